Background: an optimization exercise with open tools, aiming at small area. Do not read the settings as production practice.
Only simulation tests tie the RTL to the original design; equivalence was not proved.
Runs are listed by start time; runs that overlapped did not see each other's results, and the first one shown may already differ from the original design.
Not every run is shown, and edits may drop behaviour that the tests do not exercise.
No activity file was given, so power comes from the tool's default toggle rates.

`flow/design.v`:
```
module processor
(
	input wire clk_i,
	input wire rst_i,
	input wire stall_i,
	output wire [31:0] addr_o,
	input wire [31:0] data_i,
	output wire [31:0] data_o,
	output wire [3:0] data_w_o,
	output wire [2:0] data_mode_o,
	input wire [7:0] extio_in,
	output wire [7:0] extio_out
);
	wire stall_cpu; wire mwait_cpu; wire irq_cpu; wire irq_ack_cpu; wire exception_cpu; wire data_b_cpu; wire data_h_cpu; wire data_access_cpu;
	wire [31:0] irq_vector_cpu; wire [31:0] inst_addr_cpu; wire [31:0] inst_in_cpu; wire [31:0] data_addr_cpu; wire [31:0] data_in_cpu; wire [31:0] data_out_cpu;
	wire [3:0] data_w_cpu;
	assign data_mode_o = {data_b_cpu,data_h_cpu,data_access_cpu};
	datapath core
	(
		.clock(clk_i),
		.reset(rst_i),
		.stall(stall_cpu),
		.mwait(mwait_cpu),
		.irq_vector(irq_vector_cpu),
		.irq(irq_cpu),
		.irq_ack(irq_ack_cpu),
		.exception(exception_cpu),
		.inst_addr(inst_addr_cpu),
		.inst_in(inst_in_cpu),
		.data_addr(data_addr_cpu),
		.data_in(data_in_cpu),
		.data_out(data_out_cpu),
		.data_w(data_w_cpu),
		.data_b(data_b_cpu),
		.data_h(data_h_cpu),
		.data_access(data_access_cpu)
	);
	interrupt_controller int_control
	(
		.clock(clk_i),
		.reset(rst_i),
		.stall(stall_i),
		.stall_cpu(stall_cpu),
		.mwait_cpu(mwait_cpu),
		.irq_vector_cpu(irq_vector_cpu),
		.irq_cpu(irq_cpu),
		.irq_ack_cpu(irq_ack_cpu),
		.exception_cpu(exception_cpu),
		.inst_addr_cpu(inst_addr_cpu),
		.inst_in_cpu(inst_in_cpu),
		.data_addr_cpu(data_addr_cpu),
		.data_in_cpu(data_in_cpu),
		.data_out_cpu(data_out_cpu),
		.data_w_cpu(data_w_cpu),
		.data_access_cpu(data_access_cpu),
		.addr_mem(addr_o),
		.data_read_mem(data_i),
		.data_write_mem(data_o),
		.data_we_mem(data_w_o),
		.extio_in(extio_in),
		.extio_out(extio_out)
	);
endmodule
module datapath
(
	input wire clock,
	input wire reset,
	input wire stall,
	input wire mwait,
	input wire [31:0] irq_vector,
	input wire irq,
	output wire irq_ack,
	output wire exception,
	output wire [31:0] inst_addr,
	input wire [31:0] inst_in,
	output wire [31:0] data_addr,
	input wire [31:0] data_in,
	output reg [31:0] data_out,
	output reg [3:0] data_w,
	output wire data_b,
	output wire data_h,
	output wire data_access
);
	wire [31:0] inst_in_s; reg [31:0] data_in_s; reg [31:0] pc; reg [31:0] pc_last;
	reg [31:0] pc_last2; wire [31:0] pc_plus4; wire [31:0] pc_next;
	wire [31:0] result; wire [31:0] branch; wire [31:0] ext32b;
	wire [31:0] ext32h; wire [31:0] alu_src1; wire [31:0] alu_src2;
	wire [31:12] ext32;
	wire [6:0] opcode; wire [6:0] funct7;
	wire [2:0] funct3;
	wire [3:0] read_reg1; wire [3:0] read_reg2; wire [3:0] write_reg;
	wire [4:0] rs1; wire [4:0] rs2; wire [4:0] rd;
	wire [31:0] write_data; wire [31:0] read_data1; wire [31:0] read_data2;
	wire [31:0] imm_i; wire [31:0] imm_s; wire [31:0] imm_sb;
	wire [31:0] imm_uj; wire [31:0] branch_src1; wire [31:0] branch_src2;
	wire [31:12] imm_u;
	wire wreg; wire zero; wire less_than; wire branch_taken; wire jump_taken; reg stall_reg;
	wire irq_ack_s; reg irq_ack_s_dly; reg bds; wire data_access_s; reg data_access_s_dly;
	wire reg_write_ctl; wire alu_src1_ctl; wire sig_read_ctl; wire reg_to_mem; wire mem_to_reg; wire except;
	wire [1:0] jump_ctl; wire [1:0] mem_write_ctl; wire [1:0] mem_read_ctl;
	wire [2:0] alu_src2_ctl; wire [2:0] branch_ctl;
	wire [3:0] alu_op_ctl;
	reg [4:0] rs1_r; reg [4:0] rs2_r; reg [4:0] rd_r;
	reg [31:0] imm_i_r; reg [31:0] imm_s_r; reg [31:0] imm_sb_r; reg [31:0] imm_uj_r;
	reg [31:12] imm_u_r;
	reg reg_write_ctl_r; reg alu_src1_ctl_r; reg sig_read_ctl_r; reg reg_to_mem_r; reg mem_to_reg_r;
	reg [1:0] jump_ctl_r; reg [1:0] mem_write_ctl_r; reg [1:0] mem_read_ctl_r;
	reg [2:0] alu_src2_ctl_r; reg [2:0] branch_ctl_r;
	reg [3:0] alu_op_ctl_r;
	always @(posedge clock or posedge reset) begin
		if (reset == 1'b1) begin
			pc <= {32{1'b0}};
			pc_last <= {32{1'b0}};
			pc_last2 <= {32{1'b0}};
		end else begin
			if (stall == 1'b0) begin
				pc <= pc_next;
				pc_last <= pc;
				pc_last2 <= pc_last;
			end
		end
	end
	assign pc_plus4 = pc + 4;
	assign pc_next = (irq == 1'b1 && irq_ack_s == 1'b1) || except == 1'b1 ? 
	irq_vector : branch_taken == 1'b1 || jump_taken == 1'b1 ? 
	branch : data_access_s == 1'b1 ?
	pc_last : pc_plus4;
	assign irq_ack_s = irq == 1'b1 && bds == 1'b0 && branch_taken == 1'b0 && jump_taken == 1'b0 && reg_to_mem_r == 1'b0 && mem_to_reg_r == 1'b0 ? 1'b1 : 1'b0;
	assign irq_ack = irq_ack_s_dly;
	assign exception = except == 1'b1 ? 1'b1 : 1'b0;
	always @(posedge clock or posedge reset) begin
		if (reset == 1'b1) begin
			irq_ack_s_dly <= 1'b0;
			bds <= 1'b0;
			data_access_s_dly <= 1'b0;
			stall_reg <= 1'b0;
		end else begin
			stall_reg <= stall;
			if (stall == 1'b0) begin
				data_access_s_dly <= data_access_s;
				if (mwait == 1'b0) begin
					irq_ack_s_dly <= irq_ack_s;
					if (branch_taken == 1'b1 || jump_taken == 1'b1) begin
						bds <= 1'b1;
					end
					else begin
						bds <= 1'b0;
					end
				end
			end
		end
	end
	assign inst_in_s = data_access_s == 1'b1 || except == 1'b1 || branch_taken == 1'b1 || 
		jump_taken == 1'b1 || bds == 1'b1 || irq_ack_s == 1'b1 ? 32'h00000000 : 
		{inst_in[7:0],inst_in[15:8],inst_in[23:16],inst_in[31:24]};
	assign opcode = inst_in_s[6:0];
	assign funct3 = inst_in_s[14:12];
	assign funct7 = inst_in_s[31:25];
	assign rd = inst_in_s[11:7];
	assign rs1 = inst_in_s[19:15];
	assign rs2 = inst_in_s[24:20];
	assign imm_i = {ext32[31:12],inst_in_s[31:20]};
	assign imm_s = {ext32[31:12],inst_in_s[31:25],inst_in_s[11:7]};
	assign imm_sb = {ext32[31:13],inst_in_s[31],inst_in_s[7],inst_in_s[30:25],inst_in_s[11:8],1'b0};
	assign imm_u = inst_in_s[31:12];
	assign imm_uj = {ext32[31:21],inst_in_s[31],inst_in_s[19:12],inst_in_s[20],inst_in_s[30:21],1'b0};
	assign ext32 = inst_in_s[31] == 1'b1 ? {20{1'b1}} : {20{1'b0}};
	control control_unit
	(
		.opcode(opcode),
		.funct3(funct3),
		.funct7(funct7),
		.reg_write(reg_write_ctl),
		.alu_src1(alu_src1_ctl),
		.alu_src2(alu_src2_ctl),
		.alu_op(alu_op_ctl),
		.jump(jump_ctl),
		.branch(branch_ctl),
		.mem_write(mem_write_ctl),
		.mem_read(mem_read_ctl),
		.sig_read(sig_read_ctl)
	);
	assign reg_to_mem = mem_write_ctl != 2'b00 ? 1'b1 : 1'b0;
	assign mem_to_reg = mem_read_ctl != 2'b00 ? 1'b1 : 1'b0;
	always @(posedge clock or posedge reset) begin
		if (reset == 1'b1) begin
			rd_r <= {5{1'b0}};
			rs1_r <= {5{1'b0}};
			rs2_r <= {5{1'b0}};
			imm_i_r <= {32{1'b0}};
			imm_s_r <= {32{1'b0}};
			imm_sb_r <= {32{1'b0}};
			imm_u_r <= {20{1'b0}};
			imm_uj_r <= {32{1'b0}};
			reg_write_ctl_r <= 1'b0;
			alu_src1_ctl_r <= 1'b0;
			alu_src2_ctl_r <= {3{1'b0}};
			alu_op_ctl_r <= {4{1'b0}};
			jump_ctl_r <= {2{1'b0}};
			branch_ctl_r <= {3{1'b0}};
			mem_write_ctl_r <= {2{1'b0}};
			mem_read_ctl_r <= {2{1'b0}};
			sig_read_ctl_r <= 1'b0;
			reg_to_mem_r <= 1'b0;
			mem_to_reg_r <= 1'b0;
		end else begin
			if (stall == 1'b0 && mwait == 1'b0) begin
				rd_r <= rd;
				rs1_r <= rs1;
				rs2_r <= rs2;
				imm_i_r <= imm_i;
				imm_s_r <= imm_s;
				imm_sb_r <= imm_sb;
				imm_u_r <= imm_u;
				imm_uj_r <= imm_uj;
				reg_write_ctl_r <= reg_write_ctl;
				alu_src1_ctl_r <= alu_src1_ctl;
				alu_src2_ctl_r <= alu_src2_ctl;
				alu_op_ctl_r <= alu_op_ctl;
				jump_ctl_r <= jump_ctl;
				branch_ctl_r <= branch_ctl;
				mem_write_ctl_r <= mem_write_ctl;
				mem_read_ctl_r <= mem_read_ctl;
				sig_read_ctl_r <= sig_read_ctl;
				reg_to_mem_r <= reg_to_mem;
				mem_to_reg_r <= mem_to_reg;
			end
		end
	end
	reg_bank register_bank
	(
		.clock(clock),
		.read_reg1(read_reg1),
		.read_reg2(read_reg2),
		.write_reg(write_reg),
		.wreg(wreg),
		.write_data(write_data),
		.read_data1(read_data1),
		.read_data2(read_data2)
	);
	assign read_reg1 = rs1_r[3:0];
	assign read_reg2 = rs2_r[3:0];
	assign write_reg = rd_r[3:0];
	assign wreg = (reg_write_ctl_r | mem_to_reg_r) &  ~mwait &  ~stall_reg;
	alu alu
	(
		.op1(alu_src1),
		.op2(alu_src2),
		.alu_op(alu_op_ctl_r),
		.result(result),
		.zero(zero),
		.less_than(less_than)
	);
	assign alu_src1 = alu_src1_ctl_r == 1'b0 ? read_data1 : pc_last2;
	assign alu_src2 = alu_src2_ctl_r == 3'b000 ? {imm_u_r,12'h000} : alu_src2_ctl_r == 3'b001 ? 
		imm_i_r : alu_src2_ctl_r == 3'b010 ? imm_s_r : alu_src2_ctl_r == 3'b011 ? 
		pc : alu_src2_ctl_r == 3'b100 ? {24'h000000,3'b000,rs2_r} : read_data2;
	assign branch_src1 = jump_ctl_r == 2'b11 ? read_data1 : pc_last2;
	assign branch_src2 = jump_ctl_r == 2'b10 ? imm_uj_r : jump_ctl_r == 2'b11 ? imm_i_r : imm_sb_r;
	assign branch = branch_src1 + branch_src2;
	assign branch_taken = (zero == 1'b1 && branch_ctl_r == 3'b001) || 
		(zero == 1'b0 && branch_ctl_r == 3'b010) || (less_than == 1'b1 && branch_ctl_r == 3'b011) || 
		(less_than == 1'b0 && branch_ctl_r == 3'b100) || (less_than == 1'b1 && branch_ctl_r == 3'b101) || 
		(less_than == 1'b0 && branch_ctl_r == 3'b110) ? 1'b1 : 1'b0;
	assign except = branch_ctl_r == 3'b111 ? 1'b1 : 1'b0;
	assign jump_taken = jump_ctl_r != 2'b00 ? 1'b1 : 1'b0;
	assign inst_addr = pc;
	assign data_addr = result;
	assign data_b = mem_read_ctl_r == 2'b01 || mem_write_ctl_r == 2'b01 ? 1'b1 : 1'b0;
	assign data_h = mem_read_ctl_r == 2'b10 || mem_write_ctl_r == 2'b10 ? 1'b1 : 1'b0;
	assign data_access_s = reg_to_mem_r == 1'b1 || mem_to_reg_r == 1'b1 ? 1'b1 : 1'b0;
	assign data_access = data_access_s == 1'b1 && data_access_s_dly == 1'b0 ? 1'b1 : 1'b0;
	always @(mem_write_ctl_r, result, read_data2) begin
		case (mem_write_ctl_r)
		2'b11 : begin
			data_out <= {read_data2[7:0],read_data2[15:8],read_data2[23:16],read_data2[31:24]};
			data_w <= 4'b1111;
		end
		2'b01 : begin
			data_out <= {read_data2[7:0],read_data2[7:0],read_data2[7:0],read_data2[7:0]};
			case (result[1:0])
			2'b11 : begin data_w <= 4'b0001; end
			2'b10 : begin data_w <= 4'b0010; end
			2'b01 : begin data_w <= 4'b0100; end
			default : begin data_w <= 4'b1000; end
			endcase
		end
		2'b10 : begin
			data_out <= {read_data2[7:0],read_data2[15:8],read_data2[7:0],read_data2[15:8]};
			case (result[1])
			1'b1 : begin data_w <= 4'b0011; end
			default : begin data_w <= 4'b1100; end
			endcase
			end
		default : begin
			data_out <= {read_data2[7:0],read_data2[15:8],read_data2[23:16],read_data2[31:24]};
			data_w <= 4'b0000;
		end
		endcase
	end
	always @(mem_read_ctl_r, result, data_in) begin
		case (mem_read_ctl_r)
		2'b01 : begin
			case (result[1:0])
			2'b11 : begin data_in_s <= {24'h000000,data_in[7:0]}; end
			2'b10 : begin data_in_s <= {24'h000000,data_in[15:8]}; end
			2'b01 : begin data_in_s <= {24'h000000,data_in[23:16]}; end
			default : begin data_in_s <= {24'h000000,data_in[31:24]}; end
			endcase
		end
		2'b10 : begin
			case (result[1])
			1'b1 : begin data_in_s <= {16'h0000,data_in[7:0],data_in[15:8]}; end
			default : begin data_in_s <= {16'h0000,data_in[23:16],data_in[31:24]}; end
			endcase
		end
		default : begin
			data_in_s <= {data_in[7:0],data_in[15:8],data_in[23:16],data_in[31:24]};
		end
		endcase
	end
	assign ext32b = (data_in_s[7] == 1'b0 || sig_read_ctl_r == 1'b0) ? 
		{24'h000000,data_in_s[7:0]} : {24'hffffff,data_in_s[7:0]};
	assign ext32h = (data_in_s[15] == 1'b0 || sig_read_ctl_r == 1'b0) ? 
		{16'h0000,data_in_s[15:0]} : {16'hffff,data_in_s[15:0]};
	assign write_data = mem_read_ctl_r == 2'b11 ? data_in_s : mem_read_ctl_r == 2'b01 ? 
		ext32b : mem_read_ctl_r == 2'b10 ? ext32h : jump_taken == 1'b1 ? 
		pc_last : result;
endmodule
module control
(
	input wire [6:0] opcode,
	input wire [2:0] funct3,
	input wire [6:0] funct7,
	output reg reg_write,
	output reg alu_src1,
	output reg [2:0] alu_src2,
	output reg [3:0] alu_op,
	output reg [1:0] jump,
	output reg [2:0] branch,
	output reg [1:0] mem_write,
	output reg [1:0] mem_read,
	output reg sig_read
);
	always @(opcode, funct3, funct7) begin
		case (opcode)			 
		7'b0110111 : begin		 
			reg_write <= 1'b1;
			alu_src1 <= 1'b0;
			alu_src2 <= 3'b000;
			alu_op <= 4'b0110;
			jump <= 2'b00;
			branch <= 3'b000;
			mem_write <= 2'b00;
			mem_read <= 2'b00;
			sig_read <= 1'b0;
		end
		7'b0010111 : begin		 
			reg_write <= 1'b1;
			alu_src1 <= 1'b1;
			alu_src2 <= 3'b000;
			alu_op <= 4'b0100;
			jump <= 2'b00;
			branch <= 3'b000;
			mem_write <= 2'b00;
			mem_read <= 2'b00;
			sig_read <= 1'b0;
		end
		7'b1101111 : begin		 
			reg_write <= 1'b1;
			alu_src1 <= 1'b0;
			alu_src2 <= 3'b011;
			alu_op <= 4'b0110;
			jump <= 2'b10;
			branch <= 3'b000;
			mem_write <= 2'b00;
			mem_read <= 2'b00;
			sig_read <= 1'b0;
		end
		7'b1100111 : begin		 
			reg_write <= 1'b1;
			alu_src1 <= 1'b0;
			alu_src2 <= 3'b011;
			alu_op <= 4'b0110;
			jump <= 2'b11;
			branch <= 3'b000;
			mem_write <= 2'b00;
			mem_read <= 2'b00;
			sig_read <= 1'b0;
		end
		7'b1100011 : begin		 
			case (funct3)
			3'b000 : begin		 
				reg_write <= 1'b0;
				alu_src1 <= 1'b0;
				alu_src2 <= 3'b101;
				alu_op <= 4'b0101;
				jump <= 2'b00;
				branch <= 3'b001;
				mem_write <= 2'b00;
				mem_read <= 2'b00;
				sig_read <= 1'b0;
			end
			3'b001 : begin		 
				reg_write <= 1'b0;
				alu_src1 <= 1'b0;
				alu_src2 <= 3'b101;
				alu_op <= 4'b0101;
				jump <= 2'b00;
				branch <= 3'b010;
				mem_write <= 2'b00;
				mem_read <= 2'b00;
				sig_read <= 1'b0;
			end
			3'b100 : begin		 
				reg_write <= 1'b0;
				alu_src1 <= 1'b0;
				alu_src2 <= 3'b101;
				alu_op <= 4'b0111;
				jump <= 2'b00;
				branch <= 3'b011;
				mem_write <= 2'b00;
				mem_read <= 2'b00;
				sig_read <= 1'b0;
			end
			3'b101 : begin		 
				reg_write <= 1'b0;
				alu_src1 <= 1'b0;
				alu_src2 <= 3'b101;
				alu_op <= 4'b0111;
				jump <= 2'b00;
				branch <= 3'b100;
				mem_write <= 2'b00;
				mem_read <= 2'b00;
				sig_read <= 1'b0;
			end
			3'b110 : begin		 
				reg_write <= 1'b0;
				alu_src1 <= 1'b0;
				alu_src2 <= 3'b101;
				alu_op <= 4'b1000;
				jump <= 2'b00;
				branch <= 3'b101;
				mem_write <= 2'b00;
				mem_read <= 2'b00;
				sig_read <= 1'b0;
			end
			3'b111 : begin		 
				reg_write <= 1'b0;
				alu_src1 <= 1'b0;
				alu_src2 <= 3'b101;
				alu_op <= 4'b1000;
				jump <= 2'b00;
				branch <= 3'b110;
				mem_write <= 2'b00;
				mem_read <= 2'b00;
				sig_read <= 1'b0;
			end
			default : begin
				reg_write <= 1'b0;
				alu_src1 <= 1'b0;
				alu_src2 <= 3'b000;
				alu_op <= 4'b0000;
				jump <= 2'b00;
				branch <= 3'b000;
				mem_write <= 2'b00;
				mem_read <= 2'b00;
				sig_read <= 1'b0;
			end
			endcase
		end
		7'b0000011 : begin		 
			case (funct3)
			3'b000 : begin		 
				reg_write <= 1'b1;
				alu_src1 <= 1'b0;
				alu_src2 <= 3'b001;
				alu_op <= 4'b0100;
				jump <= 2'b00;
				branch <= 3'b000;
				mem_write <= 2'b00;
				mem_read <= 2'b01;
				sig_read <= 1'b1;
			end
			3'b001 : begin		 
				reg_write <= 1'b1;
				alu_src1 <= 1'b0;
				alu_src2 <= 3'b001;
				alu_op <= 4'b0100;
				jump <= 2'b00;
				branch <= 3'b000;
				mem_write <= 2'b00;
				mem_read <= 2'b10;
				sig_read <= 1'b1;
			end
			3'b010 : begin		 
				reg_write <= 1'b1;
				alu_src1 <= 1'b0;
				alu_src2 <= 3'b001;
				alu_op <= 4'b0100;
				jump <= 2'b00;
				branch <= 3'b000;
				mem_write <= 2'b00;
				mem_read <= 2'b11;
				sig_read <= 1'b1;
			end
			3'b100 : begin		 
				reg_write <= 1'b1;
				alu_src1 <= 1'b0;
				alu_src2 <= 3'b001;
				alu_op <= 4'b0100;
				jump <= 2'b00;
				branch <= 3'b000;
				mem_write <= 2'b00;
				mem_read <= 2'b01;
				sig_read <= 1'b0;
			end
			3'b101 : begin		 
				reg_write <= 1'b1;
				alu_src1 <= 1'b0;
				alu_src2 <= 3'b001;
				alu_op <= 4'b0100;
				jump <= 2'b00;
				branch <= 3'b000;
				mem_write <= 2'b00;
				mem_read <= 2'b10;
				sig_read <= 1'b0;
			end
			default : begin
				reg_write <= 1'b0;
				alu_src1 <= 1'b0;
				alu_src2 <= 3'b000;
				alu_op <= 4'b0000;
				jump <= 2'b00;
				branch <= 3'b000;
				mem_write <= 2'b00;
				mem_read <= 2'b00;
				sig_read <= 1'b0;
			end
			endcase
		end
		7'b0100011 : begin		 
			case (funct3)
			3'b000 : begin		 
				reg_write <= 1'b0;
				alu_src1 <= 1'b0;
				alu_src2 <= 3'b010;
				alu_op <= 4'b0100;
				jump <= 2'b00;
				branch <= 3'b000;
				mem_write <= 2'b01;
				mem_read <= 2'b00;
				sig_read <= 1'b0;
			end
			3'b001 : begin		 
				reg_write <= 1'b0;
				alu_src1 <= 1'b0;
				alu_src2 <= 3'b010;
				alu_op <= 4'b0100;
				jump <= 2'b00;
				branch <= 3'b000;
				mem_write <= 2'b10;
				mem_read <= 2'b00;
				sig_read <= 1'b0;
			end
			3'b010 : begin		 
				reg_write <= 1'b0;
				alu_src1 <= 1'b0;
				alu_src2 <= 3'b010;
				alu_op <= 4'b0100;
				jump <= 2'b00;
				branch <= 3'b000;
				mem_write <= 2'b11;
				mem_read <= 2'b00;
				sig_read <= 1'b0;
			end
			default : begin
				reg_write <= 1'b0;
				alu_src1 <= 1'b0;
				alu_src2 <= 3'b000;
				alu_op <= 4'b0000;
				jump <= 2'b00;
				branch <= 3'b000;
				mem_write <= 2'b00;
				mem_read <= 2'b00;
				sig_read <= 1'b0;
			end
			endcase
		end
		7'b0010011 : begin		 
			case (funct3)
			3'b000 : begin		 
				reg_write <= 1'b1;
				alu_src1 <= 1'b0;
				alu_src2 <= 3'b001;
				alu_op <= 4'b0100;
				jump <= 2'b00;
				branch <= 3'b000;
				mem_write <= 2'b00;
				mem_read <= 2'b00;
				sig_read <= 1'b0;
			end
			3'b010 : begin		 
				reg_write <= 1'b1;
				alu_src1 <= 1'b0;
				alu_src2 <= 3'b001;
				alu_op <= 4'b0111;
				jump <= 2'b00;
				branch <= 3'b000;
				mem_write <= 2'b00;
				mem_read <= 2'b00;
				sig_read <= 1'b0;
			end
			3'b011 : begin		 
				reg_write <= 1'b1;
				alu_src1 <= 1'b0;
				alu_src2 <= 3'b001;
				alu_op <= 4'b1000;
				jump <= 2'b00;
				branch <= 3'b000;
				mem_write <= 2'b00;
				mem_read <= 2'b00;
				sig_read <= 1'b0;
			end
			3'b100 : begin		 
				reg_write <= 1'b1;
				alu_src1 <= 1'b0;
				alu_src2 <= 3'b001;
				alu_op <= 4'b0010;
				jump <= 2'b00;
				branch <= 3'b000;
				mem_write <= 2'b00;
				mem_read <= 2'b00;
				sig_read <= 1'b0;
			end
			3'b110 : begin		 
				reg_write <= 1'b1;
				alu_src1 <= 1'b0;
				alu_src2 <= 3'b001;
				alu_op <= 4'b0001;
				jump <= 2'b00;
				branch <= 3'b000;
				mem_write <= 2'b00;
				mem_read <= 2'b00;
				sig_read <= 1'b0;
			end
			3'b111 : begin		 
				reg_write <= 1'b1;
				alu_src1 <= 1'b0;
				alu_src2 <= 3'b001;
				alu_op <= 4'b0000;
				jump <= 2'b00;
				branch <= 3'b000;
				mem_write <= 2'b00;
				mem_read <= 2'b00;
				sig_read <= 1'b0;
			end
			3'b001 : begin		 
				reg_write <= 1'b1;
				alu_src1 <= 1'b0;
				alu_src2 <= 3'b100;
				alu_op <= 4'b1001;
				jump <= 2'b00;
				branch <= 3'b000;
				mem_write <= 2'b00;
				mem_read <= 2'b00;
				sig_read <= 1'b0;
			end
			3'b101 : begin
				case (funct7)
				7'b0000000 : begin	 
					reg_write <= 1'b1;
					alu_src1 <= 1'b0;
					alu_src2 <= 3'b100;
					alu_op <= 4'b1010;
					jump <= 2'b00;
					branch <= 3'b000;
					mem_write <= 2'b00;
					mem_read <= 2'b00;
					sig_read <= 1'b0;
				end
				7'b0100000 : begin	 
					reg_write <= 1'b1;
					alu_src1 <= 1'b0;
					alu_src2 <= 3'b100;
					alu_op <= 4'b1100;
					jump <= 2'b00;
					branch <= 3'b000;
					mem_write <= 2'b00;
					mem_read <= 2'b00;
					sig_read <= 1'b0;
				end
				default : begin
					reg_write <= 1'b0;
					alu_src1 <= 1'b0;
					alu_src2 <= 3'b000;
					alu_op <= 4'b0000;
					jump <= 2'b00;
					branch <= 3'b000;
					mem_write <= 2'b00;
					mem_read <= 2'b00;
					sig_read <= 1'b0;
				end
				endcase
			end
			default : begin
				reg_write <= 1'b0;
				alu_src1 <= 1'b0;
				alu_src2 <= 3'b000;
				alu_op <= 4'b0000;
				jump <= 2'b00;
				branch <= 3'b000;
				mem_write <= 2'b00;
				mem_read <= 2'b00;
				sig_read <= 1'b0;
			end
			endcase
		end
		7'b0110011 : begin		 
			case (funct3)
			3'b000 : begin
				case (funct7)
				7'b0000000 : begin
				reg_write <= 1'b1;
				alu_src1 <= 1'b0;
				alu_src2 <= 3'b101;
				alu_op <= 4'b0100;
				jump <= 2'b00;
				branch <= 3'b000;
				mem_write <= 2'b00;
				mem_read <= 2'b00;
				sig_read <= 1'b0;
				end
				7'b0100000 : begin
				reg_write <= 1'b1;
				alu_src1 <= 1'b0;
				alu_src2 <= 3'b101;
				alu_op <= 4'b0101;
				jump <= 2'b00;
				branch <= 3'b000;
				mem_write <= 2'b00;
				mem_read <= 2'b00;
				sig_read <= 1'b0;
				end
				default : begin
				reg_write <= 1'b0;
				alu_src1 <= 1'b0;
				alu_src2 <= 3'b000;
				alu_op <= 4'b0000;
				jump <= 2'b00;
				branch <= 3'b000;
				mem_write <= 2'b00;
				mem_read <= 2'b00;
				sig_read <= 1'b0;
				end
				endcase
			end
			3'b001 : begin			 
				reg_write <= 1'b1;
				alu_src1 <= 1'b0;
				alu_src2 <= 3'b101;
				alu_op <= 4'b1001;
				jump <= 2'b00;
				branch <= 3'b000;
				mem_write <= 2'b00;
				mem_read <= 2'b00;
				sig_read <= 1'b0;
			end
			3'b010 : begin			 
				reg_write <= 1'b1;
				alu_src1 <= 1'b0;
				alu_src2 <= 3'b101;
				alu_op <= 4'b0111;
				jump <= 2'b00;
				branch <= 3'b000;
				mem_write <= 2'b00;
				mem_read <= 2'b00;
				sig_read <= 1'b0;
			end
			3'b011 : begin			 
				reg_write <= 1'b1;
				alu_src1 <= 1'b0;
				alu_src2 <= 3'b101;
				alu_op <= 4'b1000;
				jump <= 2'b00;
				branch <= 3'b000;
				mem_write <= 2'b00;
				mem_read <= 2'b00;
				sig_read <= 1'b0;
			end
			3'b100 : begin			 
				reg_write <= 1'b1;
				alu_src1 <= 1'b0;
				alu_src2 <= 3'b101;
				alu_op <= 4'b0010;
				jump <= 2'b00;
				branch <= 3'b000;
				mem_write <= 2'b00;
				mem_read <= 2'b00;
				sig_read <= 1'b0;
			end
			3'b101 : begin
				case (funct7)		
				7'b0000000 : begin	 
					reg_write <= 1'b1;
					alu_src1 <= 1'b0;
					alu_src2 <= 3'b101;
					alu_op <= 4'b1010;
					jump <= 2'b00;
					branch <= 3'b000;
					mem_write <= 2'b00;
					mem_read <= 2'b00;
					sig_read <= 1'b0;
				end
				7'b0100000 : begin	 
					reg_write <= 1'b1;
					alu_src1 <= 1'b0;
					alu_src2 <= 3'b101;
					alu_op <= 4'b1100;
					jump <= 2'b00;
					branch <= 3'b000;
					mem_write <= 2'b00;
					mem_read <= 2'b00;
					sig_read <= 1'b0;
				end
				default : begin
					reg_write <= 1'b0;
					alu_src1 <= 1'b0;
					alu_src2 <= 3'b000;
					alu_op <= 4'b0000;
					jump <= 2'b00;
					branch <= 3'b000;
					mem_write <= 2'b00;
					mem_read <= 2'b00;
					sig_read <= 1'b0;
				end
				endcase
			end
			3'b110 : begin			 
				reg_write <= 1'b1;
				alu_src1 <= 1'b0;
				alu_src2 <= 3'b101;
				alu_op <= 4'b0001;
				jump <= 2'b00;
				branch <= 3'b000;
				mem_write <= 2'b00;
				mem_read <= 2'b00;
				sig_read <= 1'b0;
			end
			3'b111 : begin			 
				reg_write <= 1'b1;
				alu_src1 <= 1'b0;
				alu_src2 <= 3'b101;
				alu_op <= 4'b0000;
				jump <= 2'b00;
				branch <= 3'b000;
				mem_write <= 2'b00;
				mem_read <= 2'b00;
				sig_read <= 1'b0;
			end
			default : begin
				reg_write <= 1'b0;
				alu_src1 <= 1'b0;
				alu_src2 <= 3'b000;
				alu_op <= 4'b0000;
				jump <= 2'b00;
				branch <= 3'b000;
				mem_write <= 2'b00;
				mem_read <= 2'b00;
				sig_read <= 1'b0;
			end
			endcase
		end
		7'b1110011 : begin		 
			reg_write <= 1'b0;
			alu_src1 <= 1'b0;
			alu_src2 <= 3'b000;
			alu_op <= 4'b0000;
			jump <= 2'b00;
			branch <= 3'b111;
			mem_write <= 2'b00;
			mem_read <= 2'b00;
			sig_read <= 1'b0;
		end
		default : begin
			reg_write <= 1'b0;
			alu_src1 <= 1'b0;
			alu_src2 <= 3'b000;
			alu_op <= 4'b0000;
			jump <= 2'b00;
			branch <= 3'b000;
			mem_write <= 2'b00;
			mem_read <= 2'b00;
			sig_read <= 1'b0;
		end
		endcase
	end
endmodule
module reg_bank
(
	input wire clock,
	input wire [3:0] read_reg1,
	input wire [3:0] read_reg2,
	input wire [3:0] write_reg,
	input wire wreg,
	input wire [31:0] write_data,
	output wire [31:0] read_data1,
	output wire [31:0] read_data2
);
	reg [31:0] registers[0:15];
	always @(posedge clock) begin
		if (write_reg != 4'b0000 && wreg == 1'b1) begin
			registers[write_reg] <= write_data;
		end
	end
	assign read_data1 = read_reg1 != 4'b0000 ? registers[read_reg1] : {32{1'b0}};
	assign read_data2 = read_reg2 != 4'b0000 ? registers[read_reg2] : {32{1'b0}};
endmodule
module alu
(
	input wire [31:0] op1,
	input wire [31:0] op2,
	input wire [3:0] alu_op,
	output wire [31:0] result,
	output wire zero,
	output wire less_than
);
	reg [31:0] r; wire [31:0] shift;
	wire [4:0] shift_op2;
	wire [32:0] addsub;
	wire less; wire lshift; wire logical;
	always @(op1, op2, alu_op, addsub, less, shift_op2, shift) begin
		case (alu_op)
		4'b0000 : begin r <= op1 & op2; end
		4'b0001 : begin r <= op1 | op2; end
		4'b0010 : begin r <= op1 ^ op2; end
		4'b0100, 4'b0101 : begin r <= addsub[31:0]; end
		4'b0110 : begin r <= op2; end
		4'b0111,4'b1000 : begin r <= {28'h0000000,3'b000,less}; end
		default : begin r <= shift; end
		endcase
	end
	assign addsub = alu_op > 4'b0100 ? ({1'b0,op1}) - ({1'b0,op2}) : ({1'b0,op1}) + ({1'b0,op2});
	assign less = op1[31] == op2[31] || alu_op == 4'b1000 ? addsub[32] : op1[31];
	assign less_than = less;
	assign zero =  ~(r[31] | r[30] | r[29] | r[28] | r[27] | r[26] | 
		r[25] | r[24] | r[23] | r[22] | r[21] | r[20] | r[19] | 
		r[18] | r[17] | r[16] | r[15] | r[14] | r[13] | r[12] | 
		r[11] | r[10] | r[9] | r[8] | r[7] | r[6] | r[5] | r[4] | 
		r[3] | r[2] | r[1] | r[0]);
	assign shift_op2 = op2[4:0];
	assign lshift = alu_op[0] == 1'b1 ? 1'b1 : 1'b0;
	assign logical = alu_op[2] == 1'b0 ? 1'b1 : 1'b0;
	bshift barrel_shifter
	(
		.lshift(lshift),
		.logical(logical),
		.shift(shift_op2),
		.in(op1),
		.out(shift)
	);
	assign result = r;
endmodule
module bshift
(
	input wire lshift,
	input wire logical,
	input wire [4:0] shift,
	input wire [31:0] in,
	output wire [31:0] out
);
	wire [31:0] shift1l; wire [31:0] shift2l; wire [31:0] shift4l; wire [31:0] shift8l; wire [31:0] shift16l;
	wire [31:0] shift1r; wire [31:0] shift2r; wire [31:0] shift4r; wire [31:0] shift8r; wire [31:0] shift16r;
	wire [31:16] fill;
	assign fill = logical == 1'b0 ? {16{in[31]}} : 16'h0000;
	assign shift1l = shift[0] == 1'b1 ? {in[30:0],1'b0} : in;
	assign shift2l = shift[1] == 1'b1 ? {shift1l[29:0],2'b00} : shift1l;
	assign shift4l = shift[2] == 1'b1 ? {shift2l[27:0],4'h0} : shift2l;
	assign shift8l = shift[3] == 1'b1 ? {shift4l[23:0],8'h00} : shift4l;
	assign shift16l = shift[4] == 1'b1 ? {shift8l[15:0],16'h0000} : shift8l;
	assign shift1r = shift[0] == 1'b1 ? {fill[31],in[31:1]} : in;
	assign shift2r = shift[1] == 1'b1 ? {fill[31:30],shift1r[31:2]} : shift1r;
	assign shift4r = shift[2] == 1'b1 ? {fill[31:28],shift2r[31:4]} : shift2r;
	assign shift8r = shift[3] == 1'b1 ? {fill[31:24],shift4r[31:8]} : shift4r;
	assign shift16r = shift[4] == 1'b1 ? {fill[31:16],shift8r[31:16]} : shift8r;
	assign out = lshift == 1'b0 ? shift16r : shift16l;
endmodule
module interrupt_controller
(
	input wire clock,
	input wire reset,
	input wire stall,
	output wire stall_cpu,
	output wire mwait_cpu,
	output wire [31:0] irq_vector_cpu,
	output wire irq_cpu,
	input wire irq_ack_cpu,
	input wire exception_cpu,
	input wire [31:0] inst_addr_cpu,
	output wire [31:0] inst_in_cpu,
	input wire [31:0] data_addr_cpu,
	output wire [31:0] data_in_cpu,
	input wire [31:0] data_out_cpu,
	input wire [3:0] data_w_cpu,
	input wire data_access_cpu,
	output wire [31:0] addr_mem,
	input wire [31:0] data_read_mem,
	output wire [31:0] data_write_mem,
	output wire [3:0] data_we_mem,
	input wire [7:0] extio_in,
	output wire [7:0] extio_out
);
	wire [7:0] irq_cause; reg [7:0] irq_mask_reg; reg [7:0] irq_status_reg; reg [7:0] extio_out_reg;
	reg [31:0] periph_data; reg [31:0] irq_vector_reg; reg [31:0] irq_epc_reg; reg [31:0] inst_reg;
	wire interrupt; reg irq; reg data_access_cpu_dly;
	parameter [2:0] irq_idle = 0, irq_int = 1, irq_req = 2, irq_ackn = 3, irq_done = 4;
	reg [2:0] pulse_state;
	reg [2:0] pulse_next_state;
	wire periph_access; reg periph_access_dly; wire periph_access_we;
	wire [3:0] data_we_mem_s;
	always @(posedge clock or posedge reset) begin
		if (reset == 1'b1) begin
			periph_data <= {32{1'b0}};
		end else begin
			if (periph_access == 1'b1) begin
			case (data_addr_cpu[7:4])
			4'b0000 : begin periph_data <= irq_vector_reg; end			 
			4'b0001 : begin periph_data <= {irq_cause[7:0],24'h000000}; end		 
			4'b0010 : begin periph_data <= {irq_mask_reg[7:0],24'h000000}; end	 
			4'b0011 : begin periph_data <= {irq_status_reg,24'h000000}; end		 
			4'b0100 : begin 							 
				periph_data <= {irq_epc_reg[7:0],irq_epc_reg[15:8],irq_epc_reg[23:16],irq_epc_reg[31:24]};
			end
			4'b1000 : begin periph_data <= {extio_in,24'h000000}; end		 
			4'b1001 : begin periph_data <= {extio_out_reg,24'h000000}; end		 
			default : begin periph_data <= data_read_mem; end
			endcase
			end
		end
	end
	assign inst_in_cpu = data_access_cpu == 1'b0 ? data_read_mem : inst_reg;
	assign data_in_cpu = periph_access_dly == 1'b0 ? data_read_mem : periph_data;
	always @(posedge clock or posedge reset) begin
		if (reset == 1'b1) begin
			irq_vector_reg <= {32{1'b0}};
			irq_mask_reg <= {8{1'b0}};
			irq_status_reg <= {8{1'b0}};
			extio_out_reg <= {8{1'b0}};
		end else begin
			if (periph_access == 1'b1 && periph_access_we == 1'b1) begin
				case (data_addr_cpu[7:4])
				4'b0000 : begin				 
					irq_vector_reg <= {data_out_cpu[7:0],data_out_cpu[15:8],data_out_cpu[23:16],data_out_cpu[31:24]};
				end
				4'b0010 : begin				 
					irq_mask_reg <= data_out_cpu[31:24];
				end
				4'b0011 : begin				 
					irq_status_reg <= data_out_cpu[31:24];
				end
				4'b1001 : begin				 
					extio_out_reg <= data_out_cpu[31:24];
				end
				default : begin
				end
				endcase
			end
			if (irq_ack_cpu == 1'b1 || exception_cpu == 1'b1) begin
				irq_status_reg[0] <= 1'b0;		 
			end
		end
	end
	always @(posedge clock or posedge reset) begin
		if (reset == 1'b1) begin
			irq_epc_reg <= 32'h00000000;
		end else begin
			if (((irq == 1'b1 && irq_ack_cpu == 1'b0) || exception_cpu == 1'b1)) begin
				irq_epc_reg <= inst_addr_cpu;
			end
		end
	end
	always @(posedge clock or posedge reset) begin
		if (reset == 1'b1) begin
			pulse_state <= irq_idle;
			pulse_next_state <= irq_idle;
			irq <= 1'b0;
		end else begin
			if (stall == 1'b0) begin
				pulse_state <= pulse_next_state;
				case (pulse_state)
				irq_idle : begin
					if (interrupt == 1'b1 && irq_status_reg[0] == 1'b1) begin
						pulse_next_state <= irq_int;
					end
				end
				irq_int : begin
					irq <= 1'b1;
					pulse_next_state <= irq_req;
				end
				irq_req : begin
					if (irq_ack_cpu == 1'b1) begin
						irq <= 1'b0;
						pulse_next_state <= irq_ackn;
					end
				end
				irq_ackn : begin
					pulse_next_state <= irq_done;
				end
				irq_done : begin
					if (irq_status_reg[0] == 1'b1) begin
						pulse_next_state <= irq_idle;
					end
				end
				default : begin
					pulse_next_state <= irq_idle;
				end
				endcase
			end
		end
	end
	always @(posedge clock or posedge reset) begin
		if (reset == 1'b1) begin
			periph_access_dly <= 1'b0;
			data_access_cpu_dly <= 1'b0;
			inst_reg <= {32{1'b0}};
		end else begin
			if (stall == 1'b0) begin
				periph_access_dly <= periph_access;
				data_access_cpu_dly <= data_access_cpu;
				if ((data_access_cpu == 1'b0)) begin
					inst_reg <= data_read_mem;
				end
			end
		end
	end
	assign periph_access = data_addr_cpu[31:27] == 5'b11110 && data_access_cpu == 1'b1 ? 1'b1 : 1'b0;
	assign periph_access_we = periph_access <= 1'b1 && data_w_cpu != 4'b0000 ? 1'b1 : 1'b0;
	assign addr_mem = data_access_cpu == 1'b1 ? data_addr_cpu : inst_addr_cpu;
	assign data_write_mem = data_out_cpu;
	assign data_we_mem_s = data_access_cpu == 1'b1 && periph_access == 1'b0 ? data_w_cpu : 4'b0000;
	assign data_we_mem = data_we_mem_s;
	assign mwait_cpu = data_access_cpu == 1'b1 && data_access_cpu_dly == 1'b0 ? 1'b1 : 1'b0;
	assign stall_cpu = stall;
	assign interrupt = (irq_cause & irq_mask_reg) == 16'h0000 ? 1'b0 : 1'b1;
	assign irq_cause = extio_in;
	assign irq_cpu = irq;
	assign irq_vector_cpu = irq_vector_reg;
	assign extio_out = extio_out_reg;
endmodule
```
`flow/config.mk`:
```
export PLATFORM = sky130hd
export DESIGN_NAME = processor
export DESIGN_NICKNAME = processor
export VERILOG_FILES = /design/flow/design.v
export SDC_FILE = /design/flow/constraint.sdc
export NUM_CORES = 4
export LEC_CHECK = 0
export CAP_MARGIN = 20
export CORE_MARGIN = 2
export CORE_UTILIZATION = 40
export SLEW_MARGIN = 20
```
`flow/constraint.sdc`:
```
create_clock -name core_clock -period 12.0 [get_ports {clk_i}]
set_input_delay 2.4000 -clock core_clock [delete_from_list [all_inputs] [get_ports {clk_i}]]
set_output_delay 2.4000 -clock core_clock [all_outputs]
set_load 0.01 [all_outputs]
```
`flow/run.sh`:
```
#!/bin/bash
# synth_recipe.tcl (not shown) runs the flow's synth.tcl, then flattens the netlist and writes it again
# the make line also repeats each setting of config.mk as NAME=value (left out here)
make -C /OpenROAD-flow-scripts/flow DESIGN_CONFIG=/design/flow/config.mk WORK_HOME=/design/flow/orfs CLKGATE_MAP_FILE= SYNTH_SCRIPT=/design/flow/synth_recipe.tcl finish
```
==> results of run 1 <==
==> worst min-delay path by stage <==
stage                                                 from  slack (ns)                                           to
4_1_cts                   core.reg_write_ctl_r$_DFFE_PP0P_        0.49             core.reg_write_ctl_r$_DFFE_PP0P_
3_5_place_dp              core.reg_write_ctl_r$_DFFE_PP0P_        0.47             core.reg_write_ctl_r$_DFFE_PP0P_
5_1_grt                int_control.inst_reg[4]$_DFFE_PP0N_        0.52          int_control.inst_reg[4]$_DFFE_PP0N_
2_1_floorplan             core.reg_write_ctl_r$_DFFE_PP0P_        0.45             core.reg_write_ctl_r$_DFFE_PP0P_
6_report                    core.irq_ack_s_dly$_DFFE_PP0P_        0.50    int_control.irq_status_reg[0]$_DFFE_PP0P_
3_3_place_gp   int_control.data_access_cpu_dly$_DFFE_PP0N_        0.47  int_control.data_access_cpu_dly$_DFFE_PP0N_
==> worst max-delay path, delay by kind of cell, from the launching register on <==
kind                       cells  cell delay, ns
DFF                            1            0.62
and+or+nand+nor                8            2.48
AOI/OAI and AO/OA             12            3.04
xor gates and xnor gates       1            0.26
muxes                          1            0.21
adders and majority gates      2            0.63
buffers and inverters          6            1.35
==> power by group <==
| part | internal [mW] | leakage [nW] | total, mW | switching (mW) |
|---|---|---|---|---|
| registers | 3.22 | 8.55 | 3.56 | 0.344 |
| logic | 1.92 | 12.7 | 5.46 | 3.54 |
| clock network | 1.65 | 1.47 | 2.86 | 1.21 |
==> placed cells by master (no fill, tap or decap), drive strengths merged, types with 136 or more instances in the layout <==
cell,synthesis,layout
a21oi,295,295
buf,168,231
dfrtp,292,292
edfxtp,512,512
ha,136,136
mux2,204,204
mux2i,212,212
mux4,272,272
nand2,362,362
nor2,298,298
o21ai,295,295
==> metrics by stage <==
stage                     worst slack, ns  power (mW)
after floorplan                      1.54        6.42
after global placement              0.627        8.74
after detailed placement            0.612        8.75
after CTS                         0.00926        11.6
after global routing              0.00283        12.1
final                               0.320        11.9
==> logic make-up (layout without fill, tap and decap cells) <==
kind of cell | after synthesis | in the layout | share of synthesized area
multiplexers | 688 | 688 | 0.200
flip-flops | 804 | 804 | 0.430
AND/OR/NAND/NOR | 1096 | 1096 | 0.0994
AO/OA/AOI/OAI | 1352 | 1352 | 0.175
buffers and inverters | 526 | 647 | 0.0435
XOR/XNOR | 110 | 110 | 0.0183
adder cells (fa/ha/maj) | 140 | 140 | 0.0334
other | 1 | 44 | 0.0000711
==> cell type report <==
cell class | instances | area (um^2) | share of cell area
multi-input cells | 3418 | 28300 | 0.473
flip-flops and latches | 804 | 22700 | 0.380
repair buffers | 353 | 3090 | 0.0516
clock buffers | 125 | 2450 | 0.0410
well taps | 1755 | 2200 | 0.0367
clock inverters | 39 | 566 | 0.00946
inverters | 130 | 495 | 0.00829
diodes | 12 | 30.0 | 0.000502
==> layer usage <==
layer | vias to the layer above | track usage
li1 | 18600 | -
met1 | 23000 | 0.452
met2 | 3252 | 0.513
met3 | 876 | 0.125
met4 | 30 | 0.220
met5 | - | 0.00677
==> timing repair <==
action	4_1_cts	5_1_grt
buffers inserted	0	2
hold buffers	0	0
setup endpoints to repair	4	6
gates cloned	0	1
gates resized for setup	1	6
==> summary.txt, run 1 <==
Status
  • Outcome: finished clean

Synthesis
  • Synthesis Warnings: 5
  • Number of synthesized register bits: 804
  • Largest area contributor in the netlist: edfxtp_1
  • Top cells by count, synth: edfxtp_1, nand2_1, nor2_1
  • Ranking of synthesized cells by area: edfxtp_1, dfrtp_1, mux4_2
  • Top-count cell post-synth: edfxtp_1
  • FFs w/ async S/R, synth: 0.363
  • Syn Inst Count: 4,717
  • Register area share after synthesis: 0.430
  • Syn Std Cell Area: 0.0527 mm^2
  • Mean post-synth cell area: 11.2 um^2
  • Area share of the leading cell type in the synthesized netlist: 0.292
  • EDFF count, synth: 512
  • Unique masters post-synth: 112
  • Top FF cell, synth: edfxtp_1

Power
  • Pwr Density: 199 mW/mm^2
  • Peak supply drop: 0.147 mV
  • Leak Pwr: 22.8 nW

Clocking
  • Total CTS buffers: 87
  • Clock tree buffer depth: 3
  • H-Tree Depth: 3
  • Worst-Skew Late Latency: 0.72 ns
  • CTS tree: done
  • Clk root buf: clkbuf_16
  • Clk sinks: 804
  • Clock Pin Slew Worst Setup and Hold Paths: 0.06 ns

STA
  • Max-Slew Margin vs Limit: 0.110
  • Setup TNS: 0 ns
  • Final Setup Violations: 0
  • Unrepaired setup endpoints after global routing: no
  • Final setup skew: 0.0874 ns
  • Fmax: 85.6 MHz
  • Slew Limit Fails: 0
  • Hold Vio Cnt, Final: 0
  • Period Utilization, post-route: 0.973
  • Worst hold slack: 0.500 ns
  • Actual slew at the worst max-slew pin: 1.34 ns
  • Tmin final: 11.68 ns

Critical path
  • FF-to-FF End: core.pc[28]$_DFFE_PP0N_
  • Worst setup EP type: output port
  • Cell count of the worst reg-to-reg path: 36
  • CP startpoint: core.imm_u_r[20]$_DFFE_PP0P_
  • Crit start category: flop
  • Crit-path slowest cell: or4_1
  • CP Data Arrival Time: 9.28 ns
  • CP required: 9.60 ns
  • Type of the worst setup path: reg -> out
  • Flop2flop setup slack: 1.64 ns
  • Reg-to-Reg Start: core.imm_u_r[20]$_DFFE_PP0P_
  • Worst setup endpoint: data_w_o[3]
  • Crit Path Max Fanout: 15
  • Crit-path max cell delay: 0.67 ns

Final layout
  • Most flop-heavy register: core.register_bank.registers
  • Cell Count, Final, Fillers Out: 6,636
  • Number of fill cells: 12.1k
  • Final nets: 4,975
  • Area growth, synth to finish: 13.4%
  • Max reg flops: 512
  • Final instance area: 0.0598 mm^2
  • Layout cells sized above 1: 0.205
  • Final core occ: 0.456

Placed design
  • Cells after DPL: 6,455
  • Post-DP Area: 0.0566 mm^2
  • Detail Placement HPWL: 174,000 um
  • Port bufs: 121
  • GP Congestion: 1.07

Floorplanning
  • IO Count: 122
  • Core region area: 0.131 mm^2
  • Die area: 0.135 mm^2
  • Initial Utilization: 0.402
  • Row Count: 133
  • Die height: 367 um
  • Chip width: 367 um

Route
  • Metal2 WL: 103,000 um
  • Wire length on met3: 31,300 um
  • Highest Signal Layer: met5
  • Post-route DRC: 0
  • Post-DR wirelength/cell: 36.9 um
  • Pre-antenna DRT Iters: 7
  • WL met1: 91,300 um
  • DRT iter0 DRCs: 7,318
  • Vias per cell: 6.89
  • Final ANT Viol Nets: 0
  • Via count: 45.7k
  • Post-Route WL: 245,000 um

Min path
  • Worst hold stages: 1
  • Hold Path Class: reg -> reg

GRT
  • Vias in the first global route: 43.0k
  • Largest net degree at the start of global routing: 100
  • Grt ovf: 0
  • GRT Overall Usage: 0.355
  • Antenna violations before repair: 29
  • First-pass GRT wire length: 339,000 um

Run
  • Max-cap violations: 0
==> inputs of run 2 (changes only) <==
==> flow/design.v (replaced) <==
module processor
(
	input wire clk_i,
	input wire rst_i,
	input wire stall_i,
	output wire [31:0] addr_o,
	input wire [31:0] data_i,
	output wire [31:0] data_o,
	output wire [3:0] data_w_o,
	output wire [2:0] data_mode_o,
	input wire [7:0] extio_in,
	output wire [7:0] extio_out
);
	wire stall_cpu; wire mwait_cpu; wire irq_cpu; wire irq_ack_cpu; wire exception_cpu; wire data_b_cpu; wire data_h_cpu; wire data_access_cpu;
	wire [31:0] irq_vector_cpu; wire [31:0] inst_addr_cpu; wire [31:0] inst_in_cpu; wire [31:0] data_addr_cpu; wire [31:0] data_in_cpu; wire [31:0] data_out_cpu;
	wire [3:0] data_w_cpu;
	assign data_mode_o = {data_b_cpu,data_h_cpu,data_access_cpu};
	datapath core
	(
		.clock(clk_i),
		.reset(rst_i),
		.stall(stall_cpu),
		.mwait(mwait_cpu),
		.irq_vector(irq_vector_cpu),
		.irq(irq_cpu),
		.irq_ack(irq_ack_cpu),
		.exception(exception_cpu),
		.inst_addr(inst_addr_cpu),
		.inst_in(inst_in_cpu),
		.data_addr(data_addr_cpu),
		.data_in(data_in_cpu),
		.data_out(data_out_cpu),
		.data_w(data_w_cpu),
		.data_b(data_b_cpu),
		.data_h(data_h_cpu),
		.data_access(data_access_cpu)
	);
	interrupt_controller int_control
	(
		.clock(clk_i),
		.reset(rst_i),
		.stall(stall_i),
		.stall_cpu(stall_cpu),
		.mwait_cpu(mwait_cpu),
		.irq_vector_cpu(irq_vector_cpu),
		.irq_cpu(irq_cpu),
		.irq_ack_cpu(irq_ack_cpu),
		.exception_cpu(exception_cpu),
		.inst_addr_cpu(inst_addr_cpu),
		.inst_in_cpu(inst_in_cpu),
		.data_addr_cpu(data_addr_cpu),
		.data_in_cpu(data_in_cpu),
		.data_out_cpu(data_out_cpu),
		.data_w_cpu(data_w_cpu),
		.data_access_cpu(data_access_cpu),
		.addr_mem(addr_o),
		.data_read_mem(data_i),
		.data_write_mem(data_o),
		.data_we_mem(data_w_o),
		.extio_in(extio_in),
		.extio_out(extio_out)
	);
endmodule
module datapath
(
	input wire clock,
	input wire reset,
	input wire stall,
	input wire mwait,
	input wire [31:0] irq_vector,
	input wire irq,
	output wire irq_ack,
	output wire exception,
	output wire [31:0] inst_addr,
	input wire [31:0] inst_in,
	output wire [31:0] data_addr,
	input wire [31:0] data_in,
	output reg [31:0] data_out,
	output reg [3:0] data_w,
	output wire data_b,
	output wire data_h,
	output wire data_access
);
	localparam [3:0] T_NOP = 4'b0000, T_SYS = 4'b0001, T_JAL = 4'b0010, T_JALR = 4'b0011,
		T_BR = 4'b0100, T_LUI = 4'b0101, T_AUIPC = 4'b0110, T_OPI = 4'b1000, T_OP = 4'b1001,
		T_LD = 4'b1100, T_ST = 4'b1101;
	reg [31:0] pc; reg [31:0] pc_last; reg [31:0] pc_last2;
	wire [31:0] pc_plus4; wire [31:0] pc_next; wire [31:0] branch;
	wire [31:0] inst_sw; wire [3:0] itype_dec;
	reg [3:0] t; reg [31:7] ir;
	reg stall_reg; reg irq_ack_s_dly; reg bds; reg data_access_s_dly;
	wire irq_ack_s; wire data_access_s; wire branch_taken; wire jump_taken; wire except; wire kill;
	wire [31:0] read_data1; wire [31:0] read_data2; wire [31:0] write_data;
	wire [31:0] alu_src1; wire [31:0] alu_src2; wire [31:0] result;
	wire [31:0] imm_i; wire [31:0] imm_s; wire [31:0] imm_sb; wire [31:0] imm_uj; wire [31:0] imm_u;
	wire [31:0] ld; wire wreg; wire equal; wire less_than;
	wire [2:0] f3;
	always @(posedge clock or posedge reset) begin
		if (reset == 1'b1) begin
			pc <= {32{1'b0}};
			pc_last <= {32{1'b0}};
		end else begin
			if (stall == 1'b0) begin
				pc <= pc_next;
				pc_last <= pc;
			end
		end
	end
	always @(posedge clock) begin
		if (stall == 1'b0)
			pc_last2 <= pc_last;
	end
	assign pc_plus4 = {pc[31:2] + 30'd1, pc[1:0]};
	assign pc_next = irq_ack_s == 1'b1 || except == 1'b1 ? irq_vector :
		branch_taken == 1'b1 || jump_taken == 1'b1 ? branch :
		data_access_s == 1'b1 ? pc_last : pc_plus4;
	assign irq_ack_s = irq & ~bds & ~branch_taken & ~jump_taken & ~data_access_s;
	assign irq_ack = irq_ack_s_dly;
	assign exception = except;
	always @(posedge clock or posedge reset) begin
		if (reset == 1'b1) begin
			irq_ack_s_dly <= 1'b0;
			bds <= 1'b0;
			data_access_s_dly <= 1'b0;
			stall_reg <= 1'b0;
		end else begin
			stall_reg <= stall;
			if (stall == 1'b0) begin
				data_access_s_dly <= data_access_s;
				if (mwait == 1'b0) begin
					irq_ack_s_dly <= irq_ack_s;
					bds <= branch_taken | jump_taken;
				end
			end
		end
	end
	assign inst_sw = {inst_in[7:0],inst_in[15:8],inst_in[23:16],inst_in[31:24]};
	assign kill = data_access_s | except | branch_taken | jump_taken | bds | irq_ack_s;
	control control_unit
	(
		.opcode(inst_sw[6:0]),
		.funct3(inst_sw[14:12]),
		.funct7(inst_sw[31:25]),
		.itype(itype_dec)
	);
	always @(posedge clock or posedge reset) begin
		if (reset == 1'b1) begin
			t <= T_NOP;
		end else begin
			if (stall == 1'b0 && mwait == 1'b0)
				t <= kill ? T_NOP : itype_dec;
		end
	end
	always @(posedge clock) begin
		if (stall == 1'b0 && mwait == 1'b0)
			ir <= inst_sw[31:7];
	end
	wire is_mem = t[3] & t[2];
	wire is_ld = t == T_LD;
	wire is_st = t == T_ST;
	wire is_br = t == T_BR;
	wire is_jal = t == T_JAL;
	wire is_jalr = t == T_JALR;
	wire is_lui = t == T_LUI;
	wire is_auipc = t == T_AUIPC;
	wire is_op = t == T_OP;
	wire is_alu = t[3] & ~t[2];
	wire rw = is_jal | is_jalr | is_lui | is_auipc | is_alu | is_ld;
	assign f3 = ir[14:12];
	assign imm_i = {{20{ir[31]}}, ir[31:20]};
	assign imm_s = {{20{ir[31]}}, ir[31:25], ir[11:7]};
	assign imm_sb = {{19{ir[31]}}, ir[31], ir[7], ir[30:25], ir[11:8], 1'b0};
	assign imm_uj = {{11{ir[31]}}, ir[31], ir[19:12], ir[20], ir[30:21], 1'b0};
	assign imm_u = {ir[31:12], 12'h000};
	reg_bank register_bank
	(
		.clock(clock),
		.read_reg1(ir[18:15]),
		.read_reg2(ir[23:20]),
		.write_reg(ir[10:7]),
		.wreg(wreg),
		.write_data(write_data),
		.read_data1(read_data1),
		.read_data2(read_data2)
	);
	assign wreg = rw & ~mwait & ~stall_reg;
	assign alu_src1 = is_auipc ? pc_last2 : read_data1;
	assign alu_src2 = (is_op | is_br) ? read_data2 : is_st ? imm_s : (is_lui | is_auipc) ? imm_u : imm_i;
	alu alu
	(
		.op1(alu_src1),
		.op2(alu_src2),
		.sel(is_alu ? f3 : 3'b000),
		.sub(is_br | (is_alu & f3[2:1] == 2'b01) | (is_op & f3 == 3'b000 & ir[30])),
		.unsgn(is_br ? f3[1] : f3[0]),
		.arith(ir[30]),
		.pass(is_lui),
		.result(result),
		.equal(equal),
		.less_than(less_than)
	);
	assign branch = (is_jalr ? read_data1 : pc_last2) + (is_jal ? imm_uj : is_jalr ? imm_i : imm_sb);
	assign branch_taken = is_br & (f3[2] ? less_than ^ f3[0] : equal ^ f3[0]);
	assign except = t == T_SYS;
	assign jump_taken = is_jal | is_jalr;
	assign inst_addr = pc;
	assign data_addr = result;
	assign data_b = is_mem & f3[1:0] == 2'b00;
	assign data_h = is_mem & f3[1:0] == 2'b01;
	assign data_access_s = is_mem;
	assign data_access = data_access_s & ~data_access_s_dly;
	always @(*) begin
		data_out[31:24] = read_data2[7:0];
		data_out[23:16] = f3[1:0] == 2'b00 ? read_data2[7:0] : read_data2[15:8];
		data_out[15:8] = f3[1:0] == 2'b10 ? read_data2[23:16] : read_data2[7:0];
		data_out[7:0] = f3[1:0] == 2'b10 ? read_data2[31:24] : f3[1:0] == 2'b01 ? read_data2[15:8] : read_data2[7:0];
		if (is_st == 1'b0)
			data_w = 4'b0000;
		else if (f3[1:0] == 2'b10)
			data_w = 4'b1111;
		else if (f3[1:0] == 2'b01)
			data_w = result[1] ? 4'b0011 : 4'b1100;
		else
			case (result[1:0])
			2'b11 : data_w = 4'b0001;
			2'b10 : data_w = 4'b0010;
			2'b01 : data_w = 4'b0100;
			default : data_w = 4'b1000;
			endcase
	end
	wire [7:0] ld_b0; wire [7:0] ld_b1; wire ld_sign;
	assign ld_b0 = f3[1:0] == 2'b10 || result[1:0] == 2'b00 || (f3[1:0] == 2'b01 && result[1] == 1'b0) ? data_in[31:24] :
		result[1:0] == 2'b01 ? data_in[23:16] : result[1:0] == 2'b10 || f3[1:0] == 2'b01 ? data_in[15:8] : data_in[7:0];
	assign ld_b1 = f3[1:0] == 2'b10 || result[1] == 1'b0 ? data_in[23:16] : data_in[7:0];
	assign ld_sign = ~f3[2] & (f3[1:0] == 2'b00 ? ld_b0[7] : ld_b1[7]);
	assign ld = f3[1:0] == 2'b10 ? {data_in[7:0], data_in[15:8], ld_b1, ld_b0} :
		f3[1:0] == 2'b01 ? {{16{ld_sign}}, ld_b1, ld_b0} : {{24{ld_sign}}, ld_b0};
	assign write_data = is_ld ? ld : jump_taken ? pc_last : result;
endmodule
module control
(
	input wire [6:0] opcode,
	input wire [2:0] funct3,
	input wire [6:0] funct7,
	output reg [3:0] itype
);
	wire f7z = funct7 == 7'b0000000;
	wire f7s = funct7 == 7'b0100000;
	always @(*) begin
		case (opcode)
		7'b0110111 : itype = 4'b0101;
		7'b0010111 : itype = 4'b0110;
		7'b1101111 : itype = 4'b0010;
		7'b1100111 : itype = 4'b0011;
		7'b1100011 : itype = (funct3[2:1] == 2'b01) ? 4'b0000 : 4'b0100;
		7'b0000011 : itype = (funct3 == 3'b011 || funct3[2:1] == 2'b11) ? 4'b0000 : 4'b1100;
		7'b0100011 : itype = (funct3[2] == 1'b1 || funct3[1:0] == 2'b11) ? 4'b0000 : 4'b1101;
		7'b0010011 : itype = (funct3 == 3'b101 && !f7z && !f7s) ? 4'b0000 : 4'b1000;
		7'b0110011 : itype = ((funct3 == 3'b000 || funct3 == 3'b101) && !f7z && !f7s) ? 4'b0000 : 4'b1001;
		7'b1110011 : itype = 4'b0001;
		default : itype = 4'b0000;
		endcase
	end
endmodule
module reg_bank
(
	input wire clock,
	input wire [3:0] read_reg1,
	input wire [3:0] read_reg2,
	input wire [3:0] write_reg,
	input wire wreg,
	input wire [31:0] write_data,
	output wire [31:0] read_data1,
	output wire [31:0] read_data2
);
	reg [31:0] registers[1:15];
	reg [31:0] rd1; reg [31:0] rd2;
	integer i;
	always @(posedge clock) begin
		for (i = 1; i < 16; i = i + 1)
			if (wreg == 1'b1 && write_reg == i)
				registers[i] <= write_data;
	end
	always @(*) begin
		rd1 = {32{1'b0}};
		rd2 = {32{1'b0}};
		for (i = 1; i < 16; i = i + 1) begin
			rd1 = rd1 | (registers[i] & {32{read_reg1 == i}});
			rd2 = rd2 | (registers[i] & {32{read_reg2 == i}});
		end
	end
	assign read_data1 = rd1;
	assign read_data2 = rd2;
endmodule
module alu
(
	input wire [31:0] op1,
	input wire [31:0] op2,
	input wire [2:0] sel,
	input wire sub,
	input wire unsgn,
	input wire arith,
	input wire pass,
	output reg [31:0] result,
	output wire equal,
	output wire less_than
);
	wire [32:0] addsub; wire [31:0] shift; wire [31:0] x;
	wire less;
	assign addsub = sub ? {1'b0, op1} - {1'b0, op2} : {1'b0, op1} + {1'b0, op2};
	assign less = (op1[31] == op2[31] || unsgn) ? addsub[32] : op1[31];
	assign less_than = less;
	assign x = op1 ^ op2;
	assign equal = ~|x;
	bshift barrel_shifter
	(
		.lshift(~sel[2]),
		.arith(arith),
		.shift(op2[4:0]),
		.in(op1),
		.out(shift)
	);
	always @(*) begin
		if (pass)
			result = op2;
		else
			case (sel)
			3'b000 : result = addsub[31:0];
			3'b010, 3'b011 : result = {31'b0, less};
			3'b100 : result = x;
			3'b110 : result = op1 | op2;
			3'b111 : result = op1 & op2;
			default : result = shift;
			endcase
	end
endmodule
module bshift
(
	input wire lshift,
	input wire arith,
	input wire [4:0] shift,
	input wire [31:0] in,
	output wire [31:0] out
);
	wire [31:0] x; wire [31:0] y; wire [63:0] ext;
	wire fill;
	genvar i;
	generate
		for (i = 0; i < 32; i = i + 1) begin : rev
			assign x[i] = lshift ? in[31 - i] : in[i];
			assign out[i] = lshift ? y[31 - i] : y[i];
		end
	endgenerate
	assign fill = arith & ~lshift & in[31];
	assign ext = {{32{fill}}, x} >> shift;
	assign y = ext[31:0];
endmodule
module interrupt_controller
(
	input wire clock,
	input wire reset,
	input wire stall,
	output wire stall_cpu,
	output wire mwait_cpu,
	output wire [31:0] irq_vector_cpu,
	output wire irq_cpu,
	input wire irq_ack_cpu,
	input wire exception_cpu,
	input wire [31:0] inst_addr_cpu,
	output wire [31:0] inst_in_cpu,
	input wire [31:0] data_addr_cpu,
	output wire [31:0] data_in_cpu,
	input wire [31:0] data_out_cpu,
	input wire [3:0] data_w_cpu,
	input wire data_access_cpu,
	output wire [31:0] addr_mem,
	input wire [31:0] data_read_mem,
	output wire [31:0] data_write_mem,
	output wire [3:0] data_we_mem,
	input wire [7:0] extio_in,
	output wire [7:0] extio_out
);
	reg [7:0] irq_mask_reg; reg [7:0] irq_status_reg; reg [7:0] extio_out_reg;
	reg [31:0] periph_data; reg [31:0] irq_vector_reg; reg [31:0] irq_epc_reg;
	wire interrupt; reg irq;
	parameter [2:0] irq_idle = 0, irq_int = 1, irq_req = 2, irq_ackn = 3, irq_done = 4;
	reg [2:0] pulse_state;
	reg [2:0] pulse_next_state;
	wire periph_access; reg periph_access_dly; wire periph_access_we;
	always @(posedge clock) begin
		if (periph_access == 1'b1) begin
			case (data_addr_cpu[7:4])
			4'b0000 : begin periph_data <= irq_vector_reg; end			 
			4'b0001 : begin periph_data <= {extio_in,24'h000000}; end		 
			4'b0010 : begin periph_data <= {irq_mask_reg,24'h000000}; end		 
			4'b0011 : begin periph_data <= {irq_status_reg,24'h000000}; end		 
			4'b0100 : begin 							 
				periph_data <= {irq_epc_reg[7:0],irq_epc_reg[15:8],irq_epc_reg[23:16],irq_epc_reg[31:24]};
			end
			4'b1000 : begin periph_data <= {extio_in,24'h000000}; end		 
			4'b1001 : begin periph_data <= {extio_out_reg,24'h000000}; end		 
			default : begin periph_data <= data_read_mem; end
			endcase
		end
	end
	assign inst_in_cpu = data_read_mem;
	assign data_in_cpu = periph_access_dly == 1'b0 ? data_read_mem : periph_data;
	always @(posedge clock or posedge reset) begin
		if (reset == 1'b1) begin
			irq_vector_reg <= {32{1'b0}};
			irq_mask_reg <= {8{1'b0}};
			irq_status_reg <= {8{1'b0}};
			extio_out_reg <= {8{1'b0}};
		end else begin
			if (periph_access == 1'b1 && periph_access_we == 1'b1) begin
				case (data_addr_cpu[7:4])
				4'b0000 : begin				 
					irq_vector_reg <= {data_out_cpu[7:0],data_out_cpu[15:8],data_out_cpu[23:16],data_out_cpu[31:24]};
				end
				4'b0010 : begin				 
					irq_mask_reg <= data_out_cpu[31:24];
				end
				4'b0011 : begin				 
					irq_status_reg <= data_out_cpu[31:24];
				end
				4'b1001 : begin				 
					extio_out_reg <= data_out_cpu[31:24];
				end
				default : begin
				end
				endcase
			end
			if (irq_ack_cpu == 1'b1 || exception_cpu == 1'b1) begin
				irq_status_reg[0] <= 1'b0;		 
			end
		end
	end
	always @(posedge clock or posedge reset) begin
		if (reset == 1'b1) begin
			irq_epc_reg <= 32'h00000000;
		end else begin
			if (((irq == 1'b1 && irq_ack_cpu == 1'b0) || exception_cpu == 1'b1)) begin
				irq_epc_reg <= inst_addr_cpu;
			end
		end
	end
	always @(posedge clock or posedge reset) begin
		if (reset == 1'b1) begin
			pulse_state <= irq_idle;
			pulse_next_state <= irq_idle;
			irq <= 1'b0;
		end else begin
			if (stall == 1'b0) begin
				pulse_state <= pulse_next_state;
				case (pulse_state)
				irq_idle : begin
					if (interrupt == 1'b1 && irq_status_reg[0] == 1'b1) begin
						pulse_next_state <= irq_int;
					end
				end
				irq_int : begin
					irq <= 1'b1;
					pulse_next_state <= irq_req;
				end
				irq_req : begin
					if (irq_ack_cpu == 1'b1) begin
						irq <= 1'b0;
						pulse_next_state <= irq_ackn;
					end
				end
				irq_ackn : begin
					pulse_next_state <= irq_done;
				end
				irq_done : begin
					if (irq_status_reg[0] == 1'b1) begin
						pulse_next_state <= irq_idle;
					end
				end
				default : begin
					pulse_next_state <= irq_idle;
				end
				endcase
			end
		end
	end
	always @(posedge clock or posedge reset) begin
		if (reset == 1'b1) begin
			periph_access_dly <= 1'b0;
		end else begin
			if (stall == 1'b0) begin
				periph_access_dly <= periph_access;
			end
		end
	end
	assign periph_access = data_addr_cpu[31:27] == 5'b11110 && data_access_cpu == 1'b1 ? 1'b1 : 1'b0;
	assign periph_access_we = data_w_cpu != 4'b0000 ? 1'b1 : 1'b0;
	assign addr_mem = data_access_cpu == 1'b1 ? data_addr_cpu : inst_addr_cpu;
	assign data_write_mem = data_out_cpu;
	assign data_we_mem = data_access_cpu == 1'b1 && periph_access == 1'b0 ? data_w_cpu : 4'b0000;
	assign mwait_cpu = data_access_cpu;
	assign stall_cpu = stall;
	assign interrupt = (extio_in & irq_mask_reg) != 8'h00;
	assign irq_cpu = irq;
	assign irq_vector_cpu = irq_vector_reg;
	assign extio_out = extio_out_reg;
endmodule
--- a/flow/config.mk
+++ b/flow/config.mk
@@ -5,6 +5,7 @@
 export SDC_FILE = /design/flow/constraint.sdc
 export NUM_CORES = 4
 export LEC_CHECK = 0
+export ABC_AREA = 1
 export CAP_MARGIN = 20
 export CORE_MARGIN = 2
 export CORE_UTILIZATION = 40
==> summary.txt, run 2 <==
Status
  • Outcome: finished clean (unchanged)

Route
  • Post-DR wirelength/cell: 31.9 um (was 36.9 um)
  • Wire length on met3: 33,400 um (was 31,300 um)
  • Post-route DRC: 0 (unchanged)
  • Final ANT Viol Nets: 0 (unchanged)
  • Post-Route WL: 254,000 um (was 245,000 um)
  • Via count: 48.9k (was 45.7k)
  • Metal2 WL: 103,000 um (about the same)
  • Highest Signal Layer: met5 (unchanged)
  • DRT iter0 DRCs: 7,530 (was 7,318)
  • WL met1: 99,800 um (was 91,300 um)
  • Pre-antenna DRT Iters: 7 (unchanged)
  • Vias per cell: 6.13 (was 6.89)

Final layout
  • Max reg flops: 480 (was 512)
  • Layout cells sized above 1: 0.0802 (was 0.205)
  • Final nets: 6,525 (was 4,975)
  • Most frequent cells in the layout: nand2_1, nand3_1, edfxtp_1 (was edfxtp_1, nand2_1, dfrtp_1)
  • Number of fill cells: 12.0k (was 12.1k)
  • Most flop-heavy register: core.register_bank.registers (unchanged)
  • Area growth, synth to finish: 12.1% (was 13.4%)
  • Final core occ: 0.452 (was 0.456)
  • Commonest non-fill, non-tap cell in the layout: nand2_1 (was edfxtp_1)

Clocking
  • CTS tree: done (unchanged)
  • Worst-Skew Late Latency: 0.72 ns (about the same)
  • Clock tree buffer depth: 3 (unchanged)
  • Clk root buf: clkbuf_16 (unchanged)
  • Total CTS buffers: 85 (was 87)
  • H-Tree Depth: 3 (unchanged)
  • Hold_buf cts: 0 (unchanged)
  • Clock Pin Slew Worst Setup and Hold Paths: 0.06 ns (about the same)
  • Clk sinks: 737 (was 804)

Min path
  • Worst hold stages: 0 (was 1)
  • Hold Path Class: reg -> reg (unchanged)

Floorplanning
  • Initial Utilization: 0.403 (was 0.402)
  • Die height: 349 um (was 367 um)
  • Core region area: 0.118 mm^2 (was 0.131 mm^2)
  • Chip width: 349 um (was 367 um)
  • IO Count: 122 (unchanged)
  • Row Count: 126 (was 133)
  • Die area: 0.122 mm^2 (was 0.135 mm^2)

STA
  • Final Setup Violations: 0 (unchanged)
  • Actual slew at the worst max-slew pin: 1.38 ns (was 1.34 ns)
  • Slew Limit Fails: 0 (unchanged)
  • Hold Vio Cnt, Final: 0 (unchanged)
  • Final setup skew: 0.0890 ns (was 0.0874 ns)
  • Setup TNS: 0 ns (unchanged)
  • Unrepaired setup endpoints after global routing: no (unchanged)
  • Tmin final: 11.50 ns (was 11.68 ns)
  • Period Utilization, post-route: 0.959 (was 0.973)
  • Max-Slew Margin vs Limit: 0.0756 (was 0.110)
  • Fmax: 86.9 MHz (was 85.6 MHz)

Critical path
  • Crit-path slowest cell: o21ai_1 (was or4_1)
  • Crit start category: flop (unchanged)
  • CP Data Arrival Time: 9.10 ns (was 9.28 ns)
  • Crit Path Max Fanout: 19 (was 15)
  • Cell count of the worst reg-to-reg path: 42 (was 36)
  • Worst setup EP type: output port (unchanged)
  • Crit-path max cell delay: 0.61 ns (was 0.67 ns)
  • Most common cell on crit path: nand2_1
  • Type of the worst setup path: reg -> out (unchanged)
  • CP required: 9.60 ns (about the same)

Placed design
  • Port bufs: 121 (unchanged)
  • GP Congestion: 1.05 (was 1.07)
  • Detail Placement HPWL: 187,000 um (was 174,000 um)

Synthesis
  • Top FF cell, synth: edfxtp_1 (unchanged)
  • Mean post-synth cell area: 7.58 um^2 (was 11.2 um^2)
  • Number of synthesized register bits: 737 (was 804)
  • Ranking of synthesized cells by area: edfxtp_1, nand2_1, dfrtp_1 (was edfxtp_1, dfrtp_1, mux4_2)
  • Syn Std Cell Area: 0.0477 mm^2 (was 0.0527 mm^2)
  • FFs w/ async S/R, synth: 0.228 (was 0.363)
  • Syn Inst Count: 6,294 (was 4,717)
  • Unique masters post-synth: 69 (was 112)
  • Register area share after synthesis: 0.446 (was 0.430)
  • Top cells by count, synth: nand2_1, nand3_1, edfxtp_1 (was edfxtp_1, nand2_1, nor2_1)
  • Area share of the leading cell type in the synthesized netlist: 0.358 (was 0.292)
  • Top-count cell post-synth: nand2_1 (was edfxtp_1)
  • EDFF count, synth: 569 (was 512)
  • Synthesis Warnings: 6 (was 5)
  • Largest area contributor in the netlist: edfxtp_1 (unchanged)

GRT
  • Vias in the first global route: 44.9k (was 43.0k)
  • Antenna violations before repair: 16 (was 29)
  • Grt ovf: 0 (unchanged)
  • Largest net degree at the start of global routing: 73 (was 100)
  • GRT Overall Usage: 0.409 (was 0.355)
  • First-pass GRT wire length: 350,000 um (was 339,000 um)

Run
  • Max-cap violations: 0 (unchanged)

Power
  • Peak supply drop: 0.143 mV (was 0.147 mV)
  • Pwr Density: 178 mW/mm^2 (was 199 mW/mm^2)
  • Leak Pwr: 23.2 nW (was 22.8 nW)
[run 2: final timing paths]
| path | startpoint | end | slack, ns |
|---|---|---|---|
| worst max-delay path | core.ir[20]$_DFFE_PP_ | data_w_o[0] | 0.50 |
| worst min-delay path | core.pc_last[24]$_DFFE_PP0N_ | core.pc_last2[24]$_DFFE_PN_ | 0.48 |
| worst max register to register | core.t[3]$_DFFE_PP0P_ | core.register_bank.registers[1][18]$_DFFE_PP_ | 2.57 |
| worst min register to register | core.pc_last[24]$_DFFE_PP0N_ | core.pc_last2[24]$_DFFE_PN_ | 0.48 |
| max in group asynchronous | rst_i | core.pc[11]$_DFFE_PP0N_ | 7.86 |
| min in group asynchronous | rst_i | int_control.pulse_next_state[1]$_DFFE_PP0P_ | 2.17 |
[run 2: logic make-up (layout without fill, tap and decap cells)]
group	after synthesis	in the layout	synth area share
adders and majority gates	131	131	0.0347
AOI/OAI and AO/OA	849	849	0.101
DFF	737	737	0.446
and+or+nand+nor	3728	3728	0.331
xor gates and xnor gates	72	72	0.0132
buffers and inverters	758	885	0.0693
muxes	19	19	0.00399
other	0	9	0
[run 2: per-layer routing]
metal / global-route usage / vias to the layer above
li1: - / 21200
met3: 0.108 / 705
met4: 0.246 / 14
met5: 0.00549 / -
met1: 0.557 / 23300
met2: 0.579 / 3625
[run 2: final cells by class]
class | instances | area [um^2] | share of cell area
inverter | 454 | 1720 | 0.0322
clock inverter | 54 | 469 | 0.00877
multi-input combinational | 4799 | 23400 | 0.437
antenna | 9 | 22.5 | 0.000421
sequential | 737 | 21300 | 0.398
clock buffer | 103 | 2290 | 0.0428
timing repair buffer | 274 | 2390 | 0.0447
tap | 1536 | 1920 | 0.0359
[run 2: what timing repair did]
item	in CTS	in global routing
setup buffers	0	10
endpoints found under the setup margin	0	4
resized for setup	0	1
[run 2: metrics by stage]
stage / power (mW) / worst slack (ns) / area [um^2] / instances / hold WS [ns]
global placement: 6.76 / 1.38 / 50600 / 7790 / 0.460
global route: 9.76 / 0.00303 / 53500 / 7957 / 0.501
CTS: 9.35 / 0.340 / 53400 / 7947 / 0.474
floorplan: 5.12 / 3.98 / 47700 / 6294 / 0.447
detailed placement: 6.76 / 1.15 / 50600 / 7790 / 0.459
finish: 9.51 / 0.498 / 53500 / 7966 / 0.483
[run 2: critical path: cells and delay by family (launching register included)]
kind,cells,cell delay (ns)
adders and majority gates,1,0.39
buffers and inverters,5,1.26
and+or+nand+nor,19,3.32
AOI/OAI and AO/OA,7,2.78
xor gates and xnor gates,1,0.13
DFF,1,0.46
[run 2: power by group]
group          total, mW  switching [mW]  internal [mW]
sequential          3.45           0.238           3.21
combinational       3.43            2.58          0.841
clock               2.63            1.17           1.46
==> inputs of run 3 (changes only) <==
--- a/flow/design.v
+++ b/flow/design.v
@@ -91,7 +91,7 @@
 	reg stall_reg; reg irq_ack_s_dly; reg bds; reg data_access_s_dly;
 	wire irq_ack_s; wire data_access_s; wire branch_taken; wire jump_taken; wire except; wire kill;
 	wire [31:0] read_data1; wire [31:0] read_data2; wire [31:0] write_data;
-	wire [31:0] alu_src1; wire [31:0] alu_src2; wire [31:0] result;
+	wire [31:0] alu_src1; wire [31:0] alu_src2; wire [31:0] result; wire [31:0] sum;
 	wire [31:0] imm_i; wire [31:0] imm_s; wire [31:0] imm_sb; wire [31:0] imm_uj; wire [31:0] imm_u;
 	wire [31:0] ld; wire wreg; wire equal; wire less_than;
 	wire [2:0] f3;
@@ -196,6 +196,7 @@
 		.arith(ir[30]),
 		.pass(is_lui),
 		.result(result),
+		.sum(sum),
 		.equal(equal),
 		.less_than(less_than)
 	);
@@ -204,7 +205,7 @@
 	assign except = t == T_SYS;
 	assign jump_taken = is_jal | is_jalr;
 	assign inst_addr = pc;
-	assign data_addr = result;
+	assign data_addr = sum;
 	assign data_b = is_mem & f3[1:0] == 2'b00;
 	assign data_h = is_mem & f3[1:0] == 2'b01;
 	assign data_access_s = is_mem;
@@ -274,23 +275,50 @@
 	output wire [31:0] read_data2
 );
 	reg [31:0] registers[1:15];
-	reg [31:0] rd1; reg [31:0] rd2;
+	wire [15:1] sel1; wire [15:1] sel2;
 	integer i;
+	genvar g;
 	always @(posedge clock) begin
 		for (i = 1; i < 16; i = i + 1)
 			if (wreg == 1'b1 && write_reg == i)
 				registers[i] <= write_data;
 	end
-	always @(*) begin
-		rd1 = {32{1'b0}};
-		rd2 = {32{1'b0}};
-		for (i = 1; i < 16; i = i + 1) begin
-			rd1 = rd1 | (registers[i] & {32{read_reg1 == i}});
-			rd2 = rd2 | (registers[i] & {32{read_reg2 == i}});
+	generate
+		for (g = 1; g < 16; g = g + 1) begin : dec
+			assign sel1[g] = read_reg1 == g;
+			assign sel2[g] = read_reg2 == g;
 		end
-	end
-	assign read_data1 = rd1;
-	assign read_data2 = rd2;
+	endgenerate
+	rf_read port1 (.sel(sel1), .r1(registers[1]), .r2(registers[2]), .r3(registers[3]), .r4(registers[4]), .r5(registers[5]),
+		.r6(registers[6]), .r7(registers[7]), .r8(registers[8]), .r9(registers[9]), .r10(registers[10]),
+		.r11(registers[11]), .r12(registers[12]), .r13(registers[13]), .r14(registers[14]), .r15(registers[15]), .y(read_data1));
+	rf_read port2 (.sel(sel2), .r1(registers[1]), .r2(registers[2]), .r3(registers[3]), .r4(registers[4]), .r5(registers[5]),
+		.r6(registers[6]), .r7(registers[7]), .r8(registers[8]), .r9(registers[9]), .r10(registers[10]),
+		.r11(registers[11]), .r12(registers[12]), .r13(registers[13]), .r14(registers[14]), .r15(registers[15]), .y(read_data2));
+endmodule
+module rf_read
+(
+	input wire [15:1] sel,
+	input wire [31:0] r1, input wire [31:0] r2, input wire [31:0] r3, input wire [31:0] r4, input wire [31:0] r5,
+	input wire [31:0] r6, input wire [31:0] r7, input wire [31:0] r8, input wire [31:0] r9, input wire [31:0] r10,
+	input wire [31:0] r11, input wire [31:0] r12, input wire [31:0] r13, input wire [31:0] r14, input wire [31:0] r15,
+	output wire [31:0] y
+);
+	wire [31:0] g1; wire [31:0] g2; wire [31:0] g3; wire [31:0] g4; wire [31:0] g5;
+	rf_aoi3 a1 (.a(r1), .b(r2), .c(r3), .sa(sel[1]), .sb(sel[2]), .sc(sel[3]), .y(g1));
+	rf_aoi3 a2 (.a(r4), .b(r5), .c(r6), .sa(sel[4]), .sb(sel[5]), .sc(sel[6]), .y(g2));
+	rf_aoi3 a3 (.a(r7), .b(r8), .c(r9), .sa(sel[7]), .sb(sel[8]), .sc(sel[9]), .y(g3));
+	rf_aoi3 a4 (.a(r10), .b(r11), .c(r12), .sa(sel[10]), .sb(sel[11]), .sc(sel[12]), .y(g4));
+	rf_aoi3 a5 (.a(r13), .b(r14), .c(r15), .sa(sel[13]), .sb(sel[14]), .sc(sel[15]), .y(g5));
+	assign y = ~(g1 & g2 & g3 & g4 & g5);
+endmodule
+module rf_aoi3
+(
+	input wire [31:0] a, input wire [31:0] b, input wire [31:0] c,
+	input wire sa, input wire sb, input wire sc,
+	output wire [31:0] y
+);
+	assign y = ~((a & {32{sa}}) | (b & {32{sb}}) | (c & {32{sc}}));
 endmodule
 module alu
 (
@@ -301,38 +329,80 @@
 	input wire unsgn,
 	input wire arith,
 	input wire pass,
-	output reg [31:0] result,
+	output wire [31:0] result,
+	output wire [31:0] sum,
 	output wire equal,
 	output wire less_than
 );
-	wire [32:0] addsub; wire [31:0] shift; wire [31:0] x;
-	wire less;
-	assign addsub = sub ? {1'b0, op1} - {1'b0, op2} : {1'b0, op1} + {1'b0, op2};
-	assign less = (op1[31] == op2[31] || unsgn) ? addsub[32] : op1[31];
+	wire [31:0] p; wire [31:0] g; wire [31:0] y;
+	wire cout; wire less;
+	wire s_add; wire s_slt; wire s_xor; wire s_or; wire s_and; wire s_sr; wire s_sl;
+	alu_add adder
+	(
+		.a(op1),
+		.b(op2 ^ {32{sub}}),
+		.cin(sub),
+		.p(p),
+		.g(g),
+		.sum(sum),
+		.cout(cout)
+	);
+	assign equal = &p;
+	assign less = (op1[31] == op2[31] || unsgn) ? ~cout : op1[31];
 	assign less_than = less;
-	assign x = op1 ^ op2;
-	assign equal = ~|x;
 	bshift barrel_shifter
 	(
 		.lshift(~sel[2]),
 		.arith(arith),
 		.shift(op2[4:0]),
 		.in(op1),
-		.out(shift)
+		.out(y)
 	);
+	assign s_add = ~pass & sel == 3'b000;
+	assign s_sl = ~pass & sel == 3'b001;
+	assign s_slt = ~pass & sel[2:1] == 2'b01;
+	assign s_xor = ~pass & sel == 3'b100;
+	assign s_sr = ~pass & sel == 3'b101;
+	assign s_or = ~pass & sel == 3'b110;
+	assign s_and = ~pass & sel == 3'b111;
+	genvar i;
+	generate
+		for (i = 0; i < 32; i = i + 1) begin : rmux
+			assign result[i] = (s_add & sum[i]) | (s_xor & p[i]) | (s_or & (p[i] | g[i])) | (s_and & g[i]) |
+				(s_sr & y[i]) | (s_sl & y[31 - i]) | (pass & op2[i]) | (i == 0 ? s_slt & less : 1'b0);
+		end
+	endgenerate
+endmodule
+module alu_add
+(
+	input wire [31:0] a,
+	input wire [31:0] b,
+	input wire cin,
+	output wire [31:0] p,
+	output wire [31:0] g,
+	output wire [31:0] sum,
+	output wire cout
+);
+	reg [31:0] gg; reg [31:0] pp;
+	integer d; integer i;
+	assign p = a ^ b;
+	assign g = a & b;
 	always @(*) begin
-		if (pass)
-			result = op2;
-		else
-			case (sel)
-			3'b000 : result = addsub[31:0];
-			3'b010, 3'b011 : result = {31'b0, less};
-			3'b100 : result = x;
-			3'b110 : result = op1 | op2;
-			3'b111 : result = op1 & op2;
-			default : result = shift;
-			endcase
+		gg = {g[30:0], cin};
+		pp = {p[30:0], 1'b0};
+		for (d = 1; d < 32; d = d * 2)
+			for (i = 2 * d - 1; i < 32; i = i + 2 * d) begin
+				gg[i] = gg[i] | (pp[i] & gg[i - d]);
+				pp[i] = pp[i] & pp[i - d];
+			end
+		for (d = 8; d >= 1; d = d / 2)
+			for (i = 3 * d - 1; i < 32; i = i + 2 * d) begin
+				gg[i] = gg[i] | (pp[i] & gg[i - d]);
+				pp[i] = pp[i] & pp[i - d];
+			end
 	end
+	assign sum = p ^ gg;
+	assign cout = g[31] | (p[31] & gg[31]);
 endmodule
 module bshift
 (
@@ -342,18 +412,17 @@
 	input wire [31:0] in,
 	output wire [31:0] out
 );
-	wire [31:0] x; wire [31:0] y; wire [63:0] ext;
+	wire [31:0] x; wire [63:0] ext;
 	wire fill;
 	genvar i;
 	generate
 		for (i = 0; i < 32; i = i + 1) begin : rev
 			assign x[i] = lshift ? in[31 - i] : in[i];
-			assign out[i] = lshift ? y[31 - i] : y[i];
 		end
 	endgenerate
 	assign fill = arith & ~lshift & in[31];
 	assign ext = {{32{fill}}, x} >> shift;
-	assign y = ext[31:0];
+	assign out = ext[31:0];
 endmodule
 module interrupt_controller
 (
--- a/flow/config.mk
+++ b/flow/config.mk
@@ -5,8 +5,8 @@
 export SDC_FILE = /design/flow/constraint.sdc
 export NUM_CORES = 4
 export LEC_CHECK = 0
-export ABC_AREA = 1
 export CAP_MARGIN = 20
 export CORE_MARGIN = 2
 export CORE_UTILIZATION = 40
 export SLEW_MARGIN = 20
+export SYNTH_HIERARCHICAL = 1
==> summary.txt, run 3 <==
Status
  • Outcome: finished clean (unchanged)

Clocking
  • Clock Pin Slew Worst Setup and Hold Paths: 0.05 ns (was 0.06 ns)
  • Clock tree buffer depth: 3 (unchanged)
  • Total CTS buffers: 82 (was 85)
  • Hold_buf cts: 0 (unchanged)
  • Post-CTS setup buffer count: 0 (unchanged)
  • Worst-Skew Late Latency: 0.68 ns (was 0.72 ns)
  • Clk root buf: clkbuf_16 (unchanged)
  • CTS tree: done (unchanged)
  • Cts repair resizes: 0 (unchanged)
  • H-Tree Depth: 3 (unchanged)
  • Clk sinks: 737 (unchanged)

Min path
  • WHS Endpoint: core.pc_last2[23]$_DFFE_PN_ (was core.pc_last2[24]$_DFFE_PN_)
  • Worst hold stages: 0 (unchanged)
  • HP Start: core.pc_last[23]$_DFFE_PP0N_ (was core.pc_last[24]$_DFFE_PP0N_)
  • Hold Path Class: reg -> reg (unchanged)

Critical path
  • CP required: 9.60 ns (about the same)
  • CP delay by family, top: compound AO/OA/AOI/OAI gates (was simple AND/OR/NAND/NOR gates)
  • Crit Path Max Fanout: 23 (was 19)
  • Type of the worst setup path: reg -> out (unchanged)
  • Worst setup EP type: output port (unchanged)
  • FF-to-FF End: core.register_bank.registers[15][19]$_DFFE_PP_ (was core.register_bank.registers[1][18]$_DFFE_PP_)
  • Cell count of the worst reg-to-reg path: 29 (was 42)
  • Crit-path slowest cell: nor3_2 (was o21ai_1)
  • Crit start category: flop (unchanged)
  • Flop2flop setup slack: 2.45 ns (was 2.57 ns)
  • Reg-to-Reg Start: core.ir[20]$_DFFE_PP_ (was core.t[3]$_DFFE_PP0P_)
  • Most common cell on crit path: a21oi_1 (was nand2_1)
  • CP Data Arrival Time: 8.45 ns (was 9.10 ns)
  • Buf/Inv on CP: 4 (was 5)
  • Crit-path max cell delay: 0.69 ns (was 0.61 ns)

Final layout
  • Most flop-heavy register: core.register_bank.registers (unchanged)
  • Max reg flops: 480 (unchanged)
  • Area growth, synth to finish: 11.3% (was 12.1%)
  • Commonest non-fill, non-tap cell in the layout: edfxtp_1 (was nand2_1)
  • Final core occ: 0.449 (was 0.452)
  • Most frequent cells in the layout: edfxtp_1, a222oi_1, mux2_2 (was nand2_1, nand3_1, edfxtp_1)
  • Layout cells sized above 1: 0.201 (was 0.0802)
  • Final nets: 3,795 (was 6,525)

Placed design
  • GP Congestion: 1.02 (was 1.05)
  • Detail Placement HPWL: 132,000 um (was 187,000 um)
  • Worst slack, placed: 2.13 ns (was 1.15 ns)
  • Port bufs: 121 (unchanged)

Floorplanning
  • Row Count: 121 (was 126)
  • Initial Utilization: 0.403 (about the same)
  • Die area: 0.112 mm^2 (was 0.122 mm^2)
  • Chip width: 335 um (was 349 um)
  • Die height: 335 um (was 349 um)
  • Core region area: 0.109 mm^2 (was 0.118 mm^2)
  • IO Count: 122 (unchanged)

Route
  • DRT iter0 DRCs: 7,202 (was 7,530)
  • Final ANT Viol Nets: 0 (unchanged)
  • Post-route DRC: 0 (unchanged)
  • Vias per cell: 6.98 (was 6.13)
  • Via count: 36.0k (was 48.9k)
  • Post-DR wirelength/cell: 35.6 um (was 31.9 um)
  • Post-Route WL: 183,000 um (was 254,000 um)
  • Pre-antenna DRT Iters: 13 (was 7)

STA
  • Unrepaired setup endpoints after global routing: no (unchanged)
  • Fmax: 92.2 MHz (was 86.9 MHz)
  • Tmin final: 10.85 ns (was 11.50 ns)
  • Actual slew at the worst max-slew pin: 1.23 ns (was 1.38 ns)
  • Setup TNS: 0 ns (unchanged)
  • Final Setup Violations: 0 (unchanged)
  • Final WS setup: 1.15 ns (was 0.498 ns)
  • Max-Slew Margin vs Limit: 0.182 (was 0.0756)
  • Slew Limit Fails: 0 (unchanged)
  • Hold Vio Cnt, Final: 0 (unchanged)
  • Final setup skew: 0.0615 ns (was 0.0890 ns)
  • Period Utilization, post-route: 0.904 (was 0.959)

Synthesis
  • EDFF count, synth: 569 (unchanged)
  • Unique masters post-synth: 102 (was 69)
  • Ranking of synthesized cells by area: edfxtp_1, dfrtp_1, a222oi_1 (was edfxtp_1, nand2_1, dfrtp_1)
  • Top FF cell, synth: edfxtp_1 (unchanged)
  • Syn Inst Count: 3,684 (was 6,294)
  • Mean post-synth cell area: 11.9 um^2 (was 7.58 um^2)
  • Largest area contributor in the netlist: edfxtp_1 (unchanged)
  • Top-count cell post-synth: edfxtp_1 (was nand2_1)
  • Synthesis Warnings: 13 (was 6)
  • Syn Std Cell Area: 0.0438 mm^2 (was 0.0477 mm^2)
  • Number of synthesized register bits: 737 (unchanged)
  • FFs w/ async S/R, synth: 0.228 (unchanged)
  • Top cells by count, synth: edfxtp_1, a222oi_1, mux2_2, nand2_1, dfrtp_1 (was nand2_1, nand3_1, edfxtp_1)
  • Register area share after synthesis: 0.486 (was 0.446)
  • Area share of the leading cell type in the synthesized netlist: 0.390 (was 0.358)

GRT
  • GRT Overall Usage: 0.318 (was 0.409)
  • Vias in the first global route: 33.4k (was 44.9k)
  • Antenna violations before repair: 14 (was 16)
  • Largest net degree at the start of global routing: 70 (was 73)
  • Grt ovf: 0 (unchanged)
  • First-pass GRT wire length: 256,000 um (was 350,000 um)

Power
  • Comb power frac: 0.345 (was 0.360)
  • Internal: 5.87 mW (was 5.51 mW)
  • Net Sw Power: 3.53 mW (was 3.99 mW)
  • Clock power frac: 0.284 (was 0.276)
  • Leak Pwr: 17.5 nW (was 23.2 nW)
  • Sw frac: 0.376 (was 0.420)
  • Sequential power share: 0.371 (was 0.363)
  • Pwr Density: 193 mW/mm^2 (was 178 mW/mm^2)
  • Peak supply drop: 0.107 mV (was 0.143 mV)

Run
  • Max-cap violations: 0 (unchanged)
==> run 3: changes by cell type in the layout (fill, tap and decap cells not counted), sizes merged, moves of 105 or more <==
cell,before,now
nand2,2178,260
nand3,793,126
nor2,576,144
a222oi,0,347
inv,448,110
mux2,0,261
o21ai,411,151
a22oi,4,109
==> run 3: area by class of cell <==
cell class              instances  area, um^2
repair buffers                258        2270
flip-flops and latches        737       21300
fillers                     10000       59900
diodes                          5        12.5
well taps                    1414        1770
clock inverters                52         674
clock buffers                 100        2150
inverters                     106         402
multi-input cells            2485       20200
==> run 3: worst max path at each step <==
stage	startpoint	end	slack, ns	depth (start not counted)
after floorplan	core.ir[21]$_DFFE_PP_	data_w_o[3]	4.04	28
after global placement	core.t[0]$_DFFE_PP0P_	data_w_o[3]	1.90	27
after detailed placement	core.ir[20]$_DFFE_PP_	data_w_o[0]	2.13	26
after CTS	core.ir[20]$_DFFE_PP_	data_w_o[0]	1.43	26
after global routing	core.ir[20]$_DFFE_PP_	data_w_o[0]	0.85	26
final	core.ir[20]$_DFFE_PP_	data_w_o[0]	1.15	26
==> run 3: per-layer routing <==
layer / global-route usage / part of all wire / vias to the layer above
met5: 0 / 0.00047 / -
met2: 0.475 / 0.43 / 2735
met3: 0.0690 / 0.12 / 448
met1: 0.432 / 0.38 / 17900
li1: - / - / 14900
met4: 0.168 / 0.062 / 14
==> run 3: power groups by stage <==
stage                     Clock [mW]  Combinational [mW]  Sequential [mW]
after global routing            2.78                3.37             3.49
final                           2.67                3.25             3.48
after detailed placement           0                3.13             3.52
after global placement             0                3.12             3.51
after CTS                       2.68                3.14             3.47
after floorplan                    0                1.86             3.40
==> run 3: kinds of logic after synthesis <==
logic type	after synthesis	synth area share
AO/OA/AOI/OAI	1068	0.194
AND/OR/NAND/NOR	854	0.102
flip-flops	737	0.486
buffers and inverters	462	0.0634
multiplexers	378	0.107
XOR/XNOR	101	0.0202
adder cells (fa/ha/maj)	84	0.0270
==> run 3: worst register-to-register path: cells and delay by family (launching register included) <==
family                     cells  cell delay, ns
and+or+nand+nor                7            2.67
adders and majority gates      3            0.88
AOI/OAI and AO/OA             15            3.99
xor gates and xnor gates       1            0.14
DFF                            1            0.67
buffers and inverters          3            0.86
==> run 3: per-module statistics from Yosys, one instance, submodules excluded <==
module / times used / cell area (um^2) / flip-flops and latches
reg_bank: 1 / 14700 / 480
datapath: 1 / 10800 / 129
interrupt_controller: 1 / 6990 / 128
bshift: 1 / 3090 / 0
alu: 1 / 1890 / 0
alu_add: 1 / 1420 / 0
rf_aoi3: 10 / 403 / 0
rf_read: 2 / 360 / 0
control: 1 / 191 / 0
processor: 1 / 22.5 / 0
==> run 3: through the flow <==
step	hold slack (ns)	cell area, um^2	total power [mW]	instances
CTS	0.498	48700	9.29	5149
detailed placement	0.486	45900	6.65	4997
global route	0.515	48700	9.64	5152
finish	0.502	48800	9.40	5157
floorplan	0.454	43800	5.25	3684
global placement	0.484	45800	6.64	4995
==> inputs of run 4 (changes only) <==
--- a/flow/design.v
+++ b/flow/design.v
@@ -84,15 +84,15 @@
 	localparam [3:0] T_NOP = 4'b0000, T_SYS = 4'b0001, T_JAL = 4'b0010, T_JALR = 4'b0011,
 		T_BR = 4'b0100, T_LUI = 4'b0101, T_AUIPC = 4'b0110, T_OPI = 4'b1000, T_OP = 4'b1001,
 		T_LD = 4'b1100, T_ST = 4'b1101;
-	reg [31:0] pc; reg [31:0] pc_last; reg [31:0] pc_last2;
-	wire [31:0] pc_plus4; wire [31:0] pc_next; wire [31:0] branch;
+	reg [31:0] pc; reg [31:0] pc_last; reg [31:0] tgt;
+	wire [31:0] pc_plus4; wire [31:0] pc_next; wire [31:0] imm_d; wire [31:0] tgt_d;
 	wire [31:0] inst_sw; wire [3:0] itype_dec;
 	reg [3:0] t; reg [31:7] ir;
 	reg stall_reg; reg irq_ack_s_dly; reg bds; reg data_access_s_dly;
 	wire irq_ack_s; wire data_access_s; wire branch_taken; wire jump_taken; wire except; wire kill;
 	wire [31:0] read_data1; wire [31:0] read_data2; wire [31:0] write_data;
 	wire [31:0] alu_src1; wire [31:0] alu_src2; wire [31:0] result; wire [31:0] sum;
-	wire [31:0] imm_i; wire [31:0] imm_s; wire [31:0] imm_sb; wire [31:0] imm_uj; wire [31:0] imm_u;
+	wire [31:0] imm_i; wire [31:0] imm_s; wire [31:0] imm_u;
 	wire [31:0] ld; wire wreg; wire equal; wire less_than;
 	wire [2:0] f3;
 	always @(posedge clock or posedge reset) begin
@@ -106,13 +106,9 @@
 			end
 		end
 	end
-	always @(posedge clock) begin
-		if (stall == 1'b0)
-			pc_last2 <= pc_last;
-	end
 	assign pc_plus4 = {pc[31:2] + 30'd1, pc[1:0]};
 	assign pc_next = irq_ack_s == 1'b1 || except == 1'b1 ? irq_vector :
-		branch_taken == 1'b1 || jump_taken == 1'b1 ? branch :
+		branch_taken == 1'b1 || is_jal == 1'b1 ? tgt : is_jalr == 1'b1 ? sum :
 		data_access_s == 1'b1 ? pc_last : pc_plus4;
 	assign irq_ack_s = irq & ~bds & ~branch_taken & ~jump_taken & ~data_access_s;
 	assign irq_ack = irq_ack_s_dly;
@@ -151,9 +147,24 @@
 				t <= kill ? T_NOP : itype_dec;
 		end
 	end
+	assign imm_d = inst_sw[2] == 1'b0 ? {{19{inst_sw[31]}}, inst_sw[31], inst_sw[7], inst_sw[30:25], inst_sw[11:8], 1'b0} :
+		inst_sw[3] == 1'b1 ? {{11{inst_sw[31]}}, inst_sw[31], inst_sw[19:12], inst_sw[20], inst_sw[30:21], 1'b0} :
+		{inst_sw[31:12], 12'h000};
+	alu_add target_adder
+	(
+		.a(pc_last),
+		.b(imm_d),
+		.cin(1'b0),
+		.p(),
+		.g(),
+		.sum(tgt_d),
+		.cout()
+	);
 	always @(posedge clock) begin
-		if (stall == 1'b0 && mwait == 1'b0)
+		if (stall == 1'b0 && mwait == 1'b0) begin
 			ir <= inst_sw[31:7];
+			tgt <= tgt_d;
+		end
 	end
 	wire is_mem = t[3] & t[2];
 	wire is_ld = t == T_LD;
@@ -169,8 +180,6 @@
 	assign f3 = ir[14:12];
 	assign imm_i = {{20{ir[31]}}, ir[31:20]};
 	assign imm_s = {{20{ir[31]}}, ir[31:25], ir[11:7]};
-	assign imm_sb = {{19{ir[31]}}, ir[31], ir[7], ir[30:25], ir[11:8], 1'b0};
-	assign imm_uj = {{11{ir[31]}}, ir[31], ir[19:12], ir[20], ir[30:21], 1'b0};
 	assign imm_u = {ir[31:12], 12'h000};
 	reg_bank register_bank
 	(
@@ -184,8 +193,8 @@
 		.read_data2(read_data2)
 	);
 	assign wreg = rw & ~mwait & ~stall_reg;
-	assign alu_src1 = is_auipc ? pc_last2 : read_data1;
-	assign alu_src2 = (is_op | is_br) ? read_data2 : is_st ? imm_s : (is_lui | is_auipc) ? imm_u : imm_i;
+	assign alu_src1 = read_data1;
+	assign alu_src2 = (is_op | is_br) ? read_data2 : is_st ? imm_s : is_lui ? imm_u : imm_i;
 	alu alu
 	(
 		.op1(alu_src1),
@@ -195,12 +204,13 @@
 		.unsgn(is_br ? f3[1] : f3[0]),
 		.arith(ir[30]),
 		.pass(is_lui),
+		.tgt(tgt),
+		.auipc(is_auipc),
 		.result(result),
 		.sum(sum),
 		.equal(equal),
 		.less_than(less_than)
 	);
-	assign branch = (is_jalr ? read_data1 : pc_last2) + (is_jal ? imm_uj : is_jalr ? imm_i : imm_sb);
 	assign branch_taken = is_br & (f3[2] ? less_than ^ f3[0] : equal ^ f3[0]);
 	assign except = t == T_SYS;
 	assign jump_taken = is_jal | is_jalr;
@@ -329,6 +339,8 @@
 	input wire unsgn,
 	input wire arith,
 	input wire pass,
+	input wire [31:0] tgt,
+	input wire auipc,
 	output wire [31:0] result,
 	output wire [31:0] sum,
 	output wire equal,
@@ -358,7 +370,7 @@
 		.in(op1),
 		.out(y)
 	);
-	assign s_add = ~pass & sel == 3'b000;
+	assign s_add = ~pass & ~auipc & sel == 3'b000;
 	assign s_sl = ~pass & sel == 3'b001;
 	assign s_slt = ~pass & sel[2:1] == 2'b01;
 	assign s_xor = ~pass & sel == 3'b100;
@@ -369,7 +381,7 @@
 	generate
 		for (i = 0; i < 32; i = i + 1) begin : rmux
 			assign result[i] = (s_add & sum[i]) | (s_xor & p[i]) | (s_or & (p[i] | g[i])) | (s_and & g[i]) |
-				(s_sr & y[i]) | (s_sl & y[31 - i]) | (pass & op2[i]) | (i == 0 ? s_slt & less : 1'b0);
+				(s_sr & y[i]) | (s_sl & y[31 - i]) | (pass & op2[i]) | (auipc & tgt[i]) | (i == 0 ? s_slt & less : 1'b0);
 		end
 	endgenerate
 endmodule
==> flow/flow/run.sh (new file) <==
#!/bin/bash
# Own flow: the standard layout (standard.sh) unchanged except that
# synthesis maps with an area-leaning ABC script (flow/abc_area_relaxed.script)
# through flow/my_abc_synth.tcl, which is synth_recipe.tcl with the abc call
# redirected. Registers, flattening and renaming are those of synth_recipe.tcl.
set -euo pipefail
W=$(pwd)
bash standard.sh finish SYNTH_SCRIPT="$W/flow/my_abc_synth.tcl" > "$W/standard_flow.log" 2>&1
test -f "$W/out/final.def"
==> flow/flow/abc_area_relaxed.script (new file) <==
&get -n
&st
&dch
&nf -R 1000 -p
&put
buffer -c
topo
stime -c
upsize -c
dnsize -c
==> flow/flow/my_abc_synth.tcl (new file) <==
proc synth {args} { yosys synth -nofsm -noshare {*}$args }
# map with an area-leaning ABC script in place of ORFS's speed script
set ::my_abc_script [file join [file dirname [file normalize [info script]]] abc_area_relaxed.script]
proc abc {args} {
  set i [lsearch -exact $args -script]
  if {$i >= 0} { lset args [expr {$i + 1}] $::my_abc_script }
  yosys abc {*}$args
}
source $::env(SCRIPTS_DIR)/synth.tcl
# left out here: clear keep_hierarchy, flatten, clean up, hide names made inside functions, write 1_2_yosys.v
==> flow/standard.sh (new file) <==
#!/bin/bash
# synth_recipe.tcl (not shown) runs the flow's synth.tcl, then flattens the netlist and writes it again
# the make line also repeats each setting of config.mk as NAME=value (left out here)
make -C /OpenROAD-flow-scripts/flow DESIGN_CONFIG=/design/flow/config.mk WORK_HOME=/design/flow/orfs CLKGATE_MAP_FILE= SYNTH_SCRIPT=/design/flow/synth_recipe.tcl "${@:-finish}"
removed: flow/run.sh
==> summary.txt, run 4 <==
Status
  • Outcome: finished clean (unchanged)

Final layout
  • Final nets: 3,681 (was 3,795)
  • Max reg flops: 480 (unchanged)
  • Layout cells sized above 1: 0.168 (was 0.201)
  • Most flop-heavy register: core.register_bank.registers (unchanged)
  • Area growth, synth to finish: 11.5% (was 11.3%)
  • Commonest non-fill, non-tap cell in the layout: edfxtp_1 (unchanged)
  • Most frequent cells in the layout: edfxtp_1, a222oi_1, nand2_1 (was edfxtp_1, a222oi_1, mux2_2)
  • Final instance area: 0.0460 mm^2 (was 0.0488 mm^2)

Route
  • Via count: 33.7k (was 36.0k)
  • Vias per cell: 6.76 (was 6.98)
  • Pre-antenna DRT Iters: 14 (was 13)
  • Post-route DRC: 0 (unchanged)
  • Post-Route WL: 162,000 um (was 183,000 um)
  • DRT iter0 DRCs: 6,641 (was 7,202)
  • Post-DR wirelength/cell: 32.6 um (was 35.6 um)
  • Final ANT Viol Nets: 0 (unchanged)

Synthesis
  • Synthesis Warnings: 13 (unchanged)
  • Syn Inst Count: 3,554 (was 3,684)
  • Mean post-synth cell area: 11.6 um^2 (was 11.9 um^2)
  • Syn Std Cell Area: 0.0413 mm^2 (was 0.0438 mm^2)

Floorplanning
  • Core region area: 0.102 mm^2 (was 0.109 mm^2)
  • IO Count: 122 (unchanged)
  • Die height: 325 um (was 335 um)
  • Chip width: 325 um (was 335 um)
  • Row Count: 117 (was 121)
  • Die area: 0.106 mm^2 (was 0.112 mm^2)
  • Initial Utilization: 0.405 (was 0.403)

Placed design
  • GP Congestion: 0.996 (was 1.02)
  • Port bufs: 121 (unchanged)
  • Post-DP Area: 0.0433 mm^2 (was 0.0459 mm^2)
  • Detail Placement HPWL: 115,000 um (was 132,000 um)

Clocking
  • Clk sinks: 737 (unchanged)
  • CTS tree: done (unchanged)
  • Post-CTS setup buffer count: 0 (unchanged)
  • Clk root buf: clkbuf_16 (unchanged)
  • Clock tree buffer depth: 3 (unchanged)
  • Cts repair resizes: 0 (unchanged)
  • Worst-Skew Late Latency: 0.66 ns (was 0.68 ns)
  • Clock Pin Slew Worst Setup and Hold Paths: 0.07 ns (was 0.05 ns)
  • H-Tree Depth: 3 (unchanged)
  • Hold_buf cts: 0 (unchanged)
  • Total CTS buffers: 81 (was 82)

STA
  • Final Setup Violations: 0 (unchanged)
  • Fmax: 91.0 MHz (was 92.2 MHz)
  • Slew Limit Fails: 0 (unchanged)
  • Actual slew at the worst max-slew pin: 1.17 ns (was 1.23 ns)
  • Period Utilization, post-route: 0.916 (was 0.904)
  • Tmin final: 10.99 ns (was 10.85 ns)
  • Unrepaired setup endpoints after global routing: no (unchanged)
  • Final setup skew: 0.0312 ns (was 0.0615 ns)
  • Max-Slew Margin vs Limit: 0.217 (was 0.182)
  • Hold Vio Cnt, Final: 0 (unchanged)
  • Setup TNS: 0 ns (unchanged)

Critical path
  • Crit start category: flop (unchanged)
  • Reg-to-Reg Start: core.ir[21]$_DFFE_PP_ (was core.ir[20]$_DFFE_PP_)
  • CP delay by family, top: simple AND/OR/NAND/NOR gates (was compound AO/OA/AOI/OAI gates)
  • Type of the worst setup path: reg -> out (unchanged)
  • CP startpoint: core.ir[21]$_DFFE_PP_ (was core.ir[20]$_DFFE_PP_)
  • Crit Path Max Fanout: 39 (was 23)
  • Most common cell on crit path: nand3_1 (was a21oi_1)
  • Worst setup EP type: output port (unchanged)
  • Buf/Inv on CP: 4 (unchanged)
  • CP Data Arrival Time: 8.59 ns (was 8.45 ns)
  • Crit-path slowest cell: edfxtp_1 (was nor3_2)
  • Crit-path max cell delay: 0.55 ns (was 0.69 ns)
  • CP required: 9.60 ns (about the same)

Min path
  • Hold Path Class: reg -> reg (unchanged)
  • HP Start: int_control.pulse_next_state[1]$_DFFE_PP0P_ (was core.pc_last[23]$_DFFE_PP0N_)

Power
  • Peak supply drop: 0.108 mV (was 0.107 mV)
  • Pwr Density: 188 mW/mm^2 (was 193 mW/mm^2)
  • Leak Pwr: 16.7 nW (was 17.5 nW)
  • Power Total: 8.65 mW (was 9.40 mW)

GRT
  • Grt ovf: 0 (unchanged)
  • GRT Overall Usage: 0.298 (was 0.318)
  • Antenna violations before repair: 8 (was 14)
  • Largest net degree at the start of global routing: 67 (was 70)
  • First-pass GRT wire length: 232,000 um (was 256,000 um)
  • Vias in the first global route: 31.4k (was 33.4k)

Run
  • Max-cap violations: 0 (unchanged)
==> run 4: worst min-delay path, delay by kind of cell, from the launching register on <==
family | cells | cell delay [ns]
AND/OR/NAND/NOR | 2 | 0.10
flip-flops | 1 | 0.34
==> run 4: layout make-up <==
| type | count | area [um^2] |
|---|---|---|
| multi-input combinational | 2382 | 17800 |
| fill | 9367 | 56000 |
| tap | 1368 | 1710 |
| timing repair buffer | 249 | 2190 |
| clock inverter | 43 | 439 |
| sequential | 737 | 21300 |
| inverter | 90 | 342 |
| antenna | 12 | 30.0 |
| clock buffer | 103 | 2200 |
==> run 4: metal layers <==
| layer | share of wire | vias up | GRT usage |
|---|---|---|---|
| li1 | - | 14100 | - |
| met1 | 0.39 | 16600 | 0.407 |
| met2 | 0.44 | 2520 | 0.442 |
| met3 | 0.12 | 478 | 0.0645 |
| met4 | 0.060 | 8 | 0.161 |
| met5 | 0.00028 | - | 0 |
==> run 4: stage by stage <==
step                 util  hold slack [ns]  worst slack (ns)  cells
detailed placement  0.424            0.467              1.89   4825
global placement    0.424            0.457              2.04   4825
finish              0.451            0.474              1.01   4984
floorplan               -            0.442              3.64   3555
CTS                 0.450            0.480              1.17   4971
global route        0.451            0.494             0.669   4974
==> run 4: where the power goes <==
group / leakage (nW) / internal, mW / switching (mW) / total, mW
Clock: 1.30 / 1.42 / 1.09 / 2.51
Sequential: 7.43 / 3.26 / 0.266 / 3.52
Combinational: 7.96 / 0.848 / 1.77 / 2.62
==> run 4: path summary, 6_finish.rpt <==
path	slack, ns	cells past startpoint	endpoint
max in group asynchronous	8.57	3	int_control.pulse_state[0]$_DFFE_PP0N_
max	1.01	27	data_w_o[3]
min in group asynchronous	2.08	2	core.pc[18]$_DFFE_PP0N_
min reg2reg	0.47	2	int_control.pulse_next_state[1]$_DFFE_PP0P_
max reg2reg	2.36	32	core.register_bank.registers[3][30]$_DFFE_PP_
min	0.47	2	int_control.pulse_next_state[1]$_DFFE_PP0P_
==> inputs of run 5 (changes only) <==
==> flow/run.sh (new file) <==
#!/bin/bash
# synth_recipe.tcl (not shown) runs the flow's synth.tcl, then flattens the netlist and writes it again
# the make line also repeats each setting of config.mk as NAME=value (left out here)
make -C /OpenROAD-flow-scripts/flow DESIGN_CONFIG=/design/flow/config.mk WORK_HOME=/design/flow/orfs CLKGATE_MAP_FILE= SYNTH_SCRIPT=/design/flow/synth_recipe.tcl finish
--- a/flow/config.mk
+++ b/flow/config.mk
@@ -8,5 +8,6 @@
 export CAP_MARGIN = 20
 export CORE_MARGIN = 2
 export CORE_UTILIZATION = 40
+export CTS_BUF_LIST = sky130_fd_sc_hd__clkbuf_8
 export SLEW_MARGIN = 20
 export SYNTH_HIERARCHICAL = 1
removed: flow/flow/run.sh
removed: flow/flow/abc_area_relaxed.script
removed: flow/flow/my_abc_synth.tcl
removed: flow/standard.sh
==> summary.txt, run 5 <==
Route
  • Final ANT Viol Nets: 0 (unchanged)
  • Pre-antenna DRT Iters: 13 (was 14)
  • Vias per cell: 6.95 (was 6.76)
  • Post-DR wirelength/cell: 35.1 um (was 32.6 um)
  • DRT iter0 DRCs: 7,480 (was 6,641)
  • Post-route DRC: 0 (unchanged)
  • Post-Route WL: 179,000 um (was 162,000 um)
  • Via count: 35.5k (was 33.7k)

Clocking
  • Clock Pin Slew Worst Setup and Hold Paths: 0.06 ns (was 0.07 ns)
  • Cts repair resizes: 0 (unchanged)
  • Total CTS buffers: 115 (was 81)
  • Clk sinks: 737 (unchanged)
  • Post-CTS setup buffer count: 0 (unchanged)
  • CTS tree: done (unchanged)
  • Clk root buf: clkbuf_8 (was clkbuf_16)
  • H-Tree Depth: 3 (unchanged)
  • Hold_buf cts: 0 (unchanged)
  • Clock tree buffer depth: 3 (unchanged)
  • Worst-Skew Late Latency: 0.81 ns (was 0.66 ns)

Critical path
  • CP required: 9.60 ns (about the same)
  • Crit-path max cell delay: 0.76 ns (was 0.55 ns)
  • Crit start category: flop (unchanged)
  • Crit Path Max Fanout: 28 (was 39)
  • Type of the worst setup path: reg -> out (unchanged)
  • Most common cell on crit path: a21oi_2 (was nand3_1)
  • Worst setup EP type: output port (unchanged)
  • CP Data Arrival Time: 8.59 ns (about the same)
  • Crit-path slowest cell: nor2_2 (was edfxtp_1)

Final layout
  • Most flop-heavy register: core.register_bank.registers (unchanged)
  • Area growth, synth to finish: 10.5% (was 11.5%)
  • Layout cells sized above 1: 0.175 (was 0.168)
  • Most frequent cells in the layout: edfxtp_1, a222oi_1, nand2_1 (unchanged)
  • Final nets: 3,739 (was 3,681)
  • Max reg flops: 480 (unchanged)
  • Commonest non-fill, non-tap cell in the layout: edfxtp_1 (unchanged)
  • Number of fill cells: 9,911 (was 9,367)

Power
  • Leak Pwr: 17.5 nW (was 16.7 nW)
  • Power Total: 8.91 mW (was 8.65 mW)
  • Pwr Density: 187 mW/mm^2 (was 188 mW/mm^2)
  • Peak supply drop: 0.103 mV (was 0.108 mV)

Status
  • Outcome: finished clean (unchanged)

GRT
  • Antenna violations before repair: 20 (was 8)
  • Vias in the first global route: 33.3k (was 31.4k)
  • Largest net degree at the start of global routing: 73 (was 67)
  • First-pass GRT wire length: 252,000 um (was 232,000 um)
  • GRT Overall Usage: 0.316 (was 0.298)
  • Grt ovf: 0 (unchanged)

Placed design
  • Port bufs: 121 (unchanged)
  • Detail Placement HPWL: 126,000 um (was 115,000 um)
  • GP Congestion: 1.03 (was 0.996)

STA
  • Fmax: 91.0 MHz (about the same)
  • Max-Slew Margin vs Limit: 0.215 (was 0.217)
  • Final Setup Violations: 0 (unchanged)
  • Slew Limit Fails: 0 (unchanged)
  • Period Utilization, post-route: 0.916 (about the same)
  • Unrepaired setup endpoints after global routing: no (unchanged)
  • Final setup skew: 0.0452 ns (was 0.0312 ns)
  • Tmin final: 10.99 ns (about the same)
  • Setup TNS: 0 ns (unchanged)
  • Actual slew at the worst max-slew pin: 1.17 ns (about the same)
  • Hold Vio Cnt, Final: 0 (unchanged)

Floorplanning
  • Core region area: 0.107 mm^2 (was 0.102 mm^2)
  • IO Count: 122 (unchanged)
  • Die area: 0.110 mm^2 (was 0.106 mm^2)
  • Row Count: 120 (was 117)
  • Die height: 332 um (was 325 um)
  • Chip width: 332 um (was 325 um)
  • Initial Utilization: 0.403 (was 0.405)

Min path
  • Hold Path Class: reg -> reg (unchanged)

Run
  • Max-cap violations: 0 (unchanged)

Synthesis
  • Syn Std Cell Area: 0.0431 mm^2 (was 0.0413 mm^2)
  • Mean post-synth cell area: 12.0 um^2 (was 11.6 um^2)
  • Synthesis Warnings: 13 (unchanged)
  • Syn Inst Count: 3,585 (was 3,554)
run 5: cell types whose count changed in the layout (fill, tap and decap cells not counted), sizes merged, moves of 21 or more:
cell / before / now
mux4: 1 / 44
clkbuf: 103 / 129
o21ai: 165 / 142
inv: 93 / 178
a31oi: 3 / 24
nor2b: 21 / 47
a21oi: 206 / 144
nand2: 329 / 227
mux2i: 41 / 108
nor2: 226 / 125
run 5: area by class of cell:
class | instances | area, um^2 | area share
well taps | 1403 | 1760 | 0.0369
clock buffers | 129 | 1780 | 0.0373
diodes | 4 | 10.0 | 0.000210
clock inverters | 82 | 664 | 0.0139
repair buffers | 242 | 2150 | 0.0451
multi-input cells | 2358 | 19400 | 0.408
inverters | 145 | 548 | 0.0115
flip-flops and latches | 737 | 21300 | 0.447
run 5: routing by layer:
| metal | global-route usage | share of wire | routed length (um) | vias up |
|---|---|---|---|---|
| li1 | - | - | - | 14600 |
| met3 | 0.0743 | 0.13 | 23000 | 514 |
| met4 | 0.157 | 0.059 | 10500 | 14 |
| met2 | 0.470 | 0.43 | 76900 | 2825 |
| met1 | 0.431 | 0.38 | 68600 | 17500 |
| met5 | 0 | 0.00064 | 114 | - |
run 5: report_power, final:
part | internal, mW | switching [mW]
clock network | 1.19 | 1.07
logic | 1.02 | 2.00
registers | 3.29 | 0.338
total | 5.50 | 3.41
run 5: worst max-delay path, delay by kind of cell (launching register included):
family | cells | cell delay, ns
buffers and inverters | 3 | 0.73
DFF | 1 | 0.54
AOI/OAI and AO/OA | 10 | 2.54
xor gates and xnor gates | 1 | 0.24
and+or+nand+nor | 10 | 2.91
adders and majority gates | 2 | 0.83
run 5: final timing paths:
path,startpoint,endpoint,slack [ns],depth (start not counted)
max,core.ir[23]$_DFFE_PP_,data_w_o[3],1.01,26
min,int_control.irq_epc_reg[7]$_DFFE_PP0P_,int_control.irq_epc_reg[7]$_DFFE_PP0P_,0.51,1
max reg2reg,core.ir[23]$_DFFE_PP_,core.register_bank.registers[7][22]$_DFFE_PP_,2.54,27
min reg2reg,int_control.irq_epc_reg[7]$_DFFE_PP0P_,int_control.irq_epc_reg[7]$_DFFE_PP0P_,0.51,1
max in group asynchronous,rst_i,int_control.irq_vector_reg[30]$_DFFE_PP0P_,8.65,3
min in group asynchronous,rst_i,int_control.irq_vector_reg[9]$_DFFE_PP0P_,2.07,2
run 5: metrics by stage:
step,instance area (um^2),instances,hold WS [ns],setup slack [ns],utilization
5_1_grt,47600,5097,0.523,0.715,0.445
3_5_place_dp,45100,4884,0.496,2.06,0.422
6_report,47600,5100,0.506,1.01,0.446
4_1_cts,47600,5095,0.510,1.23,0.445
3_3_place_gp,45100,4883,0.490,2.18,0.422
2_1_floorplan,43100,3586,0.454,4.47,-
==> inputs of run 6 (changes only) <==
--- a/flow/design.v
+++ b/flow/design.v
@@ -85,14 +85,14 @@
 		T_BR = 4'b0100, T_LUI = 4'b0101, T_AUIPC = 4'b0110, T_OPI = 4'b1000, T_OP = 4'b1001,
 		T_LD = 4'b1100, T_ST = 4'b1101;
 	reg [31:0] pc; reg [31:0] pc_last; reg [31:0] tgt;
-	wire [31:0] pc_plus4; wire [31:0] pc_next; wire [31:0] imm_d; wire [31:0] tgt_d;
+	wire [31:0] pc_plus4; wire [31:0] pc_next; wire [31:0] imm_d; wire [31:0] tgt_d; wire [31:0] tgt_base;
 	wire [31:0] inst_sw; wire [3:0] itype_dec;
 	reg [3:0] t; reg [31:7] ir;
 	reg stall_reg; reg irq_ack_s_dly; reg bds; reg data_access_s_dly;
 	wire irq_ack_s; wire data_access_s; wire branch_taken; wire jump_taken; wire except; wire kill;
 	wire [31:0] read_data1; wire [31:0] read_data2; wire [31:0] write_data;
 	wire [31:0] alu_src1; wire [31:0] alu_src2; wire [31:0] result; wire [31:0] sum;
-	wire [31:0] imm_i; wire [31:0] imm_s; wire [31:0] imm_u;
+	wire [31:0] imm_i; wire [31:0] imm_s;
 	wire [31:0] ld; wire wreg; wire equal; wire less_than;
 	wire [2:0] f3;
 	always @(posedge clock or posedge reset) begin
@@ -150,9 +150,10 @@
 	assign imm_d = inst_sw[2] == 1'b0 ? {{19{inst_sw[31]}}, inst_sw[31], inst_sw[7], inst_sw[30:25], inst_sw[11:8], 1'b0} :
 		inst_sw[3] == 1'b1 ? {{11{inst_sw[31]}}, inst_sw[31], inst_sw[19:12], inst_sw[20], inst_sw[30:21], 1'b0} :
 		{inst_sw[31:12], 12'h000};
+	assign tgt_base = (inst_sw[5] & inst_sw[4] & ~inst_sw[3] & inst_sw[2]) ? 32'h00000000 : pc_last;
 	alu_add target_adder
 	(
-		.a(pc_last),
+		.a(tgt_base),
 		.b(imm_d),
 		.cin(1'b0),
 		.p(),
@@ -180,7 +181,6 @@
 	assign f3 = ir[14:12];
 	assign imm_i = {{20{ir[31]}}, ir[31:20]};
 	assign imm_s = {{20{ir[31]}}, ir[31:25], ir[11:7]};
-	assign imm_u = {ir[31:12], 12'h000};
 	reg_bank register_bank
 	(
 		.clock(clock),
@@ -194,7 +194,7 @@
 	);
 	assign wreg = rw & ~mwait & ~stall_reg;
 	assign alu_src1 = read_data1;
-	assign alu_src2 = (is_op | is_br) ? read_data2 : is_st ? imm_s : is_lui ? imm_u : imm_i;
+	assign alu_src2 = (is_op | is_br) ? read_data2 : is_st ? imm_s : imm_i;
 	alu alu
 	(
 		.op1(alu_src1),
@@ -203,9 +203,8 @@
 		.sub(is_br | (is_alu & f3[2:1] == 2'b01) | (is_op & f3 == 3'b000 & ir[30])),
 		.unsgn(is_br ? f3[1] : f3[0]),
 		.arith(ir[30]),
-		.pass(is_lui),
 		.tgt(tgt),
-		.auipc(is_auipc),
+		.use_tgt(is_auipc | is_lui),
 		.result(result),
 		.sum(sum),
 		.equal(equal),
@@ -338,9 +337,8 @@
 	input wire sub,
 	input wire unsgn,
 	input wire arith,
-	input wire pass,
 	input wire [31:0] tgt,
-	input wire auipc,
+	input wire use_tgt,
 	output wire [31:0] result,
 	output wire [31:0] sum,
 	output wire equal,
@@ -370,18 +368,18 @@
 		.in(op1),
 		.out(y)
 	);
-	assign s_add = ~pass & ~auipc & sel == 3'b000;
-	assign s_sl = ~pass & sel == 3'b001;
-	assign s_slt = ~pass & sel[2:1] == 2'b01;
-	assign s_xor = ~pass & sel == 3'b100;
-	assign s_sr = ~pass & sel == 3'b101;
-	assign s_or = ~pass & sel == 3'b110;
-	assign s_and = ~pass & sel == 3'b111;
+	assign s_add = ~use_tgt & sel == 3'b000;
+	assign s_sl = sel == 3'b001;
+	assign s_slt = sel[2:1] == 2'b01;
+	assign s_xor = sel == 3'b100;
+	assign s_sr = sel == 3'b101;
+	assign s_or = sel == 3'b110;
+	assign s_and = sel == 3'b111;
 	genvar i;
 	generate
 		for (i = 0; i < 32; i = i + 1) begin : rmux
 			assign result[i] = (s_add & sum[i]) | (s_xor & p[i]) | (s_or & (p[i] | g[i])) | (s_and & g[i]) |
-				(s_sr & y[i]) | (s_sl & y[31 - i]) | (pass & op2[i]) | (auipc & tgt[i]) | (i == 0 ? s_slt & less : 1'b0);
+				(s_sr & y[i]) | (s_sl & y[31 - i]) | (use_tgt & tgt[i]) | (i == 0 ? s_slt & less : 1'b0);
 		end
 	endgenerate
 endmodule
@@ -469,20 +467,18 @@
 	reg [2:0] pulse_next_state;
 	wire periph_access; reg periph_access_dly; wire periph_access_we;
 	always @(posedge clock) begin
-		if (periph_access == 1'b1) begin
-			case (data_addr_cpu[7:4])
-			4'b0000 : begin periph_data <= irq_vector_reg; end			 
-			4'b0001 : begin periph_data <= {extio_in,24'h000000}; end		 
-			4'b0010 : begin periph_data <= {irq_mask_reg,24'h000000}; end		 
-			4'b0011 : begin periph_data <= {irq_status_reg,24'h000000}; end		 
-			4'b0100 : begin 							 
-				periph_data <= {irq_epc_reg[7:0],irq_epc_reg[15:8],irq_epc_reg[23:16],irq_epc_reg[31:24]};
-			end
-			4'b1000 : begin periph_data <= {extio_in,24'h000000}; end		 
-			4'b1001 : begin periph_data <= {extio_out_reg,24'h000000}; end		 
-			default : begin periph_data <= data_read_mem; end
-			endcase
+		case (data_addr_cpu[7:4])
+		4'b0000 : begin periph_data <= irq_vector_reg; end			 
+		4'b0001 : begin periph_data <= {extio_in,24'h000000}; end		 
+		4'b0010 : begin periph_data <= {irq_mask_reg,24'h000000}; end		 
+		4'b0011 : begin periph_data <= {irq_status_reg,24'h000000}; end		 
+		4'b0100 : begin 							 
+			periph_data <= {irq_epc_reg[7:0],irq_epc_reg[15:8],irq_epc_reg[23:16],irq_epc_reg[31:24]};
 		end
+		4'b1000 : begin periph_data <= {extio_in,24'h000000}; end		 
+		4'b1001 : begin periph_data <= {extio_out_reg,24'h000000}; end		 
+		default : begin periph_data <= data_read_mem; end
+		endcase
 	end
 	assign inst_in_cpu = data_read_mem;
 	assign data_in_cpu = periph_access_dly == 1'b0 ? data_read_mem : periph_data;
==> flow/flow/run.sh (new file) <==
#!/bin/bash
# Own flow: the standard layout (standard.sh) with these changes:
#  - synthesis maps with an area-leaning ABC script (flow/abc_area_relaxed.script)
#    through flow/my_abc_synth.tcl, which is synth_recipe.tcl with the abc call
#    redirected (same registers, flattening and renaming);
#  - every port still gets a buffer, a sky130_fd_sc_hd__buf_1;
#  - clock tree built from clkbuf_8 without dummy loads;
#  - power recovery (downsizing off the critical paths) after global routing.
set -euo pipefail
W=$(pwd)
bash standard.sh finish \
  SYNTH_SCRIPT="$W/flow/my_abc_synth.tcl" \
  "BUFFER_PORTS_ARGS=-buffer_cell sky130_fd_sc_hd__buf_1" \
  "CTS_ARGS=-sink_clustering_enable -repair_clock_nets -buf_list sky130_fd_sc_hd__clkbuf_8 -dont_use_dummy_load" \
  RECOVER_POWER=100 \
  > "$W/standard_flow.log" 2>&1
test -f "$W/out/final.def"
==> flow/flow/abc_area_relaxed.script (new file) <==
&get -n
&st
&dch
&nf -R 1000 -p
&put
topo
stime -c
==> flow/flow/my_abc_synth.tcl (new file) <==
proc synth {args} { yosys synth -nofsm -noshare {*}$args }
# map with an area-leaning ABC script in place of ORFS's speed script
set ::my_abc_script [file join [file dirname [file normalize [info script]]] abc_area_relaxed.script]
proc abc {args} {
  set i [lsearch -exact $args -script]
  if {$i >= 0} { lset args [expr {$i + 1}] $::my_abc_script }
  yosys abc {*}$args
}
source $::env(SCRIPTS_DIR)/synth.tcl
# left out here: clear keep_hierarchy, flatten, clean up, hide names made inside functions, write 1_2_yosys.v
==> flow/standard.sh (new file) <==
#!/bin/bash
# synth_recipe.tcl (not shown) runs the flow's synth.tcl, then flattens the netlist and writes it again
# the make line also repeats each setting of config.mk as NAME=value (left out here)
make -C /OpenROAD-flow-scripts/flow DESIGN_CONFIG=/design/flow/config.mk WORK_HOME=/design/flow/orfs CLKGATE_MAP_FILE= SYNTH_SCRIPT=/design/flow/synth_recipe.tcl "${@:-finish}"
--- a/flow/config.mk
+++ b/flow/config.mk
@@ -7,7 +7,6 @@
 export LEC_CHECK = 0
 export CAP_MARGIN = 20
 export CORE_MARGIN = 2
-export CORE_UTILIZATION = 40
-export CTS_BUF_LIST = sky130_fd_sc_hd__clkbuf_8
+export CORE_UTILIZATION = 55
 export SLEW_MARGIN = 20
 export SYNTH_HIERARCHICAL = 1
removed: flow/run.sh
==> summary.txt, run 6 <==
Floorplanning
  • Core region area: 0.0698 mm^2 (was 0.107 mm^2)
  • Row Count: 97 (was 120)
  • Initial Utilization: 0.554 (was 0.403)
  • Die area: 0.0724 mm^2 (was 0.110 mm^2)
  • Die height: 269 um (was 332 um)
  • IO Count: 122 (unchanged)
  • Chip width: 269 um (was 332 um)

Route
  • Pre-antenna DRT Iters: 14 (was 13)
  • Post-route DRC: 0 (unchanged)
  • DRT iter0 DRCs: 7,565 (was 7,480)
  • WL met1: 57,000 um (was 68,600 um)
  • Via count: 33.6k (was 35.5k)
  • Vias per cell: 7.50 (was 6.95)
  • Post-DR wirelength/cell: 35.3 um (was 35.1 um)
  • Post-Route WL: 158,000 um (was 179,000 um)
  • Final ANT Viol Nets: 0 (unchanged)
  • Wire length on met3: 21,800 um (was 23,000 um)
  • Highest Signal Layer: met5 (unchanged)
  • Metal2 WL: 68,400 um (was 76,900 um)

Critical path
  • Type of the worst setup path: reg -> out (unchanged)
  • Cell count of the worst reg-to-reg path: 30 (was 27)
  • CP delay by family, top: compound AO/OA/AOI/OAI gates (was simple AND/OR/NAND/NOR gates)
  • Crit-path slowest cell: clkbuf_1 (was nor2_2)
  • Buf/Inv on CP: 3 (unchanged)
  • Crit-path max cell delay: 1.27 ns (was 0.76 ns)
  • CP required: 9.60 ns (about the same)
  • Worst setup EP type: output port (unchanged)
  • Crit Path Max Fanout: 24 (was 28)
  • CP Data Arrival Time: 9.03 ns (was 8.59 ns)
  • CP Depth: 28 (was 26)
  • Crit start category: flop (unchanged)

Final layout
  • Cell Count, Final, Fillers Out: 4,474 (was 5,100)
  • Layout cells sized above 1: 0.0698 (was 0.175)
  • Max reg flops: 480 (unchanged)
  • Final nets: 3,668 (was 3,739)
  • Most flop-heavy register: core.register_bank.registers (unchanged)
  • Area growth, synth to finish: 9.72% (was 10.5%)
  • Commonest non-fill, non-tap cell in the layout: edfxtp_1 (unchanged)
  • Most frequent cells in the layout: edfxtp_1, a222oi_1, nand2_1 (unchanged)

Clocking
  • Hold_buf cts: 0 (unchanged)
  • Total CTS buffers: 117 (was 115)
  • Cts repair resizes: 0 (unchanged)
  • Worst-Skew Late Latency: 0.80 ns (was 0.81 ns)
  • Clk root buf: clkbuf_8 (unchanged)
  • Post-CTS setup buffer count: 0 (unchanged)
  • Clock Pin Slew Worst Setup and Hold Paths: 0.06 ns (about the same)
  • Clk sinks: 736 (was 737)
  • CTS tree: done (unchanged)
  • Clock tree buffer depth: 3 (unchanged)
  • H-Tree Depth: 3 (unchanged)

GRT
  • GRT Overall Usage: 0.431 (was 0.316)
  • Grt ovf: 0 (unchanged)
  • First-pass GRT wire length: 222,000 um (was 252,000 um)
  • Vias in the first global route: 31.2k (was 33.3k)
  • Antenna violations before repair: 8 (was 20)
  • Largest net degree at the start of global routing: 81 (was 73)

STA
  • Max-Slew Margin vs Limit: -2.11 (was 0.215)
  • Hold Vio Cnt, Final: 0 (unchanged)
  • Unrepaired setup endpoints after global routing: no (unchanged)
  • Actual slew at the worst max-slew pin: 4.67 ns (was 1.17 ns)
  • Period Utilization, post-route: 0.953 (was 0.916)
  • Fmax: 87.5 MHz (was 91.0 MHz)
  • Slew Limit Fails: 1,080 (was 0)
  • Final setup skew: 0.119 ns (was 0.0452 ns)
  • Setup TNS: 0 ns (unchanged)
  • Tmin final: 11.43 ns (was 10.99 ns)
  • Final Setup Violations: 0 (unchanged)

Power
  • Pwr Density: 170 mW/mm^2 (was 187 mW/mm^2)
  • Leak Pwr: 15.4 nW (was 17.5 nW)
  • Power Total: 7.19 mW (was 8.91 mW)
  • Peak supply drop: 0.129 mV (was 0.103 mV)

Min path
  • Hold Path Class: reg -> reg (unchanged)
  • Worst hold stages: 2 (was 1)

Status
  • Failing Checks: max-capacitance violations, max-slew violations
  • Outcome: failed layout checks (was finished clean)

Synthesis
  • Syn Inst Count: 3,239 (was 3,585)
  • Synthesis Warnings: 13 (unchanged)
  • Mean post-synth cell area: 11.9 um^2 (was 12.0 um^2)
  • Syn Std Cell Area: 0.0386 mm^2 (was 0.0431 mm^2)

Run
  • Max-cap violations: 31 (was 0)

Placed design
  • Detail Placement HPWL: 113,000 um (was 126,000 um)
  • Port bufs: 121 (unchanged)
  • Cells after DPL: 4,342 (was 4,884)
  • GP Congestion: 1.03 (about the same)
==> run 6: metal layers <==
metal | global-route usage | vias up
met2 | 0.646 | 2897
met1 | 0.576 | 16300
li1 | - | 13800
met3 | 0.112 | 569
met4 | 0.232 | 8
met5 | 0 | -
==> run 6: final timing paths <==
check                                                              from                                    endpoint  slack (ns)
worst min-delay path            int_control.irq_epc_reg[25]$_DFFE_PP0P_          int_control.periph_data[1]$_DFF_P_        0.49
max in group asynchronous                                         rst_i  int_control.irq_vector_reg[17]$_DFFE_PP0P_        5.97
min in group asynchronous                                         rst_i                 core.pc_last[3]$_DFFE_PP0N_        1.66
worst max register to register                    core.ir[21]$_DFFE_PP_  int_control.irq_vector_reg[15]$_DFFE_PP0P_        0.90
worst max-delay path                              core.ir[21]$_DFFE_PP_                                 data_w_o[2]        0.57
worst min register to register  int_control.irq_epc_reg[25]$_DFFE_PP0P_          int_control.periph_data[1]$_DFF_P_        0.49
==> run 6: worst register-to-register path: cells and delay by family, from the launching register on <==
family | cells | cell delay (ns)
fa+ha+maj | 2 | 0.54
xor+xnor | 1 | 0.16
buf+inv | 3 | 2.64
simple gates | 11 | 3.46
mux | 2 | 0.68
flops | 1 | 0.54
compound gates | 11 | 2.94
==> run 6: report_power, final <==
part	internal, mW	leakage, nW	switching [mW]
combinational	0.550	7.13	1.57
clock	0.850	0.841	0.904
sequential	3.18	7.43	0.134
==> run 6: cell type report <==
class | count | area, um^2
diodes | 8 | 20.0
clock buffers | 117 | 1610
multi-input cells | 2342 | 17200
inverters | 93 | 352
flip-flops and latches | 736 | 20900
well taps | 940 | 1180
repair buffers | 238 | 1130
fillers | 5700 | 27400
==> run 6: metrics by stage <==
| stage | worst slack, ns | util | instance area [um^2] | hold slack [ns] |
|---|---|---|---|---|
| after floorplan | 0.218 | - | 38600 | 0.450 |
| after global placement | 1.62 | 0.587 | 40900 | 0.463 |
| after detailed placement | 1.45 | 0.587 | 41000 | 0.474 |
| after CTS | 0.689 | 0.610 | 42600 | 0.484 |
| after global routing | 0.0657 | 0.607 | 42400 | 0.502 |
| final | 0.568 | 0.607 | 42400 | 0.490 |
==> inputs of run 7 (changes only) <==
--- a/flow/design.v
+++ b/flow/design.v
@@ -11,51 +11,45 @@
 	input wire [7:0] extio_in,
 	output wire [7:0] extio_out
 );
-	wire stall_cpu; wire mwait_cpu; wire irq_cpu; wire irq_ack_cpu; wire exception_cpu; wire data_b_cpu; wire data_h_cpu; wire data_access_cpu;
-	wire [31:0] irq_vector_cpu; wire [31:0] inst_addr_cpu; wire [31:0] inst_in_cpu; wire [31:0] data_addr_cpu; wire [31:0] data_in_cpu; wire [31:0] data_out_cpu;
+	wire irq_cpu; wire irq_ack_cpu; wire exception_cpu;
+	wire [31:0] irq_vector_cpu; wire [31:0] inst_addr_cpu; wire [31:0] data_addr_cpu; wire [31:0] data_in_cpu;
 	wire [3:0] data_w_cpu;
-	assign data_mode_o = {data_b_cpu,data_h_cpu,data_access_cpu};
 	datapath core
 	(
 		.clock(clk_i),
 		.reset(rst_i),
-		.stall(stall_cpu),
-		.mwait(mwait_cpu),
+		.stall(stall_i),
 		.irq_vector(irq_vector_cpu),
 		.irq(irq_cpu),
 		.irq_ack(irq_ack_cpu),
 		.exception(exception_cpu),
 		.inst_addr(inst_addr_cpu),
-		.inst_in(inst_in_cpu),
+		.inst_in(data_i),
 		.data_addr(data_addr_cpu),
 		.data_in(data_in_cpu),
-		.data_out(data_out_cpu),
+		.data_out(data_o),
 		.data_w(data_w_cpu),
-		.data_b(data_b_cpu),
-		.data_h(data_h_cpu),
-		.data_access(data_access_cpu)
+		.data_b(data_mode_o[2]),
+		.data_h(data_mode_o[1]),
+		.data_access(data_mode_o[0])
 	);
 	interrupt_controller int_control
 	(
 		.clock(clk_i),
 		.reset(rst_i),
 		.stall(stall_i),
-		.stall_cpu(stall_cpu),
-		.mwait_cpu(mwait_cpu),
 		.irq_vector_cpu(irq_vector_cpu),
 		.irq_cpu(irq_cpu),
 		.irq_ack_cpu(irq_ack_cpu),
 		.exception_cpu(exception_cpu),
 		.inst_addr_cpu(inst_addr_cpu),
-		.inst_in_cpu(inst_in_cpu),
 		.data_addr_cpu(data_addr_cpu),
 		.data_in_cpu(data_in_cpu),
-		.data_out_cpu(data_out_cpu),
+		.data_out_cpu(data_o),
 		.data_w_cpu(data_w_cpu),
-		.data_access_cpu(data_access_cpu),
+		.data_access_cpu(data_mode_o[0]),
 		.addr_mem(addr_o),
 		.data_read_mem(data_i),
-		.data_write_mem(data_o),
 		.data_we_mem(data_w_o),
 		.extio_in(extio_in),
 		.extio_out(extio_out)
@@ -66,7 +60,6 @@
 	input wire clock,
 	input wire reset,
 	input wire stall,
-	input wire mwait,
 	input wire [31:0] irq_vector,
 	input wire irq,
 	output wire irq_ack,
@@ -81,6 +74,8 @@
 	output wire data_h,
 	output wire data_access
 );
+	wire mwait;
+	assign mwait = data_access;
 	localparam [3:0] T_NOP = 4'b0000, T_SYS = 4'b0001, T_JAL = 4'b0010, T_JALR = 4'b0011,
 		T_BR = 4'b0100, T_LUI = 4'b0101, T_AUIPC = 4'b0110, T_OPI = 4'b1000, T_OP = 4'b1001,
 		T_LD = 4'b1100, T_ST = 4'b1101;
@@ -439,14 +434,11 @@
 	input wire clock,
 	input wire reset,
 	input wire stall,
-	output wire stall_cpu,
-	output wire mwait_cpu,
 	output wire [31:0] irq_vector_cpu,
 	output wire irq_cpu,
 	input wire irq_ack_cpu,
 	input wire exception_cpu,
 	input wire [31:0] inst_addr_cpu,
-	output wire [31:0] inst_in_cpu,
 	input wire [31:0] data_addr_cpu,
 	output wire [31:0] data_in_cpu,
 	input wire [31:0] data_out_cpu,
@@ -454,7 +446,6 @@
 	input wire data_access_cpu,
 	output wire [31:0] addr_mem,
 	input wire [31:0] data_read_mem,
-	output wire [31:0] data_write_mem,
 	output wire [3:0] data_we_mem,
 	input wire [7:0] extio_in,
 	output wire [7:0] extio_out
@@ -480,7 +471,6 @@
 		default : begin periph_data <= data_read_mem; end
 		endcase
 	end
-	assign inst_in_cpu = data_read_mem;
 	assign data_in_cpu = periph_access_dly == 1'b0 ? data_read_mem : periph_data;
 	always @(posedge clock or posedge reset) begin
 		if (reset == 1'b1) begin
@@ -572,10 +562,7 @@
 	assign periph_access = data_addr_cpu[31:27] == 5'b11110 && data_access_cpu == 1'b1 ? 1'b1 : 1'b0;
 	assign periph_access_we = data_w_cpu != 4'b0000 ? 1'b1 : 1'b0;
 	assign addr_mem = data_access_cpu == 1'b1 ? data_addr_cpu : inst_addr_cpu;
-	assign data_write_mem = data_out_cpu;
 	assign data_we_mem = data_access_cpu == 1'b1 && periph_access == 1'b0 ? data_w_cpu : 4'b0000;
-	assign mwait_cpu = data_access_cpu;
-	assign stall_cpu = stall;
 	assign interrupt = (extio_in & irq_mask_reg) != 8'h00;
 	assign irq_cpu = irq;
 	assign irq_vector_cpu = irq_vector_reg;
--- a/flow/flow/run.sh
+++ b/flow/flow/run.sh
@@ -5,13 +5,11 @@
 #    redirected (same registers, flattening and renaming);
 #  - every port still gets a buffer, a sky130_fd_sc_hd__buf_1;
 #  - clock tree built from clkbuf_8 without dummy loads;
-#  - power recovery (downsizing off the critical paths) after global routing.
 set -euo pipefail
 W=$(pwd)
 bash standard.sh finish \
   SYNTH_SCRIPT="$W/flow/my_abc_synth.tcl" \
   "BUFFER_PORTS_ARGS=-buffer_cell sky130_fd_sc_hd__buf_1" \
   "CTS_ARGS=-sink_clustering_enable -repair_clock_nets -buf_list sky130_fd_sc_hd__clkbuf_8 -dont_use_dummy_load" \
-  RECOVER_POWER=100 \
   > "$W/standard_flow.log" 2>&1
 test -f "$W/out/final.def"
--- a/flow/config.mk
+++ b/flow/config.mk
@@ -7,6 +7,6 @@
 export LEC_CHECK = 0
 export CAP_MARGIN = 20
 export CORE_MARGIN = 2
-export CORE_UTILIZATION = 55
+export CORE_UTILIZATION = 45
 export SLEW_MARGIN = 20
 export SYNTH_HIERARCHICAL = 1
==> summary.txt, run 7 <==
Floorplanning
  • Chip width: 295 um (was 269 um)
  • Core region area: 0.0838 mm^2 (was 0.0698 mm^2)
  • Initial Utilization: 0.455 (was 0.554)
  • IO Count: 122 (unchanged)
  • Row Count: 106 (was 97)
  • Die height: 295 um (was 269 um)
  • Die area: 0.0871 mm^2 (was 0.0724 mm^2)

Final layout
  • Layout cells sized above 1: 0.0951 (was 0.0698)
  • Number of fill cells: 7,465 (was 5,700)
  • Most frequent cells in the layout: edfxtp_1, a222oi_1, nand2_1 (unchanged)
  • Final instance area: 0.0431 mm^2 (was 0.0424 mm^2)
  • Area growth, synth to finish: 13.1% (was 9.72%)
  • Final nets: 3,695 (was 3,668)
  • Max reg flops: 480 (unchanged)
  • Commonest non-fill, non-tap cell in the layout: edfxtp_1 (unchanged)
  • Most flop-heavy register: core.register_bank.registers (unchanged)
  • Multi-input logic area: 0.0172 mm^2 (about the same)
  • Register Area: 0.0209 mm^2 (unchanged)

GRT
  • First-pass GRT wire length: 234,000 um (was 222,000 um)
  • GRT Overall Usage: 0.377 (was 0.431)
  • Largest net degree at the start of global routing: 60 (was 81)
  • Antenna violations before repair: 12 (was 8)
  • Grt ovf: 0 (unchanged)
  • Vias in the first global route: 31.8k (was 31.2k)

Critical path
  • FF-to-FF End: core.register_bank.registers[12][23]$_DFFE_PP_ (was int_control.irq_vector_reg[15]$_DFFE_PP0P_)
  • Crit start category: flop (unchanged)
  • Worst setup EP type: output port (unchanged)
  • Worst setup endpoint: data_w_o[3] (was data_w_o[2])
  • Reg-to-Reg Start: core.ir[21]$_DFFE_PP_ (unchanged)
  • Crit-path max cell delay: 0.73 ns (was 1.27 ns)
  • Crit Path Max Fanout: 9 (was 24)
  • Crit-path slowest cell: o31ai_1 (was clkbuf_1)
  • CP Data Arrival Time: 9.13 ns (was 9.03 ns)
  • CP startpoint: core.ir[21]$_DFFE_PP_ (unchanged)
  • Cell count of the worst reg-to-reg path: 30 (unchanged)
  • Type of the worst setup path: reg -> out (unchanged)
  • Flop2flop setup slack: 1.59 ns (was 0.90 ns)
  • CP required: 9.60 ns (about the same)

STA
  • Actual slew at the worst max-slew pin: 1.15 ns (was 4.67 ns)
  • Tmin final: 11.53 ns (was 11.43 ns)
  • Hold Vio Cnt, Final: 0 (unchanged)
  • Period Utilization, post-route: 0.961 (was 0.953)
  • Final Setup Violations: 0 (unchanged)
  • Worst hold slack: 0.488 ns (was 0.490 ns)
  • Fmax: 86.7 MHz (was 87.5 MHz)
  • Setup TNS: 0 ns (unchanged)
  • Final WS setup: 0.467 ns (was 0.568 ns)
  • Final setup skew: 0.107 ns (was 0.119 ns)
  • Max-Slew Margin vs Limit: 0.233 (was -2.11)
  • Slew Limit Fails: 0 (was 1,080)
  • Unrepaired setup endpoints after global routing: no (unchanged)

Placed design
  • GP Congestion: 1.05 (was 1.03)
  • Port bufs: 121 (unchanged)
  • Detail Placement HPWL: 120,000 um (was 113,000 um)
  • Worst slack, placed: 1.49 ns (was 1.45 ns)
  • Post-DP Area: 0.0414 mm^2 (was 0.0410 mm^2)

Power
  • Comb power frac: 0.307 (was 0.295)
  • Leak Pwr: 15.7 nW (was 15.4 nW)
  • Pwr Density: 170 mW/mm^2 (about the same)
  • Net Sw Power: 2.68 mW (was 2.61 mW)
  • Sw frac: 0.366 (was 0.363)
  • Power Total: 7.32 mW (was 7.19 mW)
  • Peak supply drop: 0.110 mV (was 0.129 mV)
  • Clock power frac: 0.246 (was 0.244)
  • Sequential power share: 0.447 (was 0.461)
  • Internal: 4.64 mW (was 4.58 mW)

Clocking
  • Clk root buf: clkbuf_8 (unchanged)
  • Clock Pin Slew Worst Setup and Hold Paths: 0.06 ns (about the same)
  • Total CTS buffers: 121 (was 117)
  • H-Tree Depth: 3 (unchanged)
  • Post-CTS setup buffer count: 0 (unchanged)
  • Clock tree buffer depth: 3 (unchanged)
  • Worst-Skew Late Latency: 0.82 ns (was 0.80 ns)
  • Clk sinks: 736 (unchanged)
  • Cts repair resizes: 0 (unchanged)
  • Hold_buf cts: 0 (unchanged)
  • CTS tree: done (unchanged)

Synthesis
  • Syn Inst Count: 3,174 (was 3,239)
  • Mean post-synth cell area: 12.0 um^2 (was 11.9 um^2)
  • Syn Std Cell Area: 0.0381 mm^2 (was 0.0386 mm^2)
  • Synthesis Warnings: 13 (unchanged)

Route
  • Vias per cell: 7.06 (was 7.50)
  • Post-route DRC: 0 (unchanged)
  • Pre-antenna DRT Iters: 11 (was 14)
  • Post-Route WL: 167,000 um (was 158,000 um)
  • Final ANT Viol Nets: 0 (unchanged)
  • Post-DR wirelength/cell: 35.5 um (was 35.3 um)
  • Via count: 33.1k (was 33.6k)
  • DRT iter0 DRCs: 6,284 (was 7,565)

Status
  • Outcome: finished clean (was failed layout checks)

Run
  • Max-cap violations: 0 (was 31)

Min path
  • Hold Path Class: reg -> reg (unchanged)
-- run 7: routing by layer --
metal / GRT usage / vias to the layer above / wire length, um
li1: - / 13800 / -
met1: 0.502 / 16600 / 64500
met2: 0.584 / 2377 / 74900
met3: 0.0777 / 372 / 17800
met4: 0.193 / 4 / 9350
met5: 0 / - / 28
-- run 7: area by class of cell --
type / instances / area share
timing repair buffer: 257 / 0.0349
sequential: 736 / 0.485
inverter: 94 / 0.00827
antenna: 6 / 0.000348
clock buffer: 121 / 0.0386
multi-input combinational: 2345 / 0.400
tap: 1134 / 0.0329
-- run 7: worst min-delay path by stage --
stage                     depth (start not counted)                                   startpoint                                   endpoint
final                                             2      int_control.irq_epc_reg[31]$_DFFE_PP0P_         int_control.periph_data[7]$_DFF_P_
after global routing                              1      int_control.irq_epc_reg[11]$_DFFE_PP0P_    int_control.irq_epc_reg[11]$_DFFE_PP0P_
after floorplan                                   1               core.irq_ack_s_dly$_DFFE_PP0P_  int_control.irq_status_reg[0]$_DFFE_PP0P_
after detailed placement                          2      int_control.irq_epc_reg[30]$_DFFE_PP0P_         int_control.periph_data[6]$_DFF_P_
after CTS                                         2                         core.bds$_DFFE_PP0P_                       core.bds$_DFFE_PP0P_
after global placement                            1  int_control.pulse_next_state[0]$_DFFE_PP0P_     int_control.pulse_state[0]$_DFFE_PP0N_
-- run 7: power groups by stage --
stage          registers, mW  logic, mW  clock network, mW
4_1_cts                 3.27       2.17               1.83
5_1_grt                 3.28       2.37               1.92
3_5_place_dp            3.31       2.16                  0
6_report                3.27       2.25               1.80
2_1_floorplan           3.26       1.15                  0
3_3_place_gp            3.31       2.12                  0
-- run 7: worst max-delay path: cells and delay by family (launching register included) --
kind / cells / cell delay, ns
AND/OR/NAND/NOR: 11 / 2.86
adder cells (fa/ha/maj): 2 / 0.88
XOR/XNOR: 1 / 0.23
AO/OA/AOI/OAI: 10 / 3.31
flip-flops: 1 / 0.53
buffers and inverters: 4 / 0.54
-- run 7: per-stage QoR --
stage	utilization	instances
floorplan	-	3175
detailed placement	0.494	4565
finish	0.515	4693
global route	0.515	4688
CTS	0.514	4686
global placement	0.494	4565
==> inputs of run 8 (changes only) <==
==> flow/flow/run.sh (replaced) <==
#!/bin/bash
# Own flow: the standard layout (standard.sh) with these changes:
#  - synthesis maps with an area-leaning ABC script (flow/abc_area_relaxed.script)
#    through flow/my_abc_synth.tcl, which is synth_recipe.tcl with the abc call
#    redirected (same registers, flattening and renaming);
#  - every port still gets a buffer, a sky130_fd_sc_hd__buf_1;
#  - clock tree built from clkbuf_8 in clusters of up to 12 sinks, without dummy loads;
set -euo pipefail
W=$(pwd)
bash standard.sh finish \
  SYNTH_SCRIPT="$W/flow/my_abc_synth.tcl" \
  "BUFFER_PORTS_ARGS=-buffer_cell sky130_fd_sc_hd__buf_1" \
  "CTS_ARGS=-sink_clustering_enable -repair_clock_nets -buf_list sky130_fd_sc_hd__clkbuf_8 -sink_clustering_size 12 -sink_clustering_max_diameter 80 -dont_use_dummy_load" \
  > "$W/standard_flow.log" 2>&1
test -f "$W/out/final.def"
==> flow/flow/abc_area_relaxed.script (replaced) <==
&get -n
&st
&dch
&nf -R 1000 -p
&put
buffer -c
topo
stime -c
upsize -c
dnsize -c
==> summary.txt, run 8 <==
STA
  • Actual slew at the worst max-slew pin: 1.12 ns (was 1.15 ns)
  • Max-Slew Margin vs Limit: 0.251 (was 0.233)
  • Slew Limit Fails: 0 (unchanged)
  • Hold Vio Cnt, Final: 0 (unchanged)
  • Final Setup Violations: 0 (unchanged)
  • Fmax: 92.0 MHz (was 86.7 MHz)
  • Setup TNS: 0 ns (unchanged)
  • Tmin final: 10.87 ns (was 11.53 ns)
  • Period Utilization, post-route: 0.906 (was 0.961)
  • Unrepaired setup endpoints after global routing: no (unchanged)
  • Final setup skew: 0.0913 ns (was 0.107 ns)

Clocking
  • Cts repair resizes: 0 (unchanged)
  • Clk root buf: clkbuf_8 (unchanged)
  • Clk sinks: 736 (unchanged)
  • Post-CTS setup buffer count: 0 (unchanged)
  • Clock tree buffer depth: 3 (unchanged)
  • CTS tree: done (unchanged)
  • H-Tree Depth: 3 (unchanged)
  • Total CTS buffers: 73 (was 121)
  • Worst-Skew Late Latency: 0.73 ns (was 0.82 ns)
  • Clock Pin Slew Worst Setup and Hold Paths: 0.09 ns (was 0.06 ns)
  • Hold_buf cts: 0 (unchanged)

Placed design
  • Port bufs: 121 (unchanged)
  • GP Congestion: 1.03 (was 1.05)
  • Post-DP Area: 0.0418 mm^2 (was 0.0414 mm^2)
  • Detail Placement HPWL: 110,000 um (was 120,000 um)

Critical path
  • Flop2flop setup slack: 2.02 ns (was 1.59 ns)
  • Crit start category: flop (unchanged)
  • Crit Path Max Fanout: 57 (was 9)
  • Cell count of the worst reg-to-reg path: 32 (was 30)
  • Crit-path max cell delay: 0.51 ns (was 0.73 ns)
  • FF-to-FF End: core.register_bank.registers[1][10]$_DFFE_PP_ (was core.register_bank.registers[12][23]$_DFFE_PP_)
  • Type of the worst setup path: reg -> out (unchanged)
  • CP required: 9.60 ns (about the same)
  • CP startpoint: core.ir[21]$_DFFE_PP_ (unchanged)
  • Most common cell on crit path: nand2_1
  • Worst setup endpoint: data_w_o[3] (unchanged)
  • Reg-to-Reg Start: core.ir[21]$_DFFE_PP_ (unchanged)
  • Crit-path slowest cell: edfxtp_1 (was o31ai_1)
  • Worst setup EP type: output port (unchanged)
  • CP Data Arrival Time: 8.47 ns (was 9.13 ns)

Synthesis
  • Mean post-synth cell area: 11.7 um^2 (was 12.0 um^2)
  • Synthesis Warnings: 13 (unchanged)
  • Syn Inst Count: 3,438 (was 3,174)
  • Syn Std Cell Area: 0.0401 mm^2 (was 0.0381 mm^2)

Floorplanning
  • Core region area: 0.0884 mm^2 (was 0.0838 mm^2)
  • IO Count: 122 (unchanged)
  • Die height: 303 um (was 295 um)
  • Die area: 0.0916 mm^2 (was 0.0871 mm^2)
  • Chip width: 303 um (was 295 um)
  • Initial Utilization: 0.454 (was 0.455)
  • Row Count: 109 (was 106)

GRT
  • Grt ovf: 0 (unchanged)
  • Vias in the first global route: 30.5k (was 31.8k)
  • First-pass GRT wire length: 221,000 um (was 234,000 um)
  • Antenna violations before repair: 8 (was 12)
  • GRT Overall Usage: 0.336 (was 0.377)
  • Largest net degree at the start of global routing: 84 (was 60)

Power
  • Pwr Density: 160 mW/mm^2 (was 170 mW/mm^2)
  • Leak Pwr: 15.6 nW (was 15.7 nW)
  • Peak supply drop: 0.142 mV (was 0.110 mV)
  • Power Total: 6.85 mW (was 7.32 mW)

Route
  • Wire length on met3: 19,400 um (was 17,800 um)
  • Post-Route WL: 157,000 um (was 167,000 um)
  • Via count: 32.5k (was 33.1k)
  • Vias per cell: 6.98 (was 7.06)
  • Pre-antenna DRT Iters: 11 (unchanged)
  • Metal2 WL: 67,300 um (was 74,900 um)
  • Final ANT Viol Nets: 0 (unchanged)
  • Highest Signal Layer: met5 (unchanged)
  • DRT iter0 DRCs: 6,483 (was 6,284)
  • Post-DR wirelength/cell: 33.6 um (was 35.5 um)
  • Post-route DRC: 0 (unchanged)
  • WL met1: 61,400 um (was 64,500 um)

Final layout
  • Most frequent cells in the layout: edfxtp_1, a222oi_1, nand2_1 (unchanged)
  • Multi-input logic area: 0.0177 mm^2 (was 0.0172 mm^2)
  • Most flop-heavy register: core.register_bank.registers (unchanged)
  • Layout cells sized above 1: 0.158 (was 0.0951)
  • Final core occ: 0.485 (was 0.515)
  • Max reg flops: 480 (unchanged)
  • Final nets: 3,631 (was 3,695)
  • Final instance area: 0.0428 mm^2 (was 0.0431 mm^2)
  • Register Area: 0.0209 mm^2 (unchanged)
  • Number of fill cells: 8,035 (was 7,465)
  • Area growth, synth to finish: 6.73% (was 13.1%)
  • Commonest non-fill, non-tap cell in the layout: edfxtp_1 (unchanged)

Status
  • Outcome: finished clean (unchanged)

Run
  • Max-cap violations: 0 (unchanged)

Min path
  • Hold Path Class: reg -> reg (unchanged)
run 8: layout make-up:
class | count | area share
Clock buffer | 73 | 0.0235
Inverter | 94 | 0.00833
Timing Repair Buffer | 241 | 0.0317
Antenna cell | 10 | 0.000584
Multi-Input combinational cell | 2345 | 0.413
Tap cell | 1165 | 0.0340
Sequential cell | 736 | 0.489
run 8: how the worst min path moves through the flow:
stage | end | depth (start not counted) | start
2_1_floorplan | int_control.periph_data[0]$_DFF_P_ | 2 | int_control.irq_epc_reg[24]$_DFFE_PP0P_
3_3_place_gp | int_control.periph_data[13]$_DFF_P_ | 2 | int_control.irq_epc_reg[21]$_DFFE_PP0P_
3_5_place_dp | int_control.periph_data[15]$_DFF_P_ | 2 | int_control.irq_epc_reg[23]$_DFFE_PP0P_
4_1_cts | int_control.periph_data[15]$_DFF_P_ | 2 | int_control.irq_epc_reg[23]$_DFFE_PP0P_
5_1_grt | int_control.periph_data[15]$_DFF_P_ | 2 | int_control.irq_epc_reg[23]$_DFFE_PP0P_
6_report | int_control.periph_data[15]$_DFF_P_ | 2 | int_control.irq_epc_reg[23]$_DFFE_PP0P_
run 8: stage by stage:
step,hold WS (ns),setup WS (ns),instances
final,0.449,1.13,4664
after global routing,0.478,0.724,4656
after CTS,0.448,1.27,4653
after detailed placement,0.469,2.02,4580
after global placement,0.463,2.21,4579
after floorplan,0.450,3.91,3439
run 8: routing by layer:
| layer | vias up | GRT usage |
|---|---|---|
| met5 | - | 0 |
| met1 | 16000 | 0.470 |
| met4 | 2 | 0.161 |
| li1 | 13700 | - |
| met2 | 2355 | 0.496 |
| met3 | 402 | 0.0746 |
run 8: worst max-delay path: cells and delay by family, from the launching register on:
kind	cells	cell delay (ns)
DFF	1	0.51
xor gates and xnor gates	1	0.13
buffers and inverters	5	1.27
AOI/OAI and AO/OA	10	2.27
adders and majority gates	2	0.79
and+or+nand+nor	12	2.81
run 8: report_power, final:
part	internal, mW	total, mW	switching [mW]
Combinational	0.610	2.20	1.59
Clock	0.542	1.39	0.846
Sequential	3.16	3.26	0.105
==> inputs of run 9 (changes only) <==
==> flow/flow/abc_area_relaxed.script (replaced) <==
&get -n
&st
&dch
&nf -R 1000 -p
&put
topo
stime -c
==> summary.txt, run 9 <==
Status
  • Outcome: finished clean (unchanged)

Placed design
  • GP Congestion: 1.05 (was 1.03)
  • Cells after DPL: 4,565 (was 4,580)
  • Detail Placement HPWL: 120,000 um (was 110,000 um)
  • Port bufs: 121 (unchanged)

Power
  • Leak Pwr: 15.4 nW (was 15.6 nW)
  • Peak supply drop: 0.111 mV (was 0.142 mV)
  • Pwr Density: 163 mW/mm^2 (was 160 mW/mm^2)

Route
  • Post-Route WL: 167,000 um (was 157,000 um)
  • DRT iter0 DRCs: 6,828 (was 6,483)
  • Post-route DRC: 0 (unchanged)
  • Pre-antenna DRT Iters: 15 (was 11)
  • Post-DR wirelength/cell: 35.8 um (was 33.6 um)
  • Vias per cell: 7.11 (was 6.98)
  • Final ANT Viol Nets: 0 (unchanged)
  • Via count: 33.1k (was 32.5k)

STA
  • Actual slew at the worst max-slew pin: 1.14 ns (was 1.12 ns)
  • Period Utilization, post-route: 0.962 (was 0.906)
  • Fmax: 86.6 MHz (was 92.0 MHz)
  • Unrepaired setup endpoints after global routing: no (unchanged)
  • Setup TNS: 0 ns (unchanged)
  • Final Setup Violations: 0 (unchanged)
  • Tmin final: 11.55 ns (was 10.87 ns)
  • Final setup skew: 0.125 ns (was 0.0913 ns)
  • Slew Limit Fails: 0 (unchanged)
  • Max-Slew Margin vs Limit: 0.228 (was 0.251)
  • Hold Vio Cnt, Final: 0 (unchanged)

Critical path
  • Crit-path slowest cell: o31ai_1 (was edfxtp_1)
  • Cell count of the worst reg-to-reg path: 30 (was 32)
  • Reg-to-Reg Start: core.ir[21]$_DFFE_PP_ (unchanged)
  • Flop2flop setup slack: 1.38 ns (was 2.02 ns)
  • CP required: 9.60 ns (about the same)
  • Crit start category: flop (unchanged)
  • Crit Path Max Fanout: 9 (was 57)
  • CP startpoint: core.ir[21]$_DFFE_PP_ (unchanged)
  • Crit-path max cell delay: 0.71 ns (was 0.51 ns)
  • FF-to-FF End: core.register_bank.registers[13][23]$_DFFE_PP_ (was core.register_bank.registers[1][10]$_DFFE_PP_)
  • Type of the worst setup path: reg -> out (unchanged)
  • Worst setup EP type: output port (unchanged)
  • CP Data Arrival Time: 9.15 ns (was 8.47 ns)

Clocking
  • Clock Pin Slew Worst Setup and Hold Paths: 0.09 ns (about the same)
  • Clk root buf: clkbuf_8 (unchanged)
  • Hold_buf cts: 0 (unchanged)
  • Worst-Skew Late Latency: 0.77 ns (was 0.73 ns)
  • CTS tree: done (unchanged)
  • Total CTS buffers: 74 (was 73)
  • H-Tree Depth: 3 (unchanged)
  • Clock tree buffer depth: 3 (unchanged)
  • Post-CTS setup buffer count: 0 (unchanged)
  • Cts repair resizes: 0 (unchanged)
  • Clk sinks: 736 (unchanged)

Synthesis
  • Mean post-synth cell area: 12.0 um^2 (was 11.7 um^2)
  • Syn Std Cell Area: 0.0381 mm^2 (was 0.0401 mm^2)
  • Synthesis Warnings: 13 (unchanged)
  • Syn Inst Count: 3,174 (was 3,438)

Run
  • Max-cap violations: 0 (unchanged)

Min path
  • Worst hold stages: 1 (was 2)
  • HP Start: int_control.pulse_next_state[2]$_DFFE_PP0P_ (was int_control.irq_epc_reg[23]$_DFFE_PP0P_)
  • WHS Endpoint: int_control.pulse_next_state[2]$_DFFE_PP0P_ (was int_control.periph_data[15]$_DFF_P_)
  • Hold Path Class: reg -> reg (unchanged)

GRT
  • Grt ovf: 0 (unchanged)
  • Largest net degree at the start of global routing: 60 (was 84)
  • First-pass GRT wire length: 233,000 um (was 221,000 um)
  • Antenna violations before repair: 15 (was 8)
  • Vias in the first global route: 31.5k (was 30.5k)
  • GRT Overall Usage: 0.375 (was 0.336)

Final layout
  • Layout cells sized above 1: 0.0830 (was 0.158)
  • Commonest non-fill, non-tap cell in the layout: edfxtp_1 (unchanged)
  • Most frequent cells in the layout: edfxtp_1, a222oi_1, nand2_1 (unchanged)
  • Number of fill cells: 7,515 (was 8,035)
  • Final core occ: 0.507 (was 0.485)
  • Area growth, synth to finish: 11.4% (was 6.73%)
  • Register Area: 0.0209 mm^2 (unchanged)
  • Most flop-heavy register: core.register_bank.registers (unchanged)
  • Multi-input logic area: 0.0172 mm^2 (was 0.0177 mm^2)
  • Final nets: 3,648 (was 3,631)
  • Cell Count, Final, Fillers Out: 4,647 (was 4,664)
  • Max reg flops: 480 (unchanged)

Floorplanning
  • Die area: 0.0871 mm^2 (was 0.0916 mm^2)
  • Die height: 295 um (was 303 um)
  • Row Count: 106 (was 109)
  • Core region area: 0.0838 mm^2 (was 0.0884 mm^2)
  • Chip width: 295 um (was 303 um)
  • IO Count: 122 (unchanged)
  • Initial Utilization: 0.455 (was 0.454)
==> run 9: worst max path at each step <==
stage / end / slack, ns / cells past startpoint
global route: data_w_o[3] / 0.10 / 28
global placement: data_w_o[3] / 1.73 / 28
floorplan: int_control.irq_vector_reg[10]$_DFFE_PP0P_ / 0.22 / 15
CTS: data_w_o[3] / 0.71 / 28
finish: data_w_o[3] / 0.45 / 28
detailed placement: data_w_o[3] / 1.49 / 28
==> run 9: per-stage QoR <==
step	worst slack, ns	instance area, um^2	hold slack, ns	power [mW]
after floorplan	0.217	38100	0.449	4.40
after global placement	1.73	41400	0.460	5.43
after detailed placement	1.49	41400	0.473	5.47
after CTS	0.705	42400	0.496	6.86
after global routing	0.101	42500	0.524	7.15
final	0.452	42500	0.494	6.92
==> run 9: critical path, delay by kind of cell (launching register included) <==
| kind | cells | cell delay, ns |
|---|---|---|
| AOI/OAI and AO/OA | 10 | 3.33 |
| and+or+nand+nor | 11 | 2.88 |
| adders and majority gates | 2 | 0.88 |
| buffers and inverters | 4 | 0.55 |
| DFF | 1 | 0.53 |
| xor gates and xnor gates | 1 | 0.22 |
==> run 9: cell type report <==
type	count	share of cell area
Sequential cell	736	0.493
Multi-Input combinational cell	2345	0.406
Timing Repair Buffer	257	0.0354
Tap cell	1134	0.0334
Clock buffer	74	0.0240
Inverter	94	0.00839
Antenna cell	7	0.000412
==> run 9: layer usage <==
layer,global-route usage,wire (um),share of wire,vias to the layer above
met5,0,85,0.00051,-
met4,0.183,9780,0.059,12
met3,0.0762,18300,0.11,423
met2,0.585,74300,0.45,2425
met1,0.501,64200,0.39,16400
li1,-,-,-,13800
==> run 9: power by group <==
group          switching (mW)  total [mW]  internal, mW
clock                   0.857        1.41         0.549
combinational            1.64        2.25         0.606
sequential              0.115        3.27          3.15
total                    2.62        6.92          4.31
==> inputs of run 10 (changes only) <==
==> flow/flow/run.sh (replaced) <==
#!/bin/bash
# Own flow: the standard layout (standard.sh) with these changes:
#  - synthesis maps with an area-leaning ABC script (flow/abc_area_relaxed.script)
#    through flow/my_abc_synth.tcl, which is synth_recipe.tcl with the abc call
#    redirected (same registers, flattening and renaming);
#  - every port still gets a buffer, a sky130_fd_sc_hd__buf_1;
#  - clock tree built from clkbuf_8 in clusters of up to 14 sinks, without dummy loads;
set -euo pipefail
W=$(pwd)
bash standard.sh finish \
  SYNTH_SCRIPT="$W/flow/my_abc_synth.tcl" \
  "BUFFER_PORTS_ARGS=-buffer_cell sky130_fd_sc_hd__buf_1" \
  "CTS_ARGS=-sink_clustering_enable -repair_clock_nets -buf_list sky130_fd_sc_hd__clkbuf_8 -sink_clustering_size 14 -sink_clustering_max_diameter 90 -dont_use_dummy_load" \
  > "$W/standard_flow.log" 2>&1
test -f "$W/out/final.def"
--- a/flow/config.mk
+++ b/flow/config.mk
@@ -7,6 +7,6 @@
 export LEC_CHECK = 0
 export CAP_MARGIN = 20
 export CORE_MARGIN = 2
-export CORE_UTILIZATION = 45
+export CORE_UTILIZATION = 50
 export SLEW_MARGIN = 20
 export SYNTH_HIERARCHICAL = 1
==> summary.txt, run 10 <==
Status
  • Outcome: finished clean (unchanged)

GRT
  • First-pass GRT wire length: 226,000 um (was 233,000 um)
  • GRT Overall Usage: 0.399 (was 0.375)
  • Vias in the first global route: 31.3k (was 31.5k)
  • Largest net degree at the start of global routing: 87 (was 60)
  • Antenna violations before repair: 11 (was 15)
  • Grt ovf: 0 (unchanged)

STA
  • Slew Limit Fails: 0 (unchanged)
  • Final setup skew: 0.0968 ns (was 0.125 ns)
  • Worst hold slack: 0.496 ns (was 0.494 ns)
  • Final Setup Violations: 0 (unchanged)
  • Max-Slew Margin vs Limit: 0.170 (was 0.228)
  • Fmax: 89.7 MHz (was 86.6 MHz)
  • Period Utilization, post-route: 0.929 (was 0.962)
  • Unrepaired setup endpoints after global routing: no (unchanged)
  • Setup TNS: 0 ns (unchanged)
  • Tmin final: 11.15 ns (was 11.55 ns)
  • Actual slew at the worst max-slew pin: 1.24 ns (was 1.14 ns)
  • Hold Vio Cnt, Final: 0 (unchanged)

Critical path
  • Crit-path max cell delay: 0.59 ns (was 0.71 ns)
  • Reg-to-Reg Start: core.ir[23]$_DFFE_PP_ (was core.ir[21]$_DFFE_PP_)
  • Flop2flop setup slack: 2.27 ns (was 1.38 ns)
  • Type of the worst setup path: reg -> out (unchanged)
  • Cell count of the worst reg-to-reg path: 32 (was 30)
  • Crit start category: flop (unchanged)
  • Crit Path Max Fanout: 38 (was 9)
  • FF-to-FF End: core.register_bank.registers[8][20]$_DFFE_PP_ (was core.register_bank.registers[13][23]$_DFFE_PP_)
  • CP required: 9.60 ns (about the same)
  • Crit-path slowest cell: o31ai_1 (unchanged)
  • Worst setup EP type: output port (unchanged)
  • CP Data Arrival Time: 8.75 ns (was 9.15 ns)

Clocking
  • Hold_buf cts: 0 (unchanged)
  • Clk sinks: 736 (unchanged)
  • Worst-Skew Late Latency: 0.78 ns (was 0.77 ns)
  • Total CTS buffers: 60 (was 74)
  • Clk root buf: clkbuf_8 (unchanged)
  • CTS tree: done (unchanged)
  • H-Tree Depth: 2 (was 3)
  • Post-CTS setup buffer count: 0 (unchanged)
  • Clock Pin Slew Worst Setup and Hold Paths: 0.10 ns (was 0.09 ns)
  • Clock tree buffer depth: 3 (unchanged)
  • Cts repair resizes: 0 (unchanged)

Route
  • WL met1: 60,400 um (was 64,200 um)
  • DRT iter0 DRCs: 7,517 (was 6,828)
  • Post-route DRC: 0 (unchanged)
  • Post-DR wirelength/cell: 35.9 um (was 35.8 um)
  • Highest Signal Layer: met5 (unchanged)
  • Final ANT Viol Nets: 0 (unchanged)
  • Post-Route WL: 161,000 um (was 167,000 um)
  • Wire length on met3: 19,400 um (was 18,300 um)
  • Metal2 WL: 71,700 um (was 74,300 um)
  • Vias per cell: 7.44 (was 7.11)
  • Pre-antenna DRT Iters: 15 (unchanged)
  • Via count: 33.3k (was 33.1k)

Power
  • Leak Pwr: 15.3 nW (was 15.4 nW)
  • Clock power frac: 0.186 (was 0.203)
  • Sw frac: 0.376 (was 0.378)
  • Internal: 4.19 mW (was 4.31 mW)
  • Peak supply drop: 0.113 mV (was 0.111 mV)
  • Comb power frac: 0.328 (was 0.325)
  • Net Sw Power: 2.53 mW (was 2.62 mW)
  • Pwr Density: 159 mW/mm^2 (was 163 mW/mm^2)
  • Sequential power share: 0.486 (was 0.472)

Min path
  • Hold Path Class: reg -> reg (unchanged)
  • WHS Endpoint: int_control.periph_data[14]$_DFF_P_ (was int_control.pulse_next_state[2]$_DFFE_PP0P_)
  • Worst hold stages: 2 (was 1)
  • HP Start: int_control.irq_epc_reg[22]$_DFFE_PP0P_ (was int_control.pulse_next_state[2]$_DFFE_PP0P_)

Floorplanning
  • Die area: 0.0785 mm^2 (was 0.0871 mm^2)
  • Initial Utilization: 0.504 (was 0.455)
  • IO Count: 122 (unchanged)
  • Chip width: 280 um (was 295 um)
  • Row Count: 101 (was 106)
  • Core region area: 0.0757 mm^2 (was 0.0838 mm^2)
  • Die height: 280 um (was 295 um)

Final layout
  • Most frequent cells in the layout: edfxtp_1, a222oi_1, nand2_1 (unchanged)
  • Area growth, synth to finish: 10.6% (was 11.4%)
  • Commonest non-fill, non-tap cell in the layout: edfxtp_1 (unchanged)
  • Max reg flops: 480 (unchanged)
  • Final nets: 3,629 (was 3,648)
  • Cell Count, Final, Fillers Out: 4,473 (was 4,647)
  • Most flop-heavy register: core.register_bank.registers (unchanged)
  • Layout cells sized above 1: 0.0814 (was 0.0830)

Placed design
  • Port bufs: 121 (unchanged)
  • Cells after DPL: 4,403 (was 4,565)
  • GP Congestion: 1.09 (was 1.05)
  • Detail Placement HPWL: 116,000 um (was 120,000 um)

Synthesis
  • Syn Inst Count: 3,174 (unchanged)
  • Syn Std Cell Area: 0.0381 mm^2 (unchanged)
  • Synthesis Warnings: 13 (unchanged)
  • Mean post-synth cell area: 12.0 um^2 (unchanged)

Run
  • Max-cap violations: 0 (unchanged)
## run 10: layout make-up
| type | instances | area [um^2] |
|---|---|---|
| Antenna cell | 8 | 20.0 |
| Sequential cell | 736 | 20900 |
| Multi-Input combinational cell | 2345 | 17300 |
| Timing Repair Buffer | 252 | 1530 |
| Fill cell | 6352 | 33500 |
| Tap cell | 978 | 1220 |
| Inverter | 94 | 357 |
| Clock buffer | 60 | 826 |
## run 10: worst max path at each step
stage | startpoint | endpoint | cells past startpoint | slack (ns)
6_report | core.ir[23]$_DFFE_PP_ | data_w_o[3] | 28 | 0.85
4_1_cts | core.ir[22]$_DFFE_PP_ | data_w_o[3] | 28 | 1.05
5_1_grt | core.ir[22]$_DFFE_PP_ | data_w_o[3] | 28 | 0.46
2_1_floorplan | core.t[2]$_DFFE_PP0P_ | int_control.irq_vector_reg[10]$_DFFE_PP0P_ | 15 | 0.22
3_5_place_dp | core.ir[22]$_DFFE_PP_ | data_w_o[3] | 28 | 1.91
3_3_place_gp | core.ir[21]$_DFFE_PP_ | data_w_o[3] | 30 | 2.01
## run 10: routing by layer
| metal | vias up | GRT usage |
|---|---|---|
| met2 | 2667 | 0.622 |
| met1 | 16400 | 0.534 |
| met4 | 10 | 0.186 |
| met3 | 485 | 0.0882 |
| met5 | - | 0 |
| li1 | 13700 | - |
## run 10: power groups by stage
stage / Sequential, mW / Combinational, mW / Clock (mW)
finish: 3.27 / 2.21 / 1.25
global route: 3.28 / 2.31 / 1.36
CTS: 3.26 / 2.09 / 1.27
detailed placement: 3.32 / 2.09 / 0
global placement: 3.32 / 2.04 / 0
floorplan: 3.26 / 1.15 / 0
## run 10: through the flow
step,total power [mW],area (um^2),setup WS (ns),util
2_1_floorplan,4.40,38100,0.217,-
3_3_place_gp,5.36,41100,2.01,0.543
3_5_place_dp,5.40,41300,1.91,0.545
4_1_cts,6.62,42100,1.05,0.556
5_1_grt,6.94,42200,0.459,0.557
6_report,6.73,42200,0.846,0.557
## run 10: critical path: cells and delay by family, from the launching register on
family	cells	cell delay, ns
flip-flops	1	0.52
adder cells (fa/ha/maj)	2	0.88
XOR/XNOR	1	0.12
AND/OR/NAND/NOR	11	2.60
AO/OA/AOI/OAI	10	2.74
buffers and inverters	4	1.10
==> inputs of run 11 (changes only) <==
--- a/flow/design.v
+++ b/flow/design.v
@@ -90,15 +90,16 @@
 	wire [31:0] imm_i; wire [31:0] imm_s;
 	wire [31:0] ld; wire wreg; wire equal; wire less_than;
 	wire [2:0] f3;
+	wire [31:0] pc_d; wire [31:0] pc_last_d;
+	hold_mux32 pc_hold (.en(~stall), .en_n(stall), .d(pc_next), .q(pc), .y(pc_d));
+	hold_mux32 pc_last_hold (.en(~stall), .en_n(stall), .d(pc), .q(pc_last), .y(pc_last_d));
 	always @(posedge clock or posedge reset) begin
 		if (reset == 1'b1) begin
 			pc <= {32{1'b0}};
 			pc_last <= {32{1'b0}};
 		end else begin
-			if (stall == 1'b0) begin
-				pc <= pc_next;
-				pc_last <= pc;
-			end
+			pc <= pc_d;
+			pc_last <= pc_last_d;
 		end
 	end
 	assign pc_plus4 = {pc[31:2] + 30'd1, pc[1:0]};
@@ -156,11 +157,13 @@
 		.sum(tgt_d),
 		.cout()
 	);
+	wire dec_en; wire [31:0] tgt_hold;
+	assign dec_en = stall == 1'b0 && mwait == 1'b0;
+	hold_mux32 tgt_load (.en(dec_en), .en_n(~dec_en), .d(tgt_d), .q(tgt), .y(tgt_hold));
 	always @(posedge clock) begin
-		if (stall == 1'b0 && mwait == 1'b0) begin
+		if (dec_en)
 			ir <= inst_sw[31:7];
-			tgt <= tgt_d;
-		end
+		tgt <= tgt_hold;
 	end
 	wire is_mem = t[3] & t[2];
 	wire is_ld = t == T_LD;
@@ -278,27 +281,39 @@
 	output wire [31:0] read_data1,
 	output wire [31:0] read_data2
 );
-	reg [31:0] registers[1:15];
-	wire [15:1] sel1; wire [15:1] sel2;
-	integer i;
+	wire [15:1] sel1; wire [15:1] sel2; wire [15:1] we;
+	wire [31:0] r [1:15];
 	genvar g;
-	always @(posedge clock) begin
-		for (i = 1; i < 16; i = i + 1)
-			if (wreg == 1'b1 && write_reg == i)
-				registers[i] <= write_data;
-	end
 	generate
-		for (g = 1; g < 16; g = g + 1) begin : dec
+		for (g = 1; g < 16; g = g + 1) begin : regs
+			reg [31:0] q;
+			wire [31:0] d;
+			assign we[g] = wreg == 1'b1 && write_reg == g;
+			hold_mux32 hold (.en(we[g]), .en_n(~we[g]), .d(write_data), .q(q), .y(d));
+			always @(posedge clock) begin
+				q <= d;
+			end
+			assign r[g] = q;
 			assign sel1[g] = read_reg1 == g;
 			assign sel2[g] = read_reg2 == g;
 		end
 	endgenerate
-	rf_read port1 (.sel(sel1), .r1(registers[1]), .r2(registers[2]), .r3(registers[3]), .r4(registers[4]), .r5(registers[5]),
-		.r6(registers[6]), .r7(registers[7]), .r8(registers[8]), .r9(registers[9]), .r10(registers[10]),
-		.r11(registers[11]), .r12(registers[12]), .r13(registers[13]), .r14(registers[14]), .r15(registers[15]), .y(read_data1));
-	rf_read port2 (.sel(sel2), .r1(registers[1]), .r2(registers[2]), .r3(registers[3]), .r4(registers[4]), .r5(registers[5]),
-		.r6(registers[6]), .r7(registers[7]), .r8(registers[8]), .r9(registers[9]), .r10(registers[10]),
-		.r11(registers[11]), .r12(registers[12]), .r13(registers[13]), .r14(registers[14]), .r15(registers[15]), .y(read_data2));
+	rf_read port1 (.sel(sel1), .r1(r[1]), .r2(r[2]), .r3(r[3]), .r4(r[4]), .r5(r[5]),
+		.r6(r[6]), .r7(r[7]), .r8(r[8]), .r9(r[9]), .r10(r[10]),
+		.r11(r[11]), .r12(r[12]), .r13(r[13]), .r14(r[14]), .r15(r[15]), .y(read_data1));
+	rf_read port2 (.sel(sel2), .r1(r[1]), .r2(r[2]), .r3(r[3]), .r4(r[4]), .r5(r[5]),
+		.r6(r[6]), .r7(r[7]), .r8(r[8]), .r9(r[9]), .r10(r[10]),
+		.r11(r[11]), .r12(r[12]), .r13(r[13]), .r14(r[14]), .r15(r[15]), .y(read_data2));
+endmodule
+module hold_mux32
+(
+	input wire en,
+	input wire en_n,
+	input wire [31:0] d,
+	input wire [31:0] q,
+	output wire [31:0] y
+);
+	assign y = (d & {32{en}}) | (q & {32{en_n}});
 endmodule
 module rf_read
 (
@@ -472,18 +487,25 @@
 		endcase
 	end
 	assign data_in_cpu = periph_access_dly == 1'b0 ? data_read_mem : periph_data;
+	wire vec_we; wire [31:0] irq_vector_d;
+	assign vec_we = periph_access == 1'b1 && periph_access_we == 1'b1 && data_addr_cpu[7:4] == 4'b0000;
+	hold_mux32 vec_hold (.en(vec_we), .en_n(~vec_we),
+		.d({data_out_cpu[7:0],data_out_cpu[15:8],data_out_cpu[23:16],data_out_cpu[31:24]}),
+		.q(irq_vector_reg), .y(irq_vector_d));
 	always @(posedge clock or posedge reset) begin
-		if (reset == 1'b1) begin
+		if (reset == 1'b1)
 			irq_vector_reg <= {32{1'b0}};
+		else
+			irq_vector_reg <= irq_vector_d;
+	end
+	always @(posedge clock or posedge reset) begin
+		if (reset == 1'b1) begin
 			irq_mask_reg <= {8{1'b0}};
 			irq_status_reg <= {8{1'b0}};
 			extio_out_reg <= {8{1'b0}};
 		end else begin
 			if (periph_access == 1'b1 && periph_access_we == 1'b1) begin
 				case (data_addr_cpu[7:4])
-				4'b0000 : begin				 
-					irq_vector_reg <= {data_out_cpu[7:0],data_out_cpu[15:8],data_out_cpu[23:16],data_out_cpu[31:24]};
-				end
 				4'b0010 : begin				 
 					irq_mask_reg <= data_out_cpu[31:24];
 				end
@@ -502,13 +524,14 @@
 			end
 		end
 	end
+	wire epc_we; wire [31:0] irq_epc_d;
+	assign epc_we = (irq == 1'b1 && irq_ack_cpu == 1'b0) || exception_cpu == 1'b1;
+	hold_mux32 epc_hold (.en(epc_we), .en_n(~epc_we), .d(inst_addr_cpu), .q(irq_epc_reg), .y(irq_epc_d));
 	always @(posedge clock or posedge reset) begin
 		if (reset == 1'b1) begin
 			irq_epc_reg <= 32'h00000000;
 		end else begin
-			if (((irq == 1'b1 && irq_ack_cpu == 1'b0) || exception_cpu == 1'b1)) begin
-				irq_epc_reg <= inst_addr_cpu;
-			end
+			irq_epc_reg <= irq_epc_d;
 		end
 	end
 	always @(posedge clock or posedge reset) begin
==> flow/flow/run.sh (replaced) <==
#!/bin/bash
# Own flow: the standard layout (standard.sh) with these changes:
#  - synthesis maps with an area-leaning ABC script (flow/abc_area_relaxed.script)
#    through flow/my_abc_synth.tcl, which is synth_recipe.tcl with the abc call
#    redirected (same registers, flattening and renaming);
#  - every port still gets a buffer, a sky130_fd_sc_hd__buf_1;
#  - clock tree built from clkbuf_8 in clusters of up to 12 sinks, without dummy loads;
set -euo pipefail
W=$(pwd)
bash standard.sh finish \
  SYNTH_SCRIPT="$W/flow/my_abc_synth.tcl" \
  "BUFFER_PORTS_ARGS=-buffer_cell sky130_fd_sc_hd__buf_1" \
  "CTS_ARGS=-sink_clustering_enable -repair_clock_nets -buf_list sky130_fd_sc_hd__clkbuf_8 -sink_clustering_size 12 -sink_clustering_max_diameter 80 -dont_use_dummy_load" \
  > "$W/standard_flow.log" 2>&1
test -f "$W/out/final.def"
--- a/flow/config.mk
+++ b/flow/config.mk
@@ -7,6 +7,6 @@
 export LEC_CHECK = 0
 export CAP_MARGIN = 20
 export CORE_MARGIN = 2
-export CORE_UTILIZATION = 50
+export CORE_UTILIZATION = 45
 export SLEW_MARGIN = 20
 export SYNTH_HIERARCHICAL = 1
==> summary.txt, run 11 <==
GRT
  • Grt met1 use: 0.536 (was 0.534)
  • GRT Overall Usage: 0.391 (was 0.399)
  • Busiest grt layer: met2 (unchanged)
  • GRT met3 Usage: 0.0839 (was 0.0882)
  • Met2 GRT Util: 0.595 (was 0.622)
  • First-pass GRT wire length: 248,000 um (was 226,000 um)
  • Largest net degree at the start of global routing: 75 (was 87)
  • Antenna violations before repair: 11 (unchanged)
  • Grt ovf: 0 (unchanged)
  • Vias in the first global route: 34.3k (was 31.3k)

Final layout
  • Most frequent cells in the layout: a22o_1, dfxtp_1, a222oi_1 (was edfxtp_1, a222oi_1, nand2_1)
  • Register Area: 0.0158 mm^2 (was 0.0209 mm^2)
  • Final instance area: 0.0416 mm^2 (was 0.0422 mm^2)
  • Number of fill cells: 7,734 (was 6,352)
  • Layout cells sized above 1: 0.0751 (was 0.0814)
  • Max reg flops: 480 (unchanged)
  • Final core occ: 0.507 (was 0.557)
  • Area growth, synth to finish: 11.7% (was 10.6%)
  • Most flop-heavy register: core.register_bank.regs.q (was core.register_bank.registers)
  • Multi-input logic area: 0.0214 mm^2 (was 0.0173 mm^2)
  • Commonest non-fill, non-tap cell in the layout: a22o_1 (was edfxtp_1)
  • Final nets: 4,164 (was 3,629)

Synthesis
  • Syn Std Cell Area: 0.0373 mm^2 (was 0.0381 mm^2)
  • Mean post-synth cell area: 10.2 um^2 (was 12.0 um^2)
  • Synthesis Warnings: 11 (was 13)
  • Syn Inst Count: 3,667 (was 3,174)

Critical path
  • FF-to-FF End: core.register_bank.regs[10].q[30]$_DFF_P_ (was core.register_bank.registers[8][20]$_DFFE_PP_)
  • Crit Path Max Fanout: 12 (was 38)
  • Cell count of the worst reg-to-reg path: 35 (was 32)
  • Crit start category: flop (unchanged)
  • Reg-to-Reg Start: core.ir[20]$_DFFE_PP_ (was core.ir[23]$_DFFE_PP_)
  • Worst setup EP type: output port (unchanged)
  • Crit-path max cell delay: 0.93 ns (was 0.59 ns)
  • CP required: 9.60 ns (about the same)
  • CP Data Arrival Time: 8.92 ns (was 8.75 ns)
  • Type of the worst setup path: reg -> out (unchanged)
  • Crit-path slowest cell: nor3_2 (was o31ai_1)
  • Flop2flop setup slack: 1.60 ns (was 2.27 ns)

Run
  • Max-cap violations: 0 (unchanged)

Clocking
  • Cts repair resizes: 0 (unchanged)
  • Clk root buf: clkbuf_8 (unchanged)
  • Total CTS buffers: 73 (was 60)
  • Hold_buf cts: 0 (unchanged)
  • Clock tree buffer depth: 3 (unchanged)
  • Post-CTS setup buffer count: 0 (unchanged)
  • H-Tree Depth: 3 (was 2)
  • CTS tree: done (unchanged)
  • Clock Pin Slew Worst Setup and Hold Paths: 0.09 ns (was 0.10 ns)
  • Worst-Skew Late Latency: 0.77 ns (was 0.78 ns)
  • Clk sinks: 736 (unchanged)

Placed design
  • GP Congestion: 1.02 (was 1.09)
  • Post-DP Area: 0.0406 mm^2 (was 0.0413 mm^2)
  • Detail Placement HPWL: 119,000 um (was 116,000 um)
  • Port bufs: 121 (unchanged)

Route
  • Final ANT Viol Nets: 0 (unchanged)
  • Post-DR wirelength/cell: 33.9 um (was 35.9 um)
  • DRT iter0 DRCs: 8,245 (was 7,517)
  • Vias per cell: 7.35 (was 7.44)
  • Via count: 37.5k (was 33.3k)
  • Pre-antenna DRT Iters: 14 (was 15)
  • Post-Route WL: 173,000 um (was 161,000 um)
  • Post-route DRC: 0 (unchanged)

Floorplanning
  • Die height: 292 um (was 280 um)
  • IO Count: 122 (unchanged)
  • Die area: 0.0852 mm^2 (was 0.0785 mm^2)
  • Row Count: 105 (was 101)
  • Initial Utilization: 0.454 (was 0.504)
  • Chip width: 292 um (was 280 um)
  • Core region area: 0.0821 mm^2 (was 0.0757 mm^2)

STA
  • Actual slew at the worst max-slew pin: 1.20 ns (was 1.24 ns)
  • Fmax: 88.3 MHz (was 89.7 MHz)
  • Slew Limit Fails: 0 (unchanged)
  • Setup TNS: 0 ns (unchanged)
  • Tmin final: 11.32 ns (was 11.15 ns)
  • Unrepaired setup endpoints after global routing: no (unchanged)
  • Hold Vio Cnt, Final: 0 (unchanged)
  • Max-Slew Margin vs Limit: 0.198 (was 0.170)
  • Final setup skew: 0.136 ns (was 0.0968 ns)
  • Period Utilization, post-route: 0.944 (was 0.929)
  • Final Setup Violations: 0 (unchanged)

Min path
  • WHS Endpoint: int_control.periph_data[22]$_DFF_P_ (was int_control.periph_data[14]$_DFF_P_)
  • Hold Path Class: reg -> reg (unchanged)
  • Worst hold stages: 2 (unchanged)
  • HP Start: int_control.irq_epc_reg[14]$_DFF_PP0_ (was int_control.irq_epc_reg[22]$_DFFE_PP0P_)

Power
  • Peak supply drop: 0.0958 mV (was 0.113 mV)
  • Leak Pwr: 16.4 nW (was 15.3 nW)
  • Pwr Density: 142 mW/mm^2 (was 159 mW/mm^2)

Status
  • Outcome: finished clean (unchanged)
-- run 11: routing by layer --
| layer | part of all wire | up-vias |
|---|---|---|
| li1 | - | 15900 |
| met1 | 0.40 | 18200 |
| met2 | 0.43 | 2789 |
| met3 | 0.12 | 506 |
| met4 | 0.053 | 14 |
| met5 | 0.00048 | - |
-- run 11: critical path, delay by kind of cell (launching register included) --
kind | cells | cell delay (ns)
fa+ha+maj | 2 | 0.85
buf+inv | 4 | 0.52
flops | 1 | 0.53
xor+xnor | 1 | 0.22
simple gates | 9 | 2.72
compound gates | 11 | 3.35
-- run 11: final cells by class --
cell class	count	area share
inverter	110	0.0100
timing repair buffer	281	0.0401
tap	1070	0.0321
sequential	736	0.380
antenna	6	0.000361
multi-input combinational	2822	0.514
clock buffer	73	0.0241
-- run 11: how the worst max path moves through the flow --
stage | slack, ns | to | start
finish | 0.68 | data_w_o[3] | core.ir[20]$_DFFE_PP_
global route | 0.34 | data_w_o[3] | core.ir[20]$_DFFE_PP_
CTS | 0.93 | data_w_o[3] | core.ir[20]$_DFFE_PP_
detailed placement | 1.71 | data_w_o[3] | core.ir[20]$_DFFE_PP_
global placement | 1.89 | data_w_o[3] | core.ir[20]$_DFFE_PP_
floorplan | 0.04 | data_w_o[3] | core.t[2]$_DFFE_PP0P_
-- run 11: stage by stage --
stage | instances | hold WS [ns] | setup WS (ns) | power [mW]
after floorplan | 3668 | 0.441 | 0.0388 | 3.83
after global placement | 5019 | 0.453 | 1.89 | 4.47
after detailed placement | 5019 | 0.458 | 1.71 | 4.48
after CTS | 5092 | 0.462 | 0.933 | 5.87
after global routing | 5094 | 0.477 | 0.342 | 6.13
final | 5098 | 0.462 | 0.677 | 5.92
-- run 11: power breakdown --
part / leakage [nW] / internal [mW] / switching (mW)
registers: 6.94 / 2.72 / 0.341
logic: 8.94 / 0.527 / 0.915
clock network: 0.525 / 0.542 / 0.877
==> inputs of run 12 (changes only) <==
--- a/flow/design.v
+++ b/flow/design.v
@@ -80,7 +80,7 @@
 		T_BR = 4'b0100, T_LUI = 4'b0101, T_AUIPC = 4'b0110, T_OPI = 4'b1000, T_OP = 4'b1001,
 		T_LD = 4'b1100, T_ST = 4'b1101;
 	reg [31:0] pc; reg [31:0] pc_last; reg [31:0] tgt;
-	wire [31:0] pc_plus4; wire [31:0] pc_next; wire [31:0] imm_d; wire [31:0] tgt_d; wire [31:0] tgt_base;
+	wire [31:0] pc_plus4; wire [31:0] imm_d; wire [31:0] tgt_d; wire [31:0] tgt_base;
 	wire [31:0] inst_sw; wire [3:0] itype_dec;
 	reg [3:0] t; reg [31:7] ir;
 	reg stall_reg; reg irq_ack_s_dly; reg bds; reg data_access_s_dly;
@@ -91,7 +91,14 @@
 	wire [31:0] ld; wire wreg; wire equal; wire less_than;
 	wire [2:0] f3;
 	wire [31:0] pc_d; wire [31:0] pc_last_d;
-	hold_mux32 pc_hold (.en(~stall), .en_n(stall), .d(pc_next), .q(pc), .y(pc_d));
+	wire s_vec; wire s_tgt; wire s_jalr; wire s_last; wire s_inc;
+	assign s_vec = ~stall & (irq_ack_s | except);
+	assign s_tgt = ~stall & (branch_taken | is_jal);
+	assign s_jalr = ~stall & is_jalr;
+	assign s_last = ~stall & data_access_s;
+	assign s_inc = ~stall & ~(irq_ack_s | except | branch_taken | jump_taken | data_access_s);
+	sel6_32 pc_sel (.s0(stall), .d0(pc), .s1(s_vec), .d1(irq_vector), .s2(s_tgt), .d2(tgt),
+		.s3(s_jalr), .d3(sum), .s4(s_last), .d4(pc_last), .s5(s_inc), .d5(pc_plus4), .y(pc_d));
 	hold_mux32 pc_last_hold (.en(~stall), .en_n(stall), .d(pc), .q(pc_last), .y(pc_last_d));
 	always @(posedge clock or posedge reset) begin
 		if (reset == 1'b1) begin
@@ -103,9 +110,6 @@
 		end
 	end
 	assign pc_plus4 = {pc[31:2] + 30'd1, pc[1:0]};
-	assign pc_next = irq_ack_s == 1'b1 || except == 1'b1 ? irq_vector :
-		branch_taken == 1'b1 || is_jal == 1'b1 ? tgt : is_jalr == 1'b1 ? sum :
-		data_access_s == 1'b1 ? pc_last : pc_plus4;
 	assign irq_ack_s = irq & ~bds & ~branch_taken & ~jump_taken & ~data_access_s;
 	assign irq_ack = irq_ack_s_dly;
 	assign exception = except;
@@ -245,6 +249,18 @@
 		f3[1:0] == 2'b01 ? {{16{ld_sign}}, ld_b1, ld_b0} : {{24{ld_sign}}, ld_b0};
 	assign write_data = is_ld ? ld : jump_taken ? pc_last : result;
 endmodule
+module sel6_32
+(
+	input wire s0, input wire [31:0] d0,
+	input wire s1, input wire [31:0] d1,
+	input wire s2, input wire [31:0] d2,
+	input wire s3, input wire [31:0] d3,
+	input wire s4, input wire [31:0] d4,
+	input wire s5, input wire [31:0] d5,
+	output wire [31:0] y
+);
+	assign y = (d0 & {32{s0}}) | (d1 & {32{s1}}) | (d2 & {32{s2}}) | (d3 & {32{s3}}) | (d4 & {32{s4}}) | (d5 & {32{s5}});
+endmodule
 module control
 (
 	input wire [6:0] opcode,
@@ -432,17 +448,31 @@
 	input wire [31:0] in,
 	output wire [31:0] out
 );
-	wire [31:0] x; wire [63:0] ext;
+	wire [31:0] rev; wire [31:0] x_n; wire [31:0] s0; wire [31:0] s1_n; wire [31:0] s2; wire [31:0] s3_n;
 	wire fill;
 	genvar i;
 	generate
-		for (i = 0; i < 32; i = i + 1) begin : rev
-			assign x[i] = lshift ? in[31 - i] : in[i];
+		for (i = 0; i < 32; i = i + 1) begin : reverse
+			assign rev[i] = in[31 - i];
 		end
 	endgenerate
 	assign fill = arith & ~lshift & in[31];
-	assign ext = {{32{fill}}, x} >> shift;
-	assign out = ext[31:0];
+	aoi_mux32 st_rev (.a(rev), .b(in), .s(lshift), .s_n(~lshift), .y(x_n));
+	aoi_mux32 st0 (.a({~fill, x_n[31:1]}), .b(x_n), .s(shift[0]), .s_n(~shift[0]), .y(s0));
+	aoi_mux32 st1 (.a({{2{fill}}, s0[31:2]}), .b(s0), .s(shift[1]), .s_n(~shift[1]), .y(s1_n));
+	aoi_mux32 st2 (.a({{4{~fill}}, s1_n[31:4]}), .b(s1_n), .s(shift[2]), .s_n(~shift[2]), .y(s2));
+	aoi_mux32 st3 (.a({{8{fill}}, s2[31:8]}), .b(s2), .s(shift[3]), .s_n(~shift[3]), .y(s3_n));
+	aoi_mux32 st4 (.a({{16{~fill}}, s3_n[31:16]}), .b(s3_n), .s(shift[4]), .s_n(~shift[4]), .y(out));
+endmodule
+module aoi_mux32
+(
+	input wire [31:0] a,
+	input wire [31:0] b,
+	input wire s,
+	input wire s_n,
+	output wire [31:0] y
+);
+	assign y = ~((a & {32{s}}) | (b & {32{s_n}}));
 endmodule
 module interrupt_controller
 (
@@ -486,7 +516,7 @@
 		default : begin periph_data <= data_read_mem; end
 		endcase
 	end
-	assign data_in_cpu = periph_access_dly == 1'b0 ? data_read_mem : periph_data;
+	hold_mux32 data_in_sel (.en(periph_access_dly), .en_n(~periph_access_dly), .d(periph_data), .q(data_read_mem), .y(data_in_cpu));
 	wire vec_we; wire [31:0] irq_vector_d;
 	assign vec_we = periph_access == 1'b1 && periph_access_we == 1'b1 && data_addr_cpu[7:4] == 4'b0000;
 	hold_mux32 vec_hold (.en(vec_we), .en_n(~vec_we),
@@ -584,7 +614,7 @@
 	end
 	assign periph_access = data_addr_cpu[31:27] == 5'b11110 && data_access_cpu == 1'b1 ? 1'b1 : 1'b0;
 	assign periph_access_we = data_w_cpu != 4'b0000 ? 1'b1 : 1'b0;
-	assign addr_mem = data_access_cpu == 1'b1 ? data_addr_cpu : inst_addr_cpu;
+	hold_mux32 addr_sel (.en(data_access_cpu), .en_n(~data_access_cpu), .d(data_addr_cpu), .q(inst_addr_cpu), .y(addr_mem));
 	assign data_we_mem = data_access_cpu == 1'b1 && periph_access == 1'b0 ? data_w_cpu : 4'b0000;
 	assign interrupt = (extio_in & irq_mask_reg) != 8'h00;
 	assign irq_cpu = irq;
==> summary.txt, run 12 <==
Floorplanning
  • Die area: 0.0833 mm^2 (was 0.0852 mm^2)
  • Die height: 289 um (was 292 um)
  • Initial Utilization: 0.454 (about the same)
  • IO Count: 122 (unchanged)
  • Core region area: 0.0803 mm^2 (was 0.0821 mm^2)
  • Row Count: 104 (was 105)
  • Chip width: 289 um (was 292 um)

Critical path
  • Crit-path slowest cell: edfxtp_1 (was nor3_2)
  • Flop2flop setup slack: 1.47 ns (was 1.60 ns)
  • FF-to-FF End: int_control.irq_vector_reg[29]$_DFF_PP0_ (was core.register_bank.regs[10].q[30]$_DFF_P_)
  • Crit Path Max Fanout: 34 (was 12)
  • Worst setup EP type: output port (unchanged)
  • Crit-path max cell delay: 0.53 ns (was 0.93 ns)
  • Most common cell on crit path: nand2_1
  • CP Data Arrival Time: 9.21 ns (was 8.92 ns)
  • Cell count of the worst reg-to-reg path: 32 (was 35)
  • Crit start category: flop (unchanged)
  • CP startpoint: core.ir[21]$_DFFE_PP_ (was core.ir[20]$_DFFE_PP_)
  • CP required: 9.60 ns (about the same)
  • Reg-to-Reg Start: core.ir[21]$_DFFE_PP_ (was core.ir[20]$_DFFE_PP_)
  • Worst setup endpoint: data_w_o[3] (unchanged)
  • Type of the worst setup path: reg -> out (unchanged)

Synthesis
  • Mean post-synth cell area: 10.4 um^2 (was 10.2 um^2)
  • Syn Std Cell Area: 0.0364 mm^2 (was 0.0373 mm^2)
  • Synthesis Warnings: 11 (unchanged)
  • Syn Inst Count: 3,496 (was 3,667)

Clocking
  • Total CTS buffers: 74 (was 73)
  • Post-CTS setup buffer count: 0 (unchanged)
  • Clk root buf: clkbuf_8 (unchanged)
  • Worst-Skew Late Latency: 0.73 ns (was 0.77 ns)
  • Clock Pin Slew Worst Setup and Hold Paths: 0.10 ns (was 0.09 ns)
  • H-Tree Depth: 3 (unchanged)
  • CTS tree: done (unchanged)
  • Clock tree buffer depth: 3 (unchanged)
  • Clk sinks: 736 (unchanged)

Final layout
  • Commonest non-fill, non-tap cell in the layout: a22o_1 (unchanged)
  • Most flop-heavy register: core.register_bank.regs.q (unchanged)
  • Area growth, synth to finish: 11.9% (was 11.7%)
  • Max reg flops: 480 (unchanged)
  • Most frequent cells in the layout: a22o_1, dfxtp_1, a222oi_1 (unchanged)
  • Layout cells sized above 1: 0.0774 (was 0.0751)
  • Final nets: 3,991 (was 4,164)

Route
  • Post-Route WL: 168,000 um (was 173,000 um)
  • Via count: 37.0k (was 37.5k)
  • Pre-antenna DRT Iters: 13 (was 14)
  • Final ANT Viol Nets: 0 (unchanged)
  • Vias per cell: 7.52 (was 7.35)
  • Post-DR wirelength/cell: 34.2 um (was 33.9 um)
  • Post-route DRC: 0 (unchanged)
  • DRT iter0 DRCs: 7,861 (was 8,245)

STA
  • Actual slew at the worst max-slew pin: 1.17 ns (was 1.20 ns)
  • Period Utilization, post-route: 0.968 (was 0.944)
  • Final setup skew: 0.119 ns (was 0.136 ns)
  • Hold Vio Cnt, Final: 0 (unchanged)
  • Fmax: 86.1 MHz (was 88.3 MHz)
  • Worst hold slack: 0.483 ns (was 0.462 ns)
  • Final Setup Violations: 0 (unchanged)
  • Setup TNS: 0 ns (unchanged)
  • Slew Limit Fails: 0 (unchanged)
  • Tmin final: 11.61 ns (was 11.32 ns)
  • Unrepaired setup endpoints after global routing: no (unchanged)
  • Max-Slew Margin vs Limit: 0.214 (was 0.198)

GRT
  • GRT Overall Usage: 0.390 (was 0.391)
  • Largest net degree at the start of global routing: 66 (was 75)
  • Antenna violations before repair: 8 (was 11)
  • Vias in the first global route: 33.5k (was 34.3k)
  • Grt ovf: 0 (unchanged)
  • First-pass GRT wire length: 241,000 um (was 248,000 um)

Min path
  • Hold Path Class: reg -> reg (unchanged)

Status
  • Outcome: finished clean (unchanged)

Power
  • Leak Pwr: 15.9 nW (was 16.4 nW)
  • Pwr Density: 121 mW/mm^2 (was 142 mW/mm^2)
  • Peak supply drop: 0.114 mV (was 0.0958 mV)

Run
  • Max-cap violations: 0 (unchanged)

Placed design
  • GP Congestion: 1.01 (was 1.02)
  • Detail Placement HPWL: 116,000 um (was 119,000 um)
  • Port bufs: 121 (unchanged)
==> run 12: area by class of cell <==
cell class / count / area, um^2
Tap cell: 1060 / 1330
Fill cell: 7433 / 39500
Sequential cell: 736 / 15800
Antenna cell: 4 / 10.0
Clock buffer: 74 / 1020
Multi-Input combinational cell: 2640 / 20500
Timing Repair Buffer: 280 / 1670
Inverter: 119 / 452
==> run 12: worst min-delay path by stage <==
stage / from / to / slack [ns] / cells after the start
after floorplan: core.irq_ack_s_dly$_DFFE_PP0P_ / int_control.irq_status_reg[0]$_DFFE_PP0P_ / 0.44 / 1
after CTS: int_control.pulse_next_state[0]$_DFFE_PP0P_ / int_control.pulse_state[0]$_DFFE_PP0N_ / 0.49 / 1
after global placement: int_control.pulse_next_state[0]$_DFFE_PP0P_ / int_control.pulse_next_state[0]$_DFFE_PP0P_ / 0.46 / 1
after global routing: core.register_bank.regs[15].q[1]$_DFF_P_ / core.register_bank.regs[15].q[1]$_DFF_P_ / 0.51 / 1
final: int_control.pulse_next_state[0]$_DFFE_PP0P_ / int_control.pulse_next_state[0]$_DFFE_PP0P_ / 0.48 / 1
after detailed placement: int_control.pulse_next_state[0]$_DFFE_PP0P_ / int_control.pulse_state[0]$_DFFE_PP0N_ / 0.47 / 1
==> run 12: layer usage <==
metal  global-route usage  share of wire
met4                0.181          0.054
met2                0.564           0.42
met1                0.555           0.40
met3               0.0835           0.13
met5                    0       0.000077
==> run 12: stage by stage <==
stage	power, mW	setup slack [ns]	instances	area [um^2]	utilization
final	4.93	0.390	4913	40800	0.508
after global routing	5.09	0.0100	4913	40800	0.508
after CTS	4.91	0.191	4908	40700	0.507
after detailed placement	3.53	1.03	4834	39700	0.494
after global placement	3.53	1.28	4834	39700	0.494
after floorplan	3.14	0.783	3497	36400	-
==> run 12: report_power, final <==
part           internal, mW  total [mW]  switching (mW)
Clock                 0.549        1.42           0.867
Combinational         0.242       0.844           0.601
Sequential             2.57        2.67           0.102
Total                  3.36        4.93            1.57
==> run 12: timing repair <==
action                     CTS  global route
setup endpoints to repair    0             3
hold buffers                 0             0
resized for setup            0             3
==> run 12: critical path, delay by kind of cell, from the launching register on <==
family | cells | cell delay (ns)
flops | 1 | 0.53
compound gates | 10 | 2.85
simple gates | 12 | 2.97
xor+xnor | 1 | 0.15
fa+ha+maj | 2 | 0.75
buf+inv | 5 | 1.19
==> inputs of run 13 (changes only) <==
==> flow/run.sh (new file) <==
#!/bin/bash
# synth_recipe.tcl (not shown) runs the flow's synth.tcl, then flattens the netlist and writes it again
# the make line also repeats each setting of config.mk as NAME=value (left out here)
make -C /OpenROAD-flow-scripts/flow DESIGN_CONFIG=/design/flow/config.mk WORK_HOME=/design/flow/orfs CLKGATE_MAP_FILE= SYNTH_SCRIPT=/design/flow/synth_recipe.tcl finish
--- a/flow/config.mk
+++ b/flow/config.mk
@@ -8,5 +8,8 @@
 export CAP_MARGIN = 20
 export CORE_MARGIN = 2
 export CORE_UTILIZATION = 45
+export CTS_BUF_LIST = sky130_fd_sc_hd__clkbuf_8
+export CTS_CLUSTER_DIAMETER = 80
+export CTS_CLUSTER_SIZE = 12
 export SLEW_MARGIN = 20
 export SYNTH_HIERARCHICAL = 1
removed: flow/flow/run.sh
removed: flow/flow/abc_area_relaxed.script
removed: flow/flow/my_abc_synth.tcl
removed: flow/standard.sh
==> summary.txt, run 13 <==
Status
  • Outcome: finished clean (unchanged)

STA
  • Period Utilization, post-route: 0.922 (was 0.968)
  • Unrepaired setup endpoints after global routing: no (unchanged)
  • Slew Limit Fails: 0 (unchanged)
  • Max-Slew Margin vs Limit: 0.196 (was 0.214)
  • Hold Vio Cnt, Final: 0 (unchanged)
  • Actual slew at the worst max-slew pin: 1.21 ns (was 1.17 ns)
  • Tmin final: 11.07 ns (was 11.61 ns)
  • Final Setup Violations: 0 (unchanged)
  • Fmax: 90.4 MHz (was 86.1 MHz)
  • Setup TNS: 0 ns (unchanged)
  • Final setup skew: 0.0557 ns (was 0.119 ns)

Final layout
  • Most frequent cells in the layout: a22o_1, dfxtp_1, a222oi_1 (unchanged)
  • Number of fill cells: 8,565 (was 7,433)
  • Commonest non-fill, non-tap cell in the layout: a22o_1 (unchanged)
  • Area growth, synth to finish: 5.29% (was 11.9%)
  • Final core occ: 0.479 (was 0.508)
  • Max reg flops: 480 (unchanged)
  • Layout cells sized above 1: 0.110 (was 0.0774)
  • Cell Count, Final, Fillers Out: 5,168 (was 4,913)
  • Most flop-heavy register: core.register_bank.regs.q (unchanged)
  • Final nets: 4,095 (was 3,991)

GRT
  • First-pass GRT wire length: 257,000 um (was 241,000 um)
  • Grt ovf: 0 (unchanged)
  • Vias in the first global route: 34.5k (was 33.5k)
  • Largest net degree at the start of global routing: 58 (was 66)
  • Antenna violations before repair: 10 (was 8)
  • GRT Overall Usage: 0.372 (was 0.390)

Clocking
  • CTS tree: done (unchanged)
  • Hold_buf cts: 0 (unchanged)
  • Cts repair resizes: 0 (unchanged)
  • Clk sinks: 736 (unchanged)
  • Clock tree buffer depth: 3 (unchanged)
  • Clock Pin Slew Worst Setup and Hold Paths: 0.09 ns (was 0.10 ns)
  • H-Tree Depth: 3 (unchanged)
  • Total CTS buffers: 74 (unchanged)
  • Worst-Skew Late Latency: 0.76 ns (was 0.73 ns)
  • Post-CTS setup buffer count: 0 (unchanged)
  • Clk root buf: clkbuf_8 (unchanged)

Critical path
  • Most common cell on crit path: a21oi_2 (was nand2_1)
  • Crit Path Max Fanout: 34 (unchanged)
  • CP Data Arrival Time: 8.67 ns (was 9.21 ns)
  • Worst setup EP type: output port (unchanged)
  • Type of the worst setup path: reg -> out (unchanged)
  • Crit-path max cell delay: 0.91 ns (was 0.53 ns)
  • Crit-path slowest cell: nor2_4 (was edfxtp_1)
  • CP required: 9.60 ns (about the same)
  • Crit start category: flop (unchanged)

Synthesis
  • Syn Inst Count: 3,999 (was 3,496)
  • Syn Std Cell Area: 0.0409 mm^2 (was 0.0364 mm^2)
  • Synthesis Warnings: 11 (unchanged)
  • Mean post-synth cell area: 10.2 um^2 (was 10.4 um^2)

Placed design
  • GP Congestion: 1.04 (was 1.01)
  • Detail Placement HPWL: 125,000 um (was 116,000 um)
  • Cells after DPL: 5,054 (was 4,834)
  • Port bufs: 121 (unchanged)

Floorplanning
  • Die area: 0.0934 mm^2 (was 0.0833 mm^2)
  • Chip width: 306 um (was 289 um)
  • Initial Utilization: 0.455 (was 0.454)
  • Die height: 306 um (was 289 um)
  • IO Count: 122 (unchanged)
  • Row Count: 110 (was 104)
  • Core region area: 0.0900 mm^2 (was 0.0803 mm^2)

Power
  • Leak Pwr: 17.4 nW (was 15.9 nW)
  • Pwr Density: 150 mW/mm^2 (was 121 mW/mm^2)
  • Peak supply drop: 0.165 mV (was 0.114 mV)

Route
  • DRT iter0 DRCs: 9,116 (was 7,861)
  • Final ANT Viol Nets: 0 (unchanged)
  • Post-Route WL: 182,000 um (was 168,000 um)
  • Post-DR wirelength/cell: 35.2 um (was 34.2 um)
  • Pre-antenna DRT Iters: 12 (was 13)
  • Vias per cell: 7.41 (was 7.52)
  • Post-route DRC: 0 (unchanged)
  • Via count: 38.3k (was 37.0k)

Min path
  • Hold Path Class: reg -> reg (unchanged)

Run
  • Max-cap violations: 0 (unchanged)
-- run 13: final cells by class --
cell class / count / area [um^2] / share of cell area
clock inverters: 31 / 191 / 0.00444
repair buffers: 254 / 2220 / 0.0515
diodes: 5 / 12.5 / 0.000290
well taps: 1176 / 1470 / 0.0341
multi-input cells: 2740 / 21800 / 0.505
inverters: 149 / 564 / 0.0131
clock buffers: 77 / 1060 / 0.0246
flip-flops and latches: 736 / 15800 / 0.367
-- run 13: stage by stage --
stage	area (um^2)	power (mW)	hold slack (ns)	setup WS, ns
2_1_floorplan	40900	4.11	0.461	3.92
3_3_place_gp	41800	4.86	0.475	1.95
3_5_place_dp	41800	4.87	0.476	1.91
4_1_cts	43100	6.39	0.501	1.07
5_1_grt	43100	6.67	0.516	0.638
6_report	43100	6.47	0.503	0.935
-- run 13: layer usage --
metal	global-route usage	wire, um	up-vias
met5	0	25	-
met4	0.193	11100	4
met3	0.0863	25300	516
met2	0.519	73700	3103
met1	0.530	71700	18600
li1	-	-	16100
-- run 13: final timing paths --
path                                                          start                                       end  slack [ns]  depth (start not counted)
setup / recovery                              core.ir[23]$_DFFE_PP_                               data_w_o[3]        0.93                         28
hold / removal             core.register_bank.regs[12].q[9]$_DFF_P_  core.register_bank.regs[12].q[9]$_DFF_P_        0.50                          1
setup reg to reg                              core.ir[23]$_DFFE_PP_   int_control.irq_vector_reg[0]$_DFF_PP0_        3.00                         33
hold reg to reg            core.register_bank.regs[12].q[9]$_DFF_P_  core.register_bank.regs[12].q[9]$_DFF_P_        0.50                          1
max in group asynchronous                                     rst_i  int_control.irq_vector_reg[16]$_DFF_PP0_        8.72                          3
min in group asynchronous                                     rst_i            core.irq_ack_s_dly$_DFFE_PP0P_        1.98                          2
-- run 13: where the power goes --
group	leakage (nW)	internal [mW]	switching [mW]
registers	6.97	2.76	0.366
logic	9.67	0.638	1.14
clock network	0.719	0.601	0.958
-- run 13: critical path: cells and delay by family (launching register included) --
kind,cells,cell delay [ns]
AND/OR/NAND/NOR,9,3.01
AO/OA/AOI/OAI,11,2.04
buffers and inverters,5,1.33
adder cells (fa/ha/maj),2,0.79
flip-flops,1,0.51
XOR/XNOR,1,0.23
==> inputs of run 14 (changes only) <==
--- a/flow/design.v
+++ b/flow/design.v
@@ -528,26 +528,26 @@
 		else
 			irq_vector_reg <= irq_vector_d;
 	end
+	wire mask_we; wire extio_we; wire [7:0] irq_mask_d; wire [7:0] extio_out_d;
+	assign mask_we = periph_access == 1'b1 && periph_access_we == 1'b1 && data_addr_cpu[7:4] == 4'b0010;
+	assign extio_we = periph_access == 1'b1 && periph_access_we == 1'b1 && data_addr_cpu[7:4] == 4'b1001;
+	hold_mux8 mask_hold (.en(mask_we), .en_n(~mask_we), .d(data_out_cpu[31:24]), .q(irq_mask_reg), .y(irq_mask_d));
+	hold_mux8 extio_hold (.en(extio_we), .en_n(~extio_we), .d(data_out_cpu[31:24]), .q(extio_out_reg), .y(extio_out_d));
 	always @(posedge clock or posedge reset) begin
 		if (reset == 1'b1) begin
 			irq_mask_reg <= {8{1'b0}};
-			irq_status_reg <= {8{1'b0}};
 			extio_out_reg <= {8{1'b0}};
 		end else begin
-			if (periph_access == 1'b1 && periph_access_we == 1'b1) begin
-				case (data_addr_cpu[7:4])
-				4'b0010 : begin				 
-					irq_mask_reg <= data_out_cpu[31:24];
-				end
-				4'b0011 : begin				 
-					irq_status_reg <= data_out_cpu[31:24];
-				end
-				4'b1001 : begin				 
-					extio_out_reg <= data_out_cpu[31:24];
-				end
-				default : begin
-				end
-				endcase
+			irq_mask_reg <= irq_mask_d;
+			extio_out_reg <= extio_out_d;
+		end
+	end
+	always @(posedge clock or posedge reset) begin
+		if (reset == 1'b1) begin
+			irq_status_reg <= {8{1'b0}};
+		end else begin
+			if (periph_access == 1'b1 && periph_access_we == 1'b1 && data_addr_cpu[7:4] == 4'b0011) begin
+				irq_status_reg <= data_out_cpu[31:24];
 			end
 			if (irq_ack_cpu == 1'b1 || exception_cpu == 1'b1) begin
 				irq_status_reg[0] <= 1'b0;		 
@@ -621,3 +621,13 @@
 	assign irq_vector_cpu = irq_vector_reg;
 	assign extio_out = extio_out_reg;
 endmodule
+module hold_mux8
+(
+	input wire en,
+	input wire en_n,
+	input wire [7:0] d,
+	input wire [7:0] q,
+	output wire [7:0] y
+);
+	assign y = (d & {8{en}}) | (q & {8{en_n}});
+endmodule
==> flow/flow/run.sh (new file) <==
#!/bin/bash
# Own flow: the standard layout (standard.sh) with these changes:
#  - synthesis maps with an area-leaning ABC script (flow/abc_area_relaxed.script)
#    through flow/my_abc_synth.tcl, which is synth_recipe.tcl with the abc call
#    redirected (same registers, flattening and renaming);
#  - every port still gets a buffer, a sky130_fd_sc_hd__buf_1;
#  - clock tree built from clkbuf_8 in clusters of up to 14 sinks, without dummy loads;
set -euo pipefail
W=$(pwd)
bash standard.sh finish \
  SYNTH_SCRIPT="$W/flow/my_abc_synth.tcl" \
  "BUFFER_PORTS_ARGS=-buffer_cell sky130_fd_sc_hd__buf_1" \
  "CTS_ARGS=-sink_clustering_enable -repair_clock_nets -buf_list sky130_fd_sc_hd__clkbuf_8 -sink_clustering_size 14 -sink_clustering_max_diameter 90 -dont_use_dummy_load" \
  > "$W/standard_flow.log" 2>&1
test -f "$W/out/final.def"
==> flow/flow/abc_area_relaxed.script (new file) <==
&get -n
&st
&dch
&nf -R 1000 -p
&put
topo
stime -c
==> flow/flow/my_abc_synth.tcl (new file) <==
proc synth {args} { yosys synth -nofsm -noshare {*}$args }
# map with an area-leaning ABC script in place of ORFS's speed script
set ::my_abc_script [file join [file dirname [file normalize [info script]]] abc_area_relaxed.script]
proc abc {args} {
  set i [lsearch -exact $args -script]
  if {$i >= 0} { lset args [expr {$i + 1}] $::my_abc_script }
  yosys abc {*}$args
}
source $::env(SCRIPTS_DIR)/synth.tcl
# left out here: clear keep_hierarchy, flatten, clean up, hide names made inside functions, write 1_2_yosys.v
==> flow/standard.sh (new file) <==
#!/bin/bash
# synth_recipe.tcl (not shown) runs the flow's synth.tcl, then flattens the netlist and writes it again
# the make line also repeats each setting of config.mk as NAME=value (left out here)
make -C /OpenROAD-flow-scripts/flow DESIGN_CONFIG=/design/flow/config.mk WORK_HOME=/design/flow/orfs CLKGATE_MAP_FILE= SYNTH_SCRIPT=/design/flow/synth_recipe.tcl "${@:-finish}"
--- a/flow/config.mk
+++ b/flow/config.mk
@@ -8,8 +8,5 @@
 export CAP_MARGIN = 20
 export CORE_MARGIN = 2
 export CORE_UTILIZATION = 45
-export CTS_BUF_LIST = sky130_fd_sc_hd__clkbuf_8
-export CTS_CLUSTER_DIAMETER = 80
-export CTS_CLUSTER_SIZE = 12
 export SLEW_MARGIN = 20
 export SYNTH_HIERARCHICAL = 1
removed: flow/run.sh
==> summary.txt, run 14 <==
Synthesis
  • Syn Inst Count: 3,471 (was 3,999)
  • Mean post-synth cell area: 10.5 um^2 (was 10.2 um^2)
  • Synthesis Warnings: 11 (unchanged)
  • Syn Std Cell Area: 0.0364 mm^2 (was 0.0409 mm^2)

STA
  • Hold Vio Cnt, Final: 0 (unchanged)
  • Period Utilization, post-route: 0.937 (was 0.922)
  • Tmin final: 11.25 ns (was 11.07 ns)
  • Fmax: 88.9 MHz (was 90.4 MHz)
  • Setup TNS: 0 ns (unchanged)
  • Final setup skew: 0.153 ns (was 0.0557 ns)
  • Unrepaired setup endpoints after global routing: no (unchanged)
  • Slew Limit Fails: 0 (unchanged)
  • Final Setup Violations: 0 (unchanged)
  • Actual slew at the worst max-slew pin: 1.11 ns (was 1.21 ns)
  • Worst hold slack: 0.491 ns (was 0.503 ns)
  • Max-Slew Margin vs Limit: 0.260 (was 0.196)

Power
  • Sw frac: 0.347 (was 0.381)
  • Clock power frac: 0.246 (was 0.241)
  • Pwr Density: 131 mW/mm^2 (was 150 mW/mm^2)
  • Comb power frac: 0.217 (was 0.275)
  • Peak supply drop: 0.236 mV (was 0.165 mV)
  • Leak Pwr: 15.7 nW (was 17.4 nW)
  • Net Sw Power: 1.83 mW (was 2.47 mW)
  • Internal: 3.46 mW (was 4.00 mW)
  • Sequential power share: 0.537 (was 0.484)

Route
  • Pre-antenna DRT Iters: 15 (was 12)
  • Post-Route WL: 167,000 um (was 182,000 um)
  • Via count: 36.7k (was 38.3k)
  • Vias per cell: 7.54 (was 7.41)
  • Final ANT Viol Nets: 0 (unchanged)
  • Post-DR wirelength/cell: 34.3 um (was 35.2 um)
  • DRT iter0 DRCs: 8,422 (was 9,116)
  • Post-route DRC: 0 (unchanged)

Critical path
  • Type of the worst setup path: reg -> out (unchanged)
  • Crit start category: flop (unchanged)
  • Reg-to-Reg Start: core.ir[20]$_DFFE_PP_ (was core.ir[23]$_DFFE_PP_)
  • CP required: 9.60 ns (about the same)
  • CP delay by family, top: compound AO/OA/AOI/OAI gates (was simple AND/OR/NAND/NOR gates)
  • CP Data Arrival Time: 8.85 ns (was 8.67 ns)
  • Worst setup EP type: output port (unchanged)
  • CP startpoint: core.ir[20]$_DFFE_PP_ (was core.ir[23]$_DFFE_PP_)
  • Buf/Inv on CP: 5 (unchanged)
  • Crit-path max cell delay: 0.58 ns (was 0.91 ns)
  • Crit Path Max Fanout: 26 (was 34)
  • Crit-path slowest cell: o31ai_1 (was nor2_4)
  • Most common cell on crit path: nand2_1 (was a21oi_2)

Clocking
  • Hold_buf cts: 0 (unchanged)
  • Clk sinks: 736 (unchanged)
  • Cts repair resizes: 0 (unchanged)
  • H-Tree Depth: 2 (was 3)
  • Clock Pin Slew Worst Setup and Hold Paths: 0.11 ns (was 0.09 ns)
  • Total CTS buffers: 61 (was 74)
  • CTS tree: done (unchanged)
  • Clock tree buffer depth: 3 (unchanged)
  • Post-CTS setup buffer count: 0 (unchanged)
  • Clk root buf: clkbuf_8 (unchanged)
  • Worst-Skew Late Latency: 0.79 ns (was 0.76 ns)

Final layout
  • Cell Count, Final, Fillers Out: 4,872 (was 5,168)
  • Max reg flops: 480 (unchanged)
  • Number of fill cells: 7,354 (was 8,565)
  • Commonest non-fill, non-tap cell in the layout: a22o_1 (unchanged)
  • Area growth, synth to finish: 11.3% (was 5.29%)
  • Final nets: 3,950 (was 4,095)
  • Most frequent cells in the layout: a22o_1, dfxtp_1, a222oi_1 (unchanged)
  • Multi-input logic area: 0.0203 mm^2 (was 0.0218 mm^2)
  • Most flop-heavy register: core.register_bank.regs.q (unchanged)
  • Register Area: 0.0158 mm^2 (unchanged)
  • Layout cells sized above 1: 0.0741 (was 0.110)
  • Final instance area: 0.0405 mm^2 (was 0.0431 mm^2)

GRT
  • Vias in the first global route: 33.2k (was 34.5k)
  • First-pass GRT wire length: 239,000 um (was 257,000 um)
  • GRT Overall Usage: 0.388 (was 0.372)
  • Antenna violations before repair: 7 (was 10)
  • Grt ovf: 0 (unchanged)
  • Largest net degree at the start of global routing: 65 (was 58)

Floorplanning
  • Die area: 0.0831 mm^2 (was 0.0934 mm^2)
  • Initial Utilization: 0.453 (was 0.455)
  • Row Count: 104 (was 110)
  • Core region area: 0.0803 mm^2 (was 0.0900 mm^2)
  • Chip width: 288 um (was 306 um)
  • Die height: 288 um (was 306 um)
  • IO Count: 122 (unchanged)

Min path
  • Hold Path Class: reg -> reg (unchanged)
  • HP Start: int_control.pulse_next_state[0]$_DFFE_PP0P_ (was core.register_bank.regs[12].q[9]$_DFF_P_)

Placed design
  • Cells after DPL: 4,807 (was 5,054)
  • GP Congestion: 1.02 (was 1.04)
  • Post-DP Area: 0.0396 mm^2 (was 0.0418 mm^2)
  • Detail Placement HPWL: 115,000 um (was 125,000 um)
  • Port bufs: 121 (unchanged)

Status
  • Outcome: finished clean (unchanged)

Run
  • Max-cap violations: 0 (unchanged)
run 14: worst register-to-register path: cells and delay by family (launching register included):
kind / cells / cell delay [ns]
xor+xnor: 1 / 0.22
buf+inv: 5 / 1.18
simple gates: 8 / 2.36
flops: 1 / 0.50
fa+ha+maj: 2 / 0.84
compound gates: 17 / 4.97
run 14: layout make-up:
type	count	share of cell area
Timing Repair Buffer	277	0.0402
Inverter	144	0.0135
Multi-Input combinational cell	2590	0.502
Clock buffer	61	0.0208
Antenna cell	4	0.000247
Tap cell	1060	0.0328
Sequential cell	736	0.391
run 14: power groups by stage:
stage                     registers, mW  clock network, mW  logic (mW)
after detailed placement           2.88                  0        1.11
after global routing               2.85               1.39        1.21
after global placement             2.89                  0        1.10
after CTS                          2.83               1.31        1.11
after floorplan                    2.79                  0       0.670
final                              2.84               1.30        1.15
run 14: path summary, 6_finish.rpt:
kind	to	depth (start not counted)	slack, ns
max in group asynchronous	int_control.irq_vector_reg[2]$_DFF_PP0_	3	8.97
min reg2reg	int_control.pulse_state[0]$_DFFE_PP0N_	1	0.49
max	data_w_o[3]	29	0.75
min	int_control.pulse_state[0]$_DFFE_PP0N_	1	0.49
max reg2reg	core.register_bank.regs[12].q[22]$_DFF_P_	33	1.75
min in group asynchronous	core.pc_last[13]$_DFF_PP0_	2	1.72
run 14: through the flow:
step | setup slack (ns) | power (mW) | util
2_1_floorplan | 0.722 | 3.46 | -
3_3_place_gp | 2.03 | 3.99 | 0.493
3_5_place_dp | 1.84 | 3.99 | 0.493
4_1_cts | 0.971 | 5.25 | 0.504
5_1_grt | 0.227 | 5.45 | 0.504
6_report | 0.754 | 5.29 | 0.504
run 14: routing by layer:
metal,up-vias,global-route usage,share of wire
met5,-,0,0.00044
met4,10,0.166,0.051
met3,441,0.0724,0.13
met2,2813,0.561,0.42
met1,18000,0.563,0.40
li1,15500,-,-
==> inputs of run 15 (changes only) <==
--- a/flow/config.mk
+++ b/flow/config.mk
@@ -7,6 +7,6 @@
 export LEC_CHECK = 0
 export CAP_MARGIN = 20
 export CORE_MARGIN = 2
-export CORE_UTILIZATION = 45
+export CORE_UTILIZATION = 48
 export SLEW_MARGIN = 20
 export SYNTH_HIERARCHICAL = 1
==> summary.txt, run 15 <==
Status
  • Outcome: finished clean (unchanged)

Critical path
  • CP Data Arrival Time: 8.82 ns (was 8.85 ns)
  • CP required: 9.60 ns (about the same)
  • Cell count of the worst reg-to-reg path: 32 (was 33)
  • Crit-path max cell delay: 0.62 ns (was 0.58 ns)
  • Most common cell on crit path: nand2_1 (unchanged)
  • Crit start category: flop (unchanged)
  • Worst setup EP type: output port (unchanged)
  • Type of the worst setup path: reg -> out (unchanged)
  • Crit-path slowest cell: o31ai_1 (unchanged)
  • Crit Path Max Fanout: 34 (was 26)

Run
  • Max-cap violations: 0 (unchanged)

Final layout
  • Number of fill cells: 6,662 (was 7,354)
  • Most flop-heavy register: core.register_bank.regs.q (unchanged)
  • Commonest non-fill, non-tap cell in the layout: a22o_1 (unchanged)
  • Register Area: 0.0158 mm^2 (unchanged)
  • Max reg flops: 480 (unchanged)
  • Final nets: 3,949 (was 3,950)
  • Multi-input logic area: 0.0202 mm^2 (was 0.0203 mm^2)
  • Final instance area: 0.0403 mm^2 (was 0.0405 mm^2)
  • Area growth, synth to finish: 10.9% (was 11.3%)
  • Most frequent cells in the layout: a22o_1, dfxtp_1, a222oi_1 (unchanged)
  • Layout cells sized above 1: 0.0725 (was 0.0741)

Route
  • Pre-antenna DRT Iters: 14 (was 15)
  • Final ANT Viol Nets: 0 (unchanged)
  • Post-route DRC: 0 (unchanged)
  • Via count: 37.7k (was 36.7k)
  • DRT iter0 DRCs: 9,206 (was 8,422)
  • Post-Route WL: 172,000 um (was 167,000 um)
  • Vias per cell: 7.87 (was 7.54)
  • Post-DR wirelength/cell: 36.0 um (was 34.3 um)

Clocking
  • Clock tree buffer depth: 3 (unchanged)
  • Clk root buf: clkbuf_8 (unchanged)
  • Post-CTS setup buffer count: 0 (unchanged)
  • Hold_buf cts: 0 (unchanged)
  • Clk sinks: 736 (unchanged)
  • Cts repair resizes: 0 (unchanged)
  • Worst-Skew Late Latency: 0.77 ns (was 0.79 ns)
  • Total CTS buffers: 59 (was 61)
  • CTS tree: done (unchanged)
  • Clock Pin Slew Worst Setup and Hold Paths: 0.10 ns (was 0.11 ns)
  • H-Tree Depth: 2 (unchanged)

Min path
  • Worst hold stages: 1 (unchanged)
  • Hold Path Class: reg -> reg (unchanged)

GRT
  • Vias in the first global route: 35.3k (was 33.2k)
  • First-pass GRT wire length: 248,000 um (was 239,000 um)
  • Grt met1 use: 0.580 (was 0.563)
  • Busiest grt layer: met2 (was met1)
  • Grt ovf: 0 (unchanged)
  • Met2 GRT Util: 0.626 (was 0.561)
  • GRT met3 Usage: 0.114 (was 0.0724)
  • Largest net degree at the start of global routing: 58 (was 65)
  • GRT Overall Usage: 0.427 (was 0.388)
  • Antenna violations before repair: 9 (was 7)

STA
  • Tmin final: 11.22 ns (was 11.25 ns)
  • Fmax: 89.1 MHz (was 88.9 MHz)
  • Final Setup Violations: 0 (unchanged)
  • Final setup skew: 0.0911 ns (was 0.153 ns)
  • Period Utilization, post-route: 0.935 (was 0.937)
  • Unrepaired setup endpoints after global routing: no (unchanged)
  • Setup TNS: 0 ns (unchanged)
  • Slew Limit Fails: 0 (unchanged)
  • Hold Vio Cnt, Final: 0 (unchanged)
  • Actual slew at the worst max-slew pin: 1.12 ns (was 1.11 ns)
  • Max-Slew Margin vs Limit: 0.252 (was 0.260)

Floorplanning
  • Row Count: 100 (was 104)
  • Die area: 0.0780 mm^2 (was 0.0831 mm^2)
  • Initial Utilization: 0.487 (was 0.453)
  • Chip width: 279 um (was 288 um)
  • Core region area: 0.0747 mm^2 (was 0.0803 mm^2)
  • Die height: 279 um (was 288 um)
  • IO Count: 122 (unchanged)

Placed design
  • GP Congestion: 1.01 (was 1.02)
  • Port bufs: 121 (unchanged)
  • Detail Placement HPWL: 121,000 um (was 115,000 um)
  • Post-DP Area: 0.0394 mm^2 (was 0.0396 mm^2)

Synthesis
  • Synthesis Warnings: 11 (unchanged)
  • Syn Inst Count: 3,471 (unchanged)
  • Mean post-synth cell area: 10.5 um^2 (unchanged)
  • Syn Std Cell Area: 0.0364 mm^2 (unchanged)

Power
  • Pwr Density: 131 mW/mm^2 (about the same)
  • Leak Pwr: 15.7 nW (about the same)
  • Peak supply drop: 0.138 mV (was 0.236 mV)
[run 15: routing by layer]
| metal | vias up | part of all wire | routed length [um] |
|---|---|---|---|
| li1 | 15500 | - | - |
| met1 | 18400 | 0.38 | 65700 |
| met2 | 3274 | 0.42 | 72200 |
| met3 | 551 | 0.14 | 24400 |
| met4 | 4 | 0.058 | 10100 |
| met5 | - | 0.00015 | 26 |
[run 15: layout make-up]
cell class | count | share of cell area
Clock buffer | 59 | 0.0201
Sequential cell | 736 | 0.392
Multi-Input combinational cell | 2590 | 0.502
Antenna cell | 15 | 0.000931
Timing Repair Buffer | 278 | 0.0410
Tap cell | 969 | 0.0301
Inverter | 144 | 0.0135
[run 15: worst paths after layout]
| check | to | slack [ns] | start |
|---|---|---|---|
| hold reg to reg | int_control.pulse_state[0]$_DFFE_PP0N_ | 0.49 | int_control.pulse_next_state[0]$_DFFE_PP0P_ |
| setup reg to reg | int_control.irq_vector_reg[18]$_DFF_PP0_ | 1.98 | core.ir[22]$_DFFE_PP_ |
| max in group asynchronous | int_control.irq_vector_reg[18]$_DFF_PP0_ | 8.94 | rst_i |
| setup / recovery | data_w_o[3] | 0.78 | core.ir[22]$_DFFE_PP_ |
| min in group asynchronous | core.pc[6]$_DFF_PP0_ | 1.64 | rst_i |
| hold / removal | int_control.pulse_state[0]$_DFFE_PP0N_ | 0.49 | int_control.pulse_next_state[0]$_DFFE_PP0P_ |
[run 15: power by group]
group          internal (mW)  switching, mW  total [mW]  leakage (nW)
Combinational          0.374          0.799        1.17          8.30
Clock                  0.436          0.848        1.28         0.424
Sequential              2.64          0.202        2.84          6.97
[run 15: per-stage QoR]
stage / hold WS, ns / instances / setup WS, ns / utilization / power, mW
floorplan: 0.450 / 3472 / 0.722 / - / 3.46
global placement: 0.462 / 4716 / 1.96 / 0.528 / 3.97
detailed placement: 0.477 / 4716 / 1.85 / 0.528 / 3.99
CTS: 0.497 / 4775 / 1.04 / 0.539 / 5.23
global route: 0.519 / 4779 / 0.271 / 0.539 / 5.45
finish: 0.492 / 4791 / 0.779 / 0.540 / 5.30
[run 15: critical path: cells and delay by family (launching register included)]
family	cells	cell delay [ns]
AND/OR/NAND/NOR	12	2.88
AO/OA/AOI/OAI	9	2.64
XOR/XNOR	1	0.15
adder cells (fa/ha/maj)	2	0.79
flip-flops	1	0.51
buffers and inverters	4	1.08

## re-timing with driven ports
The results above use ideal ports. As a check the final layouts listed here were re-extracted and re-timed, cells and wires unchanged.
Step 1, drivers: a clkbuf_16 drives clk_i and a buf_2 each remaining input, both assumed.
Step 2 times the ports against the registers' clock, not the clock port: input delays grow and output delays shrink by t, the midpoint of the rising clock arrivals with the driver on.
a / b / c = ideal ports / drivers / drivers and shift; a / b = the first two.
run | shift t [ns] | setup slack, ns | worst setup path at the end | latest minus earliest clock arrival (ns) | slew at the worst register clock pin (ns)
run 1 | 0.750 | 0.320 / 0.244 / 0.993 | register to output | 0.088 / 0.087 | 0.07 / 0.07
run 2 | 0.762 | 0.498 / 0.413 / 1.175 | register to output | 0.089 / 0.089 | 0.07 / 0.07
run 3 | 0.724 | 1.151 / 1.079 / 1.803 | register to output | 0.061 / 0.062 | 0.07 / 0.07
run 4 | 0.716 | 1.007 / 0.937 / 1.654 | register to output | 0.031 / 0.031 | 0.07 / 0.07
run 5 | 0.845 | 1.009 / 0.946 / 1.791 | register to output | 0.046 / 0.046 | 0.07 / 0.07
run 6 | 0.794 | 0.568 / 0.513 / 0.896 | register to register | 0.119 / 0.120 | 0.07 / 0.07
run 7 | 0.826 | 0.467 / 0.409 / 1.234 | register to output | 0.107 / 0.107 | 0.06 / 0.06
run 8 | 0.744 | 1.127 / 1.063 / 1.808 | register to output | 0.091 / 0.091 | 0.09 / 0.09
run 9 | 0.771 | 0.452 / 0.386 / 1.157 | register to output | 0.125 / 0.125 | 0.10 / 0.10
run 10 | 0.791 | 0.846 / 0.787 / 1.578 | register to output | 0.097 / 0.096 | 0.11 / 0.11
run 11 | 0.759 | 0.677 / 0.616 / 1.376 | register to output | 0.136 / 0.137 | 0.10 / 0.10
run 12 | 0.739 | 0.390 / 0.327 / 1.065 | register to output | 0.119 / 0.119 | 0.10 / 0.10
run 13 | 0.810 | 0.935 / 0.861 / 1.671 | register to output | 0.056 / 0.056 | 0.10 / 0.10
run 14 | 0.775 | 0.754 / 0.688 / 1.463 | register to output | 0.152 / 0.153 | 0.11 / 0.11
run 15 | 0.795 | 0.779 / 0.706 / 1.501 | register to output | 0.091 / 0.091 | 0.11 / 0.11
